This design comes from an exercise in tuning for small area on the open sky130 flow, not from production work.
Only simulation tests tie the RTL to the original design; equivalence was not proved.
Order is by start time. A run may have started before the one above it ended, and the first run may already hold edits.
The series may have gaps, and a smaller design here may also do less where the tests do not look.
No activity file was given, so power comes from the tool's default toggle rates.

File: design/flow/design.v
`timescale 1ns / 1ps
module display_controller(
	input clk,
	input rst,
	output hSync, vSync,
	output reg bright,
	output reg[9:0] hCount, 
	output reg [9:0] vCount  
	);
	reg pulse;
	reg clk25;
	wire tick = !pulse && !clk25;
	always @(posedge clk)
		if (rst) begin
			pulse <= 0;
			clk25 <= 0;
		end else begin
			pulse <= ~pulse;
			if (!pulse)
				clk25 <= ~clk25;
		end
	always @ (posedge clk)
		if (rst)
			begin
			hCount <= 0;
			vCount <= 0;
			end
		else if (tick)
		begin
		if (hCount < 10'd799)
			begin
			hCount <= hCount + 1;
			end
		else if (vCount < 10'd524)
			begin
			hCount <= 0;
			vCount <= vCount + 1;
			end
		else
			begin
			hCount <= 0;
			vCount <= 0;
			end
		end
	assign hSync = (hCount < 96) ? 1:0;
	assign vSync = (vCount < 2) ? 1:0;
	always @(posedge clk)
		if (rst)
			bright <= 0;
		else if (tick)
		begin
		if(hCount > 10'd143 && hCount < 10'd784 && vCount > 10'd34 && vCount < 10'd516)
			bright <= 1;
		else
			bright <= 0;
		end	
endmodule
`timescale 1ns / 1ps
module cursor_controller(
    input  wire        clk,
    input  wire        rst,
    input  wire        bright,
    input  wire [9:0]  hCount,
    input  wire [9:0]  vCount,
    input  wire        btn_l,
    input  wire        btn_r,
    input  wire        btn_u,
    input  wire        btn_d,
    output reg  [11:0] rgb,        
    output wire [3:0]  sprite_row,
    output wire [3:0]  sprite_col,
    output wire        in_sprite
);
  localparam integer GRID_SIZE    = 10;
  localparam integer CELL_WIDTH   = 64;
  localparam integer CELL_HEIGHT  = 48;
  localparam integer GRID_LEFT    = 144;
  localparam integer GRID_TOP     = 35;
  localparam integer LINE_THICK   = 1;
  localparam integer SPRITE_W     = 64;
  localparam integer SPRITE_H     = 48;
  reg [2:0] btn_l_hist, btn_r_hist, btn_u_hist, btn_d_hist;
  reg btn_l_debounced, btn_r_debounced, btn_u_debounced, btn_d_debounced;
  reg btn_l_prev, btn_r_prev, btn_u_prev, btn_d_prev;
  reg [9:0] sample_cnt;    
  wire sample_tick = (sample_cnt == 0);
  always @(posedge clk) begin
    if (rst) begin
      sample_cnt <= 0;
      btn_l_hist <= 0; btn_r_hist <= 0; btn_u_hist <= 0; btn_d_hist <= 0;
      btn_l_prev <= 0; btn_r_prev <= 0; btn_u_prev <= 0; btn_d_prev <= 0;
      btn_l_debounced <= 0; btn_r_debounced <= 0;
      btn_u_debounced <= 0; btn_d_debounced <= 0;
    end else begin
    sample_cnt <= sample_cnt + 1;
    if (sample_tick) begin
      btn_l_hist <= {btn_l_hist[1:0], btn_l};
      btn_r_hist <= {btn_r_hist[1:0], btn_r};
      btn_u_hist <= {btn_u_hist[1:0], btn_u};
      btn_d_hist <= {btn_d_hist[1:0], btn_d};
      btn_l_prev <= btn_l_debounced;
      btn_r_prev <= btn_r_debounced;
      btn_u_prev <= btn_u_debounced;
      btn_d_prev <= btn_d_debounced;
      btn_l_debounced <= &btn_l_hist;
      btn_r_debounced <= &btn_r_hist;
      btn_u_debounced <= &btn_u_hist;
      btn_d_debounced <= &btn_d_hist;
    end
    end
  end
  wire btn_l_edge = btn_l_debounced & ~btn_l_prev;
  wire btn_r_edge = btn_r_debounced & ~btn_r_prev;
  wire btn_u_edge = btn_u_debounced & ~btn_u_prev;
  wire btn_d_edge = btn_d_debounced & ~btn_d_prev;
  reg [3:0] col_reg, row_reg;
  assign sprite_col = col_reg;
  assign sprite_row = row_reg;
  always @(posedge clk) begin
    if (rst) begin
      col_reg <= 0;
      row_reg <= 0;
    end else if (sample_tick) begin
      if (btn_l_edge && col_reg > 0)        col_reg <= col_reg - 1;
      else if (btn_r_edge && col_reg < GRID_SIZE-1) col_reg <= col_reg + 1;
      if (btn_u_edge && row_reg > 0)        row_reg <= row_reg - 1;
      else if (btn_d_edge && row_reg < GRID_SIZE-1) row_reg <= row_reg + 1;
    end
  end
  wire [9:0] sprite_x = GRID_LEFT + col_reg*CELL_WIDTH + LINE_THICK + ((CELL_WIDTH - 2*LINE_THICK - SPRITE_W)/2);
  wire [9:0] sprite_y = GRID_TOP  + row_reg*CELL_HEIGHT + LINE_THICK + ((CELL_HEIGHT-2*LINE_THICK - SPRITE_H)/2);
  assign in_sprite = bright
    && (hCount >= sprite_x) && (hCount < sprite_x + SPRITE_W)
    && (vCount >= sprite_y) && (vCount < sprite_y + SPRITE_H);
  always @(*) rgb = 12'h000;
endmodule
`timescale 1ns / 1ps
module sprite_rom (
  input  wire        clk,
  input  wire [11:0] addr,         
  output reg  [11:0] color
);
  localparam integer W = 64;
  localparam integer H = 48;
  reg [11:0] mem [0:W*H-1];   
  initial begin
    $readmemh("sprite.mem", mem);
  end
  always @(posedge clk) begin
    color <= (addr < W*H) ? mem[addr] : 12'h00F;
  end
endmodule
`timescale 1ns / 1ps
module game_state(
  input  wire        clk,
  input  wire        rst,           
  input  wire        reset,         
  input  wire        btn_c,         
  input  wire [3:0]  sprite_row,    
  input  wire [3:0]  sprite_col,    
  input  wire        show_answer,   
  output reg  [199:0] cell_status_flat,
  output reg  [4:0]  turns_left,
  output reg  [2:0]  ships_remaining
);
  reg [1:0] cell_status [0:9][0:9];   
  reg       ship_map    [0:9][0:9];   
  reg [2:0] ship_id     [0:9][0:9];   
  reg       ship1_sunk, ship2_sunk, ship3_sunk, ship4_sunk, ship5_sunk;
  integer   r, c;
  reg reset_d;
  wire reset_rise;
  always @(posedge clk)
    if (rst) reset_d <= 1'b0;
    else     reset_d <= reset;
  assign reset_rise = reset && !reset_d;
  reg [2:0] patternIndex;
  always @(posedge clk)
    if (rst)
      patternIndex <= 3'd0;
    else if (reset_rise)
      patternIndex <= (patternIndex + 1) % 5;
  reg btnc_d;
  wire bomb_edge;
  always @(posedge clk)
    if (rst) btnc_d <= 1'b0;
    else     btnc_d <= btn_c;
  assign bomb_edge = btn_c && !btnc_d;
  wire all_sunk =
       ship1_sunk
    && ship2_sunk
    && ship3_sunk
    && ship4_sunk
    && ship5_sunk;
  function is_valid_position;
    input [3:0] row, col;
    reg valid;
    integer i, j;
    begin
      valid = 1'b1;
      for (i = -1; i <= 1; i = i + 1) begin
        for (j = -1; j <= 1; j = j + 1) begin
          if (row+i >= 0 && row+i < 10 && col+j >= 0 && col+j < 10) begin
            if (ship_map[row+i][col+j] == 1'b1) valid = 1'b0;
          end
        end
      end
      is_valid_position = valid;
    end
  endfunction
  always @(posedge clk) begin
    if (rst || reset) begin
      turns_left      <= 5'd15;
      ships_remaining <= 3'd5;
      ship1_sunk <= 1'b0; ship2_sunk <= 1'b0;
      ship3_sunk <= 1'b0; ship4_sunk <= 1'b0;
      ship5_sunk <= 1'b0;
      for (r = 0; r < 10; r = r + 1)
        for (c = 0; c < 10; c = c + 1) begin
          ship_map[r][c] <= 1'b0;
          cell_status[r][c] <= 2'b00;
          ship_id[r][c] <= 3'd0;
        end
      case (rst ? 3'd0 : patternIndex)
        3'd0: begin
          for (c = 1; c <= 6; c = c + 1) begin
            ship_map[1][c] <= 1'b1;
            ship_id[1][c] <= 3'd1;
          end
          for (r = 3; r <= 7; r = r + 1) begin
            ship_map[r][3] <= 1'b1;
            ship_id[r][3] <= 3'd2;
          end
          for (c = 5; c <= 9; c = c + 1) begin
            ship_map[5][c] <= 1'b1;
            ship_id[5][c] <= 3'd3;
          end
          for (r = 0; r <= 2; r = r + 1) begin
            ship_map[r][8] <= 1'b1;
            ship_id[r][8] <= 3'd4;
          end
          for (r = 7; r <= 9; r = r + 1) begin
            ship_map[r][0] <= 1'b1;
            ship_id[r][0] <= 3'd5;
          end
        end
        3'd1: begin
          for (c = 0; c <= 5; c = c + 1) begin
            ship_map[0][c] <= 1'b1;
            ship_id[0][c] <= 3'd1;
          end
          for (r = 2; r <= 6; r = r + 1) begin
            ship_map[r][2] <= 1'b1;
            ship_id[r][2] <= 3'd2;
          end
          for (c = 4; c <= 8; c = c + 1) begin
            ship_map[8][c] <= 1'b1;
            ship_id[8][c] <= 3'd3;
          end
          for (r = 0; r <= 2; r = r + 1) begin
            ship_map[r][9] <= 1'b1;
            ship_id[r][9] <= 3'd4;
          end
          for (r = 7; r <= 9; r = r + 1) begin
            ship_map[r][0] <= 1'b1;
            ship_id[r][0] <= 3'd5;
          end
        end
        3'd2: begin
          for (r = 0; r <= 5; r = r + 1) begin
            ship_map[r][0] <= 1'b1;
            ship_id[r][0] <= 3'd1;
          end
          for (c = 2; c <= 6; c = c + 1) begin
            ship_map[7][c] <= 1'b1;
            ship_id[7][c] <= 3'd2;
          end
          for (r = 2; r <= 6; r = r + 1) begin
            ship_map[r][9] <= 1'b1;
            ship_id[r][9] <= 3'd3;
          end
          for (c = 7; c <= 9; c = c + 1) begin
            ship_map[0][c] <= 1'b1;
            ship_id[0][c] <= 3'd4;
          end
          for (c = 0; c <= 2; c = c + 1) begin
            ship_map[9][c] <= 1'b1;
            ship_id[9][c] <= 3'd5;
          end
        end
        3'd3: begin
          for (c = 4; c <= 9; c = c + 1) begin
            ship_map[9][c] <= 1'b1;
            ship_id[9][c] <= 3'd1;
          end
          for (r = 0; r <= 4; r = r + 1) begin
            ship_map[r][3] <= 1'b1;
            ship_id[r][3] <= 3'd2;
          end
          for (c = 0; c <= 4; c = c + 1) begin
            ship_map[6][c] <= 1'b1;
            ship_id[6][c] <= 3'd3;
          end
          for (r = 0; r <= 2; r = r + 1) begin
            ship_map[r][7] <= 1'b1;
            ship_id[r][7] <= 3'd4;
          end
          for (r = 0; r <= 2; r = r + 1) begin
            ship_map[r][0] <= 1'b1;
            ship_id[r][0] <= 3'd5;
          end
        end
        3'd4: begin
          for (r = 0; r <= 5; r = r + 1) begin
            ship_map[r][9] <= 1'b1;
            ship_id[r][9] <= 3'd1;
          end
          for (c = 2; c <= 6; c = c + 1) begin
            ship_map[0][c] <= 1'b1;
            ship_id[0][c] <= 3'd2;
          end
          for (r = 3; r <= 7; r = r + 1) begin
            ship_map[r][4] <= 1'b1;
            ship_id[r][4] <= 3'd3;
          end
          for (c = 0; c <= 2; c = c + 1) begin
            ship_map[8][c] <= 1'b1;
            ship_id[8][c] <= 3'd4;
          end
          for (c = 0; c <= 2; c = c + 1) begin
            ship_map[2][c] <= 1'b1;
            ship_id[2][c] <= 3'd5;
          end
        end
      endcase
    end else begin
      if (bomb_edge && turns_left > 0 && !all_sunk) begin
        if (cell_status[sprite_row][sprite_col] == 2'b00) begin
          if (ship_map[sprite_row][sprite_col])
            cell_status[sprite_row][sprite_col] <= 2'b10;   
          else begin
            cell_status[sprite_row][sprite_col] <= 2'b01;   
            turns_left <= turns_left - 1;
          end
        end
      end
      if (!ship1_sunk) begin
        ship1_sunk = 1'b1;  
        for (r = 0; r < 10; r = r + 1) begin
          for (c = 0; c < 10; c = c + 1) begin
            if (ship_id[r][c] == 3'd1 && cell_status[r][c] != 2'b10)
              ship1_sunk = 1'b0;  
          end
        end
        if (ship1_sunk) begin
          for (r = 0; r < 10; r = r + 1) begin
            for (c = 0; c < 10; c = c + 1) begin
              if (ship_id[r][c] == 3'd1)
                cell_status[r][c] <= 2'b11;
            end
          end
          ships_remaining <= ships_remaining - 1;
        end
      end
      if (!ship2_sunk) begin
        ship2_sunk = 1'b1;  
        for (r = 0; r < 10; r = r + 1) begin
          for (c = 0; c < 10; c = c + 1) begin
            if (ship_id[r][c] == 3'd2 && cell_status[r][c] != 2'b10)
              ship2_sunk = 1'b0;  
          end
        end
        if (ship2_sunk) begin
          for (r = 0; r < 10; r = r + 1) begin
            for (c = 0; c < 10; c = c + 1) begin
              if (ship_id[r][c] == 3'd2)
                cell_status[r][c] <= 2'b11;
            end
          end
          ships_remaining <= ships_remaining - 1;
        end
      end
      if (!ship3_sunk) begin
        ship3_sunk = 1'b1;  
        for (r = 0; r < 10; r = r + 1) begin
          for (c = 0; c < 10; c = c + 1) begin
            if (ship_id[r][c] == 3'd3 && cell_status[r][c] != 2'b10)
              ship3_sunk = 1'b0;  
          end
        end
        if (ship3_sunk) begin
          for (r = 0; r < 10; r = r + 1) begin
            for (c = 0; c < 10; c = c + 1) begin
              if (ship_id[r][c] == 3'd3)
                cell_status[r][c] <= 2'b11;
            end
          end
          ships_remaining <= ships_remaining - 1;
        end
      end
      if (!ship4_sunk) begin
        ship4_sunk = 1'b1;  
        for (r = 0; r < 10; r = r + 1) begin
          for (c = 0; c < 10; c = c + 1) begin
            if (ship_id[r][c] == 3'd4 && cell_status[r][c] != 2'b10)
              ship4_sunk = 1'b0;  
          end
        end
        if (ship4_sunk) begin
          for (r = 0; r < 10; r = r + 1) begin
            for (c = 0; c < 10; c = c + 1) begin
              if (ship_id[r][c] == 3'd4)
                cell_status[r][c] <= 2'b11;
            end
          end
          ships_remaining <= ships_remaining - 1;
        end
      end
      if (!ship5_sunk) begin
        ship5_sunk = 1'b1;  
        for (r = 0; r < 10; r = r + 1) begin
          for (c = 0; c < 10; c = c + 1) begin
            if (ship_id[r][c] == 3'd5 && cell_status[r][c] != 2'b10)
              ship5_sunk = 1'b0;  
          end
        end
        if (ship5_sunk) begin
          for (r = 0; r < 10; r = r + 1) begin
            for (c = 0; c < 10; c = c + 1) begin
              if (ship_id[r][c] == 3'd5)
                cell_status[r][c] <= 2'b11;
            end
          end
          ships_remaining <= ships_remaining - 1;
        end
      end
    end
  end
  always @(*) begin
    for (r = 0; r < 10; r = r + 1) begin
      for (c = 0; c < 10; c = c + 1) begin
        if (show_answer && !all_sunk && ship_map[r][c])
          cell_status_flat[(r*10 + c)*2 +:2] = 2'b11;
        else
          cell_status_flat[(r*10 + c)*2 +:2] = cell_status[r][c];
      end
    end
  end
endmodule
`timescale 1ns / 1ps
module renderer(
  input  wire        clk,
  input  wire        bright,
  input  wire [9:0]  hCount,
  input  wire [9:0]  vCount,
  input  wire [11:0] sprite_color,
  input  wire        in_sprite,
  input  wire [199:0] cell_status_flat,
  output reg  [11:0] rgb
);
  localparam BLACK=12'h000, WHITE=12'hFFF, BLUE=12'h00F,
             GRAY=12'h888, RED=12'hF00;
  localparam integer GRID_LEFT=144, GRID_TOP=35,
                     CELL_WIDTH=64, CELL_HEIGHT=48,
                     LINE_THICK=1;
  wire inGrid = bright &&
                (hCount>=GRID_LEFT) && (hCount<GRID_LEFT+CELL_WIDTH*10) &&
                (vCount>=GRID_TOP)  && (vCount<GRID_TOP +CELL_HEIGHT*10);
  wire [3:0] row = (vCount - GRID_TOP) / CELL_HEIGHT;
  wire [3:0] col = (hCount - GRID_LEFT) / CELL_WIDTH;
  wire isV = inGrid && (((hCount - GRID_LEFT) % CELL_WIDTH) < LINE_THICK);
  wire isH = inGrid && (((vCount - GRID_TOP) % CELL_HEIGHT) < LINE_THICK);
  wire [1:0] status = inGrid ? cell_status_flat[(row*10+col)*2 +: 2] : 2'b00;
  reg  [11:0] bg;
  always @(*) begin
    case(status)
      2'b00: bg = BLUE;    
      2'b01: bg = GRAY;    
      2'b10: bg = BLACK;   
      2'b11: bg = RED;     
      default: bg = BLUE;
    endcase
  end
  always @(*) begin
    if (!bright)
      rgb = BLACK;
    else if (in_sprite && sprite_color!=12'h00F)
      rgb = sprite_color;
    else if (isV || isH)
      rgb = WHITE;
    else
      rgb = bg;
  end
endmodule
`timescale 1ns / 1ps
module ssd_controller(
  input  wire       clk,
  input  wire       rst,
  input  wire [4:0] turns_left,
  input  wire [2:0] ships_remaining,   
  output reg [7:0]  anode,
  output reg [6:0]  ssdOut
);
  function [6:0] seg7;
    input [3:0] val;
    case(val)
      4'h0: seg7 = 7'b1000000;
      4'h1: seg7 = 7'b1111001;
      4'h2: seg7 = 7'b0100100;
      4'h3: seg7 = 7'b0110000;
      4'h4: seg7 = 7'b0011001;
      4'h5: seg7 = 7'b0010010;
      4'h6: seg7 = 7'b0000010;
      4'h7: seg7 = 7'b1111000;
      4'h8: seg7 = 7'b0000000;
      4'h9: seg7 = 7'b0010000;
      4'hA: seg7 = 7'b0001000;
      4'hB: seg7 = 7'b0000011;
      4'hC: seg7 = 7'b1000110;
      4'hD: seg7 = 7'b0100001;
      4'hE: seg7 = 7'b0000110;
      4'hF: seg7 = 7'b0001110;
      default: seg7 = 7'b1111111;
    endcase
  endfunction
  reg [15:0] refresh_cnt;
  always @(posedge clk) begin
    if (rst)
      refresh_cnt <= 0;
    else
      refresh_cnt <= refresh_cnt + 1;
  end
  wire display_select = refresh_cnt[15];
  always @(*) begin
    if (display_select) begin
      anode = 8'b11111110;   
      ssdOut = seg7(turns_left[3:0]);
    end else begin
      anode = 8'b11101111;  
      ssdOut = seg7({1'b0, ships_remaining});   
    end
  end
endmodule
`timescale 1ns / 1ps
module A7_vga_top(
  input  wire        ClkPort,
  input  wire        rst,             
  input  wire        BtnL, BtnR, BtnU, BtnD, BtnC,
  input  wire        SW0,             
  input  wire        SW1,
  output wire        hSync, vSync,
  output wire [3:0]  vgaR, vgaG, vgaB,
  output wire [7:0]  Anodes,
  output wire [6:0]  Segs,
  output wire        QuadSpiFlashCS
);
  wire        bright;
  wire [9:0]  hc, vc;
  wire [11:0] rgb_pix, sprite_color;
  wire        in_sprite;
  wire [3:0]  sprite_row, sprite_col;
  wire [199:0] cell_status_flat;
  wire [4:0]   turns_left;
  wire [2:0]   ships_remaining;        
  display_controller dc(
    .clk    (ClkPort),
    .rst    (rst),
    .hSync  (hSync),
    .vSync  (vSync),
    .bright (bright),
    .hCount (hc),
    .vCount (vc)
  );
  cursor_controller cursor_control(
    .clk        (ClkPort),
    .rst        (rst),
    .bright     (bright),
    .hCount     (hc),
    .vCount     (vc),
    .btn_l      (BtnL),
    .btn_r      (BtnR),
    .btn_u      (BtnU),
    .btn_d      (BtnD),
    .rgb        (),
    .sprite_row (sprite_row),
    .sprite_col (sprite_col),
    .in_sprite  (in_sprite)
  );
  sprite_rom rom(
    .clk   (ClkPort),
    .addr  (in_sprite 
            ? ((vc - (35 + sprite_row*48 + 1))*64 + (hc - (144 + sprite_col*64 + 1))) 
            : 12'd0),
    .color (sprite_color)
  );
  game_state gs(
    .clk               (ClkPort),
    .rst               (rst),
    .reset             (SW0), 
    .btn_c             (BtnC),
    .sprite_row        (sprite_row),
    .sprite_col        (sprite_col),
    .show_answer       (SW1),
    .cell_status_flat  (cell_status_flat),
    .turns_left        (turns_left),
    .ships_remaining   (ships_remaining)   
  );
  renderer rdr(
    .clk              (ClkPort),
    .bright           (bright),
    .hCount           (hc),
    .vCount           (vc),
    .sprite_color     (sprite_color),
    .in_sprite        (in_sprite),
    .cell_status_flat (cell_status_flat),
    .rgb              (rgb_pix)
  );
  assign vgaR = rgb_pix[11:8];
  assign vgaG = rgb_pix[7 :4];
  assign vgaB = rgb_pix[3 :0];
  ssd_controller ssd(
    .clk             (ClkPort),
    .rst             (rst),
    .turns_left      (turns_left),
    .ships_remaining (ships_remaining),   
    .anode           (Anodes),
    .ssdOut          (Segs)
  );
  assign QuadSpiFlashCS = 1'b1;
endmodule
File: design/flow/sprite.mem
00f
00f
00f
00f
00f
00f
00f
00f
00f
00f
00f
00f
00f
00f
00f
00f
00f
00f
00f
00f
00f
00f
00f
00f
00f
00f
00f
00f
00f
00f
00f
00f
00f
00f
00f
00f
00f
00f
00f
00f
00f
00f
00f
00f
00f
00f
00f
00f
00f
00f
00f
00f
00f
00f
00f
00f
00f
00f
00f
00f
00f
00f
00f
00f
00f
00f
00f
00f
00f
00f
00f
00f
00f
00f
00f
00f
00f
00f
00f
00f
00f
00f
00f
00f
00f
00f
00f
00f
00f
00f
00f
00f
00f
00f
00f
00f
00f
00f
00f
00f
00f
00f
00f
00f
00f
00f
00f
00f
00f
00f
00f
00f
00f
00f
00f
00f
00f
00f
00f
00f
00f
00f
00f
00f
00f
00f
00f
00f
00f
00f
00f
00f
00f
00f
00f
00f
00f
00f
00f
00f
33f
44f
44f
44f
44f
44f
44f
44f
44f
44f
44f
44f
44f
44f
44f
44f
33f
00f
00f
00f
00f
00f
00f
22f
44f
44f
44f
44f
44f
44f
44f
44f
44f
44f
44f
44f
44f
44f
44f
44f
22f
00f
00f
00f
00f
00f
00f
00f
00f
00f
00f
00f
00f
00f
00f
00f
00f
00f
00f
00f
00f
00f
00f
44f
eef
fff
fff
fff
fff
fff
fff
fff
fff
fff
fff
fff
fff
fff
fff
fff
fff
66f
00f
00f
00f
00f
11f
ccf
fff
fff
fff
fff
fff
fff
fff
fff
fff
fff
fff
fff
fff
fff
fff
fff
bbf
00f
00f
00f
00f
00f
00f
00f
00f
00f
00f
00f
00f
00f
00f
00f
00f
00f
00f
00f
00f
00f
00f
55f
fff
ccf
99f
99f
99f
99f
99f
99f
99f
99f
99f
99f
99f
99f
99f
bbf
fff
88f
00f
00f
00f
00f
22f
eef
eef
99f
99f
99f
99f
99f
99f
99f
99f
99f
99f
99f
99f
99f
aaf
eef
ccf
11f
00f
00f
00f
00f
00f
00f
00f
00f
00f
00f
00f
00f
00f
00f
00f
00f
00f
00f
00f
00f
00f
55f
fff
66f
00f
00f
00f
00f
00f
00f
00f
00f
00f
00f
00f
00f
00f
33f
fff
88f
00f
00f
00f
00f
22f
eef
bbf
00f
00f
00f
00f
00f
00f
00f
00f
00f
00f
00f
00f
00f
11f
ccf
ccf
11f
00f
00f
00f
00f
00f
00f
00f
00f
00f
00f
00f
00f
00f
00f
00f
00f
00f
00f
00f
00f
00f
55f
fff
66f
00f
00f
00f
00f
00f
00f
00f
00f
00f
00f
00f
00f
00f
33f
fff
88f
00f
00f
00f
00f
22f
eef
bbf
00f
00f
00f
00f
00f
00f
00f
00f
00f
00f
00f
00f
00f
11f
ccf
ccf
11f
00f
00f
00f
00f
00f
00f
00f
00f
00f
00f
00f
00f
00f
00f
00f
00f
00f
00f
00f
00f
00f
55f
fff
66f
00f
00f
00f
00f
00f
00f
00f
00f
00f
00f
00f
00f
00f
33f
fff
88f
00f
00f
00f
00f
22f
eef
bbf
00f
00f
00f
00f
00f
00f
00f
00f
00f
00f
00f
00f
00f
11f
ccf
ccf
11f
00f
00f
00f
00f
00f
00f
00f
00f
00f
00f
00f
00f
00f
00f
00f
00f
00f
00f
00f
00f
00f
55f
fff
66f
00f
00f
00f
00f
00f
00f
00f
00f
00f
00f
00f
00f
00f
33f
fff
88f
00f
00f
00f
00f
22f
eef
bbf
00f
00f
00f
00f
00f
00f
00f
00f
00f
00f
00f
00f
00f
11f
ccf
ccf
11f
00f
00f
00f
00f
00f
00f
00f
00f
00f
00f
00f
00f
00f
00f
00f
00f
00f
00f
00f
00f
00f
55f
fff
66f
00f
00f
00f
00f
00f
00f
00f
00f
00f
00f
00f
00f
00f
44f
fff
88f
00f
00f
00f
00f
22f
eef
bbf
11f
00f
00f
00f
00f
00f
00f
00f
00f
00f
00f
00f
00f
11f
ccf
ccf
11f
00f
00f
00f
00f
00f
00f
00f
00f
00f
00f
00f
00f
00f
00f
00f
00f
00f
00f
00f
00f
00f
55f
fff
66f
00f
00f
00f
00f
11f
aaf
ccf
ccf
ccf
ccf
ccf
ccf
ccf
ccf
fff
88f
00f
00f
00f
00f
22f
eef
eef
ccf
ccf
ccf
ccf
ccf
ccf
ccf
ccf
66f
00f
00f
00f
00f
11f
ccf
ccf
11f
00f
00f
00f
00f
00f
00f
00f
00f
00f
00f
00f
00f
00f
00f
00f
00f
00f
00f
00f
00f
00f
55f
fff
66f
00f
00f
00f
00f
33f
eef
eef
ddf
ddf
ddf
ddf
ddf
ddf
ddf
ddf
66f
00f
00f
00f
00f
00f
aaf
ddf
ddf
ddf
ddf
ddf
ddf
ddf
ddf
fff
aaf
00f
00f
00f
00f
11f
ccf
ccf
11f
00f
00f
00f
00f
00f
00f
00f
00f
00f
00f
00f
00f
00f
00f
00f
00f
00f
00f
00f
00f
00f
55f
fff
66f
00f
00f
00f
00f
33f
eef
aaf
11f
11f
11f
11f
11f
11f
11f
11f
00f
00f
00f
00f
00f
00f
00f
11f
11f
11f
11f
11f
11f
11f
33f
eef
aaf
00f
00f
00f
00f
11f
ccf
ccf
11f
00f
00f
00f
00f
00f
00f
00f
00f
00f
00f
00f
00f
00f
00f
00f
00f
00f
00f
00f
00f
00f
55f
fff
66f
00f
00f
00f
00f
33f
fff
99f
00f
00f
00f
00f
00f
00f
00f
00f
00f
00f
00f
00f
00f
00f
00f
00f
00f
00f
00f
00f
00f
00f
22f
eef
aaf
00f
00f
00f
00f
11f
ccf
ccf
11f
00f
00f
00f
00f
00f
00f
00f
00f
00f
00f
00f
00f
00f
00f
00f
00f
00f
00f
00f
00f
00f
55f
fff
66f
00f
00f
00f
00f
33f
fff
99f
00f
00f
00f
00f
00f
00f
00f
00f
00f
00f
00f
00f
00f
00f
00f
00f
00f
00f
00f
00f
00f
00f
22f
eef
aaf
00f
00f
00f
00f
11f
ccf
ccf
11f
00f
00f
00f
00f
00f
00f
00f
00f
00f
00f
00f
00f
00f
00f
00f
00f
00f
00f
00f
00f
00f
55f
fff
66f
00f
00f
00f
00f
33f
fff
99f
00f
00f
00f
00f
00f
00f
00f
00f
00f
00f
00f
00f
00f
00f
00f
00f
00f
00f
00f
00f
00f
00f
22f
eef
aaf
00f
00f
00f
00f
11f
ccf
ccf
11f
00f
00f
00f
00f
00f
00f
00f
00f
00f
00f
00f
00f
00f
00f
00f
00f
00f
00f
00f
00f
00f
55f
fff
66f
00f
00f
00f
00f
33f
fff
99f
00f
00f
00f
00f
00f
00f
00f
00f
00f
00f
00f
00f
00f
00f
00f
00f
00f
00f
00f
00f
00f
00f
22f
eef
aaf
00f
00f
00f
00f
11f
ccf
ccf
11f
00f
00f
00f
00f
00f
00f
00f
00f
00f
00f
00f
00f
00f
00f
00f
00f
00f
00f
00f
00f
00f
55f
fff
66f
00f
00f
00f
00f
33f
fff
99f
00f
00f
00f
00f
00f
00f
00f
00f
00f
00f
00f
00f
00f
00f
00f
00f
00f
00f
00f
00f
00f
00f
22f
eef
aaf
00f
00f
00f
00f
11f
ccf
ccf
11f
00f
00f
00f
00f
00f
00f
00f
00f
00f
00f
00f
00f
00f
00f
00f
00f
00f
00f
00f
00f
00f
55f
fff
66f
00f
00f
00f
00f
33f
fff
99f
00f
00f
00f
00f
00f
00f
00f
00f
00f
00f
00f
00f
00f
00f
00f
00f
00f
00f
00f
00f
00f
00f
22f
eef
aaf
00f
00f
00f
00f
11f
ccf
ccf
11f
00f
00f
00f
00f
00f
00f
00f
00f
00f
00f
00f
00f
00f
00f
00f
00f
00f
00f
00f
00f
00f
55f
fff
ccf
aaf
aaf
aaf
aaf
bbf
fff
99f
00f
00f
00f
00f
00f
00f
00f
00f
00f
00f
00f
00f
00f
00f
00f
00f
00f
00f
00f
00f
00f
00f
22f
eef
eef
aaf
aaf
aaf
aaf
aaf
eef
ccf
11f
00f
00f
00f
00f
00f
00f
00f
00f
00f
00f
00f
00f
00f
00f
00f
00f
00f
00f
00f
00f
00f
44f
eef
eef
fff
fff
fff
fff
eef
eef
77f
00f
00f
00f
00f
00f
00f
00f
00f
00f
00f
00f
00f
00f
00f
00f
00f
00f
00f
00f
00f
00f
00f
11f
ccf
eef
fff
fff
fff
fff
eef
eef
aaf
00f
00f
00f
00f
00f
00f
00f
00f
00f
00f
00f
00f
00f
00f
00f
00f
00f
00f
00f
00f
00f
00f
00f
33f
33f
33f
33f
33f
33f
33f
33f
00f
00f
00f
00f
00f
00f
00f
00f
00f
00f
00f
00f
00f
00f
00f
00f
00f
00f
00f
00f
00f
00f
00f
00f
22f
33f
33f
33f
33f
33f
33f
33f
11f
00f
00f
00f
00f
00f
00f
00f
00f
00f
00f
00f
00f
00f
00f
00f
00f
00f
00f
00f
00f
00f
00f
00f
00f
00f
00f
00f
00f
00f
00f
00f
00f
00f
00f
00f
00f
00f
00f
00f
00f
00f
00f
00f
00f
00f
00f
00f
00f
00f
00f
00f
00f
00f
00f
00f
00f
00f
00f
00f
00f
00f
00f
00f
00f
00f
00f
00f
00f
00f
00f
00f
00f
00f
00f
00f
00f
00f
00f
00f
00f
00f
00f
00f
00f
00f
00f
00f
00f
00f
00f
00f
00f
00f
00f
00f
00f
00f
00f
00f
00f
00f
00f
00f
00f
00f
00f
00f
00f
00f
00f
00f
00f
00f
00f
00f
00f
00f
00f
00f
00f
00f
00f
00f
00f
00f
00f
00f
00f
00f
00f
00f
00f
00f
00f
00f
00f
00f
00f
00f
00f
00f
00f
00f
00f
00f
00f
00f
00f
00f
00f
00f
00f
00f
00f
00f
00f
00f
00f
00f
00f
00f
00f
00f
00f
00f
00f
00f
00f
00f
00f
00f
00f
00f
00f
00f
00f
00f
00f
00f
00f
00f
00f
00f
00f
00f
00f
00f
00f
00f
00f
00f
00f
00f
00f
00f
00f
00f
00f
00f
00f
00f
00f
00f
00f
00f
00f
00f
00f
00f
00f
00f
00f
00f
00f
00f
00f
00f
00f
00f
00f
00f
00f
00f
00f
00f
00f
00f
00f
00f
00f
00f
00f
00f
00f
00f
00f
00f
00f
00f
00f
00f
00f
00f
00f
00f
00f
00f
00f
00f
00f
00f
00f
00f
00f
00f
00f
00f
00f
00f
00f
00f
00f
00f
00f
00f
00f
00f
00f
00f
00f
00f
00f
00f
00f
00f
00f
00f
00f
00f
44f
55f
55f
55f
55f
55f
55f
55f
11f
00f
00f
00f
00f
00f
00f
00f
00f
00f
00f
00f
00f
00f
00f
00f
00f
00f
00f
00f
00f
00f
00f
00f
33f
55f
55f
55f
55f
55f
55f
55f
33f
00f
00f
00f
00f
00f
00f
00f
00f
00f
00f
00f
00f
00f
00f
00f
00f
00f
00f
00f
00f
00f
00f
55f
eef
fff
fff
fff
fff
fff
fff
fff
77f
00f
00f
00f
00f
00f
00f
00f
00f
00f
00f
00f
00f
00f
00f
00f
00f
00f
00f
00f
00f
00f
00f
22f
ccf
fff
fff
fff
fff
fff
fff
fff
bbf
00f
00f
00f
00f
00f
00f
00f
00f
00f
00f
00f
00f
00f
00f
00f
00f
00f
00f
00f
00f
00f
00f
55f
fff
bbf
77f
77f
77f
77f
99f
fff
99f
00f
00f
00f
00f
00f
00f
00f
00f
00f
00f
00f
00f
00f
00f
00f
00f
00f
00f
00f
00f
00f
00f
22f
eef
ccf
77f
77f
77f
77f
88f
eef
ccf
11f
00f
00f
00f
00f
00f
00f
00f
00f
00f
00f
00f
00f
00f
00f
00f
00f
00f
00f
00f
00f
00f
55f
fff
66f
00f
00f
00f
00f
33f
fff
99f
00f
00f
00f
00f
00f
00f
00f
00f
00f
00f
00f
00f
00f
00f
00f
00f
00f
00f
00f
00f
00f
00f
22f
eef
aaf
00f
00f
00f
00f
00f
ccf
ccf
11f
00f
00f
00f
00f
00f
00f
00f
00f
00f
00f
00f
00f
00f
00f
00f
00f
00f
00f
00f
00f
00f
55f
fff
66f
00f
00f
00f
00f
33f
fff
99f
00f
00f
00f
00f
00f
00f
00f
00f
00f
00f
00f
00f
00f
00f
00f
00f
00f
00f
00f
00f
00f
00f
22f
eef
aaf
00f
00f
00f
00f
11f
ccf
ccf
11f
00f
00f
00f
00f
00f
00f
00f
00f
00f
00f
00f
00f
00f
00f
00f
00f
00f
00f
00f
00f
00f
55f
fff
66f
00f
00f
00f
00f
33f
fff
99f
00f
00f
00f
00f
00f
00f
00f
00f
00f
00f
00f
00f
00f
00f
00f
00f
00f
00f
00f
00f
00f
00f
22f
eef
aaf
00f
00f
00f
00f
11f
ccf
ccf
11f
00f
00f
00f
00f
00f
00f
00f
00f
00f
00f
00f
00f
00f
00f
00f
00f
00f
00f
00f
00f
00f
55f
fff
66f
00f
00f
00f
00f
33f
fff
99f
00f
00f
00f
00f
00f
00f
00f
00f
00f
00f
00f
00f
00f
00f
00f
00f
00f
00f
00f
00f
00f
00f
22f
eef
aaf
00f
00f
00f
00f
11f
ccf
ccf
11f
00f
00f
00f
00f
00f
00f
00f
00f
00f
00f
00f
00f
00f
00f
00f
00f
00f
00f
00f
00f
00f
55f
fff
66f
00f
00f
00f
00f
33f
fff
99f
00f
00f
00f
00f
00f
00f
00f
00f
00f
00f
00f
00f
00f
00f
00f
00f
00f
00f
00f
00f
00f
00f
22f
eef
aaf
00f
00f
00f
00f
11f
ccf
ccf
11f
00f
00f
00f
00f
00f
00f
00f
00f
00f
00f
00f
00f
00f
00f
00f
00f
00f
00f
00f
00f
00f
55f
fff
66f
00f
00f
00f
00f
33f
fff
99f
00f
00f
00f
00f
00f
00f
00f
00f
00f
00f
00f
00f
00f
00f
00f
00f
00f
00f
00f
00f
00f
00f
22f
eef
aaf
00f
00f
00f
00f
11f
ccf
ccf
11f
00f
00f
00f
00f
00f
00f
00f
00f
00f
00f
00f
00f
00f
00f
00f
00f
00f
00f
00f
00f
00f
55f
fff
66f
00f
00f
00f
00f
33f
eef
aaf
33f
33f
33f
33f
33f
33f
33f
33f
00f
00f
00f
00f
00f
00f
11f
33f
33f
33f
33f
33f
33f
33f
55f
eef
aaf
00f
00f
00f
00f
11f
ccf
ccf
11f
00f
00f
00f
00f
00f
00f
00f
00f
00f
00f
00f
00f
00f
00f
00f
00f
00f
00f
00f
00f
00f
55f
fff
66f
00f
00f
00f
00f
33f
eef
fff
eef
eef
eef
eef
eef
eef
eef
eef
66f
00f
00f
00f
00f
11f
ccf
eef
eef
eef
eef
eef
eef
eef
eef
fff
aaf
00f
00f
00f
00f
11f
ccf
ccf
11f
00f
00f
00f
00f
00f
00f
00f
00f
00f
00f
00f
00f
00f
00f
00f
00f
00f
00f
00f
00f
00f
55f
fff
66f
00f
00f
00f
00f
11f
88f
aaf
aaf
aaf
aaf
aaf
aaf
aaf
ccf
fff
88f
00f
00f
00f
00f
22f
eef
eef
aaf
aaf
aaf
aaf
aaf
aaf
aaf
aaf
55f
00f
00f
00f
00f
11f
ccf
ccf
11f
00f
00f
00f
00f
00f
00f
00f
00f
00f
00f
00f
00f
00f
00f
00f
00f
00f
00f
00f
00f
00f
55f
fff
66f
00f
00f
00f
00f
00f
00f
00f
00f
00f
00f
00f
00f
00f
44f
fff
88f
00f
00f
00f
00f
22f
eef
bbf
00f
00f
00f
00f
00f
00f
00f
00f
00f
00f
00f
00f
00f
11f
ccf
ccf
11f
00f
00f
00f
00f
00f
00f
00f
00f
00f
00f
00f
00f
00f
00f
00f
00f
00f
00f
00f
00f
00f
55f
fff
66f
00f
00f
00f
00f
00f
00f
00f
00f
00f
00f
00f
00f
00f
33f
fff
88f
00f
00f
00f
00f
22f
eef
bbf
00f
00f
00f
00f
00f
00f
00f
00f
00f
00f
00f
00f
00f
11f
ccf
ccf
11f
00f
00f
00f
00f
00f
00f
00f
00f
00f
00f
00f
00f
00f
00f
00f
00f
00f
00f
00f
00f
00f
55f
fff
66f
00f
00f
00f
00f
00f
00f
00f
00f
00f
00f
00f
00f
00f
33f
fff
88f
00f
00f
00f
00f
22f
eef
bbf
00f
00f
00f
00f
00f
00f
00f
00f
00f
00f
00f
00f
00f
11f
ccf
ccf
11f
00f
00f
00f
00f
00f
00f
00f
00f
00f
00f
00f
00f
00f
00f
00f
00f
00f
00f
00f
00f
00f
55f
fff
66f
00f
00f
00f
00f
00f
00f
00f
00f
00f
00f
00f
00f
00f
33f
fff
88f
00f
00f
00f
00f
22f
eef
bbf
00f
00f
00f
00f
00f
00f
00f
00f
00f
00f
00f
00f
00f
11f
ccf
ccf
11f
00f
00f
00f
00f
00f
00f
00f
00f
00f
00f
00f
00f
00f
00f
00f
00f
00f
00f
00f
00f
00f
55f
fff
66f
00f
00f
00f
00f
00f
00f
00f
00f
00f
00f
00f
00f
00f
44f
fff
88f
00f
00f
00f
00f
22f
eef
bbf
00f
00f
00f
00f
00f
00f
00f
00f
00f
00f
00f
00f
00f
11f
ccf
ccf
11f
00f
00f
00f
00f
00f
00f
00f
00f
00f
00f
00f
00f
00f
00f
00f
00f
00f
00f
00f
00f
00f
55f
fff
ccf
bbf
bbf
bbf
bbf
bbf
bbf
bbf
bbf
bbf
bbf
bbf
bbf
bbf
ccf
fff
88f
00f
00f
00f
00f
22f
eef
eef
bbf
bbf
bbf
bbf
bbf
bbf
bbf
bbf
bbf
bbf
bbf
bbf
bbf
bbf
eef
ccf
11f
00f
00f
00f
00f
00f
00f
00f
00f
00f
00f
00f
00f
00f
00f
00f
00f
00f
00f
00f
00f
00f
33f
ddf
eef
eef
eef
eef
eef
eef
eef
eef
eef
eef
eef
eef
eef
eef
eef
eef
66f
00f
00f
00f
00f
11f
bbf
eef
eef
eef
eef
eef
eef
eef
eef
eef
eef
eef
eef
eef
eef
eef
eef
aaf
00f
00f
00f
00f
00f
00f
00f
00f
00f
00f
00f
00f
00f
00f
00f
00f
00f
00f
00f
00f
00f
00f
00f
22f
22f
22f
22f
22f
22f
22f
22f
22f
22f
22f
22f
22f
22f
22f
22f
22f
00f
00f
00f
00f
00f
00f
11f
22f
22f
22f
22f
22f
22f
22f
22f
22f
22f
22f
22f
22f
22f
22f
22f
11f
00f
00f
00f
00f
00f
00f
00f
00f
00f
00f
00f
00f
00f
00f
00f
00f
00f
00f
00f
00f
00f
00f
00f
00f
00f
00f
00f
00f
00f
00f
00f
00f
00f
00f
00f
00f
00f
00f
00f
00f
00f
00f
00f
00f
00f
00f
00f
00f
00f
00f
00f
00f
00f
00f
00f
00f
00f
00f
00f
00f
00f
00f
00f
00f
00f
00f
00f
00f
00f
00f
00f
00f
00f
00f
00f
00f
00f
00f
00f
00f
00f
00f
00f
00f
00f
00f
00f
00f
00f
00f
00f
00f
00f
00f
00f
00f
00f
00f
00f
00f
00f
00f
00f
00f
00f
00f
00f
00f
00f
00f
00f
00f
00f
00f
00f
00f
00f
00f
00f
00f
00f
00f
00f
00f
00f
00f
00f
00f
00f
00f
00f
00f
00f
00f
00f
00f
00f
00f
00f
File: design/flow/run.sh
#!/bin/bash
# synth_recipe.tcl (not shown) runs the flow's synth.tcl, then flattens the netlist and writes it again
# the make line also repeats each setting of config.mk as NAME=value (left out here)
make -C /OpenROAD-flow-scripts/flow DESIGN_CONFIG=/design/flow/config.mk WORK_HOME=/design/flow/orfs CLKGATE_MAP_FILE= SYNTH_SCRIPT=/design/flow/synth_recipe.tcl finish
File: design/flow/config.mk
export PLATFORM = sky130hd
export DESIGN_NAME = A7_vga_top
export DESIGN_NICKNAME = A7_vga_top
export VERILOG_FILES = /design/flow/design.v
export SDC_FILE = /design/flow/constraint.sdc
export NUM_CORES = 8
export LEC_CHECK = 0
export CAP_MARGIN = 20
export CORE_MARGIN = 2
export CORE_UTILIZATION = 40
export SLEW_MARGIN = 20
export SYNTH_MEMORY_MAX_BITS = 65536
File: design/flow/constraint.sdc
create_clock -name core_clock -period 11.0 [get_ports {ClkPort}]
set_input_delay 2.2000 -clock core_clock [delete_from_list [all_inputs] [get_ports {ClkPort}]]
set_output_delay 2.2000 -clock core_clock [all_outputs]
set_load 0.01 [all_outputs]
==> flow_metrics.env, run 1 <==
export IMPL_synth_cells=3507
export IMPL_synth_cell_types=106
export IMPL_wirelength_um=114000
export IMPL_powerDensity_nw_per_um2=123
export IMPL_pwr_share_comb_pct=13.3
export IMPL_die_h_um=275
export IMPL_drive_gt1_share_pct=7.44
export IMPL_hold_path_class="reg2reg"
export IMPL_clk_pin_slew_ns=0.05
export IMPL_synth_ff_type="edfxtp_1"
export IMPL_first_pass_iters=8
export IMPL_synth_edf_count=291
export IMPL_power_frac_clock_pct=41.7
export IMPL_synth_mux_area_share_pct=3.39
export IMPL_status="complete, no violations"
export IMPL_top_register="gs.cell_status"
export IMPL_synth_top_family_by_area="compound AO/OA/AOI/OAI gates"
export IMPL_dpl_hpwl_um=79800
export IMPL_required_ns=8.80
export IMPL_worstReg2RegEnd="gs.cell_status[69][1]"
export IMPL_gp_congestion=1.00
export IMPL_vias=28500
export IMPL_die_w_um=275
export IMPL_synth_avg_cell_area_um2=8.36
export IMPL_switching_power_mw=1.12
export IMPL_seq_area_frac_synth_pct=37.5
export IMPL_synth_xor_xnor_area_share_pct=3.46
export IMPL_drt_initial_drc_count=4209
export IMPL_synth_warnings=9
export IMPL_post_drt_via_cell_ratio=6.45
export IMPL_reg2reg_from="cursor_control.row_reg[1]"
export IMPL_synthToLayoutAreaGrowth_pct=9.33
export IMPL_swShare_pct=28.4
export IMPL_top_regs="gs.cell_status: 256 flops, gs.ship_id: 27 flops, ssd.refresh_cnt: 16 flops"
export IMPL_ys_ff_latch=404
export IMPL_crit_path_start_kind="flip-flop"
export IMPL_fillers=7250
export IMPL_syn_area_um2=29300
export IMPL_detail_route_antenna_nets=0
export IMPL_critical_path_class="reg2out"
export IMPL_place_area_um2=30400
export IMPL_finish_utilization_pct=44.1
export IMPL_yosys_area_share_simple_pct=21.6
export IMPL_netlist_top_cells_area="edfxtp_1 30%, dfxtp_1 7.7%, nor2_1 5.3%, o21ai_0 5.1%, nand2_1 4.6%"
export IMPL_htreeDepth=2
export IMPL_path_max_fanout=10
export IMPL_cts_buffer_depth=3
export IMPL_synth_largest_area_cell="edfxtp_1"
export IMPL_post_drt_wl_per_cell_um=25.7
export IMPL_initial_utilization_pct=40.3
export IMPL_rsz0062_at_grt="false"
export IMPL_hold_violations=0
export IMPL_die_area_um2=75400
export IMPL_grt_pass1_wl_um=168000
export IMPL_largest_reg_flops=256
export IMPL_cts_hold_buffers=0
export IMPL_worst_pin_slew_ns=1.22
export IMPL_min_delay_path_depth=1
export IMPL_grt_pass1_vias=26000
export IMPL_synthAdderAreaFrac_pct=5.00
export IMPL_antenna_found_initial=2
export IMPL_finalSetupViolCount=0
export IMPL_hold_end="ssd.refresh_cnt[0]"
export IMPL_synth_compound_area_share_pct=23.5
export IMPL_grt_usage_pct=29.4
export IMPL_coreArea_um2=72700
export IMPL_fin_area_um2=32000
export IMPL_synth_top_area_share_pct=29.8
export IMPL_io_buffers=31
export IMPL_grt_max_degree=73
export IMPL_period_share_pct=94.9
export IMPL_p_leak_nw=11.7
export IMPL_end_kind="output pin"
export IMPL_io_pins=39
export IMPL_tns_ns=0
export IMPL_internal_power_mw=2.83
export IMPL_hold_path_startpoint="ssd.refresh_cnt[0]"
export IMPL_layout_nets=3534
export IMPL_ir_drop_mv=0.109
export IMPL_cts_sinks=404
export IMPL_overflow=0
export IMPL_reg2reg_depth=14
export IMPL_p_seq_share_pct=45.0
export IMPL_cts_buffers=48
export IMPL_clockRootBuffer="clkbuf_16"
export IMPL_drv_slew=0
export IMPL_fin_skew_ns=0.0245
export IMPL_worstPathArrival_ns=8.24
export IMPL_slew_headroom_pct=18.6
export IMPL_ff2ff_setup_slack_ns=3.62
export IMPL_insertion_delay_ns=0.61
export IMPL_drc_errors=0
export IMPL_cts_tree="done"
export IMPL_clock_fmax_mhz=95.8
export IMPL_rows=99
export IMPL_maxCapViolCount=0
export IMPL_period_needed_ns=10.44
export IMPL_async_flop_share_pct=0
worst max-delay path by stage:
stage	from	end	slack (ns)	depth (start not counted)
3_5_place_dp	dc.vCount[2]	vgaR[2]	1.27	21
2_1_floorplan	dc.vCount[2]	vgaB[1]	3.15	28
6_report	dc.vCount[2]	vgaR[2]	0.56	21
3_3_place_gp	dc.vCount[2]	vgaR[1]	1.28	23
5_1_grt	dc.vCount[2]	vgaR[0]	0.09	21
4_1_cts	dc.vCount[2]	vgaR[2]	0.61	21
critical path, cell delays in order, from the launching register on:
cell	delay, ns
dfxtp_1	0.37
inv_1	0.15
ha_1	0.30
or3b_2	0.52
nand2_1	0.16
xor2_1	0.60
nand2_1	0.20
a21boi_0	0.18
o21ai_0	0.47
ha_1	0.32
ha_1	0.40
a21oi_1	0.19
xnor2_1	0.70
nor2_1	0.11
a32oi_1	0.17
o21ai_0	0.10
o41ai_1	0.73
a31oi_1	0.18
nor4_1	0.84
a21oi_1	0.24
nor2_1	0.16
clkdlybuf4s50_1	0.55
area by class of cell:
cell class / count / area [um^2] / share of cell area (%)
multi-input combinational: 2751 / 17000 / 53.0
antenna: 2 / 5.00 / 0.0156
timing repair buffer: 98 / 808 / 2.52
clock buffer: 66 / 1340 / 4.18
inverter: 112 / 424 / 1.32
tap: 959 / 1200 / 3.75
sequential: 404 / 11000 / 34.3
clock inverter: 24 / 280 / 0.875
stage by stage:
| step | total power [mW] | cells | hold slack (ns) | setup slack (ns) |
|---|---|---|---|---|
| 2_1_floorplan | 2.11 | 3537 | 0.398 | 3.15 |
| 3_3_place_gp | 2.31 | 4324 | 0.414 | 1.28 |
| 3_5_place_dp | 2.31 | 4324 | 0.424 | 1.27 |
| 4_1_cts | 3.94 | 4414 | 0.436 | 0.611 |
| 5_1_grt | 4.06 | 4414 | 0.464 | 0.0891 |
| 6_report | 3.95 | 4416 | 0.437 | 0.557 |
timing repair:
| action | in CTS | in global routing |
|---|---|---|
| buffers inserted | 0 | 0 |
| gates resized for setup | 0 | 2 |
| setup endpoints to repair | 0 | 5 |
Yosys cell counts, types with 16 or more instances:
| cell type | n |
|---|---|
| a211oi_1 | 67 |
| a21o_1 | 24 |
| a21oi_1 | 255 |
| a221oi_1 | 17 |
| a31oi_1 | 32 |
| and3_1 | 27 |
| buf_1 | 19 |
| buf_2 | 38 |
| clkbuf_1 | 191 |
| dfxtp_1 | 113 |
| edfxtp_1 | 291 |
| ha_1 | 98 |
| inv_1 | 106 |
| mux2i_1 | 46 |
| mux4_2 | 16 |
| nand2_1 | 363 |
| nand2b_1 | 48 |
| nand3_1 | 120 |
| nand4_1 | 34 |
| nor2_1 | 412 |
| nor2b_1 | 27 |
| nor3_1 | 143 |
| nor4_1 | 20 |
| o211ai_1 | 35 |
| o21a_1 | 17 |
| o21ai_0 | 298 |
| o221ai_1 | 18 |
| o22ai_1 | 35 |
| o311ai_0 | 21 |
| o31ai_1 | 68 |
| or2_2 | 20 |
| or3_1 | 58 |
| xnor2_1 | 67 |
| xor2_1 | 40 |
power groups by stage:
stage	clock network [mW]	logic (mW)	registers, mW
2_1_floorplan	0	0.359	1.75
3_3_place_gp	0	0.508	1.80
3_5_place_dp	0	0.506	1.80
4_1_cts	1.66	0.509	1.77
5_1_grt	1.72	0.567	1.78
6_report	1.65	0.527	1.78
cells in the final DEF, fill, tap and decap left out, types with 15 or more instances in the layout:
cell / Yosys / layout
a21o_1: 24 / 24
nand3_1: 120 / 120
a211o_1: 15 / 15
dfxtp_1: 113 / 112
inv_1: 106 / 106
or2_2: 20 / 20
nor4_1: 20 / 18
nor2_1: 412 / 410
ha_1: 98 / 96
xnor2_1: 67 / 60
clkdlybuf4s50_1: 0 / 30
o31ai_1: 68 / 68
a31oi_1: 32 / 32
buf_4: 15 / 67
and3_1: 27 / 27
o211ai_1: 35 / 35
nor3_1: 143 / 141
nor2b_1: 27 / 27
a21oi_1: 255 / 255
conb_1: 2 / 32
xor2_1: 40 / 36
o21a_1: 17 / 17
o221ai_1: 18 / 18
edfxtp_1: 291 / 291
or3_1: 58 / 58
a221oi_1: 17 / 17
mux4_2: 16 / 16
o311ai_0: 21 / 21
nand2_1: 363 / 363
a211oi_1: 67 / 67
nand2b_1: 48 / 48
nand4_1: 34 / 34
o22ai_1: 35 / 35
mux2i_1: 46 / 46
and2_1: 15 / 15
o21ai_0: 298 / 297
clkbuf_16: 0 / 48
logic make-up after synthesis:
family / Yosys count
DFF: 404
muxes: 77
buffers and inverters: 382
other: 2
and+or+nand+nor: 1350
xor gates and xnor gates: 110
adders and majority gates: 110
AOI/OAI and AO/OA: 1072
routing by layer:
| metal | routed length, um | GRT usage (%) |
|---|---|---|
| met1 | 45600 | 40.0 |
| met2 | 48400 | 44.0 |
| met3 | 11900 | 5.30 |
| met4 | 7740 | 17.1 |
| met5 | 0 | 0 |
==> inputs of run 2 (changes only) <==
==> design/flow/design.v (replaced) <==
`timescale 1ns / 1ps
module display_controller(
  input  wire       clk,
  input  wire       rst,
  output reg [15:0] cnt,       
  output reg [9:0]  hp,
  output reg [3:0]  vcell,
  output reg [5:0]  vpix,
  output wire       hSync,
  output wire       vSync,
  output wire       bright
);
  wire tick = (cnt[1:0] == 2'b00);    
  always @(posedge clk)
    if (rst) cnt <= 16'd0;
    else     cnt <= cnt + 16'd1;
  wire h_end = (hp == 10'd655);                       
  wire v_end = (vcell == 4'd10) && (vpix == 6'd9);    
  always @(posedge clk)
    if (rst) begin
      hp    <= 10'd880;        
      vcell <= 4'd15;          
      vpix  <= 6'd13;
    end else if (tick) begin
      if (!h_end)
        hp <= hp + 10'd1;
      else begin
        hp <= 10'd880;
        if (v_end) begin
          vcell <= 4'd15;
          vpix  <= 6'd13;
        end else if (vpix == 6'd47) begin
          vcell <= vcell + 4'd1;
          vpix  <= 6'd0;
        end else
          vpix <= vpix + 6'd1;
      end
    end
  assign hSync = (hp >= 10'd880) && (hp < 10'd976);
  assign vSync = (vcell == 4'd15) && (vpix < 6'd15);
  assign bright = (hp != 10'd0) && (hp <= 10'd640) &&
                  ((vcell < 4'd10) || (vcell == 4'd10 && vpix == 6'd0));
endmodule
`timescale 1ns / 1ps
module cursor_controller(
  input  wire       clk,
  input  wire       rst,
  input  wire       sample_tick,
  input  wire       btn_l,
  input  wire       btn_r,
  input  wire       btn_u,
  input  wire       btn_d,
  output reg  [3:0] col,
  output reg  [3:0] row,
  output wire [3:0] next_col,    
  output wire [3:0] next_row
);
  reg [2:0] l_hist, r_hist, u_hist, d_hist;
  reg l_deb, r_deb, u_deb, d_deb;
  reg l_prev, r_prev, u_prev, d_prev;
  always @(posedge clk) begin
    if (rst) begin
      l_hist <= 0; r_hist <= 0; u_hist <= 0; d_hist <= 0;
      l_prev <= 0; r_prev <= 0; u_prev <= 0; d_prev <= 0;
      l_deb <= 0; r_deb <= 0; u_deb <= 0; d_deb <= 0;
    end else if (sample_tick) begin
      l_hist <= {l_hist[1:0], btn_l};
      r_hist <= {r_hist[1:0], btn_r};
      u_hist <= {u_hist[1:0], btn_u};
      d_hist <= {d_hist[1:0], btn_d};
      l_prev <= l_deb; r_prev <= r_deb; u_prev <= u_deb; d_prev <= d_deb;
      l_deb <= &l_hist; r_deb <= &r_hist; u_deb <= &u_hist; d_deb <= &d_hist;
    end
  end
  wire l_edge = l_deb & ~l_prev;
  wire r_edge = r_deb & ~r_prev;
  wire u_edge = u_deb & ~u_prev;
  wire d_edge = d_deb & ~d_prev;
  wire [3:0] mv_col = (l_edge && col != 4'd0) ? col - 4'd1 :
                      (r_edge && col != 4'd9) ? col + 4'd1 : col;
  wire [3:0] mv_row = (u_edge && row != 4'd0) ? row - 4'd1 :
                      (d_edge && row != 4'd9) ? row + 4'd1 : row;
  assign next_col = rst ? 4'd0 : sample_tick ? mv_col : col;
  assign next_row = rst ? 4'd0 : sample_tick ? mv_row : row;
  always @(posedge clk) begin
    col <= next_col;
    row <= next_row;
  end
endmodule
`timescale 1ns / 1ps
module sprite_rom(
  input  wire [5:0] dy,
  input  wire [5:0] dx,
  output wire [3:0] shade
);
  wire n_new_n17;
  wire n_new_n18;
  wire n_new_n19;
  wire n_new_n20;
  wire n_new_n21;
  wire n_new_n22;
  wire n_new_n23;
  wire n_new_n24;
  wire n_new_n25;
  wire n_new_n26;
  wire n_new_n27;
  wire n_new_n28;
  wire n_new_n29;
  wire n_new_n30;
  wire n_new_n31;
  wire n_new_n32;
  wire n_new_n33;
  wire n_new_n34;
  wire n_new_n35;
  wire n_new_n36;
  wire n_new_n37;
  wire n_new_n38;
  wire n_new_n39;
  wire n_new_n40;
  wire n_new_n41;
  wire n_new_n42;
  wire n_new_n43;
  wire n_new_n44;
  wire n_new_n45;
  wire n_new_n46;
  wire n_new_n47;
  wire n_new_n48;
  wire n_new_n49;
  wire n_new_n50;
  wire n_new_n51;
  wire n_new_n52;
  wire n_new_n53;
  wire n_new_n54;
  wire n_new_n55;
  wire n_new_n56;
  wire n_new_n57;
  wire n_new_n58;
  wire n_new_n59;
  wire n_new_n60;
  wire n_new_n61;
  wire n_new_n62;
  wire n_new_n63;
  wire n_new_n64;
  wire n_new_n65;
  wire n_new_n66;
  wire n_new_n67;
  wire n_new_n68;
  wire n_new_n69;
  wire n_new_n70;
  wire n_new_n71;
  wire n_new_n72;
  wire n_new_n73;
  wire n_new_n74;
  wire n_new_n75;
  wire n_new_n76;
  wire n_new_n77;
  wire n_new_n78;
  wire n_new_n79;
  wire n_new_n80;
  wire n_new_n81;
  wire n_new_n82;
  wire n_new_n83;
  wire n_new_n84;
  wire n_new_n85;
  wire n_new_n86;
  wire n_new_n87;
  wire n_new_n88;
  wire n_new_n89;
  wire n_new_n90;
  wire n_new_n91;
  wire n_new_n92;
  wire n_new_n93;
  wire n_new_n94;
  wire n_new_n95;
  wire n_new_n96;
  wire n_new_n97;
  wire n_new_n98;
  wire n_new_n99;
  wire n_new_n100;
  wire n_new_n101;
  wire n_new_n102;
  wire n_new_n103;
  wire n_new_n104;
  wire n_new_n105;
  wire n_new_n106;
  wire n_new_n107;
  wire n_new_n108;
  wire n_new_n109;
  wire n_new_n110;
  wire n_new_n111;
  wire n_new_n113;
  wire n_new_n114;
  wire n_new_n115;
  wire n_new_n116;
  wire n_new_n117;
  wire n_new_n118;
  wire n_new_n119;
  wire n_new_n120;
  wire n_new_n121;
  wire n_new_n122;
  wire n_new_n123;
  wire n_new_n124;
  wire n_new_n125;
  wire n_new_n126;
  wire n_new_n127;
  wire n_new_n128;
  wire n_new_n129;
  wire n_new_n130;
  wire n_new_n131;
  wire n_new_n132;
  wire n_new_n133;
  wire n_new_n134;
  wire n_new_n135;
  wire n_new_n136;
  wire n_new_n137;
  wire n_new_n138;
  wire n_new_n139;
  wire n_new_n140;
  wire n_new_n141;
  wire n_new_n142;
  wire n_new_n143;
  wire n_new_n144;
  wire n_new_n145;
  wire n_new_n146;
  wire n_new_n147;
  wire n_new_n148;
  wire n_new_n149;
  wire n_new_n150;
  wire n_new_n151;
  wire n_new_n152;
  wire n_new_n153;
  wire n_new_n154;
  wire n_new_n155;
  wire n_new_n156;
  wire n_new_n157;
  wire n_new_n158;
  wire n_new_n159;
  wire n_new_n160;
  wire n_new_n161;
  wire n_new_n162;
  wire n_new_n163;
  wire n_new_n164;
  wire n_new_n165;
  wire n_new_n166;
  wire n_new_n167;
  wire n_new_n168;
  wire n_new_n169;
  wire n_new_n170;
  wire n_new_n171;
  wire n_new_n172;
  wire n_new_n173;
  wire n_new_n174;
  wire n_new_n175;
  wire n_new_n176;
  wire n_new_n177;
  wire n_new_n178;
  wire n_new_n179;
  wire n_new_n180;
  wire n_new_n181;
  wire n_new_n182;
  wire n_new_n183;
  wire n_new_n184;
  wire n_new_n185;
  wire n_new_n186;
  wire n_new_n187;
  wire n_new_n188;
  wire n_new_n189;
  wire n_new_n190;
  wire n_new_n191;
  wire n_new_n192;
  wire n_new_n193;
  wire n_new_n194;
  wire n_new_n195;
  wire n_new_n196;
  wire n_new_n197;
  wire n_new_n198;
  wire n_new_n199;
  wire n_new_n200;
  wire n_new_n201;
  wire n_new_n202;
  wire n_new_n203;
  wire n_new_n204;
  wire n_new_n205;
  wire n_new_n206;
  wire n_new_n207;
  wire n_new_n208;
  wire n_new_n209;
  wire n_new_n210;
  wire n_new_n211;
  wire n_new_n212;
  wire n_new_n213;
  wire n_new_n214;
  wire n_new_n215;
  wire n_new_n216;
  wire n_new_n217;
  wire n_new_n218;
  wire n_new_n219;
  wire n_new_n220;
  wire n_new_n221;
  wire n_new_n222;
  wire n_new_n223;
  wire n_new_n224;
  wire n_new_n225;
  wire n_new_n226;
  wire n_new_n227;
  wire n_new_n228;
  wire n_new_n229;
  wire n_new_n230;
  wire n_new_n231;
  wire n_new_n232;
  wire n_new_n233;
  wire n_new_n234;
  wire n_new_n235;
  wire n_new_n236;
  wire n_new_n237;
  wire n_new_n238;
  wire n_new_n239;
  wire n_new_n240;
  wire n_new_n241;
  wire n_new_n242;
  wire n_new_n243;
  wire n_new_n244;
  wire n_new_n245;
  wire n_new_n246;
  wire n_new_n247;
  wire n_new_n248;
  wire n_new_n249;
  wire n_new_n250;
  wire n_new_n251;
  wire n_new_n252;
  wire n_new_n253;
  wire n_new_n254;
  wire n_new_n255;
  wire n_new_n256;
  wire n_new_n257;
  wire n_new_n258;
  wire n_new_n259;
  wire n_new_n260;
  wire n_new_n261;
  wire n_new_n262;
  wire n_new_n263;
  wire n_new_n264;
  wire n_new_n265;
  wire n_new_n266;
  wire n_new_n267;
  wire n_new_n268;
  wire n_new_n269;
  wire n_new_n270;
  wire n_new_n271;
  wire n_new_n272;
  wire n_new_n273;
  wire n_new_n275;
  wire n_new_n276;
  wire n_new_n277;
  wire n_new_n278;
  wire n_new_n279;
  wire n_new_n280;
  wire n_new_n281;
  wire n_new_n282;
  wire n_new_n283;
  wire n_new_n284;
  wire n_new_n285;
  wire n_new_n286;
  wire n_new_n287;
  wire n_new_n288;
  wire n_new_n289;
  wire n_new_n290;
  wire n_new_n291;
  wire n_new_n292;
  wire n_new_n293;
  wire n_new_n294;
  wire n_new_n295;
  wire n_new_n296;
  wire n_new_n297;
  wire n_new_n298;
  wire n_new_n299;
  wire n_new_n300;
  wire n_new_n301;
  wire n_new_n302;
  wire n_new_n303;
  wire n_new_n304;
  wire n_new_n305;
  wire n_new_n306;
  wire n_new_n307;
  wire n_new_n308;
  wire n_new_n309;
  wire n_new_n310;
  wire n_new_n311;
  wire n_new_n312;
  wire n_new_n313;
  wire n_new_n314;
  wire n_new_n315;
  wire n_new_n316;
  wire n_new_n317;
  wire n_new_n318;
  wire n_new_n319;
  wire n_new_n320;
  wire n_new_n321;
  wire n_new_n322;
  wire n_new_n323;
  wire n_new_n324;
  wire n_new_n325;
  wire n_new_n326;
  wire n_new_n327;
  wire n_new_n328;
  wire n_new_n329;
  wire n_new_n330;
  wire n_new_n331;
  wire n_new_n332;
  wire n_new_n333;
  wire n_new_n334;
  wire n_new_n335;
  wire n_new_n336;
  wire n_new_n337;
  wire n_new_n338;
  wire n_new_n339;
  wire n_new_n341;
  wire n_new_n342;
  wire n_new_n343;
  wire n_new_n344;
  wire n_new_n345;
  wire n_new_n346;
  wire n_new_n347;
  wire n_new_n348;
  wire n_new_n349;
  wire n_new_n350;
  wire n_new_n351;
  wire n_new_n352;
  wire n_new_n353;
  wire n_new_n354;
  wire n_new_n355;
  wire n_new_n356;
  wire n_new_n357;
  wire n_new_n358;
  wire n_new_n359;
  wire n_new_n360;
  wire n_new_n361;
  wire n_new_n362;
  wire n_new_n363;
  wire n_new_n364;
  wire n_new_n365;
  wire n_new_n366;
  wire n_new_n367;
  wire n_new_n368;
  wire n_new_n369;
  wire n_new_n370;
  wire n_new_n371;
  wire n_new_n372;
  wire n_new_n373;
  wire n_new_n374;
  wire n_new_n375;
  wire n_new_n376;
  wire n_new_n377;
  wire n_new_n378;
  wire n_new_n379;
  wire n_new_n380;
  wire n_new_n381;
  wire n_new_n382;
  wire n_new_n383;
  wire n_new_n384;
  wire n_new_n385;
  wire n_new_n386;
  wire n_new_n387;
  wire n_new_n388;
  wire n_new_n389;
  wire n_new_n390;
  wire n_new_n391;
  wire n_new_n392;
  wire n_new_n393;
  wire n_new_n394;
  wire n_new_n395;
  wire n_new_n396;
  wire n_new_n397;
  wire n_new_n398;
  wire n_new_n399;
  wire n_new_n400;
  wire n_new_n401;
  wire n_new_n402;
  wire n_new_n403;
  wire n_new_n404;
  wire n_new_n405;
  wire n_new_n406;
  wire n_new_n407;
  wire n_new_n408;
  wire n_new_n409;
  wire n_new_n410;
  wire n_new_n411;
  wire n_new_n412;
  wire n_new_n413;
  wire n_new_n414;
  wire n_new_n415;
  wire n_new_n416;
  assign n_new_n17 = (~dy[5] & dy[4]);
  assign n_new_n18 = (dy[5] & dy[3]);
  assign n_new_n19 = (~dy[5] & ~dy[3]);
  assign n_new_n20 = (~n_new_n18 & ~n_new_n19);
  assign n_new_n21 = (~n_new_n17 & ~n_new_n20);
  assign n_new_n22 = (~dy[3] & ~dy[2]);
  assign n_new_n23 = (dy[3] & dy[2]);
  assign n_new_n24 = (~n_new_n22 & ~n_new_n23);
  assign n_new_n25 = (~n_new_n21 & ~n_new_n24);
  assign n_new_n26 = (dy[2] & ~dy[1]);
  assign n_new_n27 = (dx[4] & ~dx[3]);
  assign n_new_n28 = (~n_new_n26 & n_new_n27);
  assign n_new_n29 = (~dx[4] & dx[3]);
  assign n_new_n30 = (dx[0] & n_new_n29);
  assign n_new_n31 = (~n_new_n28 & ~n_new_n30);
  assign n_new_n32 = (n_new_n25 & ~n_new_n31);
  assign n_new_n33 = (dx[5] & ~dx[3]);
  assign n_new_n34 = (~dx[5] & dx[3]);
  assign n_new_n35 = (dx[0] & n_new_n34);
  assign n_new_n36 = (~n_new_n33 & ~n_new_n35);
  assign n_new_n37 = (n_new_n24 & ~n_new_n26);
  assign n_new_n38 = (~n_new_n17 & n_new_n37);
  assign n_new_n39 = (~n_new_n36 & n_new_n38);
  assign n_new_n40 = (~n_new_n32 & ~n_new_n39);
  assign n_new_n41 = (~dx[1] & ~n_new_n40);
  assign n_new_n42 = (~dx[1] & ~dx[0]);
  assign n_new_n43 = (n_new_n29 & ~n_new_n42);
  assign n_new_n44 = (dx[5] & dx[4]);
  assign n_new_n45 = (~dx[5] & ~dx[4]);
  assign n_new_n46 = (~n_new_n17 & ~n_new_n45);
  assign n_new_n47 = (~n_new_n44 & n_new_n46);
  assign n_new_n48 = (~dy[3] & ~dy[0]);
  assign n_new_n49 = (dy[3] & dy[0]);
  assign n_new_n50 = (~n_new_n48 & ~n_new_n49);
  assign n_new_n51 = (dx[1] & dx[0]);
  assign n_new_n52 = (n_new_n50 & ~n_new_n51);
  assign n_new_n53 = (n_new_n47 & n_new_n52);
  assign n_new_n54 = (~n_new_n43 & ~n_new_n53);
  assign n_new_n55 = (dy[0] & dx[0]);
  assign n_new_n56 = (n_new_n17 & ~n_new_n55);
  assign n_new_n57 = (dx[1] & n_new_n20);
  assign n_new_n58 = (~n_new_n56 & n_new_n57);
  assign n_new_n59 = (~n_new_n54 & ~n_new_n58);
  assign n_new_n60 = (dx[5] & ~n_new_n37);
  assign n_new_n61 = (dx[4] & n_new_n37);
  assign n_new_n62 = (~n_new_n60 & ~n_new_n61);
  assign n_new_n63 = (n_new_n50 & n_new_n62);
  assign n_new_n64 = (~dx[1] & n_new_n27);
  assign n_new_n65 = (~n_new_n63 & n_new_n64);
  assign n_new_n66 = (~n_new_n59 & ~n_new_n65);
  assign n_new_n67 = (n_new_n26 & ~n_new_n66);
  assign n_new_n68 = (~n_new_n17 & n_new_n20);
  assign n_new_n69 = (dy[4] & ~dy[3]);
  assign n_new_n70 = (~dy[5] & ~n_new_n69);
  assign n_new_n71 = (~dy[2] & ~n_new_n70);
  assign n_new_n72 = (dy[2] & dy[1]);
  assign n_new_n73 = (n_new_n70 & n_new_n72);
  assign n_new_n74 = (~n_new_n71 & ~n_new_n73);
  assign n_new_n75 = (~n_new_n68 & n_new_n74);
  assign n_new_n76 = (dx[3] & dx[1]);
  assign n_new_n77 = (~dx[0] & ~n_new_n44);
  assign n_new_n78 = (n_new_n76 & n_new_n77);
  assign n_new_n79 = (~n_new_n62 & n_new_n78);
  assign n_new_n80 = (~n_new_n75 & n_new_n79);
  assign n_new_n81 = (~n_new_n67 & ~n_new_n80);
  assign n_new_n82 = (~n_new_n41 & n_new_n81);
  assign n_new_n83 = (dx[2] & ~n_new_n82);
  assign n_new_n84 = (dx[2] & n_new_n76);
  assign n_new_n85 = (~dy[1] & n_new_n69);
  assign n_new_n86 = (n_new_n75 & ~n_new_n85);
  assign n_new_n87 = (n_new_n45 & ~n_new_n86);
  assign n_new_n88 = (dy[1] & n_new_n24);
  assign n_new_n89 = (n_new_n68 & n_new_n88);
  assign n_new_n90 = (~n_new_n87 & ~n_new_n89);
  assign n_new_n91 = (~dy[5] & dy[0]);
  assign n_new_n92 = (dy[5] & ~dy[0]);
  assign n_new_n93 = (~n_new_n91 & ~n_new_n92);
  assign n_new_n94 = (~n_new_n90 & ~n_new_n93);
  assign n_new_n95 = (~n_new_n50 & ~n_new_n75);
  assign n_new_n96 = (n_new_n26 & ~n_new_n95);
  assign n_new_n97 = (~n_new_n94 & ~n_new_n96);
  assign n_new_n98 = (~n_new_n84 & ~n_new_n97);
  assign n_new_n99 = (dx[2] & ~n_new_n42);
  assign n_new_n100 = (n_new_n17 & n_new_n27);
  assign n_new_n101 = (~n_new_n99 & n_new_n100);
  assign n_new_n102 = (dy[0] & ~dx[2]);
  assign n_new_n103 = (~n_new_n51 & n_new_n102);
  assign n_new_n104 = (n_new_n101 & ~n_new_n103);
  assign n_new_n105 = (~dx[3] & ~dx[2]);
  assign n_new_n106 = (n_new_n47 & ~n_new_n105);
  assign n_new_n107 = (~dx[2] & n_new_n27);
  assign n_new_n108 = (~n_new_n20 & n_new_n107);
  assign n_new_n109 = (~n_new_n106 & ~n_new_n108);
  assign n_new_n110 = (~n_new_n104 & n_new_n109);
  assign n_new_n111 = (n_new_n98 & ~n_new_n110);
  assign shade[3] = ~((~n_new_n83 & ~n_new_n111));
  assign n_new_n113 = (~dy[2] & dy[1]);
  assign n_new_n114 = (dy[0] & n_new_n113);
  assign n_new_n115 = (~dy[4] & dy[3]);
  assign n_new_n116 = (~n_new_n69 & ~n_new_n115);
  assign n_new_n117 = (~dy[5] & n_new_n116);
  assign n_new_n118 = (n_new_n27 & n_new_n117);
  assign n_new_n119 = (~dy[5] & dx[3]);
  assign n_new_n120 = (n_new_n47 & n_new_n119);
  assign n_new_n121 = (~n_new_n118 & ~n_new_n120);
  assign n_new_n122 = (n_new_n114 & ~n_new_n121);
  assign n_new_n123 = (~dx[2] & ~n_new_n122);
  assign n_new_n124 = (~n_new_n70 & n_new_n93);
  assign n_new_n125 = (~n_new_n68 & ~n_new_n124);
  assign n_new_n126 = (n_new_n17 & ~n_new_n50);
  assign n_new_n127 = (n_new_n21 & ~n_new_n93);
  assign n_new_n128 = (~n_new_n126 & ~n_new_n127);
  assign n_new_n129 = (n_new_n125 & n_new_n128);
  assign n_new_n130 = (~dx[4] & n_new_n93);
  assign n_new_n131 = (~n_new_n129 & ~n_new_n130);
  assign n_new_n132 = (~dx[5] & dx[0]);
  assign n_new_n133 = (n_new_n131 & ~n_new_n132);
  assign n_new_n134 = (dx[3] & ~n_new_n133);
  assign n_new_n135 = (n_new_n33 & n_new_n131);
  assign n_new_n136 = (~n_new_n134 & ~n_new_n135);
  assign n_new_n137 = (~n_new_n81 & ~n_new_n136);
  assign n_new_n138 = (dy[5] & dy[0]);
  assign n_new_n139 = (dy[5] & ~dy[3]);
  assign n_new_n140 = (dx[5] & ~n_new_n139);
  assign n_new_n141 = (~n_new_n138 & ~n_new_n140);
  assign n_new_n142 = (~dx[1] & ~n_new_n141);
  assign n_new_n143 = (n_new_n29 & ~n_new_n142);
  assign n_new_n144 = (dx[5] & n_new_n68);
  assign n_new_n145 = (n_new_n27 & ~n_new_n144);
  assign n_new_n146 = (n_new_n128 & n_new_n145);
  assign n_new_n147 = (~dx[1] & n_new_n146);
  assign n_new_n148 = (~n_new_n143 & ~n_new_n147);
  assign n_new_n149 = (~n_new_n137 & n_new_n148);
  assign n_new_n150 = (n_new_n26 & n_new_n125);
  assign n_new_n151 = (~dx[5] & n_new_n27);
  assign n_new_n152 = (n_new_n25 & n_new_n151);
  assign n_new_n153 = (~n_new_n150 & n_new_n152);
  assign n_new_n154 = (n_new_n26 & n_new_n146);
  assign n_new_n155 = (~dy[5] & n_new_n114);
  assign n_new_n156 = (~dx[0] & n_new_n155);
  assign n_new_n157 = (~n_new_n37 & ~n_new_n156);
  assign n_new_n158 = (~n_new_n17 & n_new_n33);
  assign n_new_n159 = (~dx[4] & n_new_n158);
  assign n_new_n160 = (~n_new_n157 & n_new_n159);
  assign n_new_n161 = (~n_new_n154 & ~n_new_n160);
  assign n_new_n162 = (~n_new_n153 & n_new_n161);
  assign n_new_n163 = (dx[0] & ~n_new_n94);
  assign n_new_n164 = (~n_new_n162 & n_new_n163);
  assign n_new_n165 = (~n_new_n81 & n_new_n164);
  assign n_new_n166 = (~dy[0] & dx[0]);
  assign n_new_n167 = (~dx[5] & ~dx[0]);
  assign n_new_n168 = (n_new_n17 & ~n_new_n167);
  assign n_new_n169 = (~n_new_n166 & n_new_n168);
  assign n_new_n170 = (~n_new_n17 & n_new_n167);
  assign n_new_n171 = (dy[0] & n_new_n18);
  assign n_new_n172 = (dx[1] & ~n_new_n171);
  assign n_new_n173 = (~n_new_n170 & n_new_n172);
  assign n_new_n174 = (~n_new_n169 & n_new_n173);
  assign n_new_n175 = (~n_new_n129 & n_new_n174);
  assign n_new_n176 = (n_new_n26 & ~n_new_n175);
  assign n_new_n177 = (~n_new_n165 & n_new_n176);
  assign n_new_n178 = (~n_new_n149 & n_new_n177);
  assign n_new_n179 = (~dx[4] & dx[0]);
  assign n_new_n180 = (n_new_n50 & n_new_n179);
  assign n_new_n181 = (dx[5] & ~n_new_n180);
  assign n_new_n182 = (n_new_n29 & ~n_new_n129);
  assign n_new_n183 = (~dy[0] & ~n_new_n20);
  assign n_new_n184 = (~dy[3] & n_new_n55);
  assign n_new_n185 = (~n_new_n183 & ~n_new_n184);
  assign n_new_n186 = (n_new_n27 & ~n_new_n185);
  assign n_new_n187 = (dy[3] & ~dx[0]);
  assign n_new_n188 = (dx[3] & n_new_n92);
  assign n_new_n189 = (~n_new_n187 & n_new_n188);
  assign n_new_n190 = (n_new_n121 & ~n_new_n189);
  assign n_new_n191 = (~n_new_n186 & n_new_n190);
  assign n_new_n192 = (~n_new_n182 & n_new_n191);
  assign n_new_n193 = (~n_new_n181 & ~n_new_n192);
  assign n_new_n194 = (n_new_n26 & ~n_new_n193);
  assign n_new_n195 = (~dx[4] & ~dx[0]);
  assign n_new_n196 = (n_new_n33 & n_new_n171);
  assign n_new_n197 = (dx[3] & ~n_new_n93);
  assign n_new_n198 = (~n_new_n196 & ~n_new_n197);
  assign n_new_n199 = (n_new_n195 & ~n_new_n198);
  assign n_new_n200 = (~dy[0] & ~n_new_n121);
  assign n_new_n201 = (~n_new_n199 & ~n_new_n200);
  assign n_new_n202 = (dy[0] & n_new_n121);
  assign n_new_n203 = (n_new_n131 & n_new_n202);
  assign n_new_n204 = (~n_new_n201 & ~n_new_n203);
  assign n_new_n205 = (n_new_n194 & ~n_new_n204);
  assign n_new_n206 = (~n_new_n24 & ~n_new_n114);
  assign n_new_n207 = (dy[1] & ~dx[0]);
  assign n_new_n208 = (~n_new_n206 & ~n_new_n207);
  assign n_new_n209 = (~n_new_n22 & ~n_new_n138);
  assign n_new_n210 = (~n_new_n20 & n_new_n209);
  assign n_new_n211 = (~n_new_n208 & ~n_new_n210);
  assign n_new_n212 = (~n_new_n17 & ~n_new_n195);
  assign n_new_n213 = (~n_new_n211 & n_new_n212);
  assign n_new_n214 = (~n_new_n32 & ~n_new_n213);
  assign n_new_n215 = (n_new_n34 & ~n_new_n214);
  assign n_new_n216 = (~n_new_n150 & n_new_n187);
  assign n_new_n217 = (n_new_n24 & ~n_new_n155);
  assign n_new_n218 = (dy[2] & dx[0]);
  assign n_new_n219 = (~n_new_n217 & ~n_new_n218);
  assign n_new_n220 = (n_new_n121 & n_new_n219);
  assign n_new_n221 = (~n_new_n216 & n_new_n220);
  assign n_new_n222 = (dx[5] & n_new_n221);
  assign n_new_n223 = (~n_new_n215 & ~n_new_n222);
  assign n_new_n224 = (~n_new_n29 & n_new_n221);
  assign n_new_n225 = (~n_new_n223 & ~n_new_n224);
  assign n_new_n226 = (~dy[2] & ~n_new_n122);
  assign n_new_n227 = (~n_new_n94 & ~n_new_n226);
  assign n_new_n228 = (~n_new_n225 & ~n_new_n227);
  assign n_new_n229 = (~n_new_n164 & n_new_n228);
  assign n_new_n230 = (~n_new_n205 & ~n_new_n229);
  assign n_new_n231 = (~dx[1] & n_new_n18);
  assign n_new_n232 = (n_new_n34 & n_new_n231);
  assign n_new_n233 = (~n_new_n230 & n_new_n232);
  assign n_new_n234 = (n_new_n41 & ~n_new_n164);
  assign n_new_n235 = (dx[1] & ~n_new_n195);
  assign n_new_n236 = (~n_new_n90 & ~n_new_n235);
  assign n_new_n237 = (~dy[5] & ~dy[4]);
  assign n_new_n238 = (~dy[0] & ~dx[5]);
  assign n_new_n239 = (~n_new_n237 & n_new_n238);
  assign n_new_n240 = (n_new_n26 & ~n_new_n91);
  assign n_new_n241 = (~n_new_n239 & n_new_n240);
  assign n_new_n242 = (n_new_n78 & n_new_n241);
  assign n_new_n243 = (~n_new_n236 & ~n_new_n242);
  assign n_new_n244 = (n_new_n34 & ~n_new_n243);
  assign n_new_n245 = (n_new_n76 & n_new_n195);
  assign n_new_n246 = (n_new_n94 & n_new_n245);
  assign n_new_n247 = (~n_new_n42 & n_new_n155);
  assign n_new_n248 = (~n_new_n122 & ~n_new_n247);
  assign n_new_n249 = (dx[3] & ~n_new_n142);
  assign n_new_n250 = (n_new_n47 & ~n_new_n249);
  assign n_new_n251 = (dy[3] & ~dx[5]);
  assign n_new_n252 = (~dx[1] & ~n_new_n251);
  assign n_new_n253 = (n_new_n29 & n_new_n116);
  assign n_new_n254 = (~n_new_n252 & n_new_n253);
  assign n_new_n255 = (n_new_n99 & ~n_new_n254);
  assign n_new_n256 = (~n_new_n250 & n_new_n255);
  assign n_new_n257 = (~n_new_n248 & ~n_new_n256);
  assign n_new_n258 = (~n_new_n246 & ~n_new_n257);
  assign n_new_n259 = (~n_new_n244 & n_new_n258);
  assign n_new_n260 = (~n_new_n234 & n_new_n259);
  assign n_new_n261 = (~n_new_n233 & n_new_n260);
  assign n_new_n262 = (~n_new_n178 & n_new_n261);
  assign n_new_n263 = (~n_new_n123 & ~n_new_n262);
  assign n_new_n264 = (~n_new_n58 & n_new_n101);
  assign n_new_n265 = (~dx[3] & n_new_n42);
  assign n_new_n266 = (dy[3] & ~dx[4]);
  assign n_new_n267 = (n_new_n265 & n_new_n266);
  assign n_new_n268 = (n_new_n93 & ~n_new_n267);
  assign n_new_n269 = (~n_new_n109 & n_new_n268);
  assign n_new_n270 = (~n_new_n264 & ~n_new_n269);
  assign n_new_n271 = (n_new_n264 & n_new_n269);
  assign n_new_n272 = (~n_new_n270 & ~n_new_n271);
  assign n_new_n273 = (n_new_n98 & n_new_n272);
  assign shade[2] = ~((~n_new_n263 & ~n_new_n273));
  assign n_new_n275 = (~n_new_n128 & n_new_n194);
  assign n_new_n276 = (n_new_n158 & n_new_n275);
  assign n_new_n277 = (n_new_n162 & ~n_new_n276);
  assign n_new_n278 = (n_new_n51 & ~n_new_n277);
  assign n_new_n279 = (dy[2] & ~dy[0]);
  assign n_new_n280 = (~n_new_n117 & n_new_n279);
  assign n_new_n281 = (~n_new_n26 & ~n_new_n280);
  assign n_new_n282 = (~n_new_n48 & n_new_n237);
  assign n_new_n283 = (~n_new_n281 & ~n_new_n282);
  assign n_new_n284 = (n_new_n109 & ~n_new_n264);
  assign n_new_n285 = (n_new_n283 & ~n_new_n284);
  assign n_new_n286 = (~dx[2] & ~n_new_n285);
  assign n_new_n287 = (~n_new_n278 & n_new_n286);
  assign n_new_n288 = (~n_new_n119 & ~n_new_n138);
  assign n_new_n289 = (dx[0] & n_new_n115);
  assign n_new_n290 = (n_new_n50 & ~n_new_n289);
  assign n_new_n291 = (~dy[1] & ~n_new_n290);
  assign n_new_n292 = (dy[4] & n_new_n166);
  assign n_new_n293 = (~dy[3] & ~n_new_n292);
  assign n_new_n294 = (dy[1] & ~n_new_n293);
  assign n_new_n295 = (~n_new_n291 & ~n_new_n294);
  assign n_new_n296 = (dy[1] & ~n_new_n119);
  assign n_new_n297 = (~n_new_n295 & ~n_new_n296);
  assign n_new_n298 = (~n_new_n288 & ~n_new_n297);
  assign n_new_n299 = (n_new_n288 & ~n_new_n295);
  assign n_new_n300 = (~n_new_n29 & ~n_new_n47);
  assign n_new_n301 = (dy[2] & ~n_new_n300);
  assign n_new_n302 = (~n_new_n299 & n_new_n301);
  assign n_new_n303 = (~n_new_n298 & n_new_n302);
  assign n_new_n304 = (dx[0] & n_new_n114);
  assign n_new_n305 = (n_new_n118 & n_new_n304);
  assign n_new_n306 = (~n_new_n303 & ~n_new_n305);
  assign n_new_n307 = (dx[5] & ~n_new_n306);
  assign n_new_n308 = (n_new_n161 & ~n_new_n225);
  assign n_new_n309 = (~n_new_n307 & n_new_n308);
  assign n_new_n310 = (~dx[1] & ~n_new_n309);
  assign n_new_n311 = (n_new_n250 & ~n_new_n265);
  assign n_new_n312 = (n_new_n29 & n_new_n138);
  assign n_new_n313 = (~dx[1] & ~n_new_n27);
  assign n_new_n314 = (~n_new_n312 & n_new_n313);
  assign n_new_n315 = (dy[3] & dx[5]);
  assign n_new_n316 = (~dy[5] & ~n_new_n48);
  assign n_new_n317 = (~n_new_n315 & n_new_n316);
  assign n_new_n318 = (~dy[1] & dx[1]);
  assign n_new_n319 = (~n_new_n317 & n_new_n318);
  assign n_new_n320 = (~n_new_n314 & ~n_new_n319);
  assign n_new_n321 = (~dx[0] & ~n_new_n320);
  assign n_new_n322 = (n_new_n139 & ~n_new_n314);
  assign n_new_n323 = (~n_new_n42 & ~n_new_n143);
  assign n_new_n324 = (~n_new_n322 & ~n_new_n323);
  assign n_new_n325 = (~n_new_n321 & n_new_n324);
  assign n_new_n326 = (~n_new_n311 & ~n_new_n325);
  assign n_new_n327 = (n_new_n283 & ~n_new_n326);
  assign n_new_n328 = (n_new_n47 & n_new_n217);
  assign n_new_n329 = (n_new_n64 & n_new_n167);
  assign n_new_n330 = (~n_new_n245 & ~n_new_n329);
  assign n_new_n331 = (~n_new_n75 & ~n_new_n330);
  assign n_new_n332 = (~n_new_n328 & n_new_n331);
  assign n_new_n333 = (n_new_n44 & n_new_n265);
  assign n_new_n334 = (n_new_n150 & n_new_n333);
  assign n_new_n335 = (dx[2] & ~n_new_n242);
  assign n_new_n336 = (~n_new_n334 & n_new_n335);
  assign n_new_n337 = (~n_new_n332 & n_new_n336);
  assign n_new_n338 = (~n_new_n327 & n_new_n337);
  assign n_new_n339 = (~n_new_n310 & n_new_n338);
  assign shade[1] = (~n_new_n287 & ~n_new_n339);
  assign n_new_n341 = (~dy[5] & ~n_new_n34);
  assign n_new_n342 = (n_new_n326 & n_new_n341);
  assign n_new_n343 = (~dy[4] & ~dx[5]);
  assign n_new_n344 = (dy[2] & ~dx[4]);
  assign n_new_n345 = (~n_new_n18 & n_new_n344);
  assign n_new_n346 = (~n_new_n343 & n_new_n345);
  assign n_new_n347 = (~n_new_n342 & n_new_n346);
  assign n_new_n348 = (~n_new_n295 & n_new_n347);
  assign n_new_n349 = (~dx[1] & ~n_new_n348);
  assign n_new_n350 = (dx[5] & ~n_new_n75);
  assign n_new_n351 = (~n_new_n275 & ~n_new_n350);
  assign n_new_n352 = (dx[4] & ~dx[0]);
  assign n_new_n353 = (~dy[5] & n_new_n217);
  assign n_new_n354 = (n_new_n211 & n_new_n353);
  assign n_new_n355 = (~n_new_n352 & ~n_new_n354);
  assign n_new_n356 = (~n_new_n351 & ~n_new_n355);
  assign n_new_n357 = (n_new_n26 & ~n_new_n138);
  assign n_new_n358 = (n_new_n47 & n_new_n357);
  assign n_new_n359 = (~n_new_n356 & ~n_new_n358);
  assign n_new_n360 = (~dx[3] & ~n_new_n359);
  assign n_new_n361 = (n_new_n88 & n_new_n126);
  assign n_new_n362 = (~dx[0] & ~n_new_n93);
  assign n_new_n363 = (n_new_n150 & ~n_new_n362);
  assign n_new_n364 = (~n_new_n361 & ~n_new_n363);
  assign n_new_n365 = (n_new_n29 & ~n_new_n364);
  assign n_new_n366 = (~n_new_n360 & ~n_new_n365);
  assign n_new_n367 = (~n_new_n349 & ~n_new_n366);
  assign n_new_n368 = (n_new_n48 & n_new_n133);
  assign n_new_n369 = (dx[5] & n_new_n92);
  assign n_new_n370 = (~n_new_n179 & ~n_new_n352);
  assign n_new_n371 = (n_new_n369 & n_new_n370);
  assign n_new_n372 = (~n_new_n368 & ~n_new_n371);
  assign n_new_n373 = (~dx[3] & ~n_new_n372);
  assign n_new_n374 = (~dy[3] & n_new_n215);
  assign n_new_n375 = (~n_new_n22 & ~n_new_n72);
  assign n_new_n376 = (~n_new_n152 & ~n_new_n375);
  assign n_new_n377 = (~n_new_n374 & n_new_n376);
  assign n_new_n378 = (~n_new_n164 & n_new_n377);
  assign n_new_n379 = (~n_new_n373 & n_new_n378);
  assign n_new_n380 = (dx[1] & ~n_new_n275);
  assign n_new_n381 = (n_new_n230 & ~n_new_n380);
  assign n_new_n382 = (~n_new_n379 & n_new_n381);
  assign n_new_n383 = (dx[5] & n_new_n246);
  assign n_new_n384 = (~n_new_n221 & ~n_new_n383);
  assign n_new_n385 = (n_new_n347 & ~n_new_n384);
  assign n_new_n386 = (n_new_n22 & n_new_n27);
  assign n_new_n387 = (~n_new_n29 & ~n_new_n386);
  assign n_new_n388 = (~dx[5] & ~dx[1]);
  assign n_new_n389 = (~n_new_n387 & n_new_n388);
  assign n_new_n390 = (~n_new_n75 & n_new_n389);
  assign n_new_n391 = (dx[2] & ~n_new_n390);
  assign n_new_n392 = (~n_new_n385 & n_new_n391);
  assign n_new_n393 = (~n_new_n382 & n_new_n392);
  assign n_new_n394 = (~n_new_n367 & n_new_n393);
  assign n_new_n395 = (n_new_n217 & n_new_n283);
  assign n_new_n396 = (~n_new_n217 & ~n_new_n283);
  assign n_new_n397 = (~dx[5] & ~n_new_n396);
  assign n_new_n398 = (~n_new_n395 & n_new_n397);
  assign n_new_n399 = (dx[5] & n_new_n17);
  assign n_new_n400 = (n_new_n279 & n_new_n399);
  assign n_new_n401 = (n_new_n51 & ~n_new_n400);
  assign n_new_n402 = (~n_new_n398 & n_new_n401);
  assign n_new_n403 = (n_new_n150 & ~n_new_n402);
  assign n_new_n404 = (~dy[0] & n_new_n26);
  assign n_new_n405 = (n_new_n75 & ~n_new_n404);
  assign n_new_n406 = (n_new_n402 & ~n_new_n405);
  assign n_new_n407 = (~n_new_n361 & ~n_new_n406);
  assign n_new_n408 = (~n_new_n403 & n_new_n407);
  assign n_new_n409 = (n_new_n27 & ~n_new_n408);
  assign n_new_n410 = (dx[3] & n_new_n358);
  assign n_new_n411 = (~dx[2] & ~n_new_n410);
  assign n_new_n412 = (~n_new_n409 & n_new_n411);
  assign n_new_n413 = (~n_new_n394 & ~n_new_n412);
  assign n_new_n414 = (n_new_n51 & n_new_n105);
  assign n_new_n415 = (~n_new_n131 & n_new_n414);
  assign n_new_n416 = (n_new_n327 & n_new_n415);
  assign shade[0] = ~((~n_new_n413 & ~n_new_n416));
endmodule
`timescale 1ns / 1ps
module game_state(
  input  wire       clk,
  input  wire       rst,           
  input  wire       reset,         
  input  wire       btn_c,         
  input  wire       sample_tick,   
  input  wire [3:0] sprite_row,    
  input  wire [3:0] sprite_col,    
  input  wire [3:0] next_row,      
  input  wire [3:0] next_col,
  input  wire       show_answer,   
  input  wire [3:0] disp_row,      
  input  wire [3:0] disp_col,
  output wire [1:0] disp_status,   
  output reg  [3:0] turns_left,
  output wire [2:0] ships_remaining
);
  reg  [99:0] bombed;
  reg  [4:0]  sunk;
  reg  [2:0]  pat;             
  reg  [2:0]  patternIndex;
  reg         reset_d, btnc_d;
  reg         cur_bombed, beam_bombed;
  wire [4:0]  allhit;
  wire        clr = rst | reset;
  function [4:0] shipvec;   
    input [2:0] p; input [3:0] r; input [3:0] c;
    begin
      shipvec[0] = (p == 3'd0 && r == 4'd1 && c >= 4'd1 && c <= 4'd6)
        || (p == 3'd1 && r == 4'd0 && c >= 4'd0 && c <= 4'd5)
        || (p == 3'd2 && r >= 4'd0 && r <= 4'd5 && c == 4'd0)
        || (p == 3'd3 && r == 4'd9 && c >= 4'd4 && c <= 4'd9)
        || (p == 3'd4 && r >= 4'd0 && r <= 4'd5 && c == 4'd9);
      shipvec[1] = (p == 3'd0 && r >= 4'd3 && r <= 4'd7 && c == 4'd3)
        || (p == 3'd1 && r >= 4'd2 && r <= 4'd6 && c == 4'd2)
        || (p == 3'd2 && r == 4'd7 && c >= 4'd2 && c <= 4'd6)
        || (p == 3'd3 && r >= 4'd0 && r <= 4'd4 && c == 4'd3)
        || (p == 3'd4 && r == 4'd0 && c >= 4'd2 && c <= 4'd6);
      shipvec[2] = (p == 3'd0 && r == 4'd5 && c >= 4'd5 && c <= 4'd9)
        || (p == 3'd1 && r == 4'd8 && c >= 4'd4 && c <= 4'd8)
        || (p == 3'd2 && r >= 4'd2 && r <= 4'd6 && c == 4'd9)
        || (p == 3'd3 && r == 4'd6 && c >= 4'd0 && c <= 4'd4)
        || (p == 3'd4 && r >= 4'd3 && r <= 4'd7 && c == 4'd4);
      shipvec[3] = (p == 3'd0 && r >= 4'd0 && r <= 4'd2 && c == 4'd8)
        || (p == 3'd1 && r >= 4'd0 && r <= 4'd2 && c == 4'd9)
        || (p == 3'd2 && r == 4'd0 && c >= 4'd7 && c <= 4'd9)
        || (p == 3'd3 && r >= 4'd0 && r <= 4'd2 && c == 4'd7)
        || (p == 3'd4 && r == 4'd8 && c >= 4'd0 && c <= 4'd2);
      shipvec[4] = (p == 3'd0 && r >= 4'd7 && r <= 4'd9 && c == 4'd0)
        || (p == 3'd1 && r >= 4'd7 && r <= 4'd9 && c == 4'd0)
        || (p == 3'd2 && r == 4'd9 && c >= 4'd0 && c <= 4'd2)
        || (p == 3'd3 && r >= 4'd0 && r <= 4'd2 && c == 4'd0)
        || (p == 3'd4 && r == 4'd2 && c >= 4'd0 && c <= 4'd2);
    end
  endfunction
  always @(posedge clk)
    if (rst) reset_d <= 1'b0;
    else     reset_d <= reset;
  wire reset_rise = reset && !reset_d;
  always @(posedge clk)
    if (rst)
      patternIndex <= 3'd0;
    else if (reset_rise)
      patternIndex <= (patternIndex == 3'd4) ? 3'd0 : patternIndex + 3'd1;
  always @(posedge clk)
    if (rst) btnc_d <= 1'b0;
    else     btnc_d <= btn_c;
  wire bomb_edge = btn_c && !btnc_d;
  wire all_sunk = &sunk;
  wire [3:0] rd_row = sample_tick ? next_row : disp_row;
  wire [3:0] rd_col = sample_tick ? next_col : disp_col;
  wire [9:0] rrs, rcs, wrs, wcs;
  genvar gi;
  generate for (gi = 0; gi < 10; gi = gi + 1) begin : dec
    assign rrs[gi] = (rd_row == gi);
    assign rcs[gi] = (rd_col == gi);
    assign wrs[gi] = (sprite_row == gi);
    assign wcs[gi] = (sprite_col == gi);
  end endgenerate
  wire [9:0] rowbits;
  generate for (gi = 0; gi < 10; gi = gi + 1) begin : rd
    assign rowbits[gi] = |(bombed[gi*10 +: 10] & rcs);
  end endgenerate
  wire rd_bit = |(rowbits & rrs);
  wire cur_ship = |shipvec(pat, sprite_row, sprite_col);
  wire fire = bomb_edge && (turns_left != 4'd0) && !all_sunk && !cur_bombed;
  wire cur_stays = (next_row == sprite_row) && (next_col == sprite_col);
  wire cur_on_beam = (disp_row == sprite_row) && (disp_col == sprite_col);
  always @(posedge clk) begin
    if (clr) begin
      cur_bombed  <= 1'b0;
      beam_bombed <= 1'b0;
    end else begin
      if (sample_tick) cur_bombed <= rd_bit | (fire & cur_stays);
      else             cur_bombed <= cur_bombed | fire;
      beam_bombed <= rd_bit | (fire & cur_on_beam);
    end
  end
  generate for (gi = 0; gi < 100; gi = gi + 1) begin : bcell
    always @(posedge clk)
      bombed[gi] <= !clr && (bombed[gi] || (fire && wrs[gi / 10] && wcs[gi % 10]));
  end endgenerate
  always @(posedge clk) begin
    if (clr) begin
      turns_left <= 4'd15;
      sunk       <= 5'd0;
      pat        <= rst ? 3'd0 : patternIndex;
    end else begin
      if (fire && !cur_ship)
        turns_left <= turns_left - 4'd1;
      sunk <= sunk | allhit;
    end
  end
  assign allhit[0] = (pat == 3'd0 && bombed[11] && bombed[12] && bombed[13] && bombed[14] && bombed[15] && bombed[16])
      || (pat == 3'd1 && bombed[0] && bombed[1] && bombed[2] && bombed[3] && bombed[4] && bombed[5])
      || (pat == 3'd2 && bombed[0] && bombed[10] && bombed[20] && bombed[30] && bombed[40] && bombed[50])
      || (pat == 3'd3 && bombed[94] && bombed[95] && bombed[96] && bombed[97] && bombed[98] && bombed[99])
      || (pat == 3'd4 && bombed[9] && bombed[19] && bombed[29] && bombed[39] && bombed[49] && bombed[59]);
  assign allhit[1] = (pat == 3'd0 && bombed[33] && bombed[43] && bombed[53] && bombed[63] && bombed[73])
      || (pat == 3'd1 && bombed[22] && bombed[32] && bombed[42] && bombed[52] && bombed[62])
      || (pat == 3'd2 && bombed[72] && bombed[73] && bombed[74] && bombed[75] && bombed[76])
      || (pat == 3'd3 && bombed[3] && bombed[13] && bombed[23] && bombed[33] && bombed[43])
      || (pat == 3'd4 && bombed[2] && bombed[3] && bombed[4] && bombed[5] && bombed[6]);
  assign allhit[2] = (pat == 3'd0 && bombed[55] && bombed[56] && bombed[57] && bombed[58] && bombed[59])
      || (pat == 3'd1 && bombed[84] && bombed[85] && bombed[86] && bombed[87] && bombed[88])
      || (pat == 3'd2 && bombed[29] && bombed[39] && bombed[49] && bombed[59] && bombed[69])
      || (pat == 3'd3 && bombed[60] && bombed[61] && bombed[62] && bombed[63] && bombed[64])
      || (pat == 3'd4 && bombed[34] && bombed[44] && bombed[54] && bombed[64] && bombed[74]);
  assign allhit[3] = (pat == 3'd0 && bombed[8] && bombed[18] && bombed[28])
      || (pat == 3'd1 && bombed[9] && bombed[19] && bombed[29])
      || (pat == 3'd2 && bombed[7] && bombed[8] && bombed[9])
      || (pat == 3'd3 && bombed[7] && bombed[17] && bombed[27])
      || (pat == 3'd4 && bombed[80] && bombed[81] && bombed[82]);
  assign allhit[4] = (pat == 3'd0 && bombed[70] && bombed[80] && bombed[90])
      || (pat == 3'd1 && bombed[70] && bombed[80] && bombed[90])
      || (pat == 3'd2 && bombed[90] && bombed[91] && bombed[92])
      || (pat == 3'd3 && bombed[0] && bombed[10] && bombed[20])
      || (pat == 3'd4 && bombed[20] && bombed[21] && bombed[22]);
  assign ships_remaining = 3'd5 - (sunk[0] + sunk[1] + sunk[2] + sunk[3] + sunk[4]);
  wire [4:0] d_vec = shipvec(pat, disp_row, disp_col);
  wire d_ship = |d_vec;
  wire d_bombed = sample_tick ? beam_bombed : rd_bit;
  wire d_sunk = |(d_vec & sunk);
  assign disp_status =
      (show_answer && !all_sunk && d_ship) ? 2'b11 :
      !d_bombed ? 2'b00 :
      !d_ship   ? 2'b01 :
      d_sunk    ? 2'b11 : 2'b10;
endmodule
`timescale 1ns / 1ps
module renderer(
  input  wire        bright,
  input  wire        in_grid,
  input  wire        on_line,       
  input  wire        in_sprite,
  input  wire [3:0]  sprite_shade,  
  input  wire [1:0]  status,
  output reg  [11:0] rgb
);
  always @(*) begin
    if (!bright)
      rgb = 12'h000;
    else if (in_sprite && sprite_shade != 4'd0)
      rgb = {sprite_shade, sprite_shade, 4'hF};
    else if (on_line)
      rgb = 12'hFFF;
    else if (!in_grid)
      rgb = 12'h00F;
    else
      case (status)
        2'b00: rgb = 12'h00F;    
        2'b01: rgb = 12'h888;    
        2'b10: rgb = 12'h000;    
        default: rgb = 12'hF00;  
      endcase
  end
endmodule
`timescale 1ns / 1ps
module ssd_controller(
  input  wire       sel,               
  input  wire [3:0] turns_left,
  input  wire [2:0] ships_remaining,
  output wire [7:0] anode,
  output reg  [6:0] ssdOut
);
  wire [3:0] val = sel ? turns_left : {1'b0, ships_remaining};
  assign anode = sel ? 8'b11111110 : 8'b11101111;
  always @(*)
    case (val)
      4'h0: ssdOut = 7'b1000000;
      4'h1: ssdOut = 7'b1111001;
      4'h2: ssdOut = 7'b0100100;
      4'h3: ssdOut = 7'b0110000;
      4'h4: ssdOut = 7'b0011001;
      4'h5: ssdOut = 7'b0010010;
      4'h6: ssdOut = 7'b0000010;
      4'h7: ssdOut = 7'b1111000;
      4'h8: ssdOut = 7'b0000000;
      4'h9: ssdOut = 7'b0010000;
      4'hA: ssdOut = 7'b0001000;
      4'hB: ssdOut = 7'b0000011;
      4'hC: ssdOut = 7'b1000110;
      4'hD: ssdOut = 7'b0100001;
      4'hE: ssdOut = 7'b0000110;
      default: ssdOut = 7'b0001110;
    endcase
endmodule
`timescale 1ns / 1ps
module A7_vga_top(
  input  wire        ClkPort,
  input  wire        rst,             
  input  wire        BtnL, BtnR, BtnU, BtnD, BtnC,
  input  wire        SW0,             
  input  wire        SW1,
  output wire        hSync, vSync,
  output wire [3:0]  vgaR, vgaG, vgaB,
  output wire [7:0]  Anodes,
  output wire [6:0]  Segs,
  output wire        QuadSpiFlashCS
);
  wire [15:0] cnt;
  wire [9:0]  hp;
  wire [3:0]  vcell;
  wire [5:0]  vpix;
  wire        bright;
  display_controller dc(
    .clk(ClkPort), .rst(rst), .cnt(cnt), .hp(hp), .vcell(vcell), .vpix(vpix),
    .hSync(hSync), .vSync(vSync), .bright(bright)
  );
  wire [3:0] cur_row, cur_col, nxt_row, nxt_col;
  wire       sample_tick = (cnt[9:0] == 10'd0);
  cursor_controller cursor_control(
    .clk(ClkPort), .rst(rst), .sample_tick(sample_tick),
    .btn_l(BtnL), .btn_r(BtnR), .btn_u(BtnU), .btn_d(BtnD),
    .col(cur_col), .row(cur_row), .next_col(nxt_col), .next_row(nxt_row)
  );
  wire [3:0] gcol = hp[9:6];
  wire       in_grid = bright && (hp < 10'd640) && (vcell < 4'd10);
  wire       on_line = in_grid && ((hp[5:0] == 6'd0) || (vpix == 6'd0));
  wire       in_sprite = bright && (gcol == cur_col) && (vcell == cur_row);
  wire [3:0] shade;
  reg  [3:0] shade_q;
  sprite_rom rom(.dy(vpix), .dx(hp[5:0]), .shade(shade));
  always @(posedge ClkPort)
    if (rst) shade_q <= 4'd0;
    else     shade_q <= in_sprite ? shade : 4'd0;
  wire [1:0] status;
  wire [3:0] turns_left;
  wire [2:0] ships_remaining;
  game_state gs(
    .clk(ClkPort), .rst(rst), .reset(SW0), .btn_c(BtnC),
    .sample_tick(sample_tick),
    .sprite_row(cur_row), .sprite_col(cur_col),
    .next_row(nxt_row), .next_col(nxt_col), .show_answer(SW1),
    .disp_row(vcell), .disp_col(gcol), .disp_status(status),
    .turns_left(turns_left), .ships_remaining(ships_remaining)
  );
  wire [11:0] rgb_pix;
  renderer rdr(
    .bright(bright), .in_grid(in_grid), .on_line(on_line),
    .in_sprite(in_sprite), .sprite_shade(shade_q), .status(status),
    .rgb(rgb_pix)
  );
  assign vgaR = rgb_pix[11:8];
  assign vgaG = rgb_pix[7:4];
  assign vgaB = rgb_pix[3:0];
  ssd_controller ssd(
    .sel(cnt[15]), .turns_left(turns_left), .ships_remaining(ships_remaining),
    .anode(Anodes), .ssdOut(Segs)
  );
  assign QuadSpiFlashCS = 1'b1;
endmodule
--- a/design/flow/config.mk
+++ b/design/flow/config.mk
@@ -6,4 +6,5 @@
 export NUM_CORES = 8
 export LEC_CHECK = 0
+export ABC_AREA = 1
 export CAP_MARGIN = 20
 export CORE_MARGIN = 2
removed: design/flow/sprite.mem
==> run 2 against run 1 <==
Net effect:
- register-to-register slack gained 3.3 ns
- first-iteration DRC count decreased by 63%
- die area fell by 58%
- clock power shrank 59%
- largest cell class unchanged
- routed wire length decreased by 63%
- setup slack better by 1.9 ns
- combinational power shrank 59%
- design area decreased by 59%
- maximum frequency rose by 22%
- sequential power down about 60%
==> flow_metrics.env, run 2 <==
export IMPL_vias=12700
export IMPL_crit_buf_inv=7
export IMPL_synthAdderAreaFrac_pct=5.12
export IMPL_synth_most_common_cell="nand2_1"
export IMPL_rows=63
export IMPL_multi_input_area_um2=6820
export IMPL_final_setup_worst_slack_ns=2.41
export IMPL_p_total_mw=1.59
export IMPL_required_ns=8.80
export IMPL_cts_hold_buffers=0
export IMPL_synth_warnings=6
export IMPL_synth_cells=1871
export IMPL_synth_xor_xnor_area_share_pct=1.01
export IMPL_finalSetupViolCount=0
export IMPL_synthTopCellsByCount="374 x nand2_1, 277 x inv_1, 185 x a21oi_1"
export IMPL_clock_fmax_mhz=116
export IMPL_crit_path_frequent_cell="nand2_1"
export IMPL_final_cell_mix="374 x nand2_1, 277 x inv_1, 185 x a21oi_1"
export IMPL_fin_area_um2=13300
export IMPL_preCtsSetupSlack_ns=2.47
export IMPL_post_drt_wl_per_cell_um=18.6
export IMPL_end_kind="output pin"
export IMPL_cts_sinks=187
export IMPL_top_register="gs.bombed"
export IMPL_fin_skew_ns=0.00969
export IMPL_netlist_top_cells_area="dfxtp_1 30%, nand2_1 12%, inv_1 8.6%, a21oi_1 7.6%, nor2_1 5.6%"
export IMPL_first_pass_iters=8
export IMPL_htreeDepth=4
export IMPL_place_area_um2=12700
export IMPL_layout_commonest_cell="nand2_1"
export IMPL_die_w_um=178
export IMPL_synth_avg_cell_area_um2=6.48
export IMPL_fillers=3070
export IMPL_drv_slew=0
export IMPL_async_flop_share_pct=0
export IMPL_cts_buffer_depth=2
export IMPL_initial_utilization_pct=40.8
export IMPL_critPathMaxStageDelay_ns=0.54
export IMPL_largest_reg_flops=100
export IMPL_ff_latch_area_um2=3770
export IMPL_insertion_delay_ns=0.44
export IMPL_period_share_pct=78.1
export IMPL_grt_usage_pct=26.6
export IMPL_post_drt_via_cell_ratio=5.62
export IMPL_critical_path_class="in2out"
export IMPL_worstPathArrival_ns=6.39
export IMPL_seq_area_frac_synth_pct=31.1
export IMPL_cp_top_family="buffers and inverters"
export IMPL_syn_area_um2=12100
export IMPL_synth_mux_area_share_pct=0
export IMPL_post_cts_resized=0
export IMPL_die_h_um=178
export IMPL_synth_top_area_share_pct=30.4
export IMPL_synth_cell_types=67
export IMPL_worst_pin_slew_ns=1.06
export IMPL_layout_nets=1920
export IMPL_overflow=0
export IMPL_drc_errors=0
export IMPL_antenna_found_initial=0
export IMPL_ys_ff_latch=187
export IMPL_p_leak_nw=5.31
export IMPL_io_pins=39
export IMPL_powerDensity_nw_per_um2=120
export IMPL_path_max_fanout=40
export IMPL_synth_edf_count=3
export IMPL_drive_gt1_share_pct=5.55
export IMPL_hold_path_class="reg2reg"
export IMPL_synth_largest_area_cell="dfxtp_1"
export IMPL_grt_pass1_vias=11500
export IMPL_synth_ff_type="dfxtp_1"
export IMPL_tns_ns=0
export IMPL_ir_drop_mv=0.130
export IMPL_dpl_hpwl_um=30600
export IMPL_synth_top_family_by_area="simple AND/OR/NAND/NOR gates"
export IMPL_wirelength_um=42100
export IMPL_cp_slowest_cell="clkdlybuf4s50_1"
export IMPL_top_regs="gs.bombed: 100 flops, dc.cnt: 16 flops, dc.hp: 10 flops"
export IMPL_grt_pass1_wl_um=65200
export IMPL_slew_headroom_pct=29.0
export IMPL_crit_path_start_kind="input port"
export IMPL_coreArea_um2=29700
export IMPL_yosys_area_share_simple_pct=31.8
export IMPL_grt_max_degree=65
export IMPL_io_buffers=31
export IMPL_synthToLayoutAreaGrowth_pct=9.57
export IMPL_cts_tree="done"
export IMPL_hold_violations=0
export IMPL_clk_pin_slew_ns=0.07
export IMPL_antenna_cells=0
export IMPL_status="complete, no violations"
export IMPL_detail_route_antenna_nets=0
export IMPL_gp_congestion=0.972
export IMPL_drt_initial_drc_count=1562
export IMPL_post_cts_buffers=0
export IMPL_die_area_um2=31700
export IMPL_maxCapViolCount=0
export IMPL_cts_buffers=17
export IMPL_synth_compound_area_share_pct=18.1
export IMPL_clockRootBuffer="clkbuf_16"
export IMPL_period_needed_ns=8.59
export IMPL_rsz0062_at_grt="false"
-- run 2: area by class of cell --
| class | instances | share of cell area (%) |
|---|---|---|
| clock buffer | 18 | 3.23 |
| clock inverter | 12 | 1.41 |
| inverter | 294 | 8.34 |
| multi-input combinational | 1310 | 51.4 |
| sequential | 187 | 28.4 |
| tap | 390 | 3.68 |
| timing repair buffer | 52 | 3.52 |
-- run 2: power breakdown --
| part | total [mW] | internal, mW | leakage, nW | switching, mW |
|---|---|---|---|---|
| logic | 0.215 | 0.0499 | 3.49 | 0.166 |
| clock network | 0.669 | 0.383 | 0.300 | 0.286 |
| registers | 0.707 | 0.692 | 1.52 | 0.0154 |
| total | 1.59 | 1.12 | 5.31 | 0.467 |
-- run 2: final timing paths --
kind	start	slack, ns	cells past startpoint	endpoint
setup reg to reg	dc.cnt[0]	6.93	23	gs.cur_bombed
setup / recovery	rst	2.41	25	vgaG[3]
hold / removal	gs.bombed[36]	0.45	2	gs.bombed[36]
hold reg to reg	gs.bombed[36]	0.45	2	gs.bombed[36]
-- run 2: logic make-up (layout without fill, tap and decap cells) --
family          after synthesis  count (layout)
fa+ha+maj                    49              49
xor+xnor                     14              14
other cells                   1               7
flops                       187             187
buf+inv                     380             376
compound gates              389             389
simple gates                851             851
-- run 2: metal layers --
layer,up-vias,global-route usage (%),part of all wire (%)
met5,-,0,0
met4,0,8.95,2.6
met3,90,6.95,9.9
met2,609,38.2,41
met1,5853,38.4,47
li1,6162,-,-
-- run 2: worst min-delay path: cells and delay by family (launching register included) --
family / cells / cell delay (ns)
AO/OA/AOI/OAI: 1 / 0.05
buffers and inverters: 1 / 0.05
flip-flops: 1 / 0.31
-- run 2: metrics by stage --
stage	cells	hold WS [ns]	utilization, %
CTS	2263	0.453	44.7
detailed placement	2233	0.443	42.6
floorplan	1877	0.414	-
global placement	2233	0.431	42.6
global route	2263	0.467	44.7
finish	2263	0.455	44.7
==> inputs of run 3 (changes only) <==
--- a/design/flow/design.v
+++ b/design/flow/design.v
@@ -3,6 +3,6 @@
   input  wire       clk,
   input  wire       rst,
-  output reg [15:0] cnt,       
-  output reg [9:0]  hp,
+  output reg [15:0] cnt,
+  output reg [5:0]  hblk,
   output reg [3:0]  vcell,
   output reg [5:0]  vpix,
@@ -11,20 +11,20 @@
   output wire       bright
 );
-  wire tick = (cnt[1:0] == 2'b00);    
   always @(posedge clk)
-    if (rst) cnt <= 16'd0;
+    if (rst) cnt <= 16'd3;
     else     cnt <= cnt + 16'd1;
-  wire h_end = (hp == 10'd655);                       
-  wire v_end = (vcell == 4'd10) && (vpix == 6'd9);    
+  wire blk_end = (cnt[5:0] == 6'd63);                    
+  wire h_end = (hblk == 6'd40);                           
+  wire v_end = (vcell == 4'd10) && (vpix == 6'd9);        
   always @(posedge clk)
     if (rst) begin
-      hp    <= 10'd880;        
+      hblk  <= 6'd55;          
       vcell <= 4'd15;          
       vpix  <= 6'd13;
-    end else if (tick) begin
+    end else if (blk_end) begin
       if (!h_end)
-        hp <= hp + 10'd1;
+        hblk <= hblk + 6'd1;
       else begin
-        hp <= 10'd880;
+        hblk <= 6'd55;
         if (v_end) begin
           vcell <= 4'd15;
@@ -37,7 +37,9 @@
       end
     end
-  assign hSync = (hp >= 10'd880) && (hp < 10'd976);
+  assign hSync = (hblk >= 6'd55) && (hblk <= 6'd60);
   assign vSync = (vcell == 4'd15) && (vpix < 6'd15);
-  assign bright = (hp != 10'd0) && (hp <= 10'd640) &&
+  wire h_bright = ((hblk < 6'd40) && !(hblk == 6'd0 && cnt[5:2] == 4'd0)) ||
+                  (hblk == 6'd40 && cnt[5:2] == 4'd0);
+  assign bright = h_bright &&
                   ((vcell < 4'd10) || (vcell == 4'd10 && vpix == 6'd0));
 endmodule
@@ -1115,14 +1117,15 @@
 );
   wire [15:0] cnt;
-  wire [9:0]  hp;
+  wire [5:0]  hblk;
   wire [3:0]  vcell;
   wire [5:0]  vpix;
   wire        bright;
   display_controller dc(
-    .clk(ClkPort), .rst(rst), .cnt(cnt), .hp(hp), .vcell(vcell), .vpix(vpix),
+    .clk(ClkPort), .rst(rst), .cnt(cnt), .hblk(hblk), .vcell(vcell), .vpix(vpix),
     .hSync(hSync), .vSync(vSync), .bright(bright)
   );
   wire [3:0] cur_row, cur_col, nxt_row, nxt_col;
-  wire       sample_tick = (cnt[9:0] == 10'd0);
+  wire       sample_tick = (cnt[9:0] == 10'd3);
+  wire       ssd_sel = cnt[15] ^ ((cnt[14:2] == 13'd0) && (cnt[1:0] != 2'd3));
   cursor_controller cursor_control(
     .clk(ClkPort), .rst(rst), .sample_tick(sample_tick),
@@ -1130,11 +1133,12 @@
     .col(cur_col), .row(cur_row), .next_col(nxt_col), .next_row(nxt_row)
   );
-  wire [3:0] gcol = hp[9:6];
-  wire       in_grid = bright && (hp < 10'd640) && (vcell < 4'd10);
-  wire       on_line = in_grid && ((hp[5:0] == 6'd0) || (vpix == 6'd0));
+  wire [3:0] gcol = hblk[5:2];
+  wire [5:0] gx = {hblk[1:0], cnt[5:2]};       
+  wire       in_grid = bright && (hblk < 6'd40) && (vcell < 4'd10);
+  wire       on_line = in_grid && ((gx == 6'd0) || (vpix == 6'd0));
   wire       in_sprite = bright && (gcol == cur_col) && (vcell == cur_row);
   wire [3:0] shade;
   reg  [3:0] shade_q;
-  sprite_rom rom(.dy(vpix), .dx(hp[5:0]), .shade(shade));
+  sprite_rom rom(.dy(vpix), .dx(gx), .shade(shade));
   always @(posedge ClkPort)
     if (rst) shade_q <= 4'd0;
@@ -1161,5 +1165,5 @@
   assign vgaB = rgb_pix[3:0];
   ssd_controller ssd(
-    .sel(cnt[15]), .turns_left(turns_left), .ships_remaining(ships_remaining),
+    .sel(ssd_sel), .turns_left(turns_left), .ships_remaining(ships_remaining),
     .anode(Anodes), .ssdOut(Segs)
   );
==> design/flow/flow/run.sh (new file) <==
#!/bin/bash
# Own flow: the standard synthesis; then the netlist's combinational
# logic re-synthesised for area by ABC (registers, their cells and names
# untouched); then the standard layout from that netlist, with buf_1
# port buffers and clkbuf_8 clock buffers and no CTS dummy loads.
set -euo pipefail
W=$PWD
R=$W/orfs/results/$FLOW_PLATFORM/A7_vga_top/base
YOSYS=$FLOW_HOME/../tools/install/yosys/bin/yosys
LIB=$FLOW_HOME/platforms/$FLOW_PLATFORM/lib/sky130_fd_sc_hd__tt_025C_1v80.lib
bash standard.sh "$R/1_2_yosys.v" > synth.log 2>&1
cp "$R/1_2_yosys.v" std_synth.v
python3 flow/mkcomb.py "$LIB" comb.v dont_use.txt > mkcomb.log 2>&1
printf 'set_driving_cell sky130_fd_sc_hd__buf_1\nset_load 5\n' > abc.constr
REOPT_LIB="$LIB" REOPT_COMB=comb.v REOPT_IN=std_synth.v REOPT_OUT=reopt.v REOPT_TOP="$FLOW_TOP" \
REOPT_DONT_USE=dont_use.txt REOPT_SCRIPT=flow/resyn.abc REOPT_CONSTR=abc.constr REOPT_STAT=reopt_stat.txt \
  "$YOSYS" -c flow/reopt.tcl > reopt.log 2>&1
cp reopt.v "$R/1_2_yosys.v"
export BUFFER_PORTS_ARGS="-buffer_cell sky130_fd_sc_hd__buf_1"
export CTS_ARGS="-sink_clustering_enable -repair_clock_nets -dont_use_dummy_load -buf_list sky130_fd_sc_hd__clkbuf_8"
bash standard.sh > layout.log 2>&1
==> design/flow/flow/mkcomb.py (new file) <==
# Verilog models of a liberty file's combinational cells, so that Yosys can
# flatten a mapped netlist's logic back into gates for re-synthesis.
# usage: mkcomb.py LIB OUT_V OUT_DONTUSE
import re, sys
txt = open(sys.argv[1]).read()
ms = list(re.finditer(r'\n\s*cell\s*\(\s*"?(\w+)"?\s*\)\s*\{', txt))
out, dont = [], []
for i, m in enumerate(ms):
    name = m.group(1)
    if re.search(r'lpflow|probe', name):
        dont.append(name)
    seg = txt[m.end(): ms[i + 1].start() if i + 1 < len(ms) else len(txt)]
    if re.search(r'\b(ff|latch|statetable)\s*\(', seg):
        continue
    pins = []
    for pm in re.finditer(r'\n\s*pin\s*\(\s*"?(\w+)"?\s*\)\s*\{', seg):
        body = seg[pm.end(): pm.end() + 4000]
        d = re.search(r'direction\s*:\s*"?(\w+)"?', body)
        f = re.search(r'\bfunction\s*:\s*"([^"]*)"', body)
        pins.append((pm.group(1), d.group(1) if d else None, f.group(1) if f else None))
    outs = [p for p in pins if p[1] == 'output']
    ins = [p for p in pins if p[1] == 'input']
    if not outs or any(f is None for _, _, f in outs) or re.search(r'three_state', seg):
        continue
    lines = ["module %s(%s);" % (name, ", ".join(p[0] for p in ins + outs))]
    lines += ["  input %s;" % p[0] for p in ins]
    for p in outs:
        f = p[2].replace('!', '~').replace('+', '|').replace('*', '&')
        lines += ["  output %s;" % p[0], "  assign %s = %s;" % (p[0], f)]
    lines.append("endmodule")
    out.append("\n".join(lines))
open(sys.argv[2], 'w').write("\n\n".join(out) + "\n")
open(sys.argv[3], 'w').write(" ".join(dont) + "\n")
==> design/flow/flow/reopt.tcl (new file) <==
# Re-synthesise the combinational logic of the standard synthesis's netlist
# with a stronger ABC script. Registers (and their names) are kept as they are.
yosys -import
set lib $::env(REOPT_LIB)
read_liberty -lib $lib
read_verilog -overwrite $::env(REOPT_COMB)
read_verilog $::env(REOPT_IN)
hierarchy -top $::env(REOPT_TOP)
flatten
techmap
opt -fast -purge
read_liberty -lib -overwrite $lib
set dont_use {}
foreach c [split [string trim [read [open $::env(REOPT_DONT_USE)]]]] { lappend dont_use -dont_use $c }
abc -script $::env(REOPT_SCRIPT) -liberty $lib {*}$dont_use -constr $::env(REOPT_CONSTR)
opt_clean -purge
hilomap -singleton -hicell sky130_fd_sc_hd__conb_1 HI -locell sky130_fd_sc_hd__conb_1 LO
insbuf -buf sky130_fd_sc_hd__buf_4 A X
splitnets
opt_clean -purge
check -assert -mapped
tee -o $::env(REOPT_STAT) stat -liberty $lib
write_verilog -noattr -nohex -nodec $::env(REOPT_OUT)
==> design/flow/flow/resyn.abc (new file) <==
strash
&get -n
&deepsyn -T 300
&dch -f
&nf -p -a -R 1000 -F 8 -A 8 -C 32
&put
topo
stime -c
==> design/flow/standard.sh (new file) <==
#!/bin/bash
# synth_recipe.tcl (not shown) runs the flow's synth.tcl, then flattens the netlist and writes it again
# the make line also repeats each setting of config.mk as NAME=value (left out here)
make -C /OpenROAD-flow-scripts/flow DESIGN_CONFIG=/design/flow/config.mk WORK_HOME=/design/flow/orfs CLKGATE_MAP_FILE= SYNTH_SCRIPT=/design/flow/synth_recipe.tcl "${@:-finish}"
--- a/design/flow/config.mk
+++ b/design/flow/config.mk
@@ -9,5 +9,5 @@
 export CAP_MARGIN = 20
 export CORE_MARGIN = 2
-export CORE_UTILIZATION = 40
+export CORE_UTILIZATION = 65
 export SLEW_MARGIN = 20
 export SYNTH_MEMORY_MAX_BITS = 65536
removed: design/flow/run.sh
==> run 3 against run 2 <==
Net effect:
- first-iteration DRC count rose by 44%
- highest routed layer is now met5
- still clean on timing, DRC and antenna
- flip-flop and latch count fell by 4
- non-clock buffer count fell by 5
- synthesized area fell by 19%
==> flow_metrics.env, run 3 <==
export IMPL_grt_pass1_vias=9833
export IMPL_syn_area_um2=9830
export IMPL_overflow=0
export IMPL_layout_commonest_cell="nor2_1"
export IMPL_ff_latch_area_um2=3690
export IMPL_powerDensity_nw_per_um2=112
export IMPL_final_setup_worst_slack_ns=2.41
export IMPL_vias=11000
export IMPL_period_needed_ns=8.59
export IMPL_fin_skew_ns=0.0261
export IMPL_switching_power_mw=0.318
export IMPL_cts_hold_buffers=0
export IMPL_cts_tree="done"
export IMPL_p_seq_share_pct=58.2
export IMPL_initial_utilization_pct=67.2
export IMPL_period_share_pct=78.1
export IMPL_worstPathArrival_ns=6.39
export IMPL_drive_gt1_share_pct=2.99
export IMPL_preCtsSetupSlack_ns=2.91
export IMPL_ir_drop_mv=0.158
export IMPL_crit_path_start_kind="flip-flop"
export IMPL_drc_errors=0
export IMPL_antenna_found_initial=0
export IMPL_io_pins=39
export IMPL_cts_sinks=183
export IMPL_drv_slew=0
export IMPL_power_frac_clock_pct=29.8
export IMPL_clockRootBuffer="clkbuf_8"
export IMPL_hold_violations=0
export IMPL_critical_path_class="reg2out"
export IMPL_dpl_cell_count=1504
export IMPL_cts_buffers=17
export IMPL_rsz0062_at_grt="false"
export IMPL_status="complete, no violations"
export IMPL_maxCapViolCount=0
export IMPL_cts_buffer_depth=2
export IMPL_tns_ns=0
export IMPL_die_h_um=127
export IMPL_whs_ns=0.463
export IMPL_place_area_um2=10100
export IMPL_post_cts_buffers=0
export IMPL_end_kind="output pin"
export IMPL_insertion_delay_ns=0.47
export IMPL_first_pass_iters=9
export IMPL_coreArea_um2=14600
export IMPL_layout_nets=1349
export IMPL_die_area_um2=16100
export IMPL_post_drt_via_cell_ratio=7.25
export IMPL_slew_headroom_pct=20.9
export IMPL_synth_cells=1296
export IMPL_clk_pin_slew_ns=0.09
export IMPL_synth_avg_cell_area_um2=7.59
export IMPL_rows=44
export IMPL_drt_initial_drc_count=2247
export IMPL_grt_max_degree=67
export IMPL_p_leak_nw=3.51
export IMPL_post_cts_resized=0
export IMPL_grt_pass1_wl_um=54900
export IMPL_reg2reg_depth=16
export IMPL_synthToLayoutAreaGrowth_pct=5.48
export IMPL_final_cell_mix="184 x nor2_1, 180 x dfxtp_1, 169 x nand2_1"
export IMPL_fillers=1217
export IMPL_largest_reg_flops=100
export IMPL_synth_warnings=6
export IMPL_top_register="gs.bombed"
export IMPL_dpl_hpwl_um=25200
export IMPL_clock_fmax_mhz=116
export IMPL_path_max_fanout=18
export IMPL_finalSetupViolCount=0
export IMPL_wirelength_um=35100
export IMPL_min_delay_path_depth=2
export IMPL_pwr_share_comb_pct=12.0
export IMPL_required_ns=8.80
export IMPL_top_regs="gs.bombed: 100 flops, dc.cnt: 16 flops"
export IMPL_fin_area_um2=10400
export IMPL_worst_pin_slew_ns=1.18
export IMPL_detail_route_antenna_nets=0
export IMPL_die_w_um=127
export IMPL_gp_congestion=1.11
export IMPL_internal_power_mw=0.847
export IMPL_final_cells=1522
export IMPL_io_buffers=31
export IMPL_swShare_pct=27.3
export IMPL_grt_usage_pct=43.4
export IMPL_htreeDepth=4
export IMPL_multi_input_area_um2=5900
export IMPL_post_drt_wl_per_cell_um=23.1
export IMPL_hold_path_class="reg2reg"
export IMPL_antenna_cells=0
==> run 3: worst max-delay path, cell delays in order (launching register included) <==
cell and delay [ns]:
dfxtp_1 0.75, and3_1 0.73, nor3b_1 0.13, o21ai_0 0.47, xor2_1 0.25, nor2_1 0.06, a21oi_1 0.45, nor2b_1 0.49
nor2b_1 0.69, a22o_1 0.23, a221oi_1 0.06, a31oi_1 0.25, a221oi_1 0.10, a32o_1 0.32, o221ai_1 0.23, o211ai_1 0.15
and2_0 0.20, nor3_1 0.19, buf_1 0.17
==> run 3: per-layer routing <==
metal	vias up	global-route usage, %	part of all wire [%]
li1	4898	-	-
met1	5055	61.1	39
met2	931	61.0	40
met3	153	16.0	17
met4	2	15.3	4.0
met5	-	1.86	0.12
==> run 3: path summary, 6_finish.rpt <==
check | startpoint | end | slack, ns
worst max-delay path | cursor_control.col[0] | vgaG[3] | 2.41
worst min-delay path | cursor_control.u_deb | cursor_control.u_deb | 0.46
worst max register to register | cursor_control.col[0] | gs.cur_bombed | 5.52
worst min register to register | cursor_control.u_deb | cursor_control.u_deb | 0.46
==> run 3: through the flow <==
stage          util [%]  power [mW]
2_1_floorplan         -       0.790
3_3_place_gp       69.2       0.824
3_5_place_dp       69.2       0.825
4_1_cts            70.8        1.16
5_1_grt            70.8        1.20
6_report           70.8        1.17
==> run 3: power by group through the flow <==
| stage | Sequential (mW) | Combinational (mW) | Clock, mW |
|---|---|---|---|
| floorplan | 0.693 | 0.0972 | 0 |
| global placement | 0.693 | 0.130 | 0 |
| detailed placement | 0.694 | 0.132 | 0 |
| CTS | 0.678 | 0.133 | 0.344 |
| global route | 0.680 | 0.148 | 0.370 |
| finish | 0.679 | 0.139 | 0.347 |
==> run 3: area by class of cell <==
cell class	count	share of cell area (%)
tap	184	2.22
multi-input combinational	1069	56.8
timing repair buffer	47	2.29
sequential	183	35.6
inverter	22	0.796
clock buffer	17	2.26
==> inputs of run 4 (changes only) <==
==> design/flow/design.v (replaced) <==
`timescale 1ns / 1ps
module display_controller(
  input  wire       clk,
  input  wire       rst,
  output reg [15:0] cnt,
  output reg [5:0]  hblk,
  output reg [3:0]  vcell,
  output reg [5:0]  vpix,
  output wire       hSync,
  output wire       vSync,
  output wire       bright
);
  always @(posedge clk)
    if (rst) cnt <= 16'd3;
    else     cnt <= cnt + 16'd1;
  wire blk_end = (cnt[5:0] == 6'd63);                    
  wire h_end = (hblk == 6'd40);                           
  wire v_end = (vcell == 4'd10) && (vpix == 6'd9);        
  always @(posedge clk)
    if (rst) begin
      hblk  <= 6'd55;          
      vcell <= 4'd15;          
      vpix  <= 6'd13;
    end else if (blk_end) begin
      if (!h_end)
        hblk <= hblk + 6'd1;
      else begin
        hblk <= 6'd55;
        if (v_end) begin
          vcell <= 4'd15;
          vpix  <= 6'd13;
        end else if (vpix == 6'd47) begin
          vcell <= vcell + 4'd1;
          vpix  <= 6'd0;
        end else
          vpix <= vpix + 6'd1;
      end
    end
  assign hSync = (hblk >= 6'd55) && (hblk <= 6'd60);
  assign vSync = (vcell == 4'd15) && (vpix < 6'd15);
  wire h_bright = ((hblk < 6'd40) && !(hblk == 6'd0 && cnt[5:2] == 4'd0)) ||
                  (hblk == 6'd40 && cnt[5:2] == 4'd0);
  assign bright = h_bright &&
                  ((vcell < 4'd10) || (vcell == 4'd10 && vpix == 6'd0));
endmodule
`timescale 1ns / 1ps
module cursor_controller(
  input  wire       clk,
  input  wire       rst,
  input  wire       sample_tick,
  input  wire       btn_l,
  input  wire       btn_r,
  input  wire       btn_u,
  input  wire       btn_d,
  output reg  [3:0] col,
  output reg  [3:0] row,
  output wire [3:0] next_col,    
  output wire [3:0] next_row
);
  reg [2:0] l_hist, r_hist, u_hist, d_hist;
  reg l_deb, r_deb, u_deb, d_deb;
  reg l_prev, r_prev, u_prev, d_prev;
  always @(posedge clk) begin
    if (rst) begin
      l_hist <= 0; r_hist <= 0; u_hist <= 0; d_hist <= 0;
      l_prev <= 0; r_prev <= 0; u_prev <= 0; d_prev <= 0;
      l_deb <= 0; r_deb <= 0; u_deb <= 0; d_deb <= 0;
    end else if (sample_tick) begin
      l_hist <= {l_hist[1:0], btn_l};
      r_hist <= {r_hist[1:0], btn_r};
      u_hist <= {u_hist[1:0], btn_u};
      d_hist <= {d_hist[1:0], btn_d};
      l_prev <= l_deb; r_prev <= r_deb; u_prev <= u_deb; d_prev <= d_deb;
      l_deb <= &l_hist; r_deb <= &r_hist; u_deb <= &u_hist; d_deb <= &d_hist;
    end
  end
  wire l_edge = l_deb & ~l_prev;
  wire r_edge = r_deb & ~r_prev;
  wire u_edge = u_deb & ~u_prev;
  wire d_edge = d_deb & ~d_prev;
  wire [3:0] mv_col = (l_edge && col != 4'd0) ? col - 4'd1 :
                      (r_edge && col != 4'd9) ? col + 4'd1 : col;
  wire [3:0] mv_row = (u_edge && row != 4'd0) ? row - 4'd1 :
                      (d_edge && row != 4'd9) ? row + 4'd1 : row;
  assign next_col = rst ? 4'd0 : sample_tick ? mv_col : col;
  assign next_row = rst ? 4'd0 : sample_tick ? mv_row : row;
  always @(posedge clk) begin
    col <= next_col;
    row <= next_row;
  end
endmodule
`timescale 1ns / 1ps
module sprite_rom(
  input  wire [5:0] dy,
  input  wire [5:0] dx,
  output wire [3:0] shade
);
  wire n_new_n17;
  wire n_new_n18;
  wire n_new_n19;
  wire n_new_n20;
  wire n_new_n21;
  wire n_new_n22;
  wire n_new_n23;
  wire n_new_n24;
  wire n_new_n25;
  wire n_new_n26;
  wire n_new_n27;
  wire n_new_n28;
  wire n_new_n29;
  wire n_new_n30;
  wire n_new_n31;
  wire n_new_n32;
  wire n_new_n33;
  wire n_new_n34;
  wire n_new_n35;
  wire n_new_n36;
  wire n_new_n37;
  wire n_new_n38;
  wire n_new_n39;
  wire n_new_n40;
  wire n_new_n41;
  wire n_new_n42;
  wire n_new_n43;
  wire n_new_n44;
  wire n_new_n45;
  wire n_new_n46;
  wire n_new_n47;
  wire n_new_n48;
  wire n_new_n49;
  wire n_new_n50;
  wire n_new_n51;
  wire n_new_n52;
  wire n_new_n53;
  wire n_new_n54;
  wire n_new_n55;
  wire n_new_n56;
  wire n_new_n57;
  wire n_new_n58;
  wire n_new_n59;
  wire n_new_n60;
  wire n_new_n61;
  wire n_new_n62;
  wire n_new_n63;
  wire n_new_n64;
  wire n_new_n65;
  wire n_new_n66;
  wire n_new_n67;
  wire n_new_n68;
  wire n_new_n69;
  wire n_new_n70;
  wire n_new_n71;
  wire n_new_n72;
  wire n_new_n73;
  wire n_new_n74;
  wire n_new_n75;
  wire n_new_n76;
  wire n_new_n77;
  wire n_new_n78;
  wire n_new_n79;
  wire n_new_n80;
  wire n_new_n81;
  wire n_new_n82;
  wire n_new_n83;
  wire n_new_n84;
  wire n_new_n85;
  wire n_new_n86;
  wire n_new_n87;
  wire n_new_n88;
  wire n_new_n89;
  wire n_new_n90;
  wire n_new_n91;
  wire n_new_n92;
  wire n_new_n93;
  wire n_new_n94;
  wire n_new_n95;
  wire n_new_n96;
  wire n_new_n97;
  wire n_new_n98;
  wire n_new_n99;
  wire n_new_n100;
  wire n_new_n101;
  wire n_new_n102;
  wire n_new_n103;
  wire n_new_n104;
  wire n_new_n105;
  wire n_new_n106;
  wire n_new_n107;
  wire n_new_n108;
  wire n_new_n109;
  wire n_new_n110;
  wire n_new_n111;
  wire n_new_n112;
  wire n_new_n113;
  wire n_new_n114;
  wire n_new_n115;
  wire n_new_n116;
  wire n_new_n117;
  wire n_new_n118;
  wire n_new_n119;
  wire n_new_n120;
  wire n_new_n121;
  wire n_new_n122;
  wire n_new_n123;
  wire n_new_n124;
  wire n_new_n125;
  wire n_new_n126;
  wire n_new_n127;
  wire n_new_n128;
  wire n_new_n129;
  wire n_new_n130;
  wire n_new_n131;
  wire n_new_n132;
  wire n_new_n133;
  wire n_new_n134;
  wire n_new_n135;
  wire n_new_n136;
  wire n_new_n137;
  wire n_new_n138;
  wire n_new_n139;
  wire n_new_n140;
  wire n_new_n141;
  wire n_new_n142;
  wire n_new_n143;
  wire n_new_n144;
  wire n_new_n145;
  wire n_new_n146;
  wire n_new_n147;
  wire n_new_n148;
  wire n_new_n149;
  wire n_new_n150;
  wire n_new_n151;
  wire n_new_n152;
  wire n_new_n153;
  wire n_new_n154;
  wire n_new_n155;
  wire n_new_n156;
  wire n_new_n157;
  wire n_new_n158;
  wire n_new_n159;
  wire n_new_n160;
  wire n_new_n161;
  wire n_new_n162;
  wire n_new_n163;
  wire n_new_n164;
  wire n_new_n165;
  wire n_new_n166;
  wire n_new_n167;
  wire n_new_n168;
  wire n_new_n169;
  wire n_new_n170;
  wire n_new_n171;
  wire n_new_n172;
  wire n_new_n173;
  wire n_new_n174;
  wire n_new_n175;
  wire n_new_n176;
  wire n_new_n177;
  wire n_new_n178;
  wire n_new_n179;
  wire n_new_n180;
  wire n_new_n181;
  wire n_new_n182;
  wire n_new_n183;
  wire n_new_n184;
  wire n_new_n185;
  wire n_new_n186;
  wire n_new_n187;
  wire n_new_n188;
  wire n_new_n189;
  wire n_new_n190;
  wire n_new_n191;
  wire n_new_n192;
  wire n_new_n193;
  wire n_new_n194;
  wire n_new_n195;
  wire n_new_n196;
  wire n_new_n197;
  wire n_new_n198;
  wire n_new_n199;
  wire n_new_n200;
  wire n_new_n201;
  wire n_new_n202;
  wire n_new_n203;
  wire n_new_n204;
  wire n_new_n205;
  wire n_new_n206;
  wire n_new_n207;
  wire n_new_n208;
  wire n_new_n209;
  wire n_new_n210;
  wire n_new_n211;
  wire n_new_n212;
  wire n_new_n213;
  wire n_new_n214;
  wire n_new_n215;
  wire n_new_n216;
  wire n_new_n217;
  wire n_new_n218;
  wire n_new_n219;
  wire n_new_n220;
  wire n_new_n221;
  wire n_new_n222;
  wire n_new_n223;
  wire n_new_n224;
  wire n_new_n225;
  wire n_new_n226;
  wire n_new_n227;
  wire n_new_n228;
  wire n_new_n229;
  wire n_new_n230;
  wire n_new_n231;
  wire n_new_n232;
  wire n_new_n233;
  wire n_new_n234;
  wire n_new_n235;
  wire n_new_n236;
  wire n_new_n237;
  wire n_new_n238;
  wire n_new_n239;
  wire n_new_n240;
  wire n_new_n241;
  wire n_new_n242;
  wire n_new_n243;
  wire n_new_n244;
  wire n_new_n245;
  wire n_new_n246;
  wire n_new_n247;
  wire n_new_n248;
  wire n_new_n249;
  wire n_new_n250;
  wire n_new_n251;
  wire n_new_n252;
  wire n_new_n253;
  wire n_new_n254;
  wire n_new_n255;
  wire n_new_n256;
  wire n_new_n257;
  wire n_new_n258;
  wire n_new_n259;
  wire n_new_n260;
  wire n_new_n262;
  wire n_new_n263;
  wire n_new_n264;
  wire n_new_n265;
  wire n_new_n267;
  wire n_new_n268;
  wire n_new_n269;
  wire n_new_n270;
  wire n_new_n271;
  wire n_new_n272;
  wire n_new_n273;
  wire n_new_n274;
  wire n_new_n275;
  wire n_new_n276;
  wire n_new_n277;
  wire n_new_n278;
  wire n_new_n280;
  wire n_new_n281;
  wire n_new_n282;
  wire n_new_n283;
  wire n_new_n284;
  wire n_new_n285;
  wire n_new_n286;
  wire n_new_n287;
  wire n_new_n288;
  wire n_new_n289;
  wire n_new_n290;
  wire n_new_n291;
  wire n_new_n292;
  wire n_new_n293;
  wire n_new_n294;
  wire n_new_n295;
  wire n_new_n296;
  wire n_new_n297;
  wire n_new_n298;
  wire n_new_n299;
  wire n_new_n300;
  wire n_new_n301;
  wire n_new_n302;
  wire n_new_n303;
  wire n_new_n304;
  wire n_new_n305;
  wire n_new_n306;
  wire n_new_n307;
  wire n_new_n308;
  wire n_new_n309;
  wire n_new_n310;
  wire n_new_n311;
  wire n_new_n312;
  wire n_new_n313;
  wire n_new_n314;
  wire n_new_n315;
  wire n_new_n316;
  wire n_new_n317;
  wire n_new_n318;
  wire n_new_n319;
  wire n_new_n320;
  wire n_new_n321;
  wire n_new_n322;
  wire n_new_n323;
  wire n_new_n324;
  wire n_new_n325;
  wire n_new_n326;
  wire n_new_n327;
  wire n_new_n328;
  wire n_new_n329;
  wire n_new_n330;
  wire n_new_n331;
  wire n_new_n332;
  wire n_new_n333;
  wire n_new_n334;
  wire n_new_n335;
  wire n_new_n336;
  wire n_new_n337;
  wire n_new_n338;
  wire n_new_n339;
  wire n_new_n340;
  assign n_new_n17 = (dy[2] & ~dy[1]);
  assign n_new_n18 = (~dy[5] & ~dy[4]);
  assign n_new_n19 = (~dy[3] & ~dy[0]);
  assign n_new_n20 = (n_new_n18 & ~n_new_n19);
  assign n_new_n21 = (n_new_n17 & ~n_new_n20);
  assign n_new_n22 = (dy[4] & ~dy[3]);
  assign n_new_n23 = (~dy[5] & ~n_new_n22);
  assign n_new_n24 = (dy[2] & dy[1]);
  assign n_new_n25 = (~dy[0] & n_new_n24);
  assign n_new_n26 = (~n_new_n23 & n_new_n25);
  assign n_new_n27 = (~n_new_n21 & ~n_new_n26);
  assign n_new_n28 = (~dx[1] & ~dx[0]);
  assign n_new_n29 = (dx[5] & dx[4]);
  assign n_new_n30 = (~dx[5] & ~dx[4]);
  assign n_new_n31 = (~n_new_n29 & ~n_new_n30);
  assign n_new_n32 = (~dy[5] & dy[4]);
  assign n_new_n33 = (n_new_n31 & ~n_new_n32);
  assign n_new_n34 = (~dx[3] & ~dx[2]);
  assign n_new_n35 = (dx[3] & dx[1]);
  assign n_new_n36 = (dx[2] & n_new_n35);
  assign n_new_n37 = (~n_new_n34 & ~n_new_n36);
  assign n_new_n38 = (n_new_n33 & n_new_n37);
  assign n_new_n39 = (~n_new_n28 & n_new_n38);
  assign n_new_n40 = (dy[5] & dy[0]);
  assign n_new_n41 = (dy[3] & dy[0]);
  assign n_new_n42 = (~n_new_n19 & ~n_new_n41);
  assign n_new_n43 = (dx[5] & n_new_n42);
  assign n_new_n44 = (~n_new_n40 & ~n_new_n43);
  assign n_new_n45 = (dy[3] & ~n_new_n44);
  assign n_new_n46 = (~dx[0] & ~n_new_n45);
  assign n_new_n47 = (~dx[4] & dx[3]);
  assign n_new_n48 = (dy[5] & ~dy[3]);
  assign n_new_n49 = (n_new_n44 & ~n_new_n48);
  assign n_new_n50 = (dx[0] & ~n_new_n49);
  assign n_new_n51 = (n_new_n47 & ~n_new_n50);
  assign n_new_n52 = (~n_new_n46 & n_new_n51);
  assign n_new_n53 = (~n_new_n39 & ~n_new_n52);
  assign n_new_n54 = (~n_new_n27 & ~n_new_n53);
  assign n_new_n55 = (dy[3] & ~dy[1]);
  assign n_new_n56 = (n_new_n32 & n_new_n55);
  assign n_new_n57 = (dx[0] & ~n_new_n56);
  assign n_new_n58 = (dx[1] & ~n_new_n57);
  assign n_new_n59 = (~dx[2] & ~n_new_n58);
  assign n_new_n60 = (~n_new_n54 & ~n_new_n59);
  assign n_new_n61 = (dx[2] & dx[1]);
  assign n_new_n62 = (~dy[1] & ~dy[0]);
  assign n_new_n63 = (dy[2] & ~n_new_n62);
  assign n_new_n64 = (~dy[4] & dy[3]);
  assign n_new_n65 = (~n_new_n24 & ~n_new_n64);
  assign n_new_n66 = (n_new_n23 & n_new_n65);
  assign n_new_n67 = (~n_new_n63 & n_new_n66);
  assign n_new_n68 = (dy[2] & ~n_new_n48);
  assign n_new_n69 = (~n_new_n23 & n_new_n68);
  assign n_new_n70 = (~n_new_n62 & n_new_n69);
  assign n_new_n71 = (~n_new_n67 & ~n_new_n70);
  assign n_new_n72 = (dy[1] & dy[0]);
  assign n_new_n73 = (~n_new_n71 & ~n_new_n72);
  assign n_new_n74 = (dy[1] & ~dx[0]);
  assign n_new_n75 = (~dy[5] & ~dy[2]);
  assign n_new_n76 = (dy[5] & dy[2]);
  assign n_new_n77 = (~n_new_n40 & ~n_new_n76);
  assign n_new_n78 = (~n_new_n75 & n_new_n77);
  assign n_new_n79 = (n_new_n74 & ~n_new_n78);
  assign n_new_n80 = (dx[3] & ~n_new_n32);
  assign n_new_n81 = (dy[3] & dy[2]);
  assign n_new_n82 = (~dy[2] & n_new_n48);
  assign n_new_n83 = (~n_new_n81 & ~n_new_n82);
  assign n_new_n84 = (n_new_n80 & n_new_n83);
  assign n_new_n85 = (~dx[4] & ~dx[0]);
  assign n_new_n86 = (~dx[5] & ~n_new_n85);
  assign n_new_n87 = (n_new_n84 & n_new_n86);
  assign n_new_n88 = (~n_new_n79 & n_new_n87);
  assign n_new_n89 = (~n_new_n73 & n_new_n88);
  assign n_new_n90 = (dx[5] & ~dx[3]);
  assign n_new_n91 = (~dx[5] & dx[3]);
  assign n_new_n92 = (~n_new_n90 & ~n_new_n91);
  assign n_new_n93 = (~dx[0] & ~n_new_n48);
  assign n_new_n94 = (~dy[0] & ~n_new_n93);
  assign n_new_n95 = (~n_new_n92 & ~n_new_n94);
  assign n_new_n96 = (dy[0] & dx[4]);
  assign n_new_n97 = (~n_new_n40 & ~n_new_n96);
  assign n_new_n98 = (~dx[0] & ~n_new_n97);
  assign n_new_n99 = (~n_new_n41 & ~n_new_n98);
  assign n_new_n100 = (~n_new_n95 & n_new_n99);
  assign n_new_n101 = (dy[5] & ~dx[4]);
  assign n_new_n102 = (dy[3] & n_new_n101);
  assign n_new_n103 = (n_new_n95 & n_new_n102);
  assign n_new_n104 = (~n_new_n100 & ~n_new_n103);
  assign n_new_n105 = (~dy[3] & ~n_new_n24);
  assign n_new_n106 = (~dy[5] & dy[2]);
  assign n_new_n107 = (~n_new_n105 & ~n_new_n106);
  assign n_new_n108 = (~dy[3] & n_new_n18);
  assign n_new_n109 = (~n_new_n107 & ~n_new_n108);
  assign n_new_n110 = (dx[5] & ~n_new_n109);
  assign n_new_n111 = (dx[4] & n_new_n109);
  assign n_new_n112 = (~n_new_n110 & ~n_new_n111);
  assign n_new_n113 = (~dx[3] & n_new_n112);
  assign n_new_n114 = (dx[3] & ~n_new_n112);
  assign n_new_n115 = (~n_new_n66 & ~n_new_n69);
  assign n_new_n116 = (~n_new_n17 & ~n_new_n115);
  assign n_new_n117 = (~n_new_n114 & ~n_new_n116);
  assign n_new_n118 = (~n_new_n113 & n_new_n117);
  assign n_new_n119 = (~dx[5] & n_new_n118);
  assign n_new_n120 = (~n_new_n25 & ~n_new_n75);
  assign n_new_n121 = (n_new_n22 & ~n_new_n120);
  assign n_new_n122 = (~dy[5] & ~dy[0]);
  assign n_new_n123 = (~n_new_n40 & ~n_new_n122);
  assign n_new_n124 = (~n_new_n42 & n_new_n123);
  assign n_new_n125 = (~dy[2] & ~n_new_n72);
  assign n_new_n126 = (n_new_n124 & ~n_new_n125);
  assign n_new_n127 = (~dy[0] & n_new_n22);
  assign n_new_n128 = (n_new_n17 & ~n_new_n40);
  assign n_new_n129 = (~n_new_n127 & n_new_n128);
  assign n_new_n130 = (~n_new_n126 & ~n_new_n129);
  assign n_new_n131 = (~n_new_n121 & n_new_n130);
  assign n_new_n132 = (~n_new_n119 & n_new_n131);
  assign n_new_n133 = (dx[4] & ~dx[3]);
  assign n_new_n134 = (~n_new_n115 & n_new_n133);
  assign n_new_n135 = (n_new_n17 & ~n_new_n124);
  assign n_new_n136 = (n_new_n107 & n_new_n126);
  assign n_new_n137 = (~n_new_n135 & ~n_new_n136);
  assign n_new_n138 = (dx[0] & n_new_n137);
  assign n_new_n139 = (n_new_n134 & ~n_new_n138);
  assign n_new_n140 = (~n_new_n132 & n_new_n139);
  assign n_new_n141 = (dx[3] & ~dx[0]);
  assign n_new_n142 = (~n_new_n91 & ~n_new_n141);
  assign n_new_n143 = (dy[0] & ~n_new_n142);
  assign n_new_n144 = (~n_new_n33 & ~n_new_n143);
  assign n_new_n145 = (n_new_n17 & ~n_new_n144);
  assign n_new_n146 = (~n_new_n89 & ~n_new_n145);
  assign n_new_n147 = (~n_new_n140 & n_new_n146);
  assign n_new_n148 = (~dy[0] & dx[5]);
  assign n_new_n149 = (n_new_n79 & n_new_n148);
  assign n_new_n150 = (~n_new_n29 & ~n_new_n149);
  assign n_new_n151 = (~n_new_n71 & ~n_new_n150);
  assign n_new_n152 = (dy[2] & ~dx[3]);
  assign n_new_n153 = (n_new_n151 & n_new_n152);
  assign n_new_n154 = (n_new_n147 & ~n_new_n153);
  assign n_new_n155 = (~n_new_n104 & ~n_new_n154);
  assign n_new_n156 = (~dx[0] & n_new_n115);
  assign n_new_n157 = (n_new_n155 & n_new_n156);
  assign n_new_n158 = (dx[4] & n_new_n71);
  assign n_new_n159 = (~n_new_n47 & ~n_new_n133);
  assign n_new_n160 = (~dy[5] & ~n_new_n63);
  assign n_new_n161 = (~n_new_n125 & n_new_n160);
  assign n_new_n162 = (~n_new_n159 & n_new_n161);
  assign n_new_n163 = (~n_new_n118 & ~n_new_n162);
  assign n_new_n164 = (~n_new_n158 & ~n_new_n163);
  assign n_new_n165 = (n_new_n71 & n_new_n118);
  assign n_new_n166 = (n_new_n29 & n_new_n115);
  assign n_new_n167 = (~n_new_n112 & ~n_new_n166);
  assign n_new_n168 = (n_new_n165 & n_new_n167);
  assign n_new_n169 = (n_new_n118 & ~n_new_n168);
  assign n_new_n170 = (~dx[0] & ~n_new_n169);
  assign n_new_n171 = (~n_new_n164 & ~n_new_n170);
  assign n_new_n172 = (n_new_n31 & n_new_n80);
  assign n_new_n173 = (~n_new_n134 & ~n_new_n172);
  assign n_new_n174 = (~n_new_n27 & ~n_new_n173);
  assign n_new_n175 = (n_new_n33 & n_new_n161);
  assign n_new_n176 = (~n_new_n118 & ~n_new_n175);
  assign n_new_n177 = (dx[5] & ~n_new_n176);
  assign n_new_n178 = (~dx[0] & ~n_new_n177);
  assign n_new_n179 = (dx[5] & ~n_new_n106);
  assign n_new_n180 = (~n_new_n71 & ~n_new_n179);
  assign n_new_n181 = (~n_new_n84 & ~n_new_n180);
  assign n_new_n182 = (~n_new_n178 & n_new_n181);
  assign n_new_n183 = (~n_new_n174 & ~n_new_n182);
  assign n_new_n184 = (~n_new_n171 & ~n_new_n183);
  assign n_new_n185 = (~n_new_n157 & n_new_n184);
  assign n_new_n186 = (~n_new_n89 & ~n_new_n185);
  assign n_new_n187 = (~n_new_n32 & n_new_n118);
  assign n_new_n188 = (n_new_n132 & ~n_new_n187);
  assign n_new_n189 = (n_new_n133 & ~n_new_n188);
  assign n_new_n190 = (~dx[0] & ~n_new_n76);
  assign n_new_n191 = (~n_new_n17 & ~n_new_n190);
  assign n_new_n192 = (~dx[5] & ~n_new_n191);
  assign n_new_n193 = (n_new_n115 & n_new_n192);
  assign n_new_n194 = (n_new_n189 & n_new_n193);
  assign n_new_n195 = (n_new_n186 & ~n_new_n194);
  assign n_new_n196 = (~n_new_n61 & ~n_new_n195);
  assign n_new_n197 = (n_new_n60 & ~n_new_n196);
  assign n_new_n198 = (~dx[4] & n_new_n137);
  assign n_new_n199 = (dy[1] & dx[1]);
  assign n_new_n200 = (~n_new_n90 & ~n_new_n199);
  assign n_new_n201 = (~n_new_n198 & ~n_new_n200);
  assign n_new_n202 = (~n_new_n17 & n_new_n186);
  assign n_new_n203 = (n_new_n141 & ~n_new_n202);
  assign n_new_n204 = (n_new_n165 & ~n_new_n203);
  assign n_new_n205 = (dx[0] & ~n_new_n112);
  assign n_new_n206 = (n_new_n204 & ~n_new_n205);
  assign n_new_n207 = (dx[5] & dx[1]);
  assign n_new_n208 = (~dx[5] & ~dx[1]);
  assign n_new_n209 = (~n_new_n207 & ~n_new_n208);
  assign n_new_n210 = (n_new_n32 & ~n_new_n209);
  assign n_new_n211 = (dy[5] & ~n_new_n207);
  assign n_new_n212 = (~dy[4] & ~n_new_n31);
  assign n_new_n213 = (~n_new_n211 & ~n_new_n212);
  assign n_new_n214 = (~n_new_n210 & n_new_n213);
  assign n_new_n215 = (dx[3] & ~n_new_n40);
  assign n_new_n216 = (~n_new_n42 & ~n_new_n215);
  assign n_new_n217 = (n_new_n17 & ~n_new_n216);
  assign n_new_n218 = (~n_new_n214 & n_new_n217);
  assign n_new_n219 = (~n_new_n206 & ~n_new_n218);
  assign n_new_n220 = (n_new_n118 & ~n_new_n219);
  assign n_new_n221 = (~n_new_n201 & ~n_new_n220);
  assign n_new_n222 = (n_new_n47 & ~n_new_n57);
  assign n_new_n223 = (dx[1] & ~n_new_n222);
  assign n_new_n224 = (~n_new_n80 & ~n_new_n218);
  assign n_new_n225 = (~n_new_n204 & n_new_n224);
  assign n_new_n226 = (~n_new_n223 & ~n_new_n225);
  assign n_new_n227 = (~n_new_n221 & n_new_n226);
  assign n_new_n228 = (dx[2] & n_new_n227);
  assign n_new_n229 = (n_new_n161 & n_new_n228);
  assign n_new_n230 = (~n_new_n115 & ~n_new_n159);
  assign n_new_n231 = (dx[2] & ~n_new_n28);
  assign n_new_n232 = (dx[3] & ~n_new_n231);
  assign n_new_n233 = (dx[1] & dx[0]);
  assign n_new_n234 = (dx[4] & ~n_new_n233);
  assign n_new_n235 = (dx[3] & ~n_new_n234);
  assign n_new_n236 = (n_new_n231 & ~n_new_n235);
  assign n_new_n237 = (~n_new_n232 & ~n_new_n236);
  assign n_new_n238 = (n_new_n230 & n_new_n237);
  assign n_new_n239 = (~n_new_n27 & ~n_new_n161);
  assign n_new_n240 = (n_new_n238 & n_new_n239);
  assign n_new_n241 = (~n_new_n228 & n_new_n240);
  assign n_new_n242 = (~dx[3] & ~n_new_n233);
  assign n_new_n243 = (n_new_n137 & n_new_n242);
  assign n_new_n244 = (n_new_n71 & ~n_new_n243);
  assign n_new_n245 = (n_new_n238 & ~n_new_n244);
  assign n_new_n246 = (n_new_n33 & ~n_new_n123);
  assign n_new_n247 = (~n_new_n237 & n_new_n246);
  assign n_new_n248 = (~n_new_n245 & ~n_new_n247);
  assign n_new_n249 = (n_new_n17 & ~n_new_n248);
  assign n_new_n250 = (n_new_n85 & n_new_n115);
  assign n_new_n251 = (~n_new_n110 & n_new_n250);
  assign n_new_n252 = (~n_new_n249 & ~n_new_n251);
  assign n_new_n253 = (~n_new_n241 & n_new_n252);
  assign n_new_n254 = (~n_new_n229 & n_new_n253);
  assign n_new_n255 = (n_new_n35 & ~n_new_n254);
  assign n_new_n256 = (n_new_n197 & ~n_new_n255);
  assign n_new_n257 = (dx[1] & n_new_n168);
  assign n_new_n258 = (~n_new_n60 & n_new_n257);
  assign n_new_n259 = (~dx[2] & ~n_new_n174);
  assign n_new_n260 = (~n_new_n258 & n_new_n259);
  assign shade[1] = (~n_new_n256 & ~n_new_n260);
  assign n_new_n262 = (~n_new_n38 & ~n_new_n238);
  assign n_new_n263 = (n_new_n161 & ~n_new_n262);
  assign n_new_n264 = (~shade[1] & n_new_n263);
  assign n_new_n265 = (~n_new_n228 & ~n_new_n249);
  assign shade[2] = ~((~n_new_n264 & n_new_n265));
  assign n_new_n267 = (n_new_n31 & n_new_n141);
  assign n_new_n268 = (dx[1] & ~n_new_n267);
  assign n_new_n269 = (dx[2] & ~n_new_n232);
  assign n_new_n270 = (~n_new_n268 & n_new_n269);
  assign n_new_n271 = (~n_new_n238 & ~n_new_n270);
  assign n_new_n272 = (n_new_n118 & ~n_new_n271);
  assign n_new_n273 = (~shade[2] & n_new_n272);
  assign n_new_n274 = (n_new_n165 & n_new_n270);
  assign n_new_n275 = (dy[1] & ~n_new_n33);
  assign n_new_n276 = (~n_new_n137 & ~n_new_n275);
  assign n_new_n277 = (~n_new_n262 & n_new_n276);
  assign n_new_n278 = (~n_new_n274 & ~n_new_n277);
  assign shade[3] = ~((~n_new_n273 & n_new_n278));
  assign n_new_n280 = (~n_new_n85 & n_new_n137);
  assign n_new_n281 = (n_new_n168 & n_new_n280);
  assign n_new_n282 = (n_new_n147 & ~n_new_n281);
  assign n_new_n283 = (dx[5] & n_new_n204);
  assign n_new_n284 = (~n_new_n131 & ~n_new_n173);
  assign n_new_n285 = (n_new_n23 & n_new_n284);
  assign n_new_n286 = (~n_new_n283 & n_new_n285);
  assign n_new_n287 = (n_new_n17 & ~n_new_n286);
  assign n_new_n288 = (~n_new_n282 & ~n_new_n287);
  assign n_new_n289 = (dy[0] & dx[0]);
  assign n_new_n290 = (~n_new_n204 & ~n_new_n289);
  assign n_new_n291 = (dy[3] & ~dx[3]);
  assign n_new_n292 = (~n_new_n137 & ~n_new_n291);
  assign n_new_n293 = (~n_new_n290 & ~n_new_n292);
  assign n_new_n294 = (n_new_n155 & ~n_new_n293);
  assign n_new_n295 = (n_new_n30 & n_new_n165);
  assign n_new_n296 = (dx[2] & ~n_new_n295);
  assign n_new_n297 = (~n_new_n294 & n_new_n296);
  assign n_new_n298 = (n_new_n96 & n_new_n233);
  assign n_new_n299 = (~n_new_n115 & n_new_n298);
  assign n_new_n300 = (~n_new_n297 & ~n_new_n299);
  assign n_new_n301 = (~n_new_n288 & ~n_new_n300);
  assign n_new_n302 = (dy[5] & n_new_n227);
  assign n_new_n303 = (~n_new_n301 & n_new_n302);
  assign n_new_n304 = (dy[1] & ~n_new_n148);
  assign n_new_n305 = (~n_new_n237 & ~n_new_n304);
  assign n_new_n306 = (n_new_n197 & n_new_n305);
  assign n_new_n307 = (~n_new_n197 & n_new_n304);
  assign n_new_n308 = (~dx[1] & ~n_new_n307);
  assign n_new_n309 = (~n_new_n306 & n_new_n308);
  assign n_new_n310 = (~dy[1] & n_new_n33);
  assign n_new_n311 = (~dy[1] & dx[5]);
  assign n_new_n312 = (dy[3] & ~n_new_n311);
  assign n_new_n313 = (~dy[0] & dx[1]);
  assign n_new_n314 = (~dx[0] & ~n_new_n313);
  assign n_new_n315 = (~n_new_n312 & n_new_n314);
  assign n_new_n316 = (dx[3] & ~n_new_n315);
  assign n_new_n317 = (~n_new_n310 & ~n_new_n316);
  assign n_new_n318 = (~n_new_n131 & ~n_new_n317);
  assign n_new_n319 = (n_new_n131 & n_new_n149);
  assign n_new_n320 = (~dx[0] & n_new_n29);
  assign n_new_n321 = (~n_new_n319 & ~n_new_n320);
  assign n_new_n322 = (~n_new_n318 & n_new_n321);
  assign n_new_n323 = (n_new_n74 & n_new_n101);
  assign n_new_n324 = (dx[3] & ~n_new_n323);
  assign n_new_n325 = (~n_new_n230 & n_new_n324);
  assign n_new_n326 = (dx[2] & ~n_new_n325);
  assign n_new_n327 = (~n_new_n151 & n_new_n326);
  assign n_new_n328 = (~n_new_n322 & n_new_n327);
  assign n_new_n329 = (~n_new_n309 & n_new_n328);
  assign n_new_n330 = (~n_new_n303 & n_new_n329);
  assign n_new_n331 = (~n_new_n233 & ~n_new_n284);
  assign n_new_n332 = (~dx[3] & ~n_new_n27);
  assign n_new_n333 = (n_new_n246 & n_new_n332);
  assign n_new_n334 = (~n_new_n189 & ~n_new_n333);
  assign n_new_n335 = (~n_new_n331 & ~n_new_n334);
  assign n_new_n336 = (~dy[1] & n_new_n284);
  assign n_new_n337 = (~dx[2] & ~n_new_n336);
  assign n_new_n338 = (~n_new_n335 & n_new_n337);
  assign n_new_n339 = (~n_new_n61 & ~n_new_n338);
  assign n_new_n340 = (~n_new_n301 & n_new_n339);
  assign shade[0] = ~((~n_new_n330 & ~n_new_n340));
endmodule
`timescale 1ns / 1ps
module game_state(
  input  wire       clk,
  input  wire       rst,           
  input  wire       reset,         
  input  wire       btn_c,         
  input  wire       sample_tick,   
  input  wire [3:0] sprite_row,    
  input  wire [3:0] sprite_col,    
  input  wire [3:0] next_row,      
  input  wire [3:0] next_col,
  input  wire       show_answer,   
  input  wire [3:0] disp_row,      
  input  wire [3:0] disp_col,
  output wire [1:0] disp_status,   
  output reg  [3:0] turns_left,
  output wire [2:0] ships_remaining
);
  reg  [99:0] bombed;
  reg  [4:0]  sunk;
  reg  [2:0]  pat;             
  reg  [2:0]  patternIndex;
  reg         reset_d, btnc_d;
  reg         cur_bombed, beam_bombed;
  wire [4:0]  allhit;
  wire        clr = rst | reset;
  always @(posedge clk)
    if (rst) reset_d <= 1'b0;
    else     reset_d <= reset;
  wire reset_rise = reset && !reset_d;
  always @(posedge clk)
    if (rst)
      patternIndex <= 3'd0;
    else if (reset_rise)
      patternIndex <= (patternIndex == 3'd4) ? 3'd0 : patternIndex + 3'd1;
  always @(posedge clk)
    if (rst) btnc_d <= 1'b0;
    else     btnc_d <= btn_c;
  wire bomb_edge = btn_c && !btnc_d;
  wire all_sunk = &sunk;
  wire [3:0] rd_row = sample_tick ? next_row : disp_row;
  wire [3:0] rd_col = sample_tick ? next_col : disp_col;
  wire [9:0] rrs, rcs, wrs, wcs;
  genvar gi;
  generate for (gi = 0; gi < 10; gi = gi + 1) begin : dec
    assign rrs[gi] = (rd_row == gi);
    assign rcs[gi] = (rd_col == gi);
    assign wrs[gi] = (sprite_row == gi);
    assign wcs[gi] = (sprite_col == gi);
  end endgenerate
  wire [9:0] rowbits;
  generate for (gi = 0; gi < 10; gi = gi + 1) begin : rd
    assign rowbits[gi] = |(bombed[gi*10 +: 10] & rcs);
  end endgenerate
  wire rd_bit = |(rowbits & rrs);
  wire cur_ship;
  ship_present cur_sp(.p(pat), .r(sprite_row), .c(sprite_col), .present(cur_ship));
  wire fire = bomb_edge && (turns_left != 4'd0) && !all_sunk && !cur_bombed;
  wire cur_stays = (next_row == sprite_row) && (next_col == sprite_col);
  wire cur_on_beam = (disp_row == sprite_row) && (disp_col == sprite_col);
  always @(posedge clk) begin
    if (clr) begin
      cur_bombed  <= 1'b0;
      beam_bombed <= 1'b0;
    end else begin
      if (sample_tick) cur_bombed <= rd_bit | (fire & cur_stays);
      else             cur_bombed <= cur_bombed | fire;
      beam_bombed <= rd_bit | (fire & cur_on_beam);
    end
  end
  generate for (gi = 0; gi < 100; gi = gi + 1) begin : bcell
    always @(posedge clk)
      bombed[gi] <= !clr && (bombed[gi] || (fire && wrs[gi / 10] && wcs[gi % 10]));
  end endgenerate
  always @(posedge clk) begin
    if (clr) begin
      turns_left <= 4'd15;
      sunk       <= 5'd0;
      pat        <= rst ? 3'd0 : patternIndex;
    end else begin
      if (fire && !cur_ship)
        turns_left <= turns_left - 4'd1;
      sunk <= sunk | allhit;
    end
  end
  assign allhit[0] = (pat == 3'd0 && bombed[11] && bombed[12] && bombed[13] && bombed[14] && bombed[15] && bombed[16])
      || (pat == 3'd1 && bombed[0] && bombed[1] && bombed[2] && bombed[3] && bombed[4] && bombed[5])
      || (pat == 3'd2 && bombed[0] && bombed[10] && bombed[20] && bombed[30] && bombed[40] && bombed[50])
      || (pat == 3'd3 && bombed[94] && bombed[95] && bombed[96] && bombed[97] && bombed[98] && bombed[99])
      || (pat == 3'd4 && bombed[9] && bombed[19] && bombed[29] && bombed[39] && bombed[49] && bombed[59]);
  assign allhit[1] = (pat == 3'd0 && bombed[33] && bombed[43] && bombed[53] && bombed[63] && bombed[73])
      || (pat == 3'd1 && bombed[22] && bombed[32] && bombed[42] && bombed[52] && bombed[62])
      || (pat == 3'd2 && bombed[72] && bombed[73] && bombed[74] && bombed[75] && bombed[76])
      || (pat == 3'd3 && bombed[3] && bombed[13] && bombed[23] && bombed[33] && bombed[43])
      || (pat == 3'd4 && bombed[2] && bombed[3] && bombed[4] && bombed[5] && bombed[6]);
  assign allhit[2] = (pat == 3'd0 && bombed[55] && bombed[56] && bombed[57] && bombed[58] && bombed[59])
      || (pat == 3'd1 && bombed[84] && bombed[85] && bombed[86] && bombed[87] && bombed[88])
      || (pat == 3'd2 && bombed[29] && bombed[39] && bombed[49] && bombed[59] && bombed[69])
      || (pat == 3'd3 && bombed[60] && bombed[61] && bombed[62] && bombed[63] && bombed[64])
      || (pat == 3'd4 && bombed[34] && bombed[44] && bombed[54] && bombed[64] && bombed[74]);
  assign allhit[3] = (pat == 3'd0 && bombed[8] && bombed[18] && bombed[28])
      || (pat == 3'd1 && bombed[9] && bombed[19] && bombed[29])
      || (pat == 3'd2 && bombed[7] && bombed[8] && bombed[9])
      || (pat == 3'd3 && bombed[7] && bombed[17] && bombed[27])
      || (pat == 3'd4 && bombed[80] && bombed[81] && bombed[82]);
  assign allhit[4] = (pat == 3'd0 && bombed[70] && bombed[80] && bombed[90])
      || (pat == 3'd1 && bombed[70] && bombed[80] && bombed[90])
      || (pat == 3'd2 && bombed[90] && bombed[91] && bombed[92])
      || (pat == 3'd3 && bombed[0] && bombed[10] && bombed[20])
      || (pat == 3'd4 && bombed[20] && bombed[21] && bombed[22]);
  assign ships_remaining = 3'd5 - (sunk[0] + sunk[1] + sunk[2] + sunk[3] + sunk[4]);
  wire [4:0] d_vec;
  ship_vec d_sv(.p(pat), .r(disp_row), .c(disp_col), .vec(d_vec));
  wire d_ship = |d_vec;
  wire d_bombed = sample_tick ? beam_bombed : rd_bit;
  wire d_sunk = |(d_vec & sunk);
  assign disp_status =
      (show_answer && !all_sunk && d_ship) ? 2'b11 :
      !d_bombed ? 2'b00 :
      !d_ship   ? 2'b01 :
      d_sunk    ? 2'b11 : 2'b10;
endmodule
module ship_vec(input wire [2:0] p, input wire [3:0] r, input wire [3:0] c,
                output wire [4:0] vec);
  wire n_new_n17;
  wire n_new_n18;
  wire n_new_n19;
  wire n_new_n20;
  wire n_new_n21;
  wire n_new_n22;
  wire n_new_n23;
  wire n_new_n24;
  wire n_new_n25;
  wire n_new_n26;
  wire n_new_n27;
  wire n_new_n28;
  wire n_new_n29;
  wire n_new_n30;
  wire n_new_n31;
  wire n_new_n32;
  wire n_new_n33;
  wire n_new_n34;
  wire n_new_n35;
  wire n_new_n36;
  wire n_new_n37;
  wire n_new_n38;
  wire n_new_n39;
  wire n_new_n40;
  wire n_new_n41;
  wire n_new_n42;
  wire n_new_n43;
  wire n_new_n44;
  wire n_new_n45;
  wire n_new_n46;
  wire n_new_n47;
  wire n_new_n48;
  wire n_new_n50;
  wire n_new_n51;
  wire n_new_n52;
  wire n_new_n53;
  wire n_new_n54;
  wire n_new_n55;
  wire n_new_n56;
  wire n_new_n57;
  wire n_new_n58;
  wire n_new_n59;
  wire n_new_n60;
  wire n_new_n61;
  wire n_new_n62;
  wire n_new_n63;
  wire n_new_n64;
  wire n_new_n65;
  wire n_new_n66;
  wire n_new_n68;
  wire n_new_n69;
  wire n_new_n70;
  wire n_new_n71;
  wire n_new_n72;
  wire n_new_n73;
  wire n_new_n74;
  wire n_new_n75;
  wire n_new_n76;
  wire n_new_n77;
  wire n_new_n78;
  wire n_new_n79;
  wire n_new_n80;
  wire n_new_n81;
  wire n_new_n82;
  wire n_new_n83;
  wire n_new_n84;
  wire n_new_n85;
  wire n_new_n86;
  wire n_new_n87;
  wire n_new_n88;
  wire n_new_n89;
  wire n_new_n90;
  wire n_new_n91;
  wire n_new_n93;
  wire n_new_n94;
  wire n_new_n95;
  wire n_new_n96;
  wire n_new_n97;
  wire n_new_n98;
  wire n_new_n99;
  wire n_new_n100;
  wire n_new_n101;
  wire n_new_n102;
  wire n_new_n103;
  wire n_new_n104;
  wire n_new_n105;
  wire n_new_n107;
  wire n_new_n108;
  wire n_new_n109;
  wire n_new_n110;
  wire n_new_n111;
  wire n_new_n112;
  wire n_new_n113;
  wire n_new_n114;
  wire n_new_n115;
  wire n_new_n116;
  wire n_new_n117;
  wire n_new_n118;
  wire n_new_n119;
  assign n_new_n17 = (~r[2] & ~r[1]);
  assign n_new_n18 = (r[3] & n_new_n17);
  assign n_new_n19 = (~r[2] & ~r[0]);
  assign n_new_n20 = (~n_new_n17 & ~n_new_n19);
  assign n_new_n21 = (~n_new_n18 & ~n_new_n20);
  assign n_new_n22 = (p[1] & ~n_new_n21);
  assign n_new_n23 = (r[2] & r[1]);
  assign n_new_n24 = (r[0] & n_new_n23);
  assign n_new_n25 = (~p[1] & ~n_new_n24);
  assign n_new_n26 = (~n_new_n18 & n_new_n25);
  assign n_new_n27 = (~n_new_n22 & ~n_new_n26);
  assign n_new_n28 = (~c[2] & ~c[1]);
  assign n_new_n29 = (c[3] & n_new_n28);
  assign n_new_n30 = (~c[2] & ~n_new_n29);
  assign n_new_n31 = (~p[2] & ~p[1]);
  assign n_new_n32 = (c[1] & c[0]);
  assign n_new_n33 = (~p[0] & ~n_new_n32);
  assign n_new_n34 = (~n_new_n31 & n_new_n33);
  assign n_new_n35 = (n_new_n30 & n_new_n34);
  assign n_new_n36 = (~n_new_n27 & ~n_new_n35);
  assign n_new_n37 = (c[2] & c[1]);
  assign n_new_n38 = (~n_new_n29 & ~n_new_n37);
  assign n_new_n39 = (~c[0] & n_new_n38);
  assign n_new_n40 = (n_new_n28 & n_new_n39);
  assign n_new_n41 = (~n_new_n35 & n_new_n40);
  assign n_new_n42 = (r[0] & n_new_n17);
  assign n_new_n43 = (n_new_n22 & n_new_n42);
  assign n_new_n44 = (~p[1] & ~r[0]);
  assign n_new_n45 = (~r[2] & r[1]);
  assign n_new_n46 = (n_new_n44 & n_new_n45);
  assign n_new_n47 = (~n_new_n43 & ~n_new_n46);
  assign n_new_n48 = (~n_new_n41 & n_new_n47);
  assign vec[4] = (~n_new_n36 & ~n_new_n48);
  assign n_new_n50 = (n_new_n17 & n_new_n44);
  assign n_new_n51 = (r[3] & n_new_n50);
  assign n_new_n52 = (n_new_n35 & n_new_n51);
  assign n_new_n53 = (c[0] & n_new_n29);
  assign n_new_n54 = (~p[1] & ~n_new_n53);
  assign n_new_n55 = (c[2] & n_new_n32);
  assign n_new_n56 = (p[1] & ~n_new_n55);
  assign n_new_n57 = (~n_new_n54 & ~n_new_n56);
  assign n_new_n58 = (~p[0] & n_new_n29);
  assign n_new_n59 = (~n_new_n57 & ~n_new_n58);
  assign n_new_n60 = (~c[0] & n_new_n31);
  assign n_new_n61 = (~r[1] & ~r[0]);
  assign n_new_n62 = (p[1] & n_new_n61);
  assign n_new_n63 = (~p[0] & ~n_new_n62);
  assign n_new_n64 = (~n_new_n60 & n_new_n63);
  assign n_new_n65 = (n_new_n21 & ~n_new_n64);
  assign n_new_n66 = (~n_new_n59 & n_new_n65);
  assign vec[3] = ~((~n_new_n52 & ~n_new_n66));
  assign n_new_n68 = (~n_new_n30 & n_new_n51);
  assign n_new_n69 = (~p[0] & ~n_new_n17);
  assign n_new_n70 = (~n_new_n46 & n_new_n69);
  assign n_new_n71 = (p[1] & ~r[0]);
  assign n_new_n72 = (n_new_n23 & n_new_n71);
  assign n_new_n73 = (~n_new_n70 & ~n_new_n72);
  assign n_new_n74 = (~r[1] & n_new_n31);
  assign n_new_n75 = (p[1] & ~c[2]);
  assign n_new_n76 = (c[0] & n_new_n75);
  assign n_new_n77 = (~n_new_n74 & ~n_new_n76);
  assign n_new_n78 = (~n_new_n39 & n_new_n77);
  assign n_new_n79 = (~n_new_n73 & ~n_new_n78);
  assign n_new_n80 = (~n_new_n68 & ~n_new_n79);
  assign n_new_n81 = (p[0] & ~n_new_n53);
  assign n_new_n82 = (~n_new_n39 & ~n_new_n44);
  assign n_new_n83 = (p[2] & ~p[1]);
  assign n_new_n84 = (~n_new_n82 & ~n_new_n83);
  assign n_new_n85 = (p[1] & n_new_n24);
  assign n_new_n86 = (p[2] & n_new_n50);
  assign n_new_n87 = (~p[0] & ~n_new_n86);
  assign n_new_n88 = (~n_new_n85 & n_new_n87);
  assign n_new_n89 = (~n_new_n30 & n_new_n88);
  assign n_new_n90 = (~n_new_n84 & n_new_n89);
  assign n_new_n91 = (~n_new_n81 & ~n_new_n90);
  assign vec[2] = (~n_new_n80 & ~n_new_n91);
  assign n_new_n93 = (~c[2] & ~c[0]);
  assign n_new_n94 = (~n_new_n17 & n_new_n93);
  assign n_new_n95 = (n_new_n25 & n_new_n94);
  assign n_new_n96 = (r[2] & ~n_new_n61);
  assign n_new_n97 = (n_new_n76 & ~n_new_n96);
  assign n_new_n98 = (p[0] & ~n_new_n97);
  assign n_new_n99 = (~n_new_n95 & n_new_n98);
  assign n_new_n100 = (~n_new_n18 & ~n_new_n55);
  assign n_new_n101 = (~n_new_n99 & n_new_n100);
  assign n_new_n102 = (~n_new_n28 & ~n_new_n88);
  assign n_new_n103 = (n_new_n31 & n_new_n32);
  assign n_new_n104 = (n_new_n20 & n_new_n103);
  assign n_new_n105 = (~n_new_n102 & ~n_new_n104);
  assign vec[1] = (n_new_n101 & ~n_new_n105);
  assign n_new_n107 = (~n_new_n30 & n_new_n43);
  assign n_new_n108 = (~r[3] & n_new_n50);
  assign n_new_n109 = (n_new_n38 & n_new_n108);
  assign n_new_n110 = (~n_new_n107 & ~n_new_n109);
  assign n_new_n111 = (p[0] & ~n_new_n110);
  assign n_new_n112 = (~n_new_n40 & ~n_new_n83);
  assign n_new_n113 = (~n_new_n54 & ~n_new_n112);
  assign n_new_n114 = (~n_new_n29 & n_new_n31);
  assign n_new_n115 = (n_new_n42 & n_new_n114);
  assign n_new_n116 = (~n_new_n40 & n_new_n115);
  assign n_new_n117 = (~n_new_n113 & ~n_new_n116);
  assign n_new_n118 = (~n_new_n23 & n_new_n101);
  assign n_new_n119 = (~n_new_n117 & n_new_n118);
  assign vec[0] = ~((~n_new_n111 & ~n_new_n119));
endmodule
module ship_present(input wire [2:0] p, input wire [3:0] r, input wire [3:0] c,
                    output wire present);
  wire n_new_n13;
  wire n_new_n14;
  wire n_new_n15;
  wire n_new_n16;
  wire n_new_n17;
  wire n_new_n18;
  wire n_new_n19;
  wire n_new_n20;
  wire n_new_n21;
  wire n_new_n22;
  wire n_new_n23;
  wire n_new_n24;
  wire n_new_n25;
  wire n_new_n26;
  wire n_new_n27;
  wire n_new_n28;
  wire n_new_n29;
  wire n_new_n30;
  wire n_new_n31;
  wire n_new_n32;
  wire n_new_n33;
  wire n_new_n34;
  wire n_new_n35;
  wire n_new_n36;
  wire n_new_n37;
  wire n_new_n38;
  wire n_new_n39;
  wire n_new_n40;
  wire n_new_n41;
  wire n_new_n42;
  wire n_new_n43;
  wire n_new_n44;
  wire n_new_n45;
  wire n_new_n46;
  wire n_new_n47;
  wire n_new_n48;
  wire n_new_n49;
  wire n_new_n50;
  wire n_new_n51;
  wire n_new_n52;
  wire n_new_n53;
  wire n_new_n54;
  wire n_new_n55;
  wire n_new_n56;
  wire n_new_n57;
  wire n_new_n58;
  wire n_new_n59;
  wire n_new_n60;
  wire n_new_n61;
  wire n_new_n62;
  wire n_new_n63;
  wire n_new_n64;
  wire n_new_n65;
  wire n_new_n66;
  wire n_new_n67;
  wire n_new_n68;
  wire n_new_n69;
  wire n_new_n70;
  wire n_new_n71;
  wire n_new_n72;
  wire n_new_n73;
  wire n_new_n74;
  wire n_new_n75;
  wire n_new_n76;
  wire n_new_n77;
  wire n_new_n78;
  wire n_new_n79;
  wire n_new_n80;
  wire n_new_n81;
  wire n_new_n82;
  wire n_new_n83;
  wire n_new_n84;
  wire n_new_n85;
  wire n_new_n86;
  wire n_new_n87;
  wire n_new_n88;
  wire n_new_n89;
  wire n_new_n90;
  wire n_new_n91;
  wire n_new_n92;
  wire n_new_n93;
  wire n_new_n94;
  wire n_new_n95;
  wire n_new_n96;
  wire n_new_n97;
  wire n_new_n98;
  wire n_new_n99;
  wire n_new_n100;
  wire n_new_n101;
  wire n_new_n102;
  wire n_new_n103;
  assign n_new_n13 = (~c[2] & ~c[1]);
  assign n_new_n14 = (c[3] & n_new_n13);
  assign n_new_n15 = (~c[2] & ~n_new_n14);
  assign n_new_n16 = (~c[1] & ~c[0]);
  assign n_new_n17 = (n_new_n15 & n_new_n16);
  assign n_new_n18 = (c[1] & c[0]);
  assign n_new_n19 = (p[0] & n_new_n18);
  assign n_new_n20 = (p[1] & ~n_new_n19);
  assign n_new_n21 = (~n_new_n17 & n_new_n20);
  assign n_new_n22 = (~p[2] & ~p[0]);
  assign n_new_n23 = (c[0] & n_new_n22);
  assign n_new_n24 = (~c[0] & ~n_new_n22);
  assign n_new_n25 = (n_new_n14 & ~n_new_n24);
  assign n_new_n26 = (~n_new_n23 & n_new_n25);
  assign n_new_n27 = (~p[1] & ~n_new_n26);
  assign n_new_n28 = (~p[0] & ~c[0]);
  assign n_new_n29 = (c[1] & ~n_new_n28);
  assign n_new_n30 = (c[2] & n_new_n29);
  assign n_new_n31 = (p[2] & ~p[0]);
  assign n_new_n32 = (n_new_n15 & ~n_new_n31);
  assign n_new_n33 = (~n_new_n28 & n_new_n32);
  assign n_new_n34 = (n_new_n13 & ~n_new_n33);
  assign n_new_n35 = (~n_new_n30 & ~n_new_n34);
  assign n_new_n36 = (r[0] & n_new_n22);
  assign n_new_n37 = (~r[0] & ~n_new_n22);
  assign n_new_n38 = (~n_new_n36 & ~n_new_n37);
  assign n_new_n39 = (n_new_n35 & ~n_new_n38);
  assign n_new_n40 = (n_new_n27 & ~n_new_n39);
  assign n_new_n41 = (~n_new_n21 & ~n_new_n40);
  assign n_new_n42 = (~r[0] & ~n_new_n27);
  assign n_new_n43 = (n_new_n15 & ~n_new_n18);
  assign n_new_n44 = (~p[0] & ~n_new_n43);
  assign n_new_n45 = (~p[1] & ~n_new_n37);
  assign n_new_n46 = (p[0] & n_new_n15);
  assign n_new_n47 = (~n_new_n45 & ~n_new_n46);
  assign n_new_n48 = (~n_new_n44 & n_new_n47);
  assign n_new_n49 = (n_new_n42 & ~n_new_n48);
  assign n_new_n50 = (~n_new_n35 & n_new_n49);
  assign n_new_n51 = (~r[3] & ~n_new_n50);
  assign n_new_n52 = (~n_new_n41 & n_new_n51);
  assign n_new_n53 = (~r[2] & ~r[1]);
  assign n_new_n54 = (~n_new_n42 & n_new_n48);
  assign n_new_n55 = (~p[1] & n_new_n16);
  assign n_new_n56 = (n_new_n32 & n_new_n55);
  assign n_new_n57 = (r[3] & ~n_new_n56);
  assign n_new_n58 = (~n_new_n54 & n_new_n57);
  assign n_new_n59 = (n_new_n53 & ~n_new_n58);
  assign n_new_n60 = (~n_new_n52 & n_new_n59);
  assign n_new_n61 = (~n_new_n29 & n_new_n32);
  assign n_new_n62 = (~r[2] & ~r[0]);
  assign n_new_n63 = (~n_new_n32 & ~n_new_n62);
  assign n_new_n64 = (~r[1] & ~c[0]);
  assign n_new_n65 = (r[2] & r[0]);
  assign n_new_n66 = (p[0] & n_new_n65);
  assign n_new_n67 = (~n_new_n64 & n_new_n66);
  assign n_new_n68 = (~n_new_n63 & ~n_new_n67);
  assign n_new_n69 = (~n_new_n61 & n_new_n68);
  assign n_new_n70 = (c[2] & n_new_n16);
  assign n_new_n71 = (p[2] & n_new_n70);
  assign n_new_n72 = (~n_new_n15 & ~n_new_n70);
  assign n_new_n73 = (~r[1] & n_new_n36);
  assign n_new_n74 = (n_new_n72 & n_new_n73);
  assign n_new_n75 = (~n_new_n71 & ~n_new_n74);
  assign n_new_n76 = (~n_new_n69 & n_new_n75);
  assign n_new_n77 = (~p[0] & ~n_new_n62);
  assign n_new_n78 = (~n_new_n43 & ~n_new_n77);
  assign n_new_n79 = (n_new_n27 & n_new_n78);
  assign n_new_n80 = (~n_new_n21 & ~n_new_n79);
  assign n_new_n81 = (~n_new_n76 & n_new_n80);
  assign n_new_n82 = (r[2] & r[1]);
  assign n_new_n83 = (n_new_n17 & ~n_new_n82);
  assign n_new_n84 = (p[1] & ~r[0]);
  assign n_new_n85 = (n_new_n82 & ~n_new_n84);
  assign n_new_n86 = (c[0] & n_new_n14);
  assign n_new_n87 = (~n_new_n85 & ~n_new_n86);
  assign n_new_n88 = (~n_new_n83 & n_new_n87);
  assign n_new_n89 = (n_new_n13 & n_new_n85);
  assign n_new_n90 = (~p[0] & ~n_new_n30);
  assign n_new_n91 = (~n_new_n89 & n_new_n90);
  assign n_new_n92 = (~n_new_n27 & n_new_n91);
  assign n_new_n93 = (~n_new_n88 & n_new_n92);
  assign n_new_n94 = (~n_new_n81 & ~n_new_n93);
  assign n_new_n95 = (~n_new_n53 & ~n_new_n94);
  assign n_new_n96 = (n_new_n56 & n_new_n65);
  assign n_new_n97 = (~r[2] & n_new_n21);
  assign n_new_n98 = (p[0] & n_new_n84);
  assign n_new_n99 = (~n_new_n97 & n_new_n98);
  assign n_new_n100 = (~n_new_n96 & ~n_new_n99);
  assign n_new_n101 = (r[1] & ~n_new_n72);
  assign n_new_n102 = (~n_new_n100 & n_new_n101);
  assign n_new_n103 = (~n_new_n95 & ~n_new_n102);
  assign present = ~((~n_new_n60 & n_new_n103));
endmodule
`timescale 1ns / 1ps
module renderer(
  input  wire        bright,
  input  wire        in_grid,
  input  wire        on_line,       
  input  wire        in_sprite,
  input  wire [3:0]  sprite_shade,  
  input  wire [1:0]  status,
  output reg  [11:0] rgb
);
  always @(*) begin
    if (!bright)
      rgb = 12'h000;
    else if (in_sprite && sprite_shade != 4'd0)
      rgb = {sprite_shade, sprite_shade, 4'hF};
    else if (on_line)
      rgb = 12'hFFF;
    else if (!in_grid)
      rgb = 12'h00F;
    else
      case (status)
        2'b00: rgb = 12'h00F;    
        2'b01: rgb = 12'h888;    
        2'b10: rgb = 12'h000;    
        default: rgb = 12'hF00;  
      endcase
  end
endmodule
`timescale 1ns / 1ps
module ssd_controller(
  input  wire       sel,               
  input  wire [3:0] turns_left,
  input  wire [2:0] ships_remaining,
  output wire [7:0] anode,
  output reg  [6:0] ssdOut
);
  wire [3:0] val = sel ? turns_left : {1'b0, ships_remaining};
  assign anode = sel ? 8'b11111110 : 8'b11101111;
  always @(*)
    case (val)
      4'h0: ssdOut = 7'b1000000;
      4'h1: ssdOut = 7'b1111001;
      4'h2: ssdOut = 7'b0100100;
      4'h3: ssdOut = 7'b0110000;
      4'h4: ssdOut = 7'b0011001;
      4'h5: ssdOut = 7'b0010010;
      4'h6: ssdOut = 7'b0000010;
      4'h7: ssdOut = 7'b1111000;
      4'h8: ssdOut = 7'b0000000;
      4'h9: ssdOut = 7'b0010000;
      4'hA: ssdOut = 7'b0001000;
      4'hB: ssdOut = 7'b0000011;
      4'hC: ssdOut = 7'b1000110;
      4'hD: ssdOut = 7'b0100001;
      4'hE: ssdOut = 7'b0000110;
      default: ssdOut = 7'b0001110;
    endcase
endmodule
`timescale 1ns / 1ps
module A7_vga_top(
  input  wire        ClkPort,
  input  wire        rst,             
  input  wire        BtnL, BtnR, BtnU, BtnD, BtnC,
  input  wire        SW0,             
  input  wire        SW1,
  output wire        hSync, vSync,
  output wire [3:0]  vgaR, vgaG, vgaB,
  output wire [7:0]  Anodes,
  output wire [6:0]  Segs,
  output wire        QuadSpiFlashCS
);
  wire [15:0] cnt;
  wire [5:0]  hblk;
  wire [3:0]  vcell;
  wire [5:0]  vpix;
  wire        bright;
  display_controller dc(
    .clk(ClkPort), .rst(rst), .cnt(cnt), .hblk(hblk), .vcell(vcell), .vpix(vpix),
    .hSync(hSync), .vSync(vSync), .bright(bright)
  );
  wire [3:0] cur_row, cur_col, nxt_row, nxt_col;
  wire       sample_tick = (cnt[9:0] == 10'd3);
  wire       ssd_sel = cnt[15] ^ ((cnt[14:2] == 13'd0) && (cnt[1:0] != 2'd3));
  cursor_controller cursor_control(
    .clk(ClkPort), .rst(rst), .sample_tick(sample_tick),
    .btn_l(BtnL), .btn_r(BtnR), .btn_u(BtnU), .btn_d(BtnD),
    .col(cur_col), .row(cur_row), .next_col(nxt_col), .next_row(nxt_row)
  );
  wire [3:0] gcol = hblk[5:2];
  wire [5:0] gx = {hblk[1:0], cnt[5:2]};       
  wire       in_grid = bright && (hblk < 6'd40) && (vcell < 4'd10);
  wire       on_line = in_grid && ((gx == 6'd0) || (vpix == 6'd0));
  wire       in_sprite = bright && (gcol == cur_col) && (vcell == cur_row);
  wire [3:0] shade;
  reg  [3:0] shade_q;
  sprite_rom rom(.dy(vpix), .dx(gx), .shade(shade));
  always @(posedge ClkPort)
    if (rst) shade_q <= 4'd0;
    else     shade_q <= in_sprite ? shade : 4'd0;
  wire [1:0] status;
  wire [3:0] turns_left;
  wire [2:0] ships_remaining;
  game_state gs(
    .clk(ClkPort), .rst(rst), .reset(SW0), .btn_c(BtnC),
    .sample_tick(sample_tick),
    .sprite_row(cur_row), .sprite_col(cur_col),
    .next_row(nxt_row), .next_col(nxt_col), .show_answer(SW1),
    .disp_row(vcell), .disp_col(gcol), .disp_status(status),
    .turns_left(turns_left), .ships_remaining(ships_remaining)
  );
  wire [11:0] rgb_pix;
  renderer rdr(
    .bright(bright), .in_grid(in_grid), .on_line(on_line),
    .in_sprite(in_sprite), .sprite_shade(shade_q), .status(status),
    .rgb(rgb_pix)
  );
  assign vgaR = rgb_pix[11:8];
  assign vgaG = rgb_pix[7:4];
  assign vgaB = rgb_pix[3:0];
  ssd_controller ssd(
    .sel(ssd_sel), .turns_left(turns_left), .ships_remaining(ships_remaining),
    .anode(Anodes), .ssdOut(Segs)
  );
  assign QuadSpiFlashCS = 1'b1;
endmodule
==> design/flow/flow/run.sh (replaced) <==
#!/bin/bash
# Own flow: the standard synthesis; then the netlist's combinational
# logic re-synthesised for area by ABC with several scripts in parallel
# (registers, their cells and names untouched), keeping the smallest; then
# the standard layout from that netlist, with buf_1 port buffers,
# clkbuf_8 clock buffers and no CTS dummy loads.
set -euo pipefail
W=$PWD
R=$W/orfs/results/$FLOW_PLATFORM/A7_vga_top/base
YOSYS=$FLOW_HOME/../tools/install/yosys/bin/yosys
LIB=$FLOW_HOME/platforms/$FLOW_PLATFORM/lib/sky130_fd_sc_hd__tt_025C_1v80.lib
bash standard.sh "$R/1_2_yosys.v" > synth.log 2>&1
cp "$R/1_2_yosys.v" std_synth.v
python3 flow/mkcomb.py "$LIB" comb.v dont_use.txt > mkcomb.log 2>&1
printf 'set_driving_cell sky130_fd_sc_hd__buf_1\nset_load 5\n' > abc.constr
for s in flow/abc/*.abc; do
  n=$(basename "$s" .abc)
  REOPT_LIB="$LIB" REOPT_COMB=comb.v REOPT_IN=std_synth.v REOPT_OUT="reopt_$n.v" REOPT_TOP="$FLOW_TOP" \
  REOPT_DONT_USE=dont_use.txt REOPT_SCRIPT="$s" REOPT_CONSTR=abc.constr REOPT_STAT="reopt_stat_$n.txt" \
    "$YOSYS" -c flow/reopt.tcl > "reopt_$n.log" 2>&1 &
done
wait
best=""; best_area=""
for s in flow/abc/*.abc; do
  n=$(basename "$s" .abc)
  a=$(grep -h "Chip area" "reopt_stat_$n.txt" 2>/dev/null | awk '{print $NF}' | tail -1)
  echo "$n ${a:-failed}" >> reopt_choice.txt
  if [[ -n "$a" && -s "reopt_$n.v" ]] && { [[ -z "$best" ]] || awk -v a="$a" -v b="$best_area" 'BEGIN{exit !(a < b)}'; }; then
    best=$n; best_area=$a
  fi
done
echo "chosen $best $best_area" >> reopt_choice.txt
cp "reopt_$best.v" "$R/1_2_yosys.v"
export BUFFER_PORTS_ARGS="-buffer_cell sky130_fd_sc_hd__buf_1"
export CTS_ARGS="-sink_clustering_enable -repair_clock_nets -dont_use_dummy_load -buf_list sky130_fd_sc_hd__clkbuf_8"
bash standard.sh > layout.log 2>&1
==> design/flow/flow/abc/s1.abc (new file) <==
strash
&get -n
&deepsyn -T 300 -S 1
&dch -f
&nf -p -a -R 1000 -F 8 -A 8 -C 32
&put
==> design/flow/flow/abc/s2.abc (new file) <==
strash
&get -n
&deepsyn -T 300 -S 2
&dch -f
&nf -p -a -R 1000 -F 8 -A 8 -C 32
&put
==> design/flow/flow/abc/s3.abc (new file) <==
strash
&get -n
&deepsyn -T 300 -S 3
&put
dch -f
map -a
==> design/flow/flow/abc/s4.abc (new file) <==
strash
&get -n
&deepsyn -T 300 -S 4
&put
dch -f
map -a
==> design/flow/flow/abc/s5.abc (new file) <==
strash
dc2
&get -n
&dch -f
&nf -p -a -R 1000 -F 8 -A 8 -C 32
&put
==> design/flow/flow/abc/s6.abc (new file) <==
strash
dch -f
map -a
==> design/flow/flow/abc/s7.abc (new file) <==
strash
&get -n
&dch -f
&nf -p -a -R 1000 -F 8 -A 8 -C 32
&put
--- a/design/flow/flow/reopt.tcl
+++ b/design/flow/flow/reopt.tcl
@@ -9,4 +9,5 @@
 flatten
 techmap
+yosys rename -hide w:*
 opt -fast -purge
 read_liberty -lib -overwrite $lib
@@ -16,5 +17,5 @@
 opt_clean -purge
 hilomap -singleton -hicell sky130_fd_sc_hd__conb_1 HI -locell sky130_fd_sc_hd__conb_1 LO
-insbuf -buf sky130_fd_sc_hd__buf_4 A X
+insbuf -buf sky130_fd_sc_hd__buf_1 A X
 splitnets
 opt_clean -purge
removed: design/flow/flow/resyn.abc
==> run 4 against run 3 <==
Net effect:
- global-route usage down 3.5 points
- die area down 5.6%
- synthesized cell count down 13%
- power down 1.6%
- clock skew up 0.018 ns
- design area down 4.1%
- critical path depth up 5
- clock power about the same
- register-to-register slack worse by 1.1 ns
- core utilization up 0.83 points
- routed wire length down 15%
- combinational power down 17%
- critical path type unchanged
- largest power group unchanged
==> flow_metrics.env, run 4 <==
export IMPL_overflow=0
export IMPL_die_area_um2=15200
export IMPL_clk_pin_slew_ns=0.10
export IMPL_grt_max_degree=75
export IMPL_coreArea_um2=13900
export IMPL_final_cell_mix="180 x dfxtp_1, 149 x nor2_1, 118 x nand2_1"
export IMPL_die_h_um=123
export IMPL_worstReg2RegEnd="gs.cur_bombed"
export IMPL_post_cts_resized=0
export IMPL_ff2ff_setup_slack_ns=4.44
export IMPL_layout_nets=1199
export IMPL_synth_avg_cell_area_um2=8.19
export IMPL_required_ns=8.80
export IMPL_ir_drop_mv=0.165
export IMPL_cts_sinks=183
export IMPL_rsz0062_at_grt="false"
export IMPL_syn_area_um2=9270
export IMPL_powerDensity_nw_per_um2=115
export IMPL_fin_skew_ns=0.0436
export IMPL_grt_pass1_wl_um=46900
export IMPL_antenna_found_initial=0
export IMPL_clock_fmax_mhz=99.2
export IMPL_p_leak_nw=3.41
export IMPL_multi_input_area_um2=5510
export IMPL_grt_usage_pct=39.9
export IMPL_critical_path_class="reg2out"
export IMPL_io_buffers=31
export IMPL_fillers=1138
export IMPL_reg2reg_from="dc.cnt[3]"
export IMPL_period_needed_ns=10.08
export IMPL_hold_violations=0
export IMPL_synthToLayoutAreaGrowth_pct=7.33
export IMPL_crit_path_start_kind="flip-flop"
export IMPL_insertion_delay_ns=0.48
export IMPL_path_max_fanout=21
export IMPL_htreeDepth=4
export IMPL_post_cts_buffers=0
export IMPL_maxCapViolCount=0
export IMPL_top_register="gs.bombed"
export IMPL_drv_slew=0
export IMPL_top_regs="gs.bombed: 100 flops, dc.cnt: 16 flops"
export IMPL_grt_pass1_vias=8676
export IMPL_period_share_pct=91.6
export IMPL_finalSetupViolCount=0
export IMPL_first_pass_iters=14
export IMPL_drive_gt1_share_pct=3.20
export IMPL_cts_buffer_depth=2
export IMPL_worst_pin_slew_ns=1.18
export IMPL_io_pins=39
export IMPL_slew_headroom_pct=21.2
export IMPL_rows=43
export IMPL_cts_hold_buffers=0
export IMPL_cts_buffers=17
export IMPL_wirelength_um=30000
export IMPL_ff_latch_area_um2=3690
export IMPL_die_w_um=123
export IMPL_antenna_cells=0
export IMPL_hold_path_class="reg2reg"
export IMPL_post_drt_via_cell_ratio=7.24
export IMPL_hold_path_startpoint="cursor_control.u_deb"
export IMPL_end_kind="output pin"
export IMPL_preCtsSetupSlack_ns=1.88
export IMPL_vias=9902
export IMPL_synth_warnings=6
export IMPL_final_setup_worst_slack_ns=0.919
export IMPL_largest_reg_flops=100
export IMPL_drc_errors=0
export IMPL_reg2reg_depth=19
export IMPL_clockRootBuffer="clkbuf_8"
export IMPL_tns_ns=0
export IMPL_min_delay_path_depth=2
export IMPL_worstPathArrival_ns=7.88
export IMPL_post_drt_wl_per_cell_um=21.9
export IMPL_layout_commonest_cell="dfxtp_1"
export IMPL_status="complete, no violations"
export IMPL_cts_tree="done"
export IMPL_initial_utilization_pct=66.8
export IMPL_detail_route_antenna_nets=0
export IMPL_synth_cells=1132
export IMPL_gp_congestion=1.09
export IMPL_dpl_hpwl_um=21000
export IMPL_hold_end="cursor_control.u_deb"
export IMPL_drt_initial_drc_count=2062
run 4: worst max path at each step:
stage          startpoint       endpoint  slack [ns]  depth (start not counted)
2_1_floorplan         SW0  gs.bombed[11]        3.36                          5
3_3_place_gp    dc.cnt[3]        vgaR[1]        2.29                         24
6_report        dc.cnt[3]        vgaR[0]        0.92                         23
3_5_place_dp    dc.cnt[3]        vgaR[0]        1.88                         23
5_1_grt         dc.cnt[2]        vgaR[0]        0.42                         23
4_1_cts         dc.cnt[3]        vgaR[0]        1.27                         23
run 4: per-stage QoR:
step / instance area (um^2) / power [mW] / util, % / cells / hold slack (ns)
6_report: 9950 / 1.15 / 71.7 / 1368 / 0.467
5_1_grt: 9950 / 1.18 / 71.7 / 1368 / 0.492
4_1_cts: 9940 / 1.14 / 71.6 / 1368 / 0.473
3_5_place_dp: 9700 / 0.810 / 69.9 / 1351 / 0.454
3_3_place_gp: 9690 / 0.807 / 69.8 / 1350 / 0.436
2_1_floorplan: 9290 / 0.772 / - / 1138 / 0.427
run 4: area by class of cell:
type | count | area share, %
multi-input cells | 923 | 55.4
flip-flops and latches | 183 | 37.1
clock buffers | 17 | 2.35
well taps | 180 | 2.26
repair buffers | 42 | 2.01
inverters | 23 | 0.868
run 4: metal layers:
metal / track usage, % / wire length, um / vias up
li1: - / - / 4442
met1: 57.3 / 12100 / 4548
met2: 53.9 / 11900 / 789
met3: 15.3 / 4810 / 121
met4: 14.0 / 1120 / 2
met5: 2.43 / 42 / -
run 4: where the power goes:
group	internal, mW	total [mW]	leakage, nW	switching [mW]
combinational	0.0352	0.116	1.81	0.0808
sequential	0.670	0.685	1.49	0.0140
clock	0.137	0.347	0.122	0.210
run 4: critical path, cell delays in order (launching register included):
cell and delay (ns):
dfxtp_1 0.55, or2_0 0.36, nor3_1 0.41, nand2_1 0.09, nor2_1 0.26, nand3_1 0.60, or2_0 0.51, a221o_1 0.33
xor2_1 0.16, o31ai_1 0.55, nand2_1 0.17, or2_0 0.25, nor2_1 0.69, a222oi_1 0.28, nand4_1 0.19, mux4_2 0.26
mux2i_1 0.07, o21ai_0 0.42, a2bb2oi_1 0.13, a21oi_1 0.35, nand2_1 0.12, o21ai_0 0.27, nor2b_1 0.20, buf_1 0.17
==> inputs of run 5 (changes only) <==
--- a/design/flow/design.v
+++ b/design/flow/design.v
@@ -58,25 +58,32 @@
   output wire [3:0] next_row
 );
-  reg [2:0] l_hist, r_hist, u_hist, d_hist;
-  reg l_deb, r_deb, u_deb, d_deb;
-  reg l_prev, r_prev, u_prev, d_prev;
+  reg       l_h, r_h, u_h, d_h;
+  reg [2:0] l_y, r_y, u_y, d_y;
+  function [2:0] y_next;
+    input h; input [2:0] y;
+    reg h1, h2, deb;
+    begin
+      h1 = y[1] | y[2];
+      h2 = y[0] | y[2];
+      deb = h & h1 & h2;
+      y_next = {deb, h, deb ? !y[2] : h1};
+    end
+  endfunction
   always @(posedge clk) begin
     if (rst) begin
-      l_hist <= 0; r_hist <= 0; u_hist <= 0; d_hist <= 0;
-      l_prev <= 0; r_prev <= 0; u_prev <= 0; d_prev <= 0;
-      l_deb <= 0; r_deb <= 0; u_deb <= 0; d_deb <= 0;
+      l_h <= 0; r_h <= 0; u_h <= 0; d_h <= 0;
+      l_y <= 0; r_y <= 0; u_y <= 0; d_y <= 0;
     end else if (sample_tick) begin
-      l_hist <= {l_hist[1:0], btn_l};
-      r_hist <= {r_hist[1:0], btn_r};
-      u_hist <= {u_hist[1:0], btn_u};
-      d_hist <= {d_hist[1:0], btn_d};
-      l_prev <= l_deb; r_prev <= r_deb; u_prev <= u_deb; d_prev <= d_deb;
-      l_deb <= &l_hist; r_deb <= &r_hist; u_deb <= &u_hist; d_deb <= &d_hist;
+      l_h <= btn_l; r_h <= btn_r; u_h <= btn_u; d_h <= btn_d;
+      l_y <= y_next(l_h, l_y);
+      r_y <= y_next(r_h, r_y);
+      u_y <= y_next(u_h, u_y);
+      d_y <= y_next(d_h, d_y);
     end
   end
-  wire l_edge = l_deb & ~l_prev;
-  wire r_edge = r_deb & ~r_prev;
-  wire u_edge = u_deb & ~u_prev;
-  wire d_edge = d_deb & ~d_prev;
+  wire l_edge = l_y[2] & l_y[0];
+  wire r_edge = r_y[2] & r_y[0];
+  wire u_edge = u_y[2] & u_y[0];
+  wire d_edge = d_y[2] & d_y[0];
   wire [3:0] mv_col = (l_edge && col != 4'd0) ? col - 4'd1 :
                       (r_edge && col != 4'd9) ? col + 4'd1 : col;
==> design/flow/flow/abc/s3.abc (replaced) <==
strash
&get -n
&deepsyn -T 300 -S 3
&dch -f
&nf -p -a -R 1000 -F 8 -A 8 -C 32
&put
==> design/flow/flow/abc/s4.abc (replaced) <==
strash
&get -n
&deepsyn -T 300 -S 4
&dch -f
&nf -p -a -R 1000 -F 8 -A 8 -C 32
&put
==> design/flow/flow/abc/s5.abc (replaced) <==
strash
&get -n
&deepsyn -T 300 -S 5
&dch -f
&nf -p -a -R 1000 -F 8 -A 8 -C 32
&put
==> design/flow/flow/abc/s6.abc (replaced) <==
strash
&get -n
&deepsyn -T 300 -S 6
&dch -f
&nf -p -a -R 1000 -F 8 -A 8 -C 32
&put
==> design/flow/flow/abc/s7.abc (replaced) <==
strash
&get -n
&deepsyn -T 300 -S 7
&dch -f
&nf -p -a -R 1000 -F 8 -A 8 -C 32
&put
==> design/flow/flow/abc/s8.abc (new file) <==
strash
&get -n
&deepsyn -T 300 -S 8
&dch -f
&nf -p -a -R 1000 -F 8 -A 8 -C 32
&put
==> run 5 against run 4 <==
Net effect:
- synthesized area decreased by 0.34%
- design area increased by 0.16%
- die area decreased by 0.33%
- combinational power increased by 9%
- clock power decreased by 1%
- sequential power decreased by 2%
- critical path type unchanged
- first-iteration DRC count decreased by 2.9%
- flip-flop and latch count decreased by 4
- power decreased by 0.71%
- setup slack improved by 0.67 ns
- sequential share of layout area decreased by 0.86 points
==> flow_metrics.env, run 5 <==
export IMPL_die_w_um=123
export IMPL_critPathMaxStageDelay_ns=0.67
export IMPL_cp_top_family="simple AND/OR/NAND/NOR gates"
export IMPL_powerDensity_nw_per_um2=114
export IMPL_finalSetupViolCount=0
export IMPL_place_area_um2=9730
export IMPL_insertion_delay_ns=0.47
export IMPL_drive_gt1_share_pct=3.41
export IMPL_drc_errors=0
export IMPL_grt_pass1_vias=8879
export IMPL_post_drt_wl_per_cell_um=21.0
export IMPL_synthToLayoutAreaGrowth_pct=7.87
export IMPL_hold_path_class="reg2reg"
export IMPL_vias=10200
export IMPL_cp_num_cells=24
export IMPL_dpl_hpwl_um=21100
export IMPL_critical_path_class="reg2out"
export IMPL_maxCapViolCount=0
export IMPL_crit_buf_inv=1
export IMPL_p_leak_nw=3.36
export IMPL_cts_sinks=179
export IMPL_rsz0062_at_grt="false"
export IMPL_worstPathArrival_ns=7.21
export IMPL_fin_skew_ns=0.0336
export IMPL_slew_headroom_pct=15.4
export IMPL_antenna_found_initial=0
export IMPL_post_cts_resized=0
export IMPL_cp_slowest_cell="nor2b_1"
export IMPL_grt_pass1_wl_um=47500
export IMPL_clock_fmax_mhz=106
export IMPL_cts_buffer_depth=2
export IMPL_grt_usage_pct=40.1
export IMPL_min_delay_path_depth=1
export IMPL_tns_ns=0
export IMPL_htreeDepth=4
export IMPL_period_share_pct=85.5
export IMPL_path_cells="nor2_1 -> nand2_1 -> or4_1 -> nor2_1 -> nand3_1 -> a21oi_1 -> nor2_1 -> a211oi_1 -> mux2i_1 -> nor2b_1 -> nor2b_1 -> a222oi_1 -> a31oi_1 -> a221oi_1 -> nor3b_1 -> nor4_1 -> nand2_1 -> o21ai_0 -> a41oi_1 -> a31oi_1 -> o31ai_1 -> o21ai_0 -> nor2_1 -> buf_1"
export IMPL_gp_congestion=1.04
export IMPL_hold_violations=0
export IMPL_cts_buffers=17
export IMPL_fin_area_um2=9960
export IMPL_antenna_cells=0
export IMPL_detail_route_antenna_nets=0
export IMPL_die_area_um2=15200
export IMPL_first_pass_iters=13
export IMPL_crit_path_frequent_cell="nor2_1"
export IMPL_cts_hold_buffers=0
export IMPL_post_drt_via_cell_ratio=7.07
export IMPL_initial_utilization_pct=66.5
export IMPL_layout_nets=1271
export IMPL_synth_cells=1196
export IMPL_clk_pin_slew_ns=0.09
export IMPL_layout_commonest_cell="nor2_1"
export IMPL_dpl_cell_count=1423
export IMPL_wirelength_um=30300
export IMPL_synth_avg_cell_area_um2=7.72
export IMPL_worst_pin_slew_ns=1.26
export IMPL_final_cells=1440
export IMPL_status="complete, no violations"
export IMPL_period_needed_ns=9.41
export IMPL_multi_input_area_um2=5560
export IMPL_clockRootBuffer="clkbuf_8"
export IMPL_fillers=1132
export IMPL_drv_slew=0
export IMPL_post_cts_buffers=0
export IMPL_cts_tree="done"
export IMPL_io_buffers=31
export IMPL_drt_initial_drc_count=2002
export IMPL_grt_max_degree=53
export IMPL_largest_reg_flops=100
export IMPL_path_max_fanout=16
export IMPL_die_h_um=123
export IMPL_syn_area_um2=9240
export IMPL_reg2reg_depth=18
export IMPL_required_ns=8.80
export IMPL_ir_drop_mv=0.155
export IMPL_io_pins=39
export IMPL_synth_warnings=6
export IMPL_top_regs="gs.bombed: 100 flops, dc.cnt: 16 flops"
export IMPL_ff_latch_area_um2=3610
export IMPL_end_kind="output pin"
export IMPL_top_register="gs.bombed"
export IMPL_coreArea_um2=13900
export IMPL_crit_path_start_kind="flip-flop"
export IMPL_ff2ff_setup_slack_ns=4.90
export IMPL_rows=43
export IMPL_overflow=0
export IMPL_final_cell_mix="215 x nor2_1, 176 x dfxtp_1, 172 x a21oi_1"
run 5: worst register-to-register path: cells and delay by family, from the launching register on:
| kind | cells | cell delay, ns |
|---|---|---|
| compound gates | 7 | 2.07 |
| mux | 1 | 0.50 |
| flops | 1 | 0.50 |
| simple gates | 10 | 2.90 |
run 5: path summary, 6_finish.rpt:
check / end / start
hold / removal: gs.patternIndex[2] / gs.patternIndex[2]
setup reg to reg: gs.cur_bombed / dc.cnt[3]
setup / recovery: vgaR[2] / dc.cnt[3]
hold reg to reg: gs.patternIndex[2] / gs.patternIndex[2]
run 5: where the power goes:
group / total [mW] / switching [mW] / internal, mW
clock: 0.342 / 0.205 / 0.137
sequential: 0.671 / 0.0131 / 0.658
combinational: 0.126 / 0.0893 / 0.0372
total: 1.14 / 0.308 / 0.832
run 5: final cells by class:
type / instances / share of cell area (%)
Timing Repair Buffer: 50 / 2.59
Sequential cell: 179 / 36.3
Tap cell: 180 / 2.26
Multi-Input combinational cell: 995 / 55.8
Inverter: 19 / 0.716
Clock buffer: 17 / 2.35
run 5: per-layer routing:
layer  share of wire [%]  GRT usage, %  wire length, um
met5                   0             0                0
met3                  15          13.1             4520
met4                 2.6          10.5              772
met2                  41          57.7            12300
met1                  42          57.9            12700
run 5: metrics by stage:
stage                     setup slack [ns]  hold WS, ns  util (%)  power (mW)
after floorplan                       3.37        0.416         -       0.765
after global placement                2.19        0.442      70.0       0.805
after detailed placement              2.11        0.443      70.1       0.806
after CTS                             1.97        0.465      71.8        1.13
after global routing                 0.985        0.488      71.8        1.17
final                                 1.59        0.464      71.8        1.14
==> inputs of run 6 (changes only) <==
--- a/design/flow/design.v
+++ b/design/flow/design.v
@@ -795,8 +795,8 @@
   genvar gi;
   generate for (gi = 0; gi < 10; gi = gi + 1) begin : dec
-    assign rrs[gi] = (rd_row == gi);
-    assign rcs[gi] = (rd_col == gi);
-    assign wrs[gi] = (sprite_row == gi);
-    assign wcs[gi] = (sprite_col == gi);
+    assign rrs[gi] = (gi < 8) ? (rd_row == gi) : (rd_row[3] && rd_row[0] == gi % 2);
+    assign rcs[gi] = (gi < 8) ? (rd_col == gi) : (rd_col[3] && rd_col[0] == gi % 2);
+    assign wrs[gi] = (gi < 8) ? (sprite_row == gi) : (sprite_row[3] && sprite_row[0] == gi % 2);
+    assign wcs[gi] = (gi < 8) ? (sprite_col == gi) : (sprite_col[3] && sprite_col[0] == gi % 2);
   end endgenerate
   wire [9:0] rowbits;
@@ -1354,7 +1354,7 @@
   wire [3:0] gcol = hblk[5:2];
   wire [5:0] gx = {hblk[1:0], cnt[5:2]};       
-  wire       in_grid = bright && (hblk < 6'd40) && (vcell < 4'd10);
+  wire       in_grid = bright && (hblk != 6'd40) && (vcell != 4'd10);
   wire       on_line = in_grid && ((gx == 6'd0) || (vpix == 6'd0));
-  wire       in_sprite = bright && (gcol == cur_col) && (vcell == cur_row);
+  wire       in_sprite = (gcol == cur_col) && (vcell == cur_row);
   wire [3:0] shade;
   reg  [3:0] shade_q;
==> run 6 against run 5 <==
Net effect:
- still clean
- global-route usage rose by 0.78 points
- setup slack worse by 0.15 ns
- final cell count up 0.21%
- register-to-register slack gained 0.02 ns
- non-clock buffer count fell by 8
- largest cell class unchanged
- clock-buffer cell count stayed put
- worst hold slack worse by 0.011 ns
- first-iteration DRC count decreased by 12%
- critical path depth did not move
==> flow_metrics.env, run 6 <==
export IMPL_crit_path_start_kind="flip-flop"
export IMPL_cts_hold_buffers=0
export IMPL_drv_slew=0
export IMPL_largest_reg_flops=100
export IMPL_ff_latch_area_um2=3610
export IMPL_grt_usage_pct=40.9
export IMPL_tns_ns=0
export IMPL_cts_buffers=17
export IMPL_preCtsSetupSlack_ns=2.38
export IMPL_post_cts_buffers=0
export IMPL_slew_headroom_pct=26.0
export IMPL_initial_utilization_pct=66.2
export IMPL_synth_warnings=6
export IMPL_cts_tree="done"
export IMPL_overflow=0
export IMPL_clockRootBuffer="clkbuf_8"
export IMPL_htreeDepth=4
export IMPL_first_pass_iters=13
export IMPL_rsz0062_at_grt="false"
export IMPL_required_ns=8.80
export IMPL_gp_congestion=1.07
export IMPL_maxCapViolCount=0
export IMPL_io_pins=39
export IMPL_worst_pin_slew_ns=1.11
export IMPL_clk_pin_slew_ns=0.09
export IMPL_vias=10300
export IMPL_final_cell_mix="232 x nor2_1, 186 x a21oi_1, 176 x dfxtp_1"
export IMPL_final_setup_worst_slack_ns=1.44
export IMPL_fillers=1144
export IMPL_die_w_um=123
export IMPL_hold_path_class="reg2reg"
export IMPL_dpl_hpwl_um=21900
export IMPL_grt_max_degree=111
export IMPL_critical_path_class="reg2out"
export IMPL_cts_buffer_depth=2
export IMPL_wirelength_um=31200
export IMPL_period_needed_ns=9.56
export IMPL_synth_cells=1207
export IMPL_synthToLayoutAreaGrowth_pct=7.60
export IMPL_status="complete, no violations"
export IMPL_layout_nets=1274
export IMPL_period_share_pct=86.9
export IMPL_top_register="gs.bombed"
export IMPL_clock_fmax_mhz=105
export IMPL_rows=43
export IMPL_top_regs="gs.bombed: 100 flops, dc.cnt: 16 flops"
export IMPL_fin_skew_ns=0.0413
export IMPL_post_drt_via_cell_ratio=7.12
export IMPL_insertion_delay_ns=0.48
export IMPL_hold_violations=0
export IMPL_detail_route_antenna_nets=0
export IMPL_cp_slowest_cell="a2111oi_0"
export IMPL_post_cts_resized=0
export IMPL_critPathMaxStageDelay_ns=0.90
export IMPL_grt_pass1_vias=8965
export IMPL_antenna_cells=0
export IMPL_die_h_um=123
export IMPL_crit_buf_inv=1
export IMPL_coreArea_um2=13800
export IMPL_post_drt_wl_per_cell_um=21.6
export IMPL_die_area_um2=15000
export IMPL_reg2reg_from="dc.cnt[2]"
export IMPL_layout_commonest_cell="nor2_1"
export IMPL_cp_num_cells=24
export IMPL_finalSetupViolCount=0
export IMPL_reg2reg_depth=20
export IMPL_hold_path_startpoint="gs.patternIndex[2]"
export IMPL_ir_drop_mv=0.158
export IMPL_drt_initial_drc_count=1762
export IMPL_io_buffers=31
export IMPL_cp_startpoint="dc.cnt[2]"
export IMPL_cts_sinks=179
export IMPL_powerDensity_nw_per_um2=118
export IMPL_cp_top_family="simple AND/OR/NAND/NOR gates"
export IMPL_worstPathArrival_ns=7.36
export IMPL_min_delay_path_depth=1
export IMPL_whs_ns=0.452
export IMPL_grt_pass1_wl_um=47900
export IMPL_p_total_mw=1.16
export IMPL_drc_errors=0
export IMPL_path_max_fanout=20
export IMPL_path_cells="nor4_1 -> nand2_1 -> nor2_1 -> nand3_1 -> a2111oi_0 -> and3_1 -> nor3_1 -> mux2i_1 -> nor2b_1 -> nand2_1 -> nor2_1 -> a22o_1 -> a221oi_1 -> a31oi_1 -> a221oi_1 -> nand3_1 -> nand2_1 -> a21oi_1 -> a21oi_1 -> a21oi_1 -> a21boi_0 -> nor4_1 -> nor2b_1 -> buf_1"
export IMPL_synth_avg_cell_area_um2=7.58
export IMPL_antenna_found_initial=0
export IMPL_syn_area_um2=9150
export IMPL_end_kind="output pin"
export IMPL_p_leak_nw=3.28
export IMPL_multi_input_area_um2=5470
export IMPL_drive_gt1_share_pct=3.09
[run 6: changes by cell type in the layout (fill, tap and decap cells not counted), moves of 11 or more]
cell / before / now
a21oi_1: 172 / 186
a22o_1: 30 / 11
nand2_1: 98 / 116
nand2b_1: 24 / 13
nand3_1: 40 / 25
nor2_1: 215 / 232
nor2b_1: 24 / 12
[run 6: cell type report]
type                       count  area share [%]
clock buffer                  17            2.38
timing repair buffer          42            2.07
multi-input combinational    998            55.6
sequential                   179            36.7
inverter                      27            1.03
tap                          180            2.29
[run 6: worst reg2reg max path: stages (launching register included)]
cell and delay [ns]:
dfxtp_1 0.55, nor4_1 0.73, nand2_1 0.21, nor2_1 0.17
nand3_1 0.42, a2111oi_0 0.90, and3_1 0.26, nor3_1 0.07
mux2i_1 0.27, nor2b_1 0.21, nand2_1 0.09, nor2_1 0.65
a22o_1 0.25, a221oi_1 0.06, a31oi_1 0.27, a221oi_1 0.09
nand3_1 0.10, nand2_1 0.05, a21oi_1 0.32, a311oi_1 0.11
nor3_1 0.21
[run 6: metal layers]
layer  global-route usage [%]  vias up  share of wire, %
li1                         -     4612                 -
met1                     57.8     4735                40
met2                     59.7      795                41
met3                     11.6      138                14
met4                     14.4        0               3.9
met5                        0        -                 0
[run 6: worst paths after layout]
kind,to,slack [ns]
max,vgaG[3],1.44
min,gs.patternIndex[2],0.45
max reg2reg,gs.cur_bombed,4.92
min reg2reg,gs.patternIndex[2],0.45
[run 6: through the flow]
step	cells	cell area (um^2)	utilization, %
after floorplan	1213	9180	-
after global placement	1425	9590	69.4
after detailed placement	1425	9590	69.4
after CTS	1442	9830	71.1
after global routing	1443	9850	71.2
final	1443	9850	71.2
[run 6: where the power goes]
| part | switching, mW | total, mW | internal, mW | leakage [nW] |
|---|---|---|---|---|
| registers | 0.0120 | 0.669 | 0.657 | 1.45 |
| clock network | 0.206 | 0.343 | 0.137 | 0.122 |
| logic | 0.108 | 0.151 | 0.0428 | 1.70 |
| total | 0.326 | 1.16 | 0.836 | 3.28 |
==> inputs of run 7 (changes only) <==
--- a/design/flow/design.v
+++ b/design/flow/design.v
@@ -326,5 +326,4 @@
   wire n_new_n238;
   wire n_new_n239;
-  wire n_new_n240;
   wire n_new_n241;
   wire n_new_n242;
@@ -347,8 +346,10 @@
   wire n_new_n259;
   wire n_new_n260;
+  wire n_new_n261;
   wire n_new_n262;
   wire n_new_n263;
   wire n_new_n264;
   wire n_new_n265;
+  wire n_new_n266;
   wire n_new_n267;
   wire n_new_n268;
@@ -363,8 +364,8 @@
   wire n_new_n277;
   wire n_new_n278;
+  wire n_new_n279;
   wire n_new_n280;
   wire n_new_n281;
   wire n_new_n282;
-  wire n_new_n283;
   wire n_new_n284;
   wire n_new_n285;
@@ -379,5 +380,4 @@
   wire n_new_n294;
   wire n_new_n295;
-  wire n_new_n296;
   wire n_new_n297;
   wire n_new_n298;
@@ -416,337 +416,321 @@
   wire n_new_n331;
   wire n_new_n332;
-  wire n_new_n333;
-  wire n_new_n334;
-  wire n_new_n335;
-  wire n_new_n336;
-  wire n_new_n337;
-  wire n_new_n338;
-  wire n_new_n339;
-  wire n_new_n340;
   assign n_new_n17 = (dy[2] & ~dy[1]);
-  assign n_new_n18 = (~dy[5] & ~dy[4]);
-  assign n_new_n19 = (~dy[3] & ~dy[0]);
-  assign n_new_n20 = (n_new_n18 & ~n_new_n19);
-  assign n_new_n21 = (n_new_n17 & ~n_new_n20);
-  assign n_new_n22 = (dy[4] & ~dy[3]);
-  assign n_new_n23 = (~dy[5] & ~n_new_n22);
-  assign n_new_n24 = (dy[2] & dy[1]);
-  assign n_new_n25 = (~dy[0] & n_new_n24);
-  assign n_new_n26 = (~n_new_n23 & n_new_n25);
-  assign n_new_n27 = (~n_new_n21 & ~n_new_n26);
-  assign n_new_n28 = (~dx[1] & ~dx[0]);
-  assign n_new_n29 = (dx[5] & dx[4]);
-  assign n_new_n30 = (~dx[5] & ~dx[4]);
-  assign n_new_n31 = (~n_new_n29 & ~n_new_n30);
-  assign n_new_n32 = (~dy[5] & dy[4]);
-  assign n_new_n33 = (n_new_n31 & ~n_new_n32);
-  assign n_new_n34 = (~dx[3] & ~dx[2]);
-  assign n_new_n35 = (dx[3] & dx[1]);
-  assign n_new_n36 = (dx[2] & n_new_n35);
-  assign n_new_n37 = (~n_new_n34 & ~n_new_n36);
-  assign n_new_n38 = (n_new_n33 & n_new_n37);
-  assign n_new_n39 = (~n_new_n28 & n_new_n38);
-  assign n_new_n40 = (dy[5] & dy[0]);
-  assign n_new_n41 = (dy[3] & dy[0]);
-  assign n_new_n42 = (~n_new_n19 & ~n_new_n41);
-  assign n_new_n43 = (dx[5] & n_new_n42);
-  assign n_new_n44 = (~n_new_n40 & ~n_new_n43);
-  assign n_new_n45 = (dy[3] & ~n_new_n44);
-  assign n_new_n46 = (~dx[0] & ~n_new_n45);
-  assign n_new_n47 = (~dx[4] & dx[3]);
-  assign n_new_n48 = (dy[5] & ~dy[3]);
-  assign n_new_n49 = (n_new_n44 & ~n_new_n48);
-  assign n_new_n50 = (dx[0] & ~n_new_n49);
-  assign n_new_n51 = (n_new_n47 & ~n_new_n50);
-  assign n_new_n52 = (~n_new_n46 & n_new_n51);
-  assign n_new_n53 = (~n_new_n39 & ~n_new_n52);
-  assign n_new_n54 = (~n_new_n27 & ~n_new_n53);
-  assign n_new_n55 = (dy[3] & ~dy[1]);
-  assign n_new_n56 = (n_new_n32 & n_new_n55);
-  assign n_new_n57 = (dx[0] & ~n_new_n56);
-  assign n_new_n58 = (dx[1] & ~n_new_n57);
-  assign n_new_n59 = (~dx[2] & ~n_new_n58);
-  assign n_new_n60 = (~n_new_n54 & ~n_new_n59);
-  assign n_new_n61 = (dx[2] & dx[1]);
-  assign n_new_n62 = (~dy[1] & ~dy[0]);
-  assign n_new_n63 = (dy[2] & ~n_new_n62);
-  assign n_new_n64 = (~dy[4] & dy[3]);
-  assign n_new_n65 = (~n_new_n24 & ~n_new_n64);
-  assign n_new_n66 = (n_new_n23 & n_new_n65);
-  assign n_new_n67 = (~n_new_n63 & n_new_n66);
-  assign n_new_n68 = (dy[2] & ~n_new_n48);
-  assign n_new_n69 = (~n_new_n23 & n_new_n68);
-  assign n_new_n70 = (~n_new_n62 & n_new_n69);
-  assign n_new_n71 = (~n_new_n67 & ~n_new_n70);
-  assign n_new_n72 = (dy[1] & dy[0]);
-  assign n_new_n73 = (~n_new_n71 & ~n_new_n72);
-  assign n_new_n74 = (dy[1] & ~dx[0]);
-  assign n_new_n75 = (~dy[5] & ~dy[2]);
-  assign n_new_n76 = (dy[5] & dy[2]);
-  assign n_new_n77 = (~n_new_n40 & ~n_new_n76);
-  assign n_new_n78 = (~n_new_n75 & n_new_n77);
-  assign n_new_n79 = (n_new_n74 & ~n_new_n78);
-  assign n_new_n80 = (dx[3] & ~n_new_n32);
-  assign n_new_n81 = (dy[3] & dy[2]);
-  assign n_new_n82 = (~dy[2] & n_new_n48);
-  assign n_new_n83 = (~n_new_n81 & ~n_new_n82);
-  assign n_new_n84 = (n_new_n80 & n_new_n83);
-  assign n_new_n85 = (~dx[4] & ~dx[0]);
-  assign n_new_n86 = (~dx[5] & ~n_new_n85);
-  assign n_new_n87 = (n_new_n84 & n_new_n86);
-  assign n_new_n88 = (~n_new_n79 & n_new_n87);
-  assign n_new_n89 = (~n_new_n73 & n_new_n88);
-  assign n_new_n90 = (dx[5] & ~dx[3]);
-  assign n_new_n91 = (~dx[5] & dx[3]);
-  assign n_new_n92 = (~n_new_n90 & ~n_new_n91);
-  assign n_new_n93 = (~dx[0] & ~n_new_n48);
-  assign n_new_n94 = (~dy[0] & ~n_new_n93);
-  assign n_new_n95 = (~n_new_n92 & ~n_new_n94);
-  assign n_new_n96 = (dy[0] & dx[4]);
-  assign n_new_n97 = (~n_new_n40 & ~n_new_n96);
-  assign n_new_n98 = (~dx[0] & ~n_new_n97);
-  assign n_new_n99 = (~n_new_n41 & ~n_new_n98);
-  assign n_new_n100 = (~n_new_n95 & n_new_n99);
-  assign n_new_n101 = (dy[5] & ~dx[4]);
-  assign n_new_n102 = (dy[3] & n_new_n101);
-  assign n_new_n103 = (n_new_n95 & n_new_n102);
-  assign n_new_n104 = (~n_new_n100 & ~n_new_n103);
-  assign n_new_n105 = (~dy[3] & ~n_new_n24);
-  assign n_new_n106 = (~dy[5] & dy[2]);
-  assign n_new_n107 = (~n_new_n105 & ~n_new_n106);
-  assign n_new_n108 = (~dy[3] & n_new_n18);
-  assign n_new_n109 = (~n_new_n107 & ~n_new_n108);
-  assign n_new_n110 = (dx[5] & ~n_new_n109);
-  assign n_new_n111 = (dx[4] & n_new_n109);
-  assign n_new_n112 = (~n_new_n110 & ~n_new_n111);
-  assign n_new_n113 = (~dx[3] & n_new_n112);
-  assign n_new_n114 = (dx[3] & ~n_new_n112);
-  assign n_new_n115 = (~n_new_n66 & ~n_new_n69);
-  assign n_new_n116 = (~n_new_n17 & ~n_new_n115);
-  assign n_new_n117 = (~n_new_n114 & ~n_new_n116);
-  assign n_new_n118 = (~n_new_n113 & n_new_n117);
-  assign n_new_n119 = (~dx[5] & n_new_n118);
-  assign n_new_n120 = (~n_new_n25 & ~n_new_n75);
-  assign n_new_n121 = (n_new_n22 & ~n_new_n120);
-  assign n_new_n122 = (~dy[5] & ~dy[0]);
-  assign n_new_n123 = (~n_new_n40 & ~n_new_n122);
-  assign n_new_n124 = (~n_new_n42 & n_new_n123);
-  assign n_new_n125 = (~dy[2] & ~n_new_n72);
-  assign n_new_n126 = (n_new_n124 & ~n_new_n125);
-  assign n_new_n127 = (~dy[0] & n_new_n22);
-  assign n_new_n128 = (n_new_n17 & ~n_new_n40);
-  assign n_new_n129 = (~n_new_n127 & n_new_n128);
-  assign n_new_n130 = (~n_new_n126 & ~n_new_n129);
-  assign n_new_n131 = (~n_new_n121 & n_new_n130);
-  assign n_new_n132 = (~n_new_n119 & n_new_n131);
-  assign n_new_n133 = (dx[4] & ~dx[3]);
-  assign n_new_n134 = (~n_new_n115 & n_new_n133);
-  assign n_new_n135 = (n_new_n17 & ~n_new_n124);
-  assign n_new_n136 = (n_new_n107 & n_new_n126);
-  assign n_new_n137 = (~n_new_n135 & ~n_new_n136);
-  assign n_new_n138 = (dx[0] & n_new_n137);
-  assign n_new_n139 = (n_new_n134 & ~n_new_n138);
-  assign n_new_n140 = (~n_new_n132 & n_new_n139);
-  assign n_new_n141 = (dx[3] & ~dx[0]);
-  assign n_new_n142 = (~n_new_n91 & ~n_new_n141);
-  assign n_new_n143 = (dy[0] & ~n_new_n142);
-  assign n_new_n144 = (~n_new_n33 & ~n_new_n143);
-  assign n_new_n145 = (n_new_n17 & ~n_new_n144);
-  assign n_new_n146 = (~n_new_n89 & ~n_new_n145);
-  assign n_new_n147 = (~n_new_n140 & n_new_n146);
-  assign n_new_n148 = (~dy[0] & dx[5]);
-  assign n_new_n149 = (n_new_n79 & n_new_n148);
-  assign n_new_n150 = (~n_new_n29 & ~n_new_n149);
-  assign n_new_n151 = (~n_new_n71 & ~n_new_n150);
-  assign n_new_n152 = (dy[2] & ~dx[3]);
-  assign n_new_n153 = (n_new_n151 & n_new_n152);
-  assign n_new_n154 = (n_new_n147 & ~n_new_n153);
-  assign n_new_n155 = (~n_new_n104 & ~n_new_n154);
-  assign n_new_n156 = (~dx[0] & n_new_n115);
-  assign n_new_n157 = (n_new_n155 & n_new_n156);
-  assign n_new_n158 = (dx[4] & n_new_n71);
-  assign n_new_n159 = (~n_new_n47 & ~n_new_n133);
-  assign n_new_n160 = (~dy[5] & ~n_new_n63);
-  assign n_new_n161 = (~n_new_n125 & n_new_n160);
-  assign n_new_n162 = (~n_new_n159 & n_new_n161);
-  assign n_new_n163 = (~n_new_n118 & ~n_new_n162);
-  assign n_new_n164 = (~n_new_n158 & ~n_new_n163);
-  assign n_new_n165 = (n_new_n71 & n_new_n118);
-  assign n_new_n166 = (n_new_n29 & n_new_n115);
-  assign n_new_n167 = (~n_new_n112 & ~n_new_n166);
-  assign n_new_n168 = (n_new_n165 & n_new_n167);
-  assign n_new_n169 = (n_new_n118 & ~n_new_n168);
-  assign n_new_n170 = (~dx[0] & ~n_new_n169);
-  assign n_new_n171 = (~n_new_n164 & ~n_new_n170);
-  assign n_new_n172 = (n_new_n31 & n_new_n80);
-  assign n_new_n173 = (~n_new_n134 & ~n_new_n172);
-  assign n_new_n174 = (~n_new_n27 & ~n_new_n173);
-  assign n_new_n175 = (n_new_n33 & n_new_n161);
-  assign n_new_n176 = (~n_new_n118 & ~n_new_n175);
-  assign n_new_n177 = (dx[5] & ~n_new_n176);
-  assign n_new_n178 = (~dx[0] & ~n_new_n177);
-  assign n_new_n179 = (dx[5] & ~n_new_n106);
-  assign n_new_n180 = (~n_new_n71 & ~n_new_n179);
-  assign n_new_n181 = (~n_new_n84 & ~n_new_n180);
-  assign n_new_n182 = (~n_new_n178 & n_new_n181);
-  assign n_new_n183 = (~n_new_n174 & ~n_new_n182);
-  assign n_new_n184 = (~n_new_n171 & ~n_new_n183);
-  assign n_new_n185 = (~n_new_n157 & n_new_n184);
-  assign n_new_n186 = (~n_new_n89 & ~n_new_n185);
-  assign n_new_n187 = (~n_new_n32 & n_new_n118);
-  assign n_new_n188 = (n_new_n132 & ~n_new_n187);
-  assign n_new_n189 = (n_new_n133 & ~n_new_n188);
-  assign n_new_n190 = (~dx[0] & ~n_new_n76);
-  assign n_new_n191 = (~n_new_n17 & ~n_new_n190);
-  assign n_new_n192 = (~dx[5] & ~n_new_n191);
-  assign n_new_n193 = (n_new_n115 & n_new_n192);
-  assign n_new_n194 = (n_new_n189 & n_new_n193);
-  assign n_new_n195 = (n_new_n186 & ~n_new_n194);
-  assign n_new_n196 = (~n_new_n61 & ~n_new_n195);
-  assign n_new_n197 = (n_new_n60 & ~n_new_n196);
-  assign n_new_n198 = (~dx[4] & n_new_n137);
-  assign n_new_n199 = (dy[1] & dx[1]);
-  assign n_new_n200 = (~n_new_n90 & ~n_new_n199);
-  assign n_new_n201 = (~n_new_n198 & ~n_new_n200);
-  assign n_new_n202 = (~n_new_n17 & n_new_n186);
-  assign n_new_n203 = (n_new_n141 & ~n_new_n202);
-  assign n_new_n204 = (n_new_n165 & ~n_new_n203);
-  assign n_new_n205 = (dx[0] & ~n_new_n112);
-  assign n_new_n206 = (n_new_n204 & ~n_new_n205);
-  assign n_new_n207 = (dx[5] & dx[1]);
-  assign n_new_n208 = (~dx[5] & ~dx[1]);
-  assign n_new_n209 = (~n_new_n207 & ~n_new_n208);
-  assign n_new_n210 = (n_new_n32 & ~n_new_n209);
-  assign n_new_n211 = (dy[5] & ~n_new_n207);
-  assign n_new_n212 = (~dy[4] & ~n_new_n31);
-  assign n_new_n213 = (~n_new_n211 & ~n_new_n212);
-  assign n_new_n214 = (~n_new_n210 & n_new_n213);
-  assign n_new_n215 = (dx[3] & ~n_new_n40);
-  assign n_new_n216 = (~n_new_n42 & ~n_new_n215);
-  assign n_new_n217 = (n_new_n17 & ~n_new_n216);
-  assign n_new_n218 = (~n_new_n214 & n_new_n217);
-  assign n_new_n219 = (~n_new_n206 & ~n_new_n218);
-  assign n_new_n220 = (n_new_n118 & ~n_new_n219);
-  assign n_new_n221 = (~n_new_n201 & ~n_new_n220);
-  assign n_new_n222 = (n_new_n47 & ~n_new_n57);
-  assign n_new_n223 = (dx[1] & ~n_new_n222);
-  assign n_new_n224 = (~n_new_n80 & ~n_new_n218);
-  assign n_new_n225 = (~n_new_n204 & n_new_n224);
-  assign n_new_n226 = (~n_new_n223 & ~n_new_n225);
-  assign n_new_n227 = (~n_new_n221 & n_new_n226);
-  assign n_new_n228 = (dx[2] & n_new_n227);
-  assign n_new_n229 = (n_new_n161 & n_new_n228);
-  assign n_new_n230 = (~n_new_n115 & ~n_new_n159);
-  assign n_new_n231 = (dx[2] & ~n_new_n28);
-  assign n_new_n232 = (dx[3] & ~n_new_n231);
-  assign n_new_n233 = (dx[1] & dx[0]);
-  assign n_new_n234 = (dx[4] & ~n_new_n233);
-  assign n_new_n235 = (dx[3] & ~n_new_n234);
-  assign n_new_n236 = (n_new_n231 & ~n_new_n235);
-  assign n_new_n237 = (~n_new_n232 & ~n_new_n236);
-  assign n_new_n238 = (n_new_n230 & n_new_n237);
-  assign n_new_n239 = (~n_new_n27 & ~n_new_n161);
-  assign n_new_n240 = (n_new_n238 & n_new_n239);
-  assign n_new_n241 = (~n_new_n228 & n_new_n240);
-  assign n_new_n242 = (~dx[3] & ~n_new_n233);
-  assign n_new_n243 = (n_new_n137 & n_new_n242);
-  assign n_new_n244 = (n_new_n71 & ~n_new_n243);
-  assign n_new_n245 = (n_new_n238 & ~n_new_n244);
-  assign n_new_n246 = (n_new_n33 & ~n_new_n123);
-  assign n_new_n247 = (~n_new_n237 & n_new_n246);
-  assign n_new_n248 = (~n_new_n245 & ~n_new_n247);
-  assign n_new_n249 = (n_new_n17 & ~n_new_n248);
-  assign n_new_n250 = (n_new_n85 & n_new_n115);
-  assign n_new_n251 = (~n_new_n110 & n_new_n250);
-  assign n_new_n252 = (~n_new_n249 & ~n_new_n251);
-  assign n_new_n253 = (~n_new_n241 & n_new_n252);
-  assign n_new_n254 = (~n_new_n229 & n_new_n253);
-  assign n_new_n255 = (n_new_n35 & ~n_new_n254);
-  assign n_new_n256 = (n_new_n197 & ~n_new_n255);
-  assign n_new_n257 = (dx[1] & n_new_n168);
-  assign n_new_n258 = (~n_new_n60 & n_new_n257);
-  assign n_new_n259 = (~dx[2] & ~n_new_n174);
-  assign n_new_n260 = (~n_new_n258 & n_new_n259);
-  assign shade[1] = (~n_new_n256 & ~n_new_n260);
-  assign n_new_n262 = (~n_new_n38 & ~n_new_n238);
-  assign n_new_n263 = (n_new_n161 & ~n_new_n262);
-  assign n_new_n264 = (~shade[1] & n_new_n263);
-  assign n_new_n265 = (~n_new_n228 & ~n_new_n249);
-  assign shade[2] = ~((~n_new_n264 & n_new_n265));
-  assign n_new_n267 = (n_new_n31 & n_new_n141);
-  assign n_new_n268 = (dx[1] & ~n_new_n267);
-  assign n_new_n269 = (dx[2] & ~n_new_n232);
-  assign n_new_n270 = (~n_new_n268 & n_new_n269);
-  assign n_new_n271 = (~n_new_n238 & ~n_new_n270);
-  assign n_new_n272 = (n_new_n118 & ~n_new_n271);
-  assign n_new_n273 = (~shade[2] & n_new_n272);
-  assign n_new_n274 = (n_new_n165 & n_new_n270);
-  assign n_new_n275 = (dy[1] & ~n_new_n33);
-  assign n_new_n276 = (~n_new_n137 & ~n_new_n275);
-  assign n_new_n277 = (~n_new_n262 & n_new_n276);
-  assign n_new_n278 = (~n_new_n274 & ~n_new_n277);
-  assign shade[3] = ~((~n_new_n273 & n_new_n278));
-  assign n_new_n280 = (~n_new_n85 & n_new_n137);
-  assign n_new_n281 = (n_new_n168 & n_new_n280);
-  assign n_new_n282 = (n_new_n147 & ~n_new_n281);
-  assign n_new_n283 = (dx[5] & n_new_n204);
-  assign n_new_n284 = (~n_new_n131 & ~n_new_n173);
-  assign n_new_n285 = (n_new_n23 & n_new_n284);
-  assign n_new_n286 = (~n_new_n283 & n_new_n285);
-  assign n_new_n287 = (n_new_n17 & ~n_new_n286);
-  assign n_new_n288 = (~n_new_n282 & ~n_new_n287);
-  assign n_new_n289 = (dy[0] & dx[0]);
-  assign n_new_n290 = (~n_new_n204 & ~n_new_n289);
-  assign n_new_n291 = (dy[3] & ~dx[3]);
-  assign n_new_n292 = (~n_new_n137 & ~n_new_n291);
-  assign n_new_n293 = (~n_new_n290 & ~n_new_n292);
-  assign n_new_n294 = (n_new_n155 & ~n_new_n293);
-  assign n_new_n295 = (n_new_n30 & n_new_n165);
-  assign n_new_n296 = (dx[2] & ~n_new_n295);
-  assign n_new_n297 = (~n_new_n294 & n_new_n296);
-  assign n_new_n298 = (n_new_n96 & n_new_n233);
-  assign n_new_n299 = (~n_new_n115 & n_new_n298);
-  assign n_new_n300 = (~n_new_n297 & ~n_new_n299);
-  assign n_new_n301 = (~n_new_n288 & ~n_new_n300);
-  assign n_new_n302 = (dy[5] & n_new_n227);
-  assign n_new_n303 = (~n_new_n301 & n_new_n302);
-  assign n_new_n304 = (dy[1] & ~n_new_n148);
-  assign n_new_n305 = (~n_new_n237 & ~n_new_n304);
-  assign n_new_n306 = (n_new_n197 & n_new_n305);
-  assign n_new_n307 = (~n_new_n197 & n_new_n304);
-  assign n_new_n308 = (~dx[1] & ~n_new_n307);
+  assign n_new_n18 = (dy[3] & ~dy[0]);
+  assign n_new_n19 = (~dy[3] & dy[0]);
+  assign n_new_n20 = (~n_new_n18 & ~n_new_n19);
+  assign n_new_n21 = (dy[5] & ~dy[3]);
+  assign n_new_n22 = (~dy[5] & dy[3]);
+  assign n_new_n23 = (~n_new_n21 & ~n_new_n22);
+  assign n_new_n24 = (n_new_n20 & ~n_new_n23);
+  assign n_new_n25 = (n_new_n17 & ~n_new_n24);
+  assign n_new_n26 = (~dy[3] & ~dy[2]);
+  assign n_new_n27 = (dy[3] & dy[2]);
+  assign n_new_n28 = (~n_new_n26 & ~n_new_n27);
+  assign n_new_n29 = (~n_new_n17 & ~n_new_n28);
+  assign n_new_n30 = (dy[2] & ~dy[0]);
+  assign n_new_n31 = (~dy[0] & n_new_n17);
+  assign n_new_n32 = (dy[2] & ~n_new_n31);
+  assign n_new_n33 = (dy[1] & dy[0]);
+  assign n_new_n34 = (~n_new_n32 & n_new_n33);
+  assign n_new_n35 = (~n_new_n30 & ~n_new_n34);
+  assign n_new_n36 = (~n_new_n29 & ~n_new_n35);
+  assign n_new_n37 = (dy[1] & ~n_new_n23);
+  assign n_new_n38 = (n_new_n36 & n_new_n37);
+  assign n_new_n39 = (~n_new_n25 & ~n_new_n38);
+  assign n_new_n40 = (~dx[1] & ~dx[0]);
+  assign n_new_n41 = (dx[2] & ~n_new_n40);
+  assign n_new_n42 = (~dy[5] & ~dy[4]);
+  assign n_new_n43 = (n_new_n23 & ~n_new_n42);
+  assign n_new_n44 = (~n_new_n32 & n_new_n43);
+  assign n_new_n45 = (~dy[5] & dy[4]);
+  assign n_new_n46 = (~n_new_n23 & ~n_new_n45);
+  assign n_new_n47 = (~n_new_n32 & ~n_new_n46);
+  assign n_new_n48 = (~n_new_n43 & ~n_new_n47);
+  assign n_new_n49 = (~n_new_n44 & ~n_new_n48);
+  assign n_new_n50 = (n_new_n36 & n_new_n49);
+  assign n_new_n51 = (~n_new_n33 & ~n_new_n42);
+  assign n_new_n52 = (~n_new_n50 & ~n_new_n51);
+  assign n_new_n53 = (dy[2] & ~n_new_n52);
+  assign n_new_n54 = (dx[5] & ~dx[4]);
+  assign n_new_n55 = (~dx[5] & dx[4]);
+  assign n_new_n56 = (~n_new_n54 & ~n_new_n55);
+  assign n_new_n57 = (~n_new_n45 & ~n_new_n56);
+  assign n_new_n58 = (~dx[3] & n_new_n57);
+  assign n_new_n59 = (dx[4] & ~dx[3]);
+  assign n_new_n60 = (~n_new_n31 & ~n_new_n34);
+  assign n_new_n61 = (~dy[5] & ~n_new_n60);
+  assign n_new_n62 = (n_new_n28 & ~n_new_n61);
+  assign n_new_n63 = (~dx[5] & ~dx[0]);
+  assign n_new_n64 = (~n_new_n49 & n_new_n63);
+  assign n_new_n65 = (~n_new_n62 & n_new_n64);
+  assign n_new_n66 = (dx[5] & dx[0]);
+  assign n_new_n67 = (dy[5] & dy[0]);
+  assign n_new_n68 = (n_new_n17 & n_new_n67);
+  assign n_new_n69 = (~n_new_n66 & n_new_n68);
+  assign n_new_n70 = (n_new_n57 & ~n_new_n69);
+  assign n_new_n71 = (~n_new_n65 & n_new_n70);
+  assign n_new_n72 = (dy[2] & ~dx[0]);
+  assign n_new_n73 = (dx[0] & n_new_n34);
+  assign n_new_n74 = (~n_new_n72 & ~n_new_n73);
+  assign n_new_n75 = (~dy[5] & ~n_new_n74);
+  assign n_new_n76 = (dy[5] & n_new_n18);
+  assign n_new_n77 = (~n_new_n75 & ~n_new_n76);
+  assign n_new_n78 = (n_new_n54 & n_new_n62);
+  assign n_new_n79 = (~n_new_n77 & n_new_n78);
+  assign n_new_n80 = (~n_new_n71 & ~n_new_n79);
+  assign n_new_n81 = (dx[0] & ~n_new_n80);
+  assign n_new_n82 = (~n_new_n59 & ~n_new_n81);
+  assign n_new_n83 = (n_new_n50 & ~n_new_n82);
+  assign n_new_n84 = (~dy[1] & n_new_n21);
+  assign n_new_n85 = (~dy[5] & n_new_n27);
+  assign n_new_n86 = (~n_new_n45 & ~n_new_n85);
+  assign n_new_n87 = (~n_new_n84 & n_new_n86);
+  assign n_new_n88 = (~n_new_n29 & n_new_n87);
+  assign n_new_n89 = (~dx[0] & n_new_n42);
+  assign n_new_n90 = (~n_new_n60 & n_new_n89);
+  assign n_new_n91 = (~n_new_n88 & ~n_new_n90);
+  assign n_new_n92 = (n_new_n54 & ~n_new_n91);
+  assign n_new_n93 = (~n_new_n50 & n_new_n92);
+  assign n_new_n94 = (dx[0] & n_new_n55);
+  assign n_new_n95 = (~n_new_n93 & ~n_new_n94);
+  assign n_new_n96 = (~dx[3] & n_new_n80);
+  assign n_new_n97 = (~n_new_n95 & n_new_n96);
+  assign n_new_n98 = (dy[5] & n_new_n54);
+  assign n_new_n99 = (dx[0] & ~n_new_n55);
+  assign n_new_n100 = (~n_new_n98 & ~n_new_n99);
+  assign n_new_n101 = (n_new_n39 & ~n_new_n100);
+  assign n_new_n102 = (dx[3] & ~n_new_n80);
+  assign n_new_n103 = (~n_new_n101 & ~n_new_n102);
+  assign n_new_n104 = (~n_new_n97 & n_new_n103);
+  assign n_new_n105 = (~dx[3] & dx[0]);
+  assign n_new_n106 = (n_new_n78 & n_new_n105);
+  assign n_new_n107 = (dy[1] & ~dx[0]);
+  assign n_new_n108 = (n_new_n28 & ~n_new_n107);
+  assign n_new_n109 = (n_new_n77 & ~n_new_n108);
+  assign n_new_n110 = (~dx[5] & dx[3]);
+  assign n_new_n111 = (~n_new_n109 & n_new_n110);
+  assign n_new_n112 = (~n_new_n106 & ~n_new_n111);
+  assign n_new_n113 = (~dy[4] & dx[0]);
+  assign n_new_n114 = (~n_new_n71 & ~n_new_n113);
+  assign n_new_n115 = (~n_new_n112 & ~n_new_n114);
+  assign n_new_n116 = (n_new_n30 & n_new_n43);
+  assign n_new_n117 = (dx[0] & n_new_n20);
+  assign n_new_n118 = (n_new_n17 & ~n_new_n117);
+  assign n_new_n119 = (~n_new_n116 & ~n_new_n118);
+  assign n_new_n120 = (~n_new_n115 & n_new_n119);
+  assign n_new_n121 = (~n_new_n104 & ~n_new_n120);
+  assign n_new_n122 = (~n_new_n83 & ~n_new_n121);
+  assign n_new_n123 = (dx[5] & n_new_n59);
+  assign n_new_n124 = (~dy[5] & n_new_n110);
+  assign n_new_n125 = (~dx[3] & ~dx[0]);
+  assign n_new_n126 = (dy[1] & ~n_new_n125);
+  assign n_new_n127 = (~n_new_n124 & n_new_n126);
+  assign n_new_n128 = (~n_new_n123 & n_new_n127);
+  assign n_new_n129 = (n_new_n116 & n_new_n128);
+  assign n_new_n130 = (~n_new_n122 & ~n_new_n129);
+  assign n_new_n131 = (~dy[1] & dx[3]);
+  assign n_new_n132 = (dy[5] & n_new_n131);
+  assign n_new_n133 = (n_new_n49 & ~n_new_n132);
+  assign n_new_n134 = (n_new_n17 & ~n_new_n46);
+  assign n_new_n135 = (~dx[3] & ~n_new_n29);
+  assign n_new_n136 = (~n_new_n134 & n_new_n135);
+  assign n_new_n137 = (~dx[4] & dx[3]);
+  assign n_new_n138 = (~n_new_n59 & ~n_new_n137);
+  assign n_new_n139 = (n_new_n42 & n_new_n131);
+  assign n_new_n140 = (n_new_n138 & ~n_new_n139);
+  assign n_new_n141 = (~dx[5] & ~n_new_n140);
+  assign n_new_n142 = (~n_new_n136 & n_new_n141);
+  assign n_new_n143 = (~n_new_n133 & n_new_n142);
+  assign n_new_n144 = (~n_new_n130 & ~n_new_n143);
+  assign n_new_n145 = (~dx[1] & ~n_new_n144);
+  assign n_new_n146 = (n_new_n17 & n_new_n66);
+  assign n_new_n147 = (n_new_n49 & ~n_new_n146);
+  assign n_new_n148 = (dx[2] & ~dx[1]);
+  assign n_new_n149 = (dx[3] & ~dx[0]);
+  assign n_new_n150 = (~n_new_n56 & n_new_n149);
+  assign n_new_n151 = (~n_new_n148 & ~n_new_n150);
+  assign n_new_n152 = (~n_new_n147 & ~n_new_n151);
+  assign n_new_n153 = (~n_new_n116 & ~n_new_n152);
+  assign n_new_n154 = (~n_new_n145 & ~n_new_n153);
+  assign n_new_n155 = (n_new_n134 & n_new_n137);
+  assign n_new_n156 = (n_new_n145 & ~n_new_n152);
+  assign n_new_n157 = (n_new_n155 & ~n_new_n156);
+  assign n_new_n158 = (~n_new_n154 & n_new_n157);
+  assign n_new_n159 = (~n_new_n58 & ~n_new_n158);
+  assign n_new_n160 = (n_new_n53 & ~n_new_n159);
+  assign n_new_n161 = (dx[5] & n_new_n134);
+  assign n_new_n162 = (~n_new_n54 & ~n_new_n161);
+  assign n_new_n163 = (n_new_n88 & ~n_new_n162);
+  assign n_new_n164 = (n_new_n55 & ~n_new_n134);
+  assign n_new_n165 = (~n_new_n88 & n_new_n164);
+  assign n_new_n166 = (~n_new_n163 & ~n_new_n165);
+  assign n_new_n167 = (n_new_n62 & ~n_new_n166);
+  assign n_new_n168 = (dy[3] & n_new_n66);
+  assign n_new_n169 = (dx[1] & dx[0]);
+  assign n_new_n170 = (~n_new_n168 & ~n_new_n169);
+  assign n_new_n171 = (~n_new_n49 & n_new_n170);
+  assign n_new_n172 = (~n_new_n116 & ~n_new_n171);
+  assign n_new_n173 = (~dy[0] & ~n_new_n63);
+  assign n_new_n174 = (n_new_n134 & ~n_new_n173);
+  assign n_new_n175 = (n_new_n137 & ~n_new_n174);
+  assign n_new_n176 = (~n_new_n172 & n_new_n175);
+  assign n_new_n177 = (~n_new_n167 & n_new_n176);
+  assign n_new_n178 = (~n_new_n160 & ~n_new_n177);
+  assign n_new_n179 = (n_new_n41 & ~n_new_n178);
+  assign n_new_n180 = (~dx[4] & n_new_n63);
+  assign n_new_n181 = (n_new_n132 & n_new_n180);
+  assign n_new_n182 = (n_new_n178 & n_new_n181);
+  assign n_new_n183 = (~n_new_n46 & n_new_n59);
+  assign n_new_n184 = (dx[3] & ~n_new_n56);
+  assign n_new_n185 = (~n_new_n183 & ~n_new_n184);
+  assign n_new_n186 = (n_new_n68 & ~n_new_n185);
+  assign n_new_n187 = (~n_new_n19 & ~n_new_n109);
+  assign n_new_n188 = (n_new_n49 & ~n_new_n187);
+  assign n_new_n189 = (dx[5] & ~n_new_n62);
+  assign n_new_n190 = (n_new_n137 & n_new_n189);
+  assign n_new_n191 = (~n_new_n93 & n_new_n190);
+  assign n_new_n192 = (~n_new_n188 & n_new_n191);
+  assign n_new_n193 = (n_new_n148 & ~n_new_n192);
+  assign n_new_n194 = (dx[3] & ~n_new_n53);
+  assign n_new_n195 = (n_new_n93 & ~n_new_n194);
+  assign n_new_n196 = (~n_new_n115 & ~n_new_n195);
+  assign n_new_n197 = (n_new_n193 & n_new_n196);
+  assign n_new_n198 = (~n_new_n186 & n_new_n197);
+  assign n_new_n199 = (~n_new_n46 & ~n_new_n49);
+  assign n_new_n200 = (dx[5] & ~n_new_n49);
+  assign n_new_n201 = (n_new_n34 & n_new_n66);
+  assign n_new_n202 = (~n_new_n17 & ~n_new_n201);
+  assign n_new_n203 = (~n_new_n200 & ~n_new_n202);
+  assign n_new_n204 = (~n_new_n199 & n_new_n203);
+  assign n_new_n205 = (~n_new_n116 & ~n_new_n161);
+  assign n_new_n206 = (~dx[0] & ~n_new_n205);
+  assign n_new_n207 = (~n_new_n65 & ~n_new_n206);
+  assign n_new_n208 = (~n_new_n204 & n_new_n207);
+  assign n_new_n209 = (n_new_n59 & ~n_new_n208);
+  assign n_new_n210 = (n_new_n198 & ~n_new_n209);
+  assign n_new_n211 = (~n_new_n182 & n_new_n210);
+  assign n_new_n212 = (~n_new_n61 & ~n_new_n68);
+  assign n_new_n213 = (n_new_n45 & ~n_new_n136);
+  assign n_new_n214 = (dy[2] & ~dx[5]);
+  assign n_new_n215 = (~n_new_n169 & n_new_n214);
+  assign n_new_n216 = (n_new_n41 & ~n_new_n215);
+  assign n_new_n217 = (~n_new_n185 & ~n_new_n216);
+  assign n_new_n218 = (~n_new_n213 & n_new_n217);
+  assign n_new_n219 = (~n_new_n212 & n_new_n218);
+  assign n_new_n220 = (dx[2] & dx[1]);
+  assign n_new_n221 = (~n_new_n219 & n_new_n220);
+  assign n_new_n222 = (~n_new_n211 & ~n_new_n221);
+  assign n_new_n223 = (~n_new_n179 & ~n_new_n222);
+  assign n_new_n224 = (~dy[3] & ~dx[3]);
+  assign n_new_n225 = (~dy[5] & ~n_new_n224);
+  assign n_new_n226 = (~n_new_n185 & ~n_new_n225);
+  assign n_new_n227 = (dy[0] & n_new_n169);
+  assign n_new_n228 = (~dx[3] & ~n_new_n227);
+  assign n_new_n229 = (~n_new_n57 & ~n_new_n228);
+  assign n_new_n230 = (n_new_n17 & ~n_new_n67);
+  assign n_new_n231 = (~n_new_n229 & n_new_n230);
+  assign n_new_n232 = (~n_new_n185 & n_new_n231);
+  assign n_new_n233 = (~n_new_n226 & ~n_new_n232);
+  assign n_new_n234 = (n_new_n53 & ~n_new_n233);
+  assign n_new_n235 = (~dx[3] & n_new_n169);
+  assign n_new_n236 = (~n_new_n49 & n_new_n235);
+  assign n_new_n237 = (~n_new_n166 & n_new_n236);
+  assign n_new_n238 = (~dx[2] & ~n_new_n237);
+  assign n_new_n239 = (~n_new_n234 & n_new_n238);
+  assign shade[1] = (~n_new_n223 & ~n_new_n239);
+  assign n_new_n241 = (~dy[0] & ~n_new_n22);
+  assign n_new_n242 = (~n_new_n152 & ~n_new_n241);
+  assign n_new_n243 = (n_new_n234 & n_new_n242);
+  assign n_new_n244 = (shade[1] & n_new_n243);
+  assign n_new_n245 = (~n_new_n178 & n_new_n197);
+  assign n_new_n246 = (~n_new_n41 & ~n_new_n245);
+  assign n_new_n247 = (dx[5] & ~dx[1]);
+  assign n_new_n248 = (~n_new_n39 & ~n_new_n247);
+  assign n_new_n249 = (~dx[5] & dx[1]);
+  assign n_new_n250 = (~n_new_n60 & n_new_n249);
+  assign n_new_n251 = (~n_new_n248 & ~n_new_n250);
+  assign n_new_n252 = (~n_new_n49 & ~n_new_n107);
+  assign n_new_n253 = (~n_new_n251 & ~n_new_n252);
+  assign n_new_n254 = (~dx[0] & ~n_new_n160);
+  assign n_new_n255 = (dx[0] & n_new_n160);
+  assign n_new_n256 = (~n_new_n254 & ~n_new_n255);
+  assign n_new_n257 = (dx[5] & ~n_new_n17);
+  assign n_new_n258 = (~n_new_n57 & ~n_new_n257);
+  assign n_new_n259 = (~n_new_n49 & n_new_n258);
+  assign n_new_n260 = (~n_new_n256 & n_new_n259);
+  assign n_new_n261 = (~n_new_n253 & ~n_new_n260);
+  assign n_new_n262 = (n_new_n137 & ~n_new_n261);
+  assign n_new_n263 = (n_new_n58 & ~n_new_n212);
+  assign n_new_n264 = (~n_new_n45 & n_new_n54);
+  assign n_new_n265 = (~n_new_n212 & n_new_n264);
+  assign n_new_n266 = (n_new_n251 & n_new_n265);
+  assign n_new_n267 = (~n_new_n263 & ~n_new_n266);
+  assign n_new_n268 = (~n_new_n262 & n_new_n267);
+  assign n_new_n269 = (~n_new_n246 & ~n_new_n268);
+  assign n_new_n270 = (~n_new_n130 & n_new_n200);
+  assign n_new_n271 = (n_new_n105 & ~n_new_n270);
+  assign n_new_n272 = (dx[4] & ~n_new_n57);
+  assign n_new_n273 = (n_new_n166 & ~n_new_n272);
+  assign n_new_n274 = (~dx[3] & ~n_new_n273);
+  assign n_new_n275 = (dx[3] & n_new_n273);
+  assign n_new_n276 = (~n_new_n274 & ~n_new_n275);
+  assign n_new_n277 = (n_new_n152 & ~n_new_n276);
+  assign n_new_n278 = (n_new_n149 & ~n_new_n198);
+  assign n_new_n279 = (n_new_n277 & ~n_new_n278);
+  assign n_new_n280 = (~n_new_n271 & n_new_n279);
+  assign n_new_n281 = (~n_new_n219 & ~n_new_n280);
+  assign n_new_n282 = (~n_new_n269 & n_new_n281);
+  assign shade[2] = ~((~n_new_n244 & n_new_n282));
+  assign n_new_n284 = (n_new_n39 & shade[2]);
+  assign n_new_n285 = (dx[3] & ~n_new_n41);
+  assign n_new_n286 = (~dx[3] & n_new_n41);
+  assign n_new_n287 = (~n_new_n285 & ~n_new_n286);
+  assign n_new_n288 = (~n_new_n138 & n_new_n287);
+  assign n_new_n289 = (n_new_n134 & n_new_n288);
+  assign n_new_n290 = (~n_new_n284 & n_new_n289);
+  assign n_new_n291 = (~n_new_n39 & n_new_n57);
+  assign n_new_n292 = (~n_new_n193 & n_new_n287);
+  assign n_new_n293 = (n_new_n291 & ~n_new_n292);
+  assign n_new_n294 = (n_new_n277 & ~n_new_n285);
+  assign n_new_n295 = (~n_new_n293 & ~n_new_n294);
+  assign shade[3] = ~((~n_new_n290 & n_new_n295));
+  assign n_new_n297 = (~n_new_n53 & ~n_new_n257);
+  assign n_new_n298 = (~n_new_n189 & ~n_new_n297);
+  assign n_new_n299 = (~n_new_n53 & ~n_new_n62);
+  assign n_new_n300 = (~n_new_n298 & ~n_new_n299);
+  assign n_new_n301 = (dx[4] & n_new_n236);
+  assign n_new_n302 = (~n_new_n300 & n_new_n301);
+  assign n_new_n303 = (n_new_n235 & n_new_n265);
+  assign n_new_n304 = (n_new_n53 & n_new_n303);
+  assign n_new_n305 = (~dx[3] & ~n_new_n212);
+  assign n_new_n306 = (n_new_n232 & ~n_new_n305);
+  assign n_new_n307 = (n_new_n50 & n_new_n59);
+  assign n_new_n308 = (~dx[2] & ~n_new_n307);
   assign n_new_n309 = (~n_new_n306 & n_new_n308);
-  assign n_new_n310 = (~dy[1] & n_new_n33);
-  assign n_new_n311 = (~dy[1] & dx[5]);
-  assign n_new_n312 = (dy[3] & ~n_new_n311);
-  assign n_new_n313 = (~dy[0] & dx[1]);
-  assign n_new_n314 = (~dx[0] & ~n_new_n313);
-  assign n_new_n315 = (~n_new_n312 & n_new_n314);
-  assign n_new_n316 = (dx[3] & ~n_new_n315);
-  assign n_new_n317 = (~n_new_n310 & ~n_new_n316);
-  assign n_new_n318 = (~n_new_n131 & ~n_new_n317);
-  assign n_new_n319 = (n_new_n131 & n_new_n149);
-  assign n_new_n320 = (~dx[0] & n_new_n29);
-  assign n_new_n321 = (~n_new_n319 & ~n_new_n320);
-  assign n_new_n322 = (~n_new_n318 & n_new_n321);
-  assign n_new_n323 = (n_new_n74 & n_new_n101);
-  assign n_new_n324 = (dx[3] & ~n_new_n323);
-  assign n_new_n325 = (~n_new_n230 & n_new_n324);
-  assign n_new_n326 = (dx[2] & ~n_new_n325);
-  assign n_new_n327 = (~n_new_n151 & n_new_n326);
-  assign n_new_n328 = (~n_new_n322 & n_new_n327);
-  assign n_new_n329 = (~n_new_n309 & n_new_n328);
-  assign n_new_n330 = (~n_new_n303 & n_new_n329);
-  assign n_new_n331 = (~n_new_n233 & ~n_new_n284);
-  assign n_new_n332 = (~dx[3] & ~n_new_n27);
-  assign n_new_n333 = (n_new_n246 & n_new_n332);
-  assign n_new_n334 = (~n_new_n189 & ~n_new_n333);
-  assign n_new_n335 = (~n_new_n331 & ~n_new_n334);
-  assign n_new_n336 = (~dy[1] & n_new_n284);
-  assign n_new_n337 = (~dx[2] & ~n_new_n336);
-  assign n_new_n338 = (~n_new_n335 & n_new_n337);
-  assign n_new_n339 = (~n_new_n61 & ~n_new_n338);
-  assign n_new_n340 = (~n_new_n301 & n_new_n339);
-  assign shade[0] = ~((~n_new_n330 & ~n_new_n340));
+  assign n_new_n310 = (~n_new_n304 & n_new_n309);
+  assign n_new_n311 = (~n_new_n302 & n_new_n310);
+  assign n_new_n312 = (~n_new_n134 & n_new_n168);
+  assign n_new_n313 = (~dx[1] & ~n_new_n312);
+  assign n_new_n314 = (~dx[0] & n_new_n212);
+  assign n_new_n315 = (n_new_n291 & n_new_n314);
+  assign n_new_n316 = (~n_new_n50 & ~n_new_n315);
+  assign n_new_n317 = (n_new_n137 & ~n_new_n316);
+  assign n_new_n318 = (n_new_n18 & n_new_n109);
+  assign n_new_n319 = (~dx[4] & ~n_new_n318);
+  assign n_new_n320 = (n_new_n125 & n_new_n200);
+  assign n_new_n321 = (~n_new_n319 & n_new_n320);
+  assign n_new_n322 = (n_new_n58 & n_new_n230);
+  assign n_new_n323 = (~n_new_n321 & ~n_new_n322);
+  assign n_new_n324 = (~n_new_n317 & n_new_n323);
+  assign n_new_n325 = (~n_new_n313 & ~n_new_n324);
+  assign n_new_n326 = (n_new_n169 & n_new_n212);
+  assign n_new_n327 = (n_new_n22 & n_new_n63);
+  assign n_new_n328 = (~n_new_n326 & ~n_new_n327);
+  assign n_new_n329 = (n_new_n155 & ~n_new_n328);
+  assign n_new_n330 = (dx[2] & ~n_new_n329);
+  assign n_new_n331 = (~n_new_n325 & n_new_n330);
+  assign n_new_n332 = (~n_new_n145 & n_new_n331);
+  assign shade[0] = (~n_new_n311 & ~n_new_n332);
 endmodule
 `timescale 1ns / 1ps
@@ -824,9 +808,11 @@
       bombed[gi] <= !clr && (bombed[gi] || (fire && wrs[gi / 10] && wcs[gi % 10]));
   end endgenerate
+  always @(posedge clk)
+    if (rst)        pat <= 3'd0;
+    else if (reset) pat <= patternIndex;
   always @(posedge clk) begin
     if (clr) begin
       turns_left <= 4'd15;
       sunk       <= 5'd0;
-      pat        <= rst ? 3'd0 : patternIndex;
     end else begin
       if (fire && !cur_ship)
==> run 7 against run 6 <==
Net effect:
- sequential share of layout area down 0.18 points
- non-clock buffer count up 1
- largest cell class unchanged
- combinational power down 5%
- die area is 0.15% lower
- still clean on timing, DRC and antenna
- first-iteration DRC count is 21% lower
- clock power down 1%
- critical path type is now in2out
- synthesized cell count down 7.3%
==> flow_metrics.env, run 7 <==
export IMPL_fin_skew_ns=0.0400
export IMPL_layout_nets=1187
export IMPL_cp_slowest_cell="nor3_1"
export IMPL_antenna_found_initial=0
export IMPL_gp_congestion=1.02
export IMPL_grt_pass1_vias=8231
export IMPL_endpoint="vgaG[3]"
export IMPL_crit_path_frequent_cell="a21oi_1"
export IMPL_clockRootBuffer="clkbuf_8"
export IMPL_synth_warnings=6
export IMPL_die_w_um=123
export IMPL_top_regs="gs.bombed: 100 flops, dc.cnt: 16 flops"
export IMPL_preCtsSetupSlack_ns=2.55
export IMPL_layout_commonest_cell="dfxtp_1"
export IMPL_powerDensity_nw_per_um2=117
export IMPL_path_cells="clkbuf_2 -> buf_4 -> o21bai_1 -> a21oi_1 -> mux2i_1 -> nor3_1 -> a222oi_1 -> and3_1 -> a31oi_1 -> o211ai_1 -> a21oi_1 -> a31oi_1 -> nand2_1 -> o21ai_0 -> a41o_1 -> nand2_1 -> a21oi_1 -> nor2_1 -> and2_0 -> buf_1"
export IMPL_initial_utilization_pct=66.1
export IMPL_critPathMaxStageDelay_ns=0.98
export IMPL_final_cell_mix="179 x dfxtp_1, 154 x nor2_1, 106 x nand2_1"
export IMPL_wirelength_um=27900
export IMPL_crit_buf_inv=3
export IMPL_reg2reg_from="dc.vpix[5]"
export IMPL_clock_fmax_mhz=119
export IMPL_drive_gt1_share_pct=2.89
export IMPL_vias=9626
export IMPL_cp_top_family="simple AND/OR/NAND/NOR gates"
export IMPL_ff_latch_area_um2=3580
export IMPL_ir_drop_mv=0.0898
export IMPL_finalSetupViolCount=0
export IMPL_p_leak_nw=3.41
export IMPL_p_total_mw=1.15
export IMPL_drv_slew=0
export IMPL_die_h_um=123
export IMPL_overflow=0
export IMPL_grt_max_degree=80
export IMPL_worstReg2RegEnd="shade_q[3]"
export IMPL_drt_initial_drc_count=1400
export IMPL_insertion_delay_ns=0.48
export IMPL_first_pass_iters=10
export IMPL_cp_num_cells=20
export IMPL_rows=43
export IMPL_cts_buffers=17
export IMPL_synthToLayoutAreaGrowth_pct=7.42
export IMPL_io_pins=39
export IMPL_post_drt_wl_per_cell_um=20.6
export IMPL_status="complete, no violations"
export IMPL_dpl_cell_count=1339
export IMPL_slew_headroom_pct=22.4
export IMPL_post_cts_resized=0
export IMPL_post_drt_via_cell_ratio=7.10
export IMPL_antenna_cells=0
export IMPL_tns_ns=0
export IMPL_die_area_um2=15000
export IMPL_cp_startpoint="rst"
export IMPL_synth_avg_cell_area_um2=8.17
export IMPL_multi_input_area_um2=5510
export IMPL_worstPathArrival_ns=6.19
export IMPL_syn_area_um2=9140
export IMPL_grt_pass1_wl_um=43300
export IMPL_top_register="gs.bombed"
export IMPL_largest_reg_flops=100
export IMPL_htreeDepth=4
export IMPL_reg2reg_depth=26
export IMPL_drc_errors=0
export IMPL_crit_path_start_kind="input port"
export IMPL_final_cells=1356
export IMPL_period_needed_ns=8.39
export IMPL_ff2ff_setup_slack_ns=5.37
export IMPL_synth_cells=1119
export IMPL_grt_usage_pct=36.8
export IMPL_cts_hold_buffers=0
export IMPL_dpl_hpwl_um=19900
export IMPL_required_ns=8.80
export IMPL_critical_path_class="in2out"
export IMPL_coreArea_um2=13800
export IMPL_cts_buffer_depth=2
export IMPL_end_kind="output pin"
export IMPL_detail_route_antenna_nets=0
export IMPL_rsz0062_at_grt="false"
export IMPL_cts_sinks=179
export IMPL_path_max_fanout=39
export IMPL_worst_pin_slew_ns=1.16
export IMPL_io_buffers=31
export IMPL_hold_path_class="reg2reg"
export IMPL_fillers=1160
export IMPL_final_setup_worst_slack_ns=2.61
export IMPL_maxCapViolCount=0
export IMPL_period_share_pct=76.2
export IMPL_hold_violations=0
export IMPL_cts_tree="done"
export IMPL_post_cts_buffers=0
export IMPL_clk_pin_slew_ns=0.08
run 7: worst reg2reg max path, stage by stage, from the launching register on:
cell       delay [ns]
dfxtp_1          0.78
xnor2_1          0.29
o21ai_0          0.23
o21ai_0          0.21
buf_4            0.20
clkinv_1         0.21
nor2_1           0.37
nor2_1           0.14
a31oi_1          0.17
nor3_1           0.07
a211oi_1         0.22
a21oi_1          0.06
a311oi_1         0.26
a21oi_1          0.10
nor2_1           0.18
nor2_1           0.09
nor2_1           0.11
nor4_1           0.05
a21oi_1          0.28
a21boi_0         0.35
a31oi_1          0.13
o22ai_1          0.11
o21ai_0          0.12
o311ai_0         0.35
clkinv_1         0.14
o2111ai_1        0.20
a21oi_1          0.08
run 7: per-layer routing:
layer  routed length, um  vias to the layer above  global-route usage (%)
met5                   0                        -                       0
met4                 926                        0                    12.7
met3                3380                       93                    9.39
met2               11800                      687                    54.2
met1               11700                     4417                    52.1
li1                    -                     4429                       -
run 7: how the worst min path moves through the flow:
stage,start,end,slack (ns),depth (start not counted)
floorplan,dc.cnt[0],dc.cnt[0],0.40,1
global placement,dc.cnt[0],dc.cnt[0],0.43,1
detailed placement,dc.cnt[0],dc.cnt[0],0.43,1
CTS,dc.cnt[0],dc.cnt[0],0.45,1
global route,dc.cnt[0],dc.cnt[0],0.46,1
finish,dc.cnt[0],dc.cnt[0],0.45,1
run 7: final cells by class:
cell class / instances / share of cell area [%]
Multi-Input combinational cell: 921 / 56.1
Sequential cell: 179 / 36.5
Clock buffer: 17 / 2.38
Tap cell: 180 / 2.29
Timing Repair Buffer: 43 / 2.12
Inverter: 16 / 0.612
run 7: where the power goes:
part	switching (mW)	leakage, nW	internal [mW]	total (mW)
combinational	0.0975	1.84	0.0470	0.144
clock	0.202	0.122	0.137	0.338
sequential	0.00993	1.45	0.654	0.664
run 7: through the flow:
step                      util, %  hold slack [ns]  area, um^2
after floorplan                 -            0.404        9160
after global placement       69.2            0.430        9570
after detailed placement     69.2            0.430        9570
after CTS                    70.9            0.450        9810
after global routing         71.0            0.456        9820
final                        71.0            0.449        9820
==> inputs of run 8 (changes only) <==
--- a/design/flow/design.v
+++ b/design/flow/design.v
@@ -55,6 +55,7 @@
   output reg  [3:0] col,
   output reg  [3:0] row,
-  output wire [3:0] next_col,    
-  output wire [3:0] next_row
+  output wire [3:0] mv_col,      
+  output wire [3:0] mv_row,
+  output wire       moving       
 );
   reg       l_h, r_h, u_h, d_h;
@@ -86,10 +87,12 @@
   wire u_edge = u_y[2] & u_y[0];
   wire d_edge = d_y[2] & d_y[0];
-  wire [3:0] mv_col = (l_edge && col != 4'd0) ? col - 4'd1 :
+  assign mv_col = (l_edge && col != 4'd0) ? col - 4'd1 :
                       (r_edge && col != 4'd9) ? col + 4'd1 : col;
-  wire [3:0] mv_row = (u_edge && row != 4'd0) ? row - 4'd1 :
+  assign mv_row = (u_edge && row != 4'd0) ? row - 4'd1 :
                       (d_edge && row != 4'd9) ? row + 4'd1 : row;
-  assign next_col = rst ? 4'd0 : sample_tick ? mv_col : col;
-  assign next_row = rst ? 4'd0 : sample_tick ? mv_row : row;
+  assign moving = (l_edge && col != 4'd0) || (r_edge && col != 4'd9) ||
+                  (u_edge && row != 4'd0) || (d_edge && row != 4'd9);
+  wire [3:0] next_col = rst ? 4'd0 : sample_tick ? mv_col : col;
+  wire [3:0] next_row = rst ? 4'd0 : sample_tick ? mv_row : row;
   always @(posedge clk) begin
     col <= next_col;
@@ -743,6 +746,8 @@
   input  wire [3:0] sprite_row,    
   input  wire [3:0] sprite_col,    
-  input  wire [3:0] next_row,      
-  input  wire [3:0] next_col,
+  input  wire [3:0] mv_row,        
+  input  wire [3:0] mv_col,
+  input  wire       moving,        
+  input  wire       free,          
   input  wire       show_answer,   
   input  wire [3:0] disp_row,      
@@ -757,5 +762,5 @@
   reg  [2:0]  patternIndex;
   reg         reset_d, btnc_d;
-  reg         cur_bombed, beam_bombed;
+  reg         cur_bombed, next_bombed;
   wire [4:0]  allhit;
   wire        clr = rst | reset;
@@ -774,6 +779,6 @@
   wire bomb_edge = btn_c && !btnc_d;
   wire all_sunk = &sunk;
-  wire [3:0] rd_row = sample_tick ? next_row : disp_row;
-  wire [3:0] rd_col = sample_tick ? next_col : disp_col;
+  wire [3:0] rd_row = free ? mv_row : disp_row;
+  wire [3:0] rd_col = free ? mv_col : disp_col;
   wire [9:0] rrs, rcs, wrs, wcs;
   genvar gi;
@@ -792,14 +797,13 @@
   ship_present cur_sp(.p(pat), .r(sprite_row), .c(sprite_col), .present(cur_ship));
   wire fire = bomb_edge && (turns_left != 4'd0) && !all_sunk && !cur_bombed;
-  wire cur_stays = (next_row == sprite_row) && (next_col == sprite_col);
-  wire cur_on_beam = (disp_row == sprite_row) && (disp_col == sprite_col);
+  wire next_now = free ? rd_bit : next_bombed;    
   always @(posedge clk) begin
     if (clr) begin
       cur_bombed  <= 1'b0;
-      beam_bombed <= 1'b0;
+      next_bombed <= 1'b0;
     end else begin
-      if (sample_tick) cur_bombed <= rd_bit | (fire & cur_stays);
-      else             cur_bombed <= cur_bombed | fire;
-      beam_bombed <= rd_bit | (fire & cur_on_beam);
+      if (sample_tick && moving) cur_bombed <= next_now;
+      else                       cur_bombed <= cur_bombed | fire;
+      next_bombed <= next_now;
     end
   end
@@ -850,5 +854,5 @@
   ship_vec d_sv(.p(pat), .r(disp_row), .c(disp_col), .vec(d_vec));
   wire d_ship = |d_vec;
-  wire d_bombed = sample_tick ? beam_bombed : rd_bit;
+  wire d_bombed = rd_bit;
   wire d_sunk = |(d_vec & sunk);
   assign disp_status =
@@ -1331,4 +1335,5 @@
   );
   wire [3:0] cur_row, cur_col, nxt_row, nxt_col;
+  wire       moving;
   wire       sample_tick = (cnt[9:0] == 10'd3);
   wire       ssd_sel = cnt[15] ^ ((cnt[14:2] == 13'd0) && (cnt[1:0] != 2'd3));
@@ -1336,5 +1341,5 @@
     .clk(ClkPort), .rst(rst), .sample_tick(sample_tick),
     .btn_l(BtnL), .btn_r(BtnR), .btn_u(BtnU), .btn_d(BtnD),
-    .col(cur_col), .row(cur_row), .next_col(nxt_col), .next_row(nxt_row)
+    .col(cur_col), .row(cur_row), .mv_col(nxt_col), .mv_row(nxt_row), .moving(moving)
   );
   wire [3:0] gcol = hblk[5:2];
@@ -1356,5 +1361,6 @@
     .sample_tick(sample_tick),
     .sprite_row(cur_row), .sprite_col(cur_col),
-    .next_row(nxt_row), .next_col(nxt_col), .show_answer(SW1),
+    .mv_row(nxt_row), .mv_col(nxt_col), .moving(moving),
+    .free(!in_grid || on_line), .show_answer(SW1),
     .disp_row(vcell), .disp_col(gcol), .disp_status(status),
     .turns_left(turns_left), .ships_remaining(ships_remaining)
==> design/flow/flow/run.sh (replaced) <==
#!/bin/bash
# Own flow: the standard synthesis; then the netlist's combinational
# logic re-synthesised for area by ABC with several scripts, NUM_CORES at a
# time (registers, their cells and names untouched), keeping the smallest;
# then the standard layout from that netlist, with buf_1 port buffers,
# clkbuf_8 clock buffers and no CTS dummy loads.
set -euo pipefail
W=$PWD
R=$W/orfs/results/$FLOW_PLATFORM/A7_vga_top/base
export YOSYS=$FLOW_HOME/../tools/install/yosys/bin/yosys
LIB=$FLOW_HOME/platforms/$FLOW_PLATFORM/lib/sky130_fd_sc_hd__tt_025C_1v80.lib
bash standard.sh "$R/1_2_yosys.v" > synth.log 2>&1
cp "$R/1_2_yosys.v" std_synth.v
python3 flow/mkcomb.py "$LIB" comb.v dont_use.txt > mkcomb.log 2>&1
printf 'set_driving_cell sky130_fd_sc_hd__buf_1\nset_load 5\n' > abc.constr
export REOPT_LIB="$LIB" REOPT_COMB=comb.v REOPT_IN=std_synth.v REOPT_TOP="$FLOW_TOP" \
  REOPT_DONT_USE=dont_use.txt REOPT_CONSTR=abc.constr
ls flow/abc/*.abc | xargs -P "${NUM_CORES:-8}" -n 1 bash flow/reopt_one.sh
best=""; best_area=""
for s in flow/abc/*.abc; do
  n=$(basename "$s" .abc)
  a=$(grep -h "Chip area" "reopt_stat_$n.txt" 2>/dev/null | awk '{print $NF}' | tail -1)
  echo "$n ${a:-failed}" >> reopt_choice.txt
  if [[ -n "$a" && -s "reopt_$n.v" ]] && { [[ -z "$best" ]] || awk -v a="$a" -v b="$best_area" 'BEGIN{exit !(a < b)}'; }; then
    best=$n; best_area=$a
  fi
done
echo "chosen $best $best_area" >> reopt_choice.txt
cp "reopt_$best.v" "$R/1_2_yosys.v"
export BUFFER_PORTS_ARGS="-buffer_cell sky130_fd_sc_hd__buf_1"
export CTS_ARGS="-sink_clustering_enable -repair_clock_nets -dont_use_dummy_load -buf_list sky130_fd_sc_hd__clkbuf_8"
bash standard.sh > layout.log 2>&1
==> design/flow/flow/abc/s10.abc (new file) <==
strash
&get -n
&deepsyn -T 300 -S 10
&dch -f
&nf -p -a -R 1000 -F 8 -A 8 -C 32
&put
==> design/flow/flow/abc/s11.abc (new file) <==
strash
&get -n
&deepsyn -T 300 -S 11
&dch -f
&nf -p -a -R 1000 -F 8 -A 8 -C 32
&put
==> design/flow/flow/abc/s12.abc (new file) <==
strash
&get -n
&deepsyn -T 300 -S 12
&dch -f
&nf -p -a -R 1000 -F 8 -A 8 -C 32
&put
==> design/flow/flow/abc/s13.abc (new file) <==
strash
&get -n
&deepsyn -T 300 -S 13
&dch -f
&nf -p -a -R 1000 -F 8 -A 8 -C 32
&put
==> design/flow/flow/abc/s14.abc (new file) <==
strash
&get -n
&deepsyn -T 300 -S 14
&dch -f
&nf -p -a -R 1000 -F 8 -A 8 -C 32
&put
==> design/flow/flow/abc/s15.abc (new file) <==
strash
&get -n
&deepsyn -T 300 -S 15
&dch -f
&nf -p -a -R 1000 -F 8 -A 8 -C 32
&put
==> design/flow/flow/abc/s16.abc (new file) <==
strash
&get -n
&deepsyn -T 300 -S 16
&dch -f
&nf -p -a -R 1000 -F 8 -A 8 -C 32
&put
==> design/flow/flow/abc/s9.abc (new file) <==
strash
&get -n
&deepsyn -T 300 -S 9
&dch -f
&nf -p -a -R 1000 -F 8 -A 8 -C 32
&put
==> design/flow/flow/reopt_one.sh (new file) <==
#!/bin/bash
# reopt_one.sh SCRIPT: one re-synthesis of std_synth.v with an ABC script
n=$(basename "$1" .abc)
REOPT_OUT="reopt_$n.v" REOPT_SCRIPT="$1" REOPT_STAT="reopt_stat_$n.txt" \
  "$YOSYS" -c flow/reopt.tcl > "reopt_$n.log" 2>&1
==> run 8 against run 7 <==
Net effect:
- global-route usage grew 4.5 points
- critical path depth up 3
- non-clock buffer count is 1 higher
- register-to-register slack got worse by 0.33 ns
- routed wire length up 10%
==> flow_metrics.env, run 8 <==
export IMPL_synth_warnings=6
export IMPL_drv_slew=0
export IMPL_powerDensity_nw_per_um2=113
export IMPL_dpl_hpwl_um=21300
export IMPL_clk_pin_slew_ns=0.11
export IMPL_path_max_fanout=13
export IMPL_worstPathArrival_ns=6.06
export IMPL_post_drt_via_cell_ratio=7.30
export IMPL_clock_fmax_mhz=121
export IMPL_grt_max_degree=87
export IMPL_place_area_um2=9620
export IMPL_htreeDepth=4
export IMPL_top_register="gs.bombed"
export IMPL_wirelength_um=30700
export IMPL_final_setup_worst_slack_ns=2.74
export IMPL_fin_area_um2=9850
export IMPL_layout_nets=1203
export IMPL_fillers=1085
export IMPL_cp_slowest_cell="dfxtp_1"
export IMPL_drc_errors=0
export IMPL_final_cell_mix="179 x dfxtp_1, 136 x nand2_1, 136 x nor2_1"
export IMPL_cts_sinks=179
export IMPL_end_kind="output pin"
export IMPL_synthToLayoutAreaGrowth_pct=7.72
export IMPL_hold_path_class="reg2reg"
export IMPL_layout_commonest_cell="dfxtp_1"
export IMPL_path_cells="nor2_1 -> and2_0 -> nor2_1 -> nand2_1 -> nand3_1 -> o21ai_0 -> a21oi_1 -> nand2b_1 -> xnor2_1 -> mux2i_1 -> nand2b_1 -> nor2_1 -> a222oi_1 -> nand4_1 -> nand2_1 -> nand2_1 -> a2111oi_0 -> nor3_1 -> a21oi_1 -> o21ai_0 -> a31oi_1 -> a21o_1 -> buf_1"
export IMPL_die_h_um=123
export IMPL_antenna_cells=0
export IMPL_io_buffers=31
export IMPL_ir_drop_mv=0.104
export IMPL_clockRootBuffer="clkbuf_8"
export IMPL_die_area_um2=15000
export IMPL_critPathMaxStageDelay_ns=0.66
export IMPL_synth_cells=1134
export IMPL_drive_gt1_share_pct=3.19
export IMPL_grt_pass1_wl_um=48000
export IMPL_coreArea_um2=13800
export IMPL_overflow=0
export IMPL_initial_utilization_pct=66.1
export IMPL_first_pass_iters=8
export IMPL_multi_input_area_um2=5510
export IMPL_finalSetupViolCount=0
export IMPL_grt_usage_pct=41.2
export IMPL_hold_violations=0
export IMPL_cts_buffers=17
export IMPL_gp_congestion=1.05
export IMPL_cts_tree="done"
export IMPL_fin_skew_ns=0.0436
export IMPL_post_cts_resized=0
export IMPL_top_regs="gs.bombed: 100 flops, dc.cnt: 16 flops"
export IMPL_ff_latch_area_um2=3580
export IMPL_period_needed_ns=8.26
export IMPL_crit_path_start_kind="flip-flop"
export IMPL_critical_path_class="reg2out"
export IMPL_rsz0062_at_grt="false"
export IMPL_slew_headroom_pct=16.5
export IMPL_cts_hold_buffers=0
export IMPL_grt_pass1_vias=8820
export IMPL_cts_buffer_depth=2
export IMPL_drt_initial_drc_count=2158
export IMPL_largest_reg_flops=100
export IMPL_post_drt_wl_per_cell_um=22.4
export IMPL_status="complete, no violations"
export IMPL_die_w_um=123
export IMPL_vias=10000
export IMPL_maxCapViolCount=0
export IMPL_insertion_delay_ns=0.48
export IMPL_required_ns=8.80
export IMPL_syn_area_um2=9150
export IMPL_rows=43
export IMPL_p_leak_nw=3.40
export IMPL_period_share_pct=75.1
export IMPL_tns_ns=0
export IMPL_detail_route_antenna_nets=0
export IMPL_post_cts_buffers=0
export IMPL_worst_pin_slew_ns=1.25
export IMPL_preCtsSetupSlack_ns=3.47
export IMPL_io_pins=39
export IMPL_antenna_found_initial=0
export IMPL_synth_avg_cell_area_um2=8.07
-- run 8: worst max-delay path, delay by kind of cell (launching register included) --
kind            cells  cell delay (ns)
flops               1             0.66
simple gates       12             1.93
buf+inv             1             0.16
mux                 1             0.22
xor+xnor            1             0.29
compound gates      8             2.35
-- run 8: layout make-up --
| cell class | count | share of cell area, % |
|---|---|---|
| multi-input combinational | 930 | 56.0 |
| inverter | 22 | 0.838 |
| sequential | 179 | 36.4 |
| tap | 180 | 2.29 |
| timing repair buffer | 44 | 2.17 |
| clock buffer | 17 | 2.37 |
-- run 8: layer usage --
layer | vias up | GRT usage, % | part of all wire (%)
li1 | 4458 | - | -
met1 | 4640 | 59.3 | 41
met2 | 824 | 58.5 | 41
met3 | 100 | 12.7 | 15
met4 | 0 | 13.8 | 3.1
met5 | - | 0 | 0
-- run 8: per-stage QoR --
stage                     hold WS, ns  utilization (%)  std cells  power (mW)
final                           0.485             71.3       1372        1.11
after global routing            0.502             71.3       1372        1.14
after CTS                       0.483             71.2       1372        1.11
after detailed placement        0.461             69.5       1355       0.778
after global placement          0.456             69.5       1355       0.775
after floorplan                 0.416                -       1140       0.743
-- run 8: worst paths after layout --
kind | from | endpoint | slack, ns | cells past startpoint
worst max-delay path | cursor_control.col[2] | vgaB[3] | 2.74 | 23
worst max register to register | dc.vpix[0] | shade_q[3] | 5.04 | 24
worst min-delay path | dc.cnt[0] | dc.cnt[0] | 0.49 | 1
worst min register to register | dc.cnt[0] | dc.cnt[0] | 0.49 | 1
-- run 8: power by group --
| group | leakage, nW | internal [mW] | switching [mW] |
|---|---|---|---|
| Sequential | 1.45 | 0.654 | 0.0119 |
| Combinational | 1.83 | 0.0311 | 0.0695 |
| Clock | 0.122 | 0.137 | 0.209 |

afterwards: timing with drivers on the ports:
The results above use ideal ports. As a check the final layouts listed here were re-extracted and re-timed, cells and wires unchanged. Step 1: set_driving_cell puts a clkbuf_16 on ClkPort and a buf_2 on each other input, an assumption about the parent block. Step 2 times the ports against the registers' clock, not the clock port: input delays grow and output delays shrink by t, the midpoint of the rising clock arrivals with the driver on. Slacks: ideal ports / drivers / drivers and shift; pairs: ideal ports / drivers.
run | shift t [ns] | setup WS [ns] | slew at the worst register clock pin (ns) | cell pins on the clock port's net
run 1 | 0.669 | 0.557 / 0.489 / 1.158 | 0.06 / 0.06 | 1
run 2 | 0.485 | 2.410 / 2.387 / 2.387 | 0.07 / 0.07 | 1
run 3 | 0.499 | 2.414 / 2.372 / 2.652 | 0.09 / 0.09 | 1
run 4 | 0.504 | 0.919 / 0.878 / 1.382 | 0.10 / 0.10 | 1
run 5 | 0.497 | 1.590 / 1.549 / 1.762 | 0.10 / 0.10 | 1
run 6 | 0.496 | 1.442 / 1.402 / 1.898 | 0.11 / 0.11 | 1
run 7 | 0.500 | 2.614 / 2.593 / 2.593 | 0.10 / 0.10 | 1
run 8 | 0.500 | 2.740 / 2.701 / 3.201 | 0.11 / 0.11 | 1
After both steps every run listed still meets setup and hold. For run 2, which loses most, drivers alone change the setup slack by -0.023 ns; drivers and shift together by -0.023 ns.
